From an optimization exercise on the open Yosys and OpenROAD flow, aimed at small area; shortcuts taken in it are not production practice.
At most, simulation tests tie the RTL to the original design; equivalence was not proved.
The runs stand in the order in which they began. Some may have run side by side, so a run need not build on the results above it, and the first need not be the original design.
Not every run is shown, and edits may drop behaviour that the tests do not exercise.
The RTL of run 2 was laid out without a check of its function.
Power figures rest on the tool's default switching activity, not on a simulated workload.

==> flow/design.v <==
module segments_lut(input [4:0] score, output [13:0] segments);
    reg[13:0] seg;
    assign segments = seg;
    always @(score) begin
        case(score)
            5'd0  : seg = 14'b00000000111111;
            5'd1  : seg = 14'b00000000000011;
            5'd2  : seg = 14'b00000001101101;
            5'd3  : seg = 14'b00000001100111;
            5'd4  : seg = 14'b00000001010011;
            5'd5  : seg = 14'b00000001110110;
            5'd6  : seg = 14'b00000001111110;
            5'd7  : seg = 14'b00000000100011;
            5'd8  : seg = 14'b00000001111111;
            5'd9  : seg = 14'b00000001110111;
            5'd10 : seg = 14'b00000110111111;
            5'd11 : seg = 14'b00000110000011;
            5'd12 : seg = 14'b00000111101101;
            5'd13 : seg = 14'b00000111100111;
            5'd14 : seg = 14'b00000111010011;
            5'd15 : seg = 14'b00000111110110;
            5'd16 : seg = 14'b00000111111110;
            5'd17 : seg = 14'b00000110100011;
            5'd18 : seg = 14'b00000111111111;
            5'd19 : seg = 14'b00000111110111;
            5'd20 : seg = 14'b11011010111111;
            5'd21 : seg = 14'b11011010000011;
            5'd22 : seg = 14'b11011011101101;
            5'd23 : seg = 14'b11011011100111;
            5'd24 : seg = 14'b11011011010011;
            5'd25 : seg = 14'b11011011110110;
            5'd26 : seg = 14'b11011011111110;
            5'd27 : seg = 14'b11011010100011;
            5'd28 : seg = 14'b11011011111111;
            5'd29 : seg = 14'b11011011110111;
            5'd30 : seg = 14'b11001110111111;
            5'd31 : seg = 14'b11001110000011;
            default: seg = 7'b00000001111000;
        endcase
    end
endmodule
module video_encoder(input        clk, rst,
                                  bat_size,
                                  p1_win,
                                  p2_win,
                                  turn,
                                  start_state,
                     input [1:0]  mode,
                     input [4:0]  p1_score,
                                  p2_score,
                     input [9:0] p1_y,
                                  p2_y,
                                  ball_x,
                                  ball_y,
                                  x,
                                  y,
                     output       px_data);
    localparam LB = 20,     
               RB = 620,    
               TB = 20,     
               BB = 460,    
               thick = 6;  
    reg ML_ff , ML_nxt ,   
        FBL_ff, FBL_nxt,   
        FBR_ff, FBR_nxt,   
        SQ_ff , SQ_nxt ,   
        P1_ff , P1_nxt ,   
        P1F_ff, P1F_nxt,   
        P2_ff , P2_nxt ,   
        P2F_ff, P2F_nxt,   
        P2S_ff, P2S_nxt;   
    reg [5:0] size_ff, size_nxt;  
    wire [13:0] scl, scr;
    reg px_data_ff, px_data_nxt;
    assign px_data = px_data_ff;
    segments_lut segl(p1_score, scl);
    segments_lut segr(p2_score, scr);
    function automatic [2:0] column;
        input [9:0] tlx;
        input [6:0] size, size2, size3, size4, size5;
        begin
            if(x >= tlx && x < tlx + size) begin
                column = 0;
            end else
            if(x >= tlx + size && x < tlx + size2) begin
                column = 1;
            end else
            if(x >= tlx + size2 && x < tlx + size3) begin
                column = 2;
            end else
            if(x >= tlx + size3 && x < tlx + size4) begin
                column = 3;
            end else
            if(x >= tlx + size4 && x < tlx + size5) begin
                column = 4;
            end else column = 5;
        end
    endfunction
    function automatic letter_data;
        input [9:0] tlx, tly, x, y;
        input [4:0] letter;
        input [3:0] size;
        reg [0:29] seg;
        reg [6:0] size2, size3, size4, size5, size6;
        reg[2:0] col;
        letter_data = 1'b0;
        begin
            case(letter)
                5'd0  : seg = 30'b01110_10001_11111_10001_10001_10001;  
                5'd1  : seg = 30'b11110_10001_11110_10001_10001_11110;  
                5'd2  : seg = 30'b01110_10001_10000_10000_10001_01110;  
                5'd3  : seg = 30'b11110_10001_10001_10001_10001_11110;  
                5'd4  : seg = 30'b11111_10000_11100_10000_10000_11111;  
                5'd5  : seg = 30'b11111_10000_11100_10000_10000_10000;  
                5'd6  : seg = 30'b01110_10001_10000_10011_10001_01110;  
                5'd7  : seg = 30'b10001_10001_10001_11111_10001_10001;  
                5'd8  : seg = 30'b01110_00100_00100_00100_00100_01110;  
                5'd9  : seg = 30'b00010_00010_00010_00010_01010_00100;  
                5'd10 : seg = 30'b10001_10010_11100_10010_10001_10001;  
                5'd11 : seg = 30'b10000_10000_10000_10000_10000_11111;  
                5'd12 : seg = 30'b10001_11011_10101_10001_10001_10001;  
                5'd13 : seg = 30'b10001_11001_10101_10011_10001_10001;  
                5'd14 : seg = 30'b01110_10001_10001_10001_10001_01110;  
                5'd15 : seg = 30'b11110_10001_11110_10000_10000_10000;  
                5'd16 : seg = 30'b01100_10010_10010_10010_10010_01101;  
                5'd17 : seg = 30'b11110_10001_11110_10100_10010_10001;  
                5'd18 : seg = 30'b01111_10000_01110_00001_00001_11110;  
                5'd19 : seg = 30'b11111_00100_00100_00100_00100_00100;  
                5'd20 : seg = 30'b10001_10001_10001_10001_10001_01110;  
                5'd21 : seg = 30'b10001_10001_10001_01010_01010_00100;  
                5'd22 : seg = 30'b10001_10001_10001_10101_10101_01010;  
                5'd23 : seg = 30'b10001_01010_00100_01010_10001_10001;  
                5'd24 : seg = 30'b10001_01010_00100_00100_00100_00100;  
                5'd25 : seg = 30'b11111_00010_00100_01000_10000_11111;  
                5'd26 : seg = 30'b10000_10000_10000_10000_00000_10000;  
                5'd27 : seg = 30'b00100_01010_00010_00100_00000_00100;  
                5'd28 : seg = 30'b00000_00000_00000_00000_00000_00100;  
                5'd29 : seg = 30'b00000_00000_01110_00000_00000_00000;  
                5'd30 : seg = 30'b00100_01100_10100_00100_00100_00100;  
                5'd31 : seg = 30'b01110_10001_00010_00100_01000_11111;  
                default: seg = 30'b00000_00000_00000_00000_00000_00000;
            endcase
            size2 = size  + size;
            size3 = size2 + size;
            size4 = size3 + size;
            size5 = size4 + size;
            size6 = size5 + size;
            col = column(tlx, size, size2, size3, size4, size5);
            if(col != 5) begin
                if(y >= tly && y < tly + size ) begin
                    if(seg[col]) letter_data = 1'b1;
                end
                if(y >= tly + size  && y < tly + size2) begin
                    if(seg[5 + col]) letter_data = 1'b1;
                end
                if(y >= tly + size2 && y < tly + size3) begin
                    if(seg[10 + col]) letter_data = 1'b1;
                end
                if(y >= tly + size3 && y < tly + size4) begin
                    if(seg[15 + col]) letter_data = 1'b1;
                end
                if(y >= tly + size4 && y < tly + size5) begin
                    if(seg[20 + col]) letter_data = 1'b1;
                end
                if(y >= tly + size5 && y < tly + size6) begin
                    if(seg[25 + col]) letter_data = 1'b1;
                end
            end
        end
    endfunction
    always @* begin
        ML_nxt  = ML_ff ;
        FBL_nxt = FBL_ff;
        FBR_nxt = FBR_ff;
        SQ_nxt  = SQ_ff ;
        P1_nxt  = P1_ff ;
        P1F_nxt = P1F_ff;
        P2_nxt  = P2_ff ;
        P2F_nxt = P2F_ff;
        P2S_nxt = P2S_ff;
        size_nxt = size_ff;
        px_data_nxt = 1'b0;
        case(mode)
            2'b00 : begin  
                ML_nxt  = 1'b1;
                FBL_nxt = 1'b0;
                FBR_nxt = 1'b0;
                SQ_nxt  = 1'b0;
                P1_nxt  = 1'b1;
                P1F_nxt = 1'b0;
                P2_nxt  = 1'b1;
                P2F_nxt = 1'b0;
                P2S_nxt = 1'b0;
            end
            2'b01 : begin  
                ML_nxt  = 1'b1;
                FBL_nxt = 1'b1;
                FBR_nxt = 1'b1;
                SQ_nxt  = 1'b0;
                P1_nxt  = 1'b1;
                P1F_nxt = 1'b1;
                P2_nxt  = 1'b1;
                P2F_nxt = 1'b1;
                P2S_nxt = 1'b0;
            end
            2'b10 : begin  
                ML_nxt  = 1'b0;
                FBL_nxt = 1'b1;
                FBR_nxt = 1'b0;
                SQ_nxt  = 1'b1;
                P1_nxt  = 1'b0;
                P1F_nxt = 1'b1;
                P2_nxt  = 1'b0;
                P2F_nxt = 1'b0;
                P2S_nxt = 1'b1;
            end
            2'b11 : begin  
                ML_nxt  = 1'b0;
                FBL_nxt = 1'b1;
                FBR_nxt = 1'b0;
                SQ_nxt  = 1'b1;
                P1_nxt  = 1'b0;
                P1F_nxt = 1'b1;
                P2_nxt  = 1'b0;
                P2F_nxt = 1'b0;
                P2S_nxt = 1'b0;
            end
        endcase
        if(x >= LB && x < RB) begin
            if((y >= TB && y < TB + thick) || (y < BB && y >= BB - thick)) begin
                px_data_nxt = 1'b1;
            end
        end
        if(ML_ff) begin
            if(x >= 317 && x <= 323) begin
                if(   (y >= 36 && y < 46) ||
                      (y >= 56 && y < 66) ||
                      (y >= 76 && y < 86) ||
                    (y >=  96 && y < 106) ||
                    (y >= 116 && y < 126) ||
                    (y >= 136 && y < 146) ||
                    (y >= 156 && y < 166) ||
                    (y >= 176 && y < 186) ||
                    (y >= 196 && y < 206) ||
                    (y >= 216 && y < 226) ||
                    (y >= 235 && y < 245) ||
                    (y >= 254 && y < 264) ||
                    (y >= 274 && y < 284) ||
                    (y >= 294 && y < 304) ||
                    (y >= 314 && y < 324) ||
                    (y >= 334 && y < 344) ||
                    (y >= 354 && y < 364) ||
                    (y >= 374 && y < 384) ||
                    (y >= 394 && y < 404) ||
                    (y >= 414 && y < 424) ||
                    (y >= 434 && y < 444)
                ) begin
                    px_data_nxt = 1'b1;
                end
            end
        end
        if(FBL_ff) begin
            if(x >= LB && x < LB + thick) begin
                if((y >= TB && y < 130) || (y >= 350 && y < BB)) begin
                    px_data_nxt = 1'b1;
                end
            end
        end
        if(FBR_ff) begin
            if(x >= RB - thick && x < RB) begin
                if((y >= TB && y < 130) || (y >= 350 && y < BB)) begin
                    px_data_nxt = 1'b1;
                end
            end
        end
        if(SQ_ff) begin
            if(x >= LB && x < LB + thick) begin
                if(y >= 130 && y < 350) begin
                    px_data_nxt = 1'b1;
                end
            end
        end
        if(bat_size) begin
            size_nxt = 6'd15;
        end else begin
            size_nxt = 6'd25;
        end
        if(y >= p1_y - size_ff && y < p1_y + size_ff) begin
            if(P1_ff && x >= 40 && x < 46) begin
                px_data_nxt = 1'b1;
            end
            if(P1F_ff && x >= 484 && x < 490) begin
                px_data_nxt = 1'b1;
            end
        end
        if(y >= p2_y - size_ff && y < p2_y + size_ff) begin
            if(P2_ff && x >= 594 && x < 600) begin
                px_data_nxt = 1'b1;
            end
            if(P2F_ff && x >= 150 && x < 156) begin
                px_data_nxt = 1'b1;
            end
            if(P2S_ff && (x == 500 || x == 501 || x == 504 || x == 505)) begin
                px_data_nxt = 1'b1;
            end
        end
        if(x >= ball_x - 4 && x < ball_x + 4) begin
            if(y >= ball_y - 4 && y < ball_y + 4) begin
                px_data_nxt = 1'b1;
            end
        end
        if(x >= 282 && x < 300) begin
            if(y >= 50 && y <= 56) begin
                if(scl[5]) begin
                    px_data_nxt = 1'b1;
                end
            end
            if(y >= 62 && y <= 68) begin
                if(scl[6]) begin
                    px_data_nxt = 1'b1;
                end
            end
            if(y >= 74 && y <= 80) begin
                if(scl[2]) begin
                    px_data_nxt = 1'b1;
                end
            end
        end
        if(x >= 282 && x < 288) begin
            if(y >= 50 && y < 68) begin
                if(scl[4]) begin
                    px_data_nxt = 1'b1;
                end
            end
            if(y >= 62 && y < 80) begin
                if(scl[3]) begin
                    px_data_nxt = 1'b1;
                end
            end
        end
        if(x >= 294 && x < 300) begin
            if(y >= 50 && y < 68) begin
                if(scl[0]) begin
                    px_data_nxt = 1'b1;
                end
            end
            if(y >= 62 && y < 80) begin
                if(scl[1]) begin
                    px_data_nxt = 1'b1;
                end
            end
        end
        if(x >= 258 && x < 276) begin
            if(y >= 50 && y <= 56) begin
                if(scl[12]) begin
                    px_data_nxt = 1'b1;
                end
            end
            if(y >= 62 && y <= 68) begin
                if(scl[13]) begin
                    px_data_nxt = 1'b1;
                end
            end
            if(y >= 74 && y <= 80) begin
                if(scl[9]) begin
                    px_data_nxt = 1'b1;
                end
            end
        end
        if(x >= 258 && x < 264) begin
            if(y >= 50 && y < 68) begin
                if(scl[11]) begin
                    px_data_nxt = 1'b1;
                end
            end
            if(y >= 62 && y < 80) begin
                if(scl[10]) begin
                    px_data_nxt = 1'b1;
                end
            end
        end
        if(x >= 270 && x < 276) begin
            if(y >= 50 && y < 68) begin
                if(scl[7]) begin
                    px_data_nxt = 1'b1;
                end
            end
            if(y >= 62 && y < 80) begin
                if(scl[8]) begin
                    px_data_nxt = 1'b1;
                end
            end
        end
        if(x >= 340 && x < 358) begin
            if(y >= 50 && y <= 56) begin
                if(scr[12]) begin
                    px_data_nxt = 1'b1;
                end
            end
            if(y >= 62 && y <= 68) begin
                if(scr[13]) begin
                    px_data_nxt = 1'b1;
                end
            end
            if(y >= 74 && y <= 80) begin
                if(scr[9]) begin
                    px_data_nxt = 1'b1;
                end
            end
        end
        if(x >= 340 && x < 346) begin
            if(y >= 50 && y < 68) begin
                if(scr[11]) begin
                    px_data_nxt = 1'b1;
                end
            end
            if(y >= 62 && y < 80) begin
                if(scr[10]) begin
                    px_data_nxt = 1'b1;
                end
            end
        end
        if(x >= 352 && x < 358) begin
            if(y >= 50 && y < 68) begin
                if(scr[7]) begin
                    px_data_nxt = 1'b1;
                end
            end
            if(y >= 62 && y < 80) begin
                if(scr[8]) begin
                    px_data_nxt = 1'b1;
                end
            end
        end
        if(x >= 364 && x < 382) begin
            if(y >= 50 && y <= 56) begin
                if(scr[5]) begin
                    px_data_nxt = 1'b1;
                end
            end
            if(y >= 62 && y <= 68) begin
                if(scr[6]) begin
                    px_data_nxt = 1'b1;
                end
            end
            if(y >= 74 && y <= 80) begin
                if(scr[2]) begin
                    px_data_nxt = 1'b1;
                end
            end
        end
        if(x >= 364 && x < 370) begin
            if(y >= 50 && y < 68) begin
                if(scr[4]) begin
                    px_data_nxt = 1'b1;
                end
            end
            if(y >= 62 && y < 80) begin
                if(scr[3]) begin
                    px_data_nxt = 1'b1;
                end
            end
        end
        if(x >= 376 && x < 382) begin
            if(y >= 50 && y < 68) begin
                if(scr[0]) begin
                    px_data_nxt = 1'b1;
                end
            end
            if(y >= 62 && y < 80) begin
                if(scr[1]) begin
                    px_data_nxt = 1'b1;
                end
            end
        end
        if(mode == 2'b10) begin
            if(x >= 550  && x < 570 && y >= 50 && y < 70) px_data_nxt = letter_data(10'd550 , 10'd50, x, y, 5'd15, 4'd3);
            if(x >= 570  && x < 590 && y >= 50 && y < 70) begin
                if(!turn) begin
                    px_data_nxt = letter_data(10'd570 , 10'd50, x, y, 5'd30, 4'd3);
                end else begin
                    px_data_nxt = letter_data(10'd570 , 10'd50, x, y, 5'd31, 4'd3);
                end
            end                 
        end
        if(p1_win || p2_win) begin
            if(x >= 120 && x < 160 && y >= 190 && y < 240) px_data_nxt = letter_data(10'd120, 10'd190, x, y, 5'd24, 4'd6);
            if(x >= 160 && x < 200 && y >= 190 && y < 240) px_data_nxt = letter_data(10'd160, 10'd190, x, y, 5'd14, 4'd6);
            if(x >= 200 && x < 240 && y >= 190 && y < 240) px_data_nxt = letter_data(10'd200, 10'd190, x, y, 5'd20, 4'd6);
            if(p1_win) begin
                if(x >= 114 && x < 154 && y >= 240 && y < 290) px_data_nxt = letter_data(10'd114, 10'd240, x, y, 5'd22, 4'd6);
                if(x >= 154 && x < 194 && y >= 240 && y < 290) px_data_nxt = letter_data(10'd154, 10'd240, x, y, 5'd8,  4'd6);
                if(x >= 194 && x < 234 && y >= 240 && y < 290) px_data_nxt = letter_data(10'd194, 10'd240, x, y, 5'd13, 4'd6);
                if(x >= 234 && x < 274 && y >= 240 && y < 290) px_data_nxt = letter_data(10'd234, 10'd240, x, y, 5'd26, 4'd6);
            end else begin
                if(x >=  92 && x < 132 && y >= 240 && y < 290) px_data_nxt = letter_data(10'd92 , 10'd240, x, y, 5'd11, 4'd6);
                if(x >= 132 && x < 172 && y >= 240 && y < 290) px_data_nxt = letter_data(10'd132, 10'd240, x, y, 5'd14, 4'd6);
                if(x >= 172 && x < 212 && y >= 240 && y < 290) px_data_nxt = letter_data(10'd172, 10'd240, x, y, 5'd18, 4'd6);
                if(x >= 212 && x < 252 && y >= 240 && y < 290) px_data_nxt = letter_data(10'd212, 10'd240, x, y, 5'd4,  4'd6);
                if(x >= 252 && x < 292 && y >= 240 && y < 290) px_data_nxt = letter_data(10'd252, 10'd240, x, y, 5'd26, 4'd6);
            end
            if(mode != 2'b11) begin
                if(x >= 410 && x < 450 && y >= 190 && y < 240) px_data_nxt = letter_data(10'd410, 10'd190, x, y, 5'd24, 4'd6);
                if(x >= 450 && x < 490 && y >= 190 && y < 240) px_data_nxt = letter_data(10'd450, 10'd190, x, y, 5'd14, 4'd6);
                if(x >= 490 && x < 530 && y >= 190 && y < 240) px_data_nxt = letter_data(10'd490, 10'd190, x, y, 5'd20, 4'd6);
                if(p2_win) begin
                    if(x >= 404 && x < 444 && y >= 240 && y < 290) px_data_nxt = letter_data(10'd404, 10'd240, x, y, 5'd22, 4'd6);
                    if(x >= 444 && x < 484 && y >= 240 && y < 290) px_data_nxt = letter_data(10'd444, 10'd240, x, y, 5'd8,  4'd6);
                    if(x >= 484 && x < 524 && y >= 240 && y < 290) px_data_nxt = letter_data(10'd484, 10'd240, x, y, 5'd13, 4'd6);
                    if(x >= 524 && x < 564 && y >= 240 && y < 290) px_data_nxt = letter_data(10'd524, 10'd240, x, y, 5'd26, 4'd6);
                end else begin
                    if(x >= 382 && x < 422 && y >= 240 && y < 290) px_data_nxt = letter_data(10'd382, 10'd240, x, y, 5'd11, 4'd6);
                    if(x >= 422 && x < 462 && y >= 240 && y < 290) px_data_nxt = letter_data(10'd422, 10'd240, x, y, 5'd14, 4'd6);
                    if(x >= 462 && x < 502 && y >= 240 && y < 290) px_data_nxt = letter_data(10'd462, 10'd240, x, y, 5'd18, 4'd6);
                    if(x >= 502 && x < 542 && y >= 240 && y < 290) px_data_nxt = letter_data(10'd502, 10'd240, x, y, 5'd4,  4'd6);
                    if(x >= 542 && x < 582 && y >= 240 && y < 290) px_data_nxt = letter_data(10'd542, 10'd240, x, y, 5'd26, 4'd6);
                end
            end
        end
        if(start_state) begin
            if(x >= 70  && x < 85  && y >= 380 && y < 400) px_data_nxt = letter_data(10'd70 , 10'd380, x, y, 5'd15, 4'd2);
            if(x >= 85  && x < 100 && y >= 380 && y < 400) px_data_nxt = letter_data(10'd85 , 10'd380, x, y, 5'd17, 4'd2);
            if(x >= 100 && x < 115 && y >= 380 && y < 400) px_data_nxt = letter_data(10'd100, 10'd380, x, y, 5'd4 , 4'd2);
            if(x >= 115 && x < 130 && y >= 380 && y < 400) px_data_nxt = letter_data(10'd115, 10'd380, x, y, 5'd18, 4'd2);
            if(x >= 130 && x < 145 && y >= 380 && y < 400) px_data_nxt = letter_data(10'd130, 10'd380, x, y, 5'd18, 4'd2);
            if(x >= 160 && x < 175 && y >= 380 && y < 400) px_data_nxt = letter_data(10'd160, 10'd380, x, y, 5'd18, 4'd2);
            if(x >= 175 && x < 190 && y >= 380 && y < 400) px_data_nxt = letter_data(10'd175, 10'd380, x, y, 5'd19, 4'd2);
            if(x >= 190 && x < 205 && y >= 380 && y < 400) px_data_nxt = letter_data(10'd190, 10'd380, x, y, 5'd0 , 4'd2);
            if(x >= 205 && x < 220 && y >= 380 && y < 400) px_data_nxt = letter_data(10'd205, 10'd380, x, y, 5'd17, 4'd2);
            if(x >= 220 && x < 235 && y >= 380 && y < 400) px_data_nxt = letter_data(10'd220, 10'd380, x, y, 5'd19, 4'd2);
        end         
    end     
    always @(posedge clk or posedge rst) begin
        if(rst) begin
            ML_ff      <= 1'b0;
            FBL_ff     <= 1'b0;
            FBR_ff     <= 1'b0;
            SQ_ff      <= 1'b0;
            P1_ff      <= 1'b0;
            P1F_ff     <= 1'b0;
            P2_ff      <= 1'b0;
            P2F_ff     <= 1'b0;
            P2S_ff     <= 1'b0;
            size_ff    <= 6'd0;
            px_data_ff <= 1'b0;
        end else begin
            ML_ff      <= ML_nxt;
            FBL_ff     <= FBL_nxt;
            FBR_ff     <= FBR_nxt;
            SQ_ff      <= SQ_nxt;
            P1_ff      <= P1_nxt;
            P1F_ff     <= P1F_nxt;
            P2_ff      <= P2_nxt;
            P2F_ff     <= P2F_nxt;
            P2S_ff     <= P2S_nxt;
            size_ff    <= size_nxt;
            px_data_ff <= px_data_nxt;
        end
    end
endmodule
module color_module(
    input         clk, rst,
                  px_data,
                  enable,
    input   [1:0] mode,
    input  [9:0] x, y,
    output [29:0] color_data);
    reg [29:0] color_data_ff, color_data_nxt;
    assign color_data = color_data_ff;
    always @* begin
        color_data_nxt = color_data_ff;
        if(mode == 1'b00) begin  
            if(!px_data) begin
                color_data_nxt = 30'b1101000000_0101000000_0011000000;
            end else color_data_nxt = 30'b1111111111_1111111111_1111111111;
        end else if(mode == 1'b01) begin  
            if(!px_data) begin
                if(x > 0   && x <  80 ||
                   x > 160 && x < 240 ||
                   x > 320 && x < 400 ||
                   x > 480 && x < 560) begin
                    color_data_nxt = 30'b0010000000_1000000000_0010000000;
                   end else color_data_nxt = 30'b0000000000_0110000000_0000000000;
            end else color_data_nxt = 30'b1111111111_1111111111_1111111111;
        end else begin  
            if(!px_data) begin
                if(x % 10 == 0) begin  
                    color_data_nxt = 30'b1010000000_0110000000_0010000000;
                end else color_data_nxt = 30'b1100000000_1000000000_0100000000;  
                if((x/10)%2) begin  
                    if(y == 120 || y == 240 || y == 360) begin
                        color_data_nxt = 30'b1010000000_0110000000_0010000000;
                    end
                end else begin
                    if(y == 60 || y == 180 || y == 300 || y == 420) begin
                        color_data_nxt = 30'b1010000000_0110000000_0010000000;
                    end
                end
            end else color_data_nxt = 30'b1111111111_1111111111_1111111111;
        end
    end
    always @(posedge clk or posedge rst) begin
        if(rst) begin
            color_data_ff <= 30'b0000000000_0000000000_0000000000;
        end else if(enable) begin
            color_data_ff <= color_data_nxt;
        end else if(px_data) begin
            color_data_ff <= 30'b1111111111_1111111111_1111111111;
        end else begin
            color_data_ff <= 1'b0000000000_0000000000_0000000000;
        end
    end
endmodule
`timescale 1ns/1ns
module vga_controller(input clk, px_en, rst, input[29:0] px_data, output[9:0] px_h, px_v, 
                        output[9:0] RED, GRN, BLU, output HSYNC, VSYNC);
    reg hs_ff, hs_nxt, vs_ff, vs_nxt;
    reg[9:0] hcount_ff, hcount_nxt;
    reg[9:0] vcount_ff, vcount_nxt;
    wire[11:0] h_total = 12'd800, v_total = 12'd525;
    wire[9:0] h_data = 10'd640, v_data = 10'd480;
    wire[7:0] h_fp = 8'd16, h_bp = 8'd48, h_pw = 8'd96, v_fp = 8'd10, v_bp = 8'd33, v_pw = 8'd2;
    wire polarity = 1'b1;
    assign RED = (hcount_ff < h_data && vcount_ff < v_data) ? px_data[29:20] : 10'd0;
    assign GRN = (hcount_ff < h_data && vcount_ff < v_data) ? px_data[19:10] : 10'd0;
    assign BLU = (hcount_ff < h_data && vcount_ff < v_data) ? px_data[9:0]   : 10'd0;
    assign HSYNC = hs_ff;
    assign VSYNC = vs_ff;
    assign px_h = hcount_ff < h_data ? hcount_ff : 1'b0;
    assign px_v = vcount_ff < v_data ? vcount_ff : 1'b0;
    always @* begin
        hs_nxt = hs_ff;
        vs_nxt = vs_ff;
        hcount_nxt = hcount_ff + 10'd1;
        vcount_nxt = vcount_ff;
        if(hcount_ff == h_total - 1) begin
            hcount_nxt = 10'd0;
            vcount_nxt = vcount_ff + 10'd1;
        end
        if(hcount_ff == h_data + h_fp - 1) begin
            hs_nxt = !polarity;
        end
        if(hcount_ff == h_data + h_fp + h_pw - 1) begin
            hs_nxt = polarity;
        end
        if(vcount_ff == v_total - 1) begin
            vcount_nxt = 10'd0;
        end
        if(vcount_ff == v_data + v_fp - 1) begin
            vs_nxt = !polarity;
        end
        if(vcount_ff == v_data + v_fp + v_pw - 1) begin
            vs_nxt = polarity;
        end
    end
    always @(posedge clk or posedge rst) begin
        if(rst) begin
            hs_ff <= 1'b1;
            vs_ff <= 1'b1;
            hcount_ff <= 10'd0;
            vcount_ff <= 10'd0;
        end else if(px_en) begin
            hs_ff <= hs_nxt;
            vs_ff <= vs_nxt;
            hcount_ff <= hcount_nxt;
            vcount_ff <= vcount_nxt;
        end
    end
endmodule
module clk_divider(input clk, rst, output px_clk);
    reg px_clk_ff, px_clk_nxt;
    assign px_clk = px_clk_ff;
    always @* begin
        px_clk_nxt = ~px_clk_ff;
    end
    always @(posedge clk or posedge rst) begin
        if(rst) begin
            px_clk_ff <= 1'b0;
        end else begin
            px_clk_ff <= px_clk_nxt;
        end
    end
endmodule
module adc_reader(input clk, rst, input[8:0] adc, output sel, output[9:0] p1_y, p2_y);
    reg[9:0] p1_ff, p1_nxt, p2_ff, p2_nxt;
    reg sel_ff, sel_nxt;
    reg[4:0] counter_ff, counter_nxt;  
    assign p1_y = p1_ff;
    assign p2_y = p2_ff;
    assign sel = sel_ff;
    always @* begin
        sel_nxt = sel_ff;
        p1_nxt = p1_ff;
        p2_nxt = p2_ff;
        counter_nxt = counter_ff + 5'd1;
        if(!counter_ff) begin
            sel_nxt = sel_ff + 1'b1;  
            if(sel_ff) begin
                p2_nxt[8:0] = adc;
                p2_nxt[9] = 1'b0;
            end else begin
                p1_nxt[8:0] = adc;
                p1_nxt[9] = 1'b0;
            end
        end
    end
    always @(posedge clk or posedge rst) begin
        if(rst) begin
            p1_ff <= 9'd240;
            p2_ff <= 9'd240;
            sel_ff <= 1'b0;
            counter_ff <= 5'd1;
        end else begin
            p1_ff <= p1_nxt;
            p2_ff <= p2_nxt;
            sel_ff <= sel_nxt;
            counter_ff <= counter_nxt;
        end
    end
endmodule
module paddle_controller(input clk, rst, p, m, bat_size, output[9:0] p2_y);
    reg [3:0] counter_ff, counter_nxt;  
    reg [9:0] p2_ff, p2_nxt;
    assign p2_y = p2_ff;
    always @* begin
        p2_nxt = p2_ff;
        counter_nxt = counter_ff + 4'd1;
        if(!counter_ff) begin
            if(!p) begin
                p2_nxt = p2_ff + 10'd1;
            end
            if(!m) begin
                p2_nxt = p2_ff - 10'd1;
            end
        end
        if(bat_size) begin
            if(p2_ff < 10'd40)  p2_nxt = 10'd40;
            if(p2_ff > 10'd440) p2_nxt = 10'd440;
        end else begin
            if(p2_ff < 10'd50)  p2_nxt = 10'd50;
            if(p2_ff > 10'd430) p2_nxt = 10'd430;
        end
    end
    always @(posedge clk or posedge rst) begin
        if(rst) begin
            p2_ff <= 10'd240;
            counter_ff <= 4'd1;
        end else begin
            p2_ff <= p2_nxt;
            counter_ff <= counter_nxt;
        end
    end
endmodule
module heading_detect(input clk, rst, input [9:0] x, y, output xh, yh);
    reg xh_ff, xh_nxt, yh_ff, yh_nxt;
    reg [9:0] x_ff, x_nxt, y_ff, y_nxt;
    assign xh = xh_ff;
    assign yh = yh_ff;
    always @* begin
        x_nxt = x;
        y_nxt = y;
        if(x < x_ff)
            xh_nxt = 1'b0;
        else if(x > x_ff)
            xh_nxt = 1'b1;
        else  xh_nxt = xh_ff;
        if(y < y_ff)
            yh_nxt = 1'b0;
        else if(y > y_ff)
            yh_nxt = 1'b1;
        else  yh_nxt = yh_ff;
    end
    always @(posedge clk or posedge rst) begin
        if(rst) begin
            xh_ff <= 1'b1;
            yh_ff <= 1'b1;
            x_ff <= 10'd60;
            y_ff <= 10'd60;
        end else begin
            xh_ff <= xh_nxt;
            yh_ff <= yh_nxt;
            x_ff <= x_nxt;
            y_ff <= y_nxt;
        end
    end
endmodule
module auto_player(
    input clk, rst, en,
          turn, hit, wall,   
          start_state, 
          hard_mode,         
          xh, yh,            
    input [1:0] mode,        
    input [9:0] bx, by, py,  
    output p, m              
);
reg p_ff, p_nxt,  
    m_ff, m_nxt;  
reg [4:0] err_count_ff, err_count_nxt;
reg [5:0] error_ff, error_nxt;
reg wall_ff, wall_nxt;
assign p = p_ff;
assign m = m_ff;
always @* begin
    p_nxt = p_ff;
    m_nxt = m_ff;
    err_count_nxt = err_count_ff;
    error_nxt = error_ff;
    wall_nxt = wall_ff;
    if(!hard_mode) begin
        if(hit || (mode == 2'b10 && wall)) err_count_nxt = err_count_ff + 5'd1;
    end else err_count_nxt = 1'b0;
    if(start_state) begin
        wall_nxt = 1'b0;
    end
    if(wall) begin
        wall_nxt = 1'b1;
    end
    case(err_count_ff)
        5'd0  : error_nxt = 6'd0;
        5'd1  : error_nxt = 6'd5;
        5'd2  : error_nxt = 6'd26;
        5'd3  : error_nxt = 6'd29;
        5'd4  : error_nxt = 6'd0;
        5'd5  : error_nxt = 6'd30;
        5'd6  : error_nxt = 6'd26;
        5'd7  : error_nxt = 6'd28;
        5'd8  : error_nxt = 6'd5;
        5'd9  : error_nxt = 6'd7;
        5'd10 : error_nxt = 6'd40;
        5'd11 : error_nxt = 6'd26;
        5'd12 : error_nxt = 6'd24;
        5'd13 : error_nxt = 6'd19;
        5'd14 : error_nxt = 6'd29;
        5'd15 : error_nxt = 6'd26;
        5'd16 : error_nxt = 6'd31;
        5'd17 : error_nxt = 6'd5;
        5'd18 : error_nxt = 6'd28;
        5'd19 : error_nxt = 6'd31;
        5'd20 : error_nxt = 6'd27;
        5'd21 : error_nxt = 6'd0;
        5'd22 : error_nxt = 6'd17;
        5'd23 : error_nxt = 6'd31;
        5'd24 : error_nxt = 6'd26;
        5'd25 : error_nxt = 6'd27;
        5'd26 : error_nxt = 6'd26;
        5'd27 : error_nxt = 6'd28;
        5'd28 : error_nxt = 6'd31;
        5'd29 : error_nxt = 6'd34;
        5'd30 : error_nxt = 6'd8;
        5'd31 : error_nxt = 6'd26;
        default: error_nxt = 6'd0;
    endcase
    if((mode == 2'b00 && xh) || (mode == 2'b01 && wall_ff) || (mode == 2'b10 && turn)) begin  
            if(py < by - error_ff) begin
                p_nxt = 1'b0;
                m_nxt = 1'b1;
            end else if(py > by + error_ff) begin
                p_nxt = 1'b1;
                m_nxt = 1'b0;
            end else begin
                p_nxt = 1'b1;
                m_nxt = 1'b1;
            end
    end else begin  
        p_nxt = 1'b1;
        m_nxt = 1'b1; 
    end
end
always @(posedge clk or posedge rst) begin
    if(rst) begin
        p_ff <= 1'b0;
        m_ff <= 1'b0;
        err_count_ff <= 5'd0;
        error_ff <= 6'd0;
        wall_ff <= 1'b0;
    end else if(en) begin
        p_ff <= p_nxt;
        m_ff <= m_nxt;
        err_count_ff <= err_count_nxt;
        error_ff <= error_nxt;
        wall_ff <= wall_nxt;
    end else begin
        p_ff <= 1'b1;
        m_ff <= 1'b1;
    end
end
endmodule
module sound_output(input clk, rst, hit, wall, goal, output sound);
    reg hit_ff , wall_ff , goal_ff,
        hit_nxt, wall_nxt, goal_nxt,
        sound_ff, sound_nxt;
    reg [12:0] counter_ff, counter_nxt;  
    reg [5:0] pulse_ff, pulse_nxt;  
    assign sound = sound_ff;
    always @* begin
        counter_nxt = counter_ff + 13'd1;
        hit_nxt = hit_ff;
        wall_nxt = wall_ff;
        goal_nxt = goal_ff;
        sound_nxt = sound_ff;
        pulse_nxt = 6'd1;
        if(hit) hit_nxt = 1'b1;
        if(wall) wall_nxt = 1'b1;
        if(goal) goal_nxt = 1'b1;
        if(hit || wall || goal) counter_nxt = 13'b1;
        if(!counter_ff) begin
            hit_nxt = 1'b0;
            wall_nxt = 1'b0;
            goal_nxt = 1'b0;
        end
        if(hit_ff || wall_ff || goal_ff) begin
            pulse_nxt = pulse_ff + 6'd1;
            if(hit_ff) begin
                if(pulse_ff == 6'd25)
                    pulse_nxt = 6'd0;
            end
            if(wall_ff) begin
                if(pulse_ff == 6'd50)
                    pulse_nxt = 6'd0;
            end
            if(goal_ff) begin
                if(pulse_ff == 6'd13)
                    pulse_nxt = 6'd0;
            end
            if(!pulse_ff) begin
                sound_nxt = ~sound_ff;
            end
        end else sound_nxt = 1'b0;
    end
    always @(posedge clk or posedge rst) begin
        if(rst) begin
            counter_ff <= 13'd0;
            hit_ff <= 1'b0;
            wall_ff <= 1'b0;
            goal_ff <= 1'b0;
            sound_ff <= 1'b0;
            pulse_ff <= 6'd1;
        end else begin
            counter_ff <= counter_nxt;
            hit_ff <= hit_nxt;
            wall_ff <= wall_nxt;
            goal_ff <= goal_nxt;
            sound_ff <= sound_nxt;
            pulse_ff <= pulse_nxt;
        end
    end
endmodule
module game_controller( input clk, rst,     
                        input  [9:0] p1_in,        
                                      p2_in,       
                        input  [1:0]  mode,        
                                      max_score,   
                        input         ball_speed,  
                                      serve_type,  
                                      angle,       
                                      bat_size,    
                                      restart,     
                                      start,       
                        output        p1_win,      
                                      p2_win,      
                                      turn,        
                                      start_state, 
                                      hit,         
                                      wall,        
                                      goal,        
                        output [1:0]  mode_out,    
                        output [4:0]  p1_score,    
                                      p2_score,    
                        output [9:0]  ball_x,      
                                      ball_y);     
    localparam[1:0] START = 2'b00,
                    GAME  = 2'b01,
                    SERVE = 2'b10,
                    ENDG  = 2'b11;
    reg [1:0] state_ff, state_nxt;
    reg [1:0] mode_ff, mode_nxt;
    reg start_state_ff;
    reg hit_ff, hit_nxt, wall_ff, wall_nxt, goal_ff, goal_nxt;
    reg [9:0] x_ff, x_nxt, y_ff, y_nxt;  
    reg xh_ff, xh_nxt, yh_ff, yh_nxt;     
    reg [3:0] counter_ff, counter_nxt;   
    reg mini_counter_ff, mini_counter_nxt;
    reg ball_en_ff, ball_en_nxt;
    reg [4:0] rand_pos_ff, rand_pos_nxt;
    reg [1:0] move_counter_ff, move_counter_nxt;
    reg [4:0] p1_score_ff, p1_score_nxt, p2_score_ff, p2_score_nxt;  
    reg turn_ff, turn_nxt;  
    reg [4:0] win_score;
    reg win1_ff, win1_nxt, win2_ff, win2_nxt;
    reg [4:0] bat;
    assign mode_out = mode_ff;
    assign start_state = start_state_ff;
    assign hit = hit_ff;
    assign wall = wall_ff;
    assign goal = goal_ff;
    assign p1_win = win1_ff;
    assign p2_win = win2_ff;
    assign turn = turn_ff;
    assign p1_score = p1_score_ff;
    assign p2_score = p2_score_ff;
    assign ball_x = x_ff;
    assign ball_y = y_ff;
    function [1:0] angles;
        input [4:0] pos;
        case(pos)
            5'd0  : angles = 2'd0;
            5'd1  : angles = 2'd1;
            5'd2  : angles = 2'd2;
            5'd3  : angles = 2'd1;
            5'd4  : angles = 2'd2;
            5'd5  : angles = 2'd0;
            5'd6  : angles = 2'd0;
            5'd7  : angles = 2'd2;
            5'd8  : angles = 2'd1;
            5'd9  : angles = 2'd0;
            5'd10 : angles = 2'd1;
            5'd11 : angles = 2'd0;
            5'd12 : angles = 2'd1;
            5'd13 : angles = 2'd2;
            5'd14 : angles = 2'd2;
            5'd15 : angles = 2'd0;
            5'd16 : angles = 2'd2;
            5'd17 : angles = 2'd1;
            5'd18 : angles = 2'd2;
            5'd19 : angles = 2'd0;
            5'd20 : angles = 2'd0;
            5'd21 : angles = 2'd2;
            5'd22 : angles = 2'd1;
            5'd23 : angles = 2'd0;
            5'd24 : angles = 2'd1;
            5'd25 : angles = 2'd0;
            5'd26 : angles = 2'd2;
            5'd27 : angles = 2'd1;
            5'd28 : angles = 2'd1;
            5'd29 : angles = 2'd0;
            5'd30 : angles = 2'd0;
            5'd31 : angles = 2'd2;
            default : angles = 2'd0;
        endcase
    endfunction
    always @* begin
        state_nxt = state_ff;
        mode_nxt = mode_ff;
        hit_nxt = 1'b0;
        wall_nxt = 1'b0;
        goal_nxt = 1'b0;
        p1_score_nxt = p1_score_ff;
        p2_score_nxt = p2_score_ff;
        turn_nxt = turn_ff;
        win1_nxt = win1_ff;
        win2_nxt = win2_ff;
        counter_nxt = counter_ff + 4'd1;
        mini_counter_nxt = mini_counter_ff;
        move_counter_nxt = move_counter_ff;
        rand_pos_nxt = rand_pos_ff;
        x_nxt = x_ff;
        y_nxt = y_ff;
        xh_nxt = xh_ff;
        yh_nxt = yh_ff;
        ball_en_nxt = ball_en_ff;
        case(state_ff)
            START : begin
                mode_nxt = mode;
                p1_score_nxt = 5'b0;
                p2_score_nxt = 5'b0;
                win1_nxt = 1'b0;
                win2_nxt = 1'b0;
                x_nxt = 10'd60;
                y_nxt = 10'd60;
                xh_nxt = 1'b1;
                yh_nxt = 1'b1;
                ball_en_nxt = 1'b0;
                turn_nxt = 1'b0;
                if(start) state_nxt = GAME;
            end
            GAME  : begin
                ball_en_nxt = 1'b1;
            end
            SERVE : begin
                ball_en_nxt = 1'b0;
                if(p1_score_ff >= win_score || p2_score_ff >= win_score) begin
                    state_nxt = ENDG;
                    if(p1_score_ff > p2_score_ff)
                        win1_nxt = 1'b1;
                    else win2_nxt = 1'b1;
                end else if(serve_type) state_nxt = GAME;
            end
            ENDG  : begin
                ball_en_nxt = 1'b1;
                if(restart) state_nxt = START;
            end
        endcase
        if(!counter_ff) begin
            mini_counter_nxt = mini_counter_ff + 1'b1;
        end
        if((!mini_counter_ff || ball_speed) && !counter_ff && ball_en_ff) begin
            move_counter_nxt = move_counter_ff + 1'b1;
            if(xh_ff) begin  
                x_nxt = x_ff + 10'd1;
            end else begin
                x_nxt = x_ff - 10'd1;
            end
            if(!angle || move_counter_ff == angles(rand_pos_ff)) begin
                move_counter_nxt = 2'b00;
                if(yh_ff) begin
                    y_nxt = y_ff + 10'd1;
                end else begin
                    y_nxt = y_ff - 10'd1;
                end
            end
        end
        case(mode_ff)
            2'b00 : begin  
                if(x_ff <= 10'd15) begin
                    xh_nxt = 1'b1;
                    x_nxt = 10'd160;
                    p2_score_nxt = p2_score_ff + 5'd1;
                    if(state_ff == GAME) state_nxt = SERVE;
                    goal_nxt = 1'b1;
                end
                if(x_ff >= 10'd625) begin
                    xh_nxt = 1'b0;
                    x_nxt = 10'd480;
                    p1_score_nxt = p1_score_ff + 5'd1;
                    if(state_ff == GAME) state_nxt = SERVE;
                    goal_nxt = 1'b1;
                end
            end
            2'b01 : begin  
                if(x_ff <= 10'd30) begin
                    if(!(y_ff >= 10'd134 && y_ff <= 10'd344)) begin
                        xh_nxt = 1'b1;
                        x_nxt = 10'd31;
                        wall_nxt = 1'b1;
                    end else if(x_ff <= 10'd15) begin
                        xh_nxt = 1'b1;
                        x_nxt = 10'd160;
                        p2_score_nxt = p2_score_ff + 5'd1;
                        if(state_ff == GAME) state_nxt = SERVE;
                        goal_nxt = 1'b1;
                    end
                end
                if(x_ff >= 10'd610) begin
                    if(!(y_ff >= 10'd134 && y_ff <= 10'd344)) begin
                        xh_nxt = 1'b0;
                        x_nxt = 10'd609;
                        wall_nxt = 1'b1;
                    end else if(x_ff >= 10'd625) begin
                        xh_nxt = 1'b0;
                        x_nxt = 10'd480;
                        p1_score_nxt = p1_score_ff + 5'd1;
                        if(state_ff == GAME) state_nxt = SERVE;
                        goal_nxt = 1'b1;
                    end
                end
            end
            2'b10 : begin  
                if(x_ff <= 10'd30) begin
                    xh_nxt = 1'b1;
                    x_nxt = 10'd31;
                    rand_pos_nxt = rand_pos_ff + 2'd1;
                    wall_nxt = 1'b1;
                end
                if(x_ff >= 625) begin
                    x_nxt = 10'd100;
                    goal_nxt = 1'b1;
                    if(turn_ff) begin
                        p1_score_nxt = p1_score_ff + 5'd1;
                        if(state_ff == GAME) state_nxt = SERVE;
                    end else begin
                        p2_score_nxt = p2_score_ff + 5'd1;
                        if(state_ff == GAME) state_nxt = SERVE;
                    end
                end
            end
            2'b11 : begin  
                if(x_ff <= 10'd30) begin
                    xh_nxt = 1'b1;
                    x_nxt = 10'd31;
                    rand_pos_nxt = rand_pos_ff + 2'd1;
                    wall_nxt = 1'b1;
                end
                if(x_ff >= 10'd625) begin
                    x_nxt = 10'd100;
                    p2_score_nxt = p2_score_ff + 5'd1;
                    if(state_ff == GAME) state_nxt = SERVE;
                    goal_nxt = 1'b1;
                end
            end
        endcase
        if(mode_ff== 2'b00 || mode_ff== 2'b01) begin  
            if(x_ff >= 10'd40 && x_ff < 10'd49 && y_ff >= p1_in - 4 - bat && y_ff <= p1_in + 4 + bat) begin
                xh_nxt = 1'b1;
                x_nxt = 10'd50;
                rand_pos_nxt = rand_pos_ff + 2'd1;
                hit_nxt = 1'b1;
            end
            if(x_ff >= 10'd591 && x_ff < 10'd600 && y_ff >= p2_in - 4 - bat && y_ff <= p2_in + 4 + bat) begin
                xh_nxt = 1'b0;
                x_nxt = 10'd590;
                rand_pos_nxt = rand_pos_ff + 2'd1;
                hit_nxt = 1'b1;
            end
        end
        if(mode_ff== 2'b01) begin  
            if(x_ff >= 10'd484 && x_ff < 10'd494 && y_ff >= p1_in - 4 - bat && y_ff <= p1_in + 4 + bat) begin
                xh_nxt = 1'b1;
                x_nxt = 10'd495;
                rand_pos_nxt = rand_pos_ff + 2'd1;
                hit_nxt = 1'b1;
                if(y_ff < 10'd240) begin
                    yh_nxt = 1'b1;
                end else begin
                    yh_nxt = 1'b0;
                end
            end
            if(x_ff >= 10'd146 && x_ff < 10'd156 && y_ff >= p2_in - 4 - bat && y_ff <= p2_in + 4 + bat) begin
                xh_nxt = 1'b0;
                x_nxt = 10'd145;
                rand_pos_nxt = rand_pos_ff + 2'd1;
                hit_nxt = 1'b1;
                if(y_ff < 10'd240) begin
                    yh_nxt = 1'b1;
                end else begin
                    yh_nxt = 1'b0;
                end
            end
        end
        if(mode_ff== 2'b10) begin  
            if(x_ff >= 10'd496 && x_ff < 10'd506 && y_ff >= p2_in - 4 - bat && y_ff <= p2_in + 4 + bat && turn_ff) begin
                xh_nxt = 1'b0;
                x_nxt = 10'd479;
                rand_pos_nxt = rand_pos_ff + 2'd1;
                turn_nxt = turn_ff + 1'b1;
                hit_nxt = 1'b1;
            end
        end
        if(mode_ff== 2'b10 || mode_ff== 2'b11) begin  
            if(x_ff >= 10'd480 && x_ff < 10'd490 && y_ff >= p1_in - 4 - bat && y_ff <= p1_in + 4 + bat && !turn_ff) begin
                xh_nxt = 1'b0;
                x_nxt = 10'd479;
                rand_pos_nxt = rand_pos_ff + 2'd1;
                if(mode == 2'b10) turn_nxt = turn_ff + 1'b1;
                if(mode_ff== 2'b11) begin
                    p1_score_nxt = p1_score_ff + 5'd1;
                    if(p1_score_ff >= max_score) state_nxt = SERVE;
                end
                hit_nxt = 1'b1;
            end
        end
        if(y_ff <= 10'd30) begin
            yh_nxt = 1'b1;
            y_nxt = 10'd31;
            wall_nxt = 1'b1;
        end
        if(y_ff >= 10'd450) begin
            yh_nxt = 1'b0;
            y_nxt = 10'd445;
            wall_nxt = 1'b1;
        end
    end
    always @(posedge clk or posedge rst) begin
        if(rst) begin 
            state_ff <= START;
            mode_ff <= 2'b00;
            start_state_ff <= 1'b0;
            hit_ff <= 1'b0;
            wall_ff <= 1'b0;
            goal_ff <= 1'b0;
            p1_score_ff <= 5'd0;
            p2_score_ff <= 5'd0;
            turn_ff <= 1'b0;
            win_score <= 5'd10;
            win1_ff <= 1'b0;
            win2_ff <= 1'b0;
            counter_ff <= 4'd1;
            mini_counter_ff <= 1'b1;
            move_counter_ff <= 1'b1;
            rand_pos_ff <= 5'd0;
            x_ff <= 10'd60;
            y_ff <= 10'd60;
            xh_ff <= 1'b1;
            yh_ff <= 1'b1;
            ball_en_ff <= 1'b0;
            bat <= 5'd25;
        end else begin
            state_ff <= state_nxt;
            mode_ff <= mode_nxt;
            if(state_ff != ENDG) begin
                p1_score_ff <= p1_score_nxt;
                p2_score_ff <= p2_score_nxt;
            end
            if(state_ff == START)
                start_state_ff <= 1'b1;
            else start_state_ff <= 1'b0;
            if(state_ff != ENDG) begin
                hit_ff <= hit_nxt;
                wall_ff <= wall_nxt;
                goal_ff <= goal_nxt;
            end else begin
                hit_ff <= 1'b0;
                wall_ff <= 1'b0;
                goal_ff <= 1'b0;
            end
            win1_ff <= win1_nxt;
            win2_ff <= win2_nxt;
            turn_ff <= turn_nxt;
            counter_ff <= counter_nxt;
            mini_counter_ff <= mini_counter_nxt;
            move_counter_ff <= move_counter_nxt;
            rand_pos_ff <= rand_pos_nxt;
            x_ff <= x_nxt;
            y_ff <= y_nxt;
            xh_ff <= xh_nxt;
            yh_ff <= yh_nxt;
            ball_en_ff <= ball_en_nxt;
            if(bat_size) begin
                bat <= 5'd15;
            end else begin
                bat <= 5'd25;
            end
            case(max_score)
            2'b00 : win_score <= 5'd10;
            2'b01 : win_score <= 5'd15;
            2'b10 : win_score <= 5'd20;
            2'b11 : win_score <= 5'd30;
        endcase
        end
    end
endmodule
module top(input clk, rst, ball_speed, serve_type, angle, bat_size, restart, start, en_color, auto, hard_mode, input[3:0] mode, max_score, input[8:0] adc, output sel, size, output sound, output [9:0] RED, GRN, BLU, output HSYNC, VSYNC, px_clk, blank);
    wire [9:0] x, y, p1_y, p2_y, bx, by;
    reg [9:0] p2_y_ff;
    wire px_data_out;
    wire [29:0] px_data_in;
    wire [4:0] score1, score2;
    wire p1_win, p2_win, turn, start_state, hit, wall, goal;
    wire p2p, p2m, xh, yh;
    wire [1:0] game_mode;
    reg[1:0] mode_in, score_in;
    wire [9:0] ap2_y, pp2_y;
    assign blank = 1'b1;
    assign size = bat_size;
    assign p2_y = p2_y_ff;
    always @(posedge clk) begin
        if(auto) p2_y_ff <= ap2_y;
        else p2_y_ff <= pp2_y;
    end
    always @(posedge clk or posedge rst) begin
        if(rst) begin
            mode_in <= 2'b00;
            score_in <= 2'b00;
        end else begin
        if(mode[0]) mode_in <= 2'b00;
        if(mode[1]) mode_in <= 2'b01;
        if(mode[2]) mode_in <= 2'b10;
        if(mode[3]) mode_in <= 2'b11;
        if(max_score[0]) score_in <= 2'b00;
        if(max_score[1]) score_in <= 2'b01;
        if(max_score[2]) score_in <= 2'b10;
        if(max_score[3]) score_in <= 2'b11;
        end
    end
    paddle_controller pctrl(clk, rst, p2p, p2m, bat_size, ap2_y);
    heading_detect heading_detect(clk, rst, bx, by, xh, yh);
    auto_player auto_player(clk, rst, auto, turn, hit, wall, start_state, hard_mode, xh, yh, game_mode, bx, by, ap2_y, p2p, p2m);
    adc_reader adc_reader(clk, rst, adc, sel, p1_y, pp2_y);
    clk_divider clk_divider(clk, rst, px_clk);
    sound_output sound_output(clk, rst, hit, wall, goal, sound);
    game_controller game_controller(clk, rst, p1_y, p2_y, mode_in, score_in, ball_speed, serve_type, angle, bat_size, restart, start, p1_win, p2_win, turn, start_state, hit, wall, goal, game_mode, score1, score2, bx, by);
    video_encoder video_encoder(clk, rst, bat_size, p1_win, p2_win, turn, start_state, game_mode, score1, score2, p1_y, p2_y, bx, by, x, y, px_data_out);
    color_module color_module(clk, rst, px_data_out, en_color, game_mode, x, y, px_data_in);
    vga_controller vga_controller(clk, ~px_clk, rst, px_data_in, x, y, RED, GRN, BLU, HSYNC, VSYNC);
endmodule
==> flow/run.sh <==
#!/bin/bash
# synth_recipe.tcl (not shown) runs the flow's synth.tcl, then flattens the netlist and writes it again
# the make line also repeats each setting of config.mk as NAME=value (left out here)
make -C /OpenROAD-flow-scripts/flow DESIGN_CONFIG=/design/flow/config.mk WORK_HOME=/design/flow/orfs CLKGATE_MAP_FILE= SYNTH_SCRIPT=/design/flow/synth_recipe.tcl finish
==> flow/config.mk <==
export PLATFORM = sky130hd
export DESIGN_NAME = top
export DESIGN_NICKNAME = top
export VERILOG_FILES = /design/flow/design.v
export SDC_FILE = /design/flow/constraint.sdc
export NUM_CORES = 4
export LEC_CHECK = 0
export ABC_AREA = 1
export CAP_MARGIN = 20
export CORE_MARGIN = 2
export CORE_UTILIZATION = 40
export PLACE_DENSITY = 0.6
export SLEW_MARGIN = 20
==> flow/constraint.sdc <==
create_clock -name core_clock -period 10.0 [get_ports {clk}]
set_input_delay 2.0000 -clock core_clock [delete_from_list [all_inputs] [get_ports {clk}]]
set_output_delay 2.0000 -clock core_clock [all_outputs]
set_load 0.01 [all_outputs]
==> impl_metrics.json, run 1 <==
{
  "die_area_um2": 120000,
  "cts_max_level": 1,
  "place.detailed.hpwl_mm": 133,
  "cp-end-kind": "flop",
  "cts_sinks": 203,
  "fin_hold_ws_ns": 0.453,
  "clk_latency_ns": 0.59,
  "ys.flop_type": "dfrtp_1",
  "viasPerCell": 5.60,
  "ys_async_sr_fraction_pct": 95.1,
  "min_path_type": "flop to flop",
  "cp_num_buf_inv": 4,
  "grt.total_usage_pct": 26.3,
  "drive_above_1_share_pct": 4.43,
  "crit_family": "simple AND/OR/NAND/NOR gates",
  "port_buffers": 63,
  "grt_overflow": 0,
  "nFillCells": 12450,
  "hold_buffers": 0,
  "clk_path_buf_depth": 3,
  "synth_cell_type_count": 93,
  "cts_tree": "yes",
  "worstPathArrival_ns": 8.98,
  "vdd_drop_max_v": 0.000154,
  "drc": 0,
  "period_share_pct": 85.4,
  "drv_cap": 0,
  "crit_top_cell": "nand2_1",
  "fmax_mhz": 117,
  "die_h_um": 346,
  "postRouteAntennaNets": 0,
  "critPathRequiredTime_ns": 10.45,
  "cts_resized": 0,
  "synthCells": 7302,
  "yosys_warnings": 12,
  "layout_min_cycle_time_ns": 8.54,
  "num_rows": 125,
  "initialDrtViolationCount": 4222,
  "synth.ff_latch_count": 203,
  "ioPinCount": 65,
  "mostFrequentLayoutCell": "nand2_1",
  "avgSynthCellArea_um2": 6.41,
  "gp_congestion": 1.03,
  "antenna_found_initial": 6,
  "grt_setup_unrepaired": "no",
  "path_class": "flop to flop",
  "vias": 49651,
  "area_delta_synth_final_pct": 6.91,
  "grt_pass1_wl_mm": 258,
  "cpPeakStageDelay_ns": 0.58,
  "ys_seq_area_share_pct": 10.8,
  "final_util_pct": 43.1,
  "wl_per_cell_um": 18.5,
  "stdcell_count": 8866,
  "finClkSkew_ns": 0.0223,
  "final_cell_area_um2": 50100,
  "p_leak_nw": 25.3,
  "setup_tns_ns": 0,
  "drt_pass1_iterations": 6,
  "setup_viol": 0,
  "outcome": "finished clean",
  "grt_pass1_vias": 46303,
  "start_util_pct": 40.3,
  "grt_max_degree": 119,
  "layout_common_cells": "nand2_1 (1406), inv_1 (1157), ha_1 (865)",
  "clock-root-buffer": "clkbuf_16",
  "finalHoldViolations": 0,
  "post_cts_buffers": 0,
  "tightestPinTransition_ns": 1.10,
  "drt-total-wl_mm": 164,
  "fin_nets": 8225,
  "synth_area_um2": 46800,
  "crit_fanout": 23,
  "die_w_um": 346,
  "start_kind": "flop",
  "cts_buffers": 27,
  "dpl_cell_area_um2": 49100,
  "slew_headroom_pct": 26.4,
  "powerDensity_nw_per_um2": 106,
  "critPathSlowestCell": "nor2_4",
  "clk_pin_slew_worst_paths_ns": 0.06,
  "slew_viol_final": 0,
  "coreArea_um2": 116000,
  "synth_edf_count": 0,
  "dp_cells": 8815
}
## metal layers
metal / global-route usage (%) / vias to the layer above / share of wire [%] / wire, µm
met2: 42.5 / 1647 / 44 / 71500
met5: 0 / - / 0.016 / 27
li1: - / 24572 / - / -
met4: 8.25 / 4 / 3.5 / 5780
met3: 2.91 / 299 / 6.6 / 10800
met1: 36.5 / 23129 / 46 / 75800
## cell type report
class | instances | area (µm²) | area share, %
multi-input combinational | 5781 | 36700 | 73.3
sequential | 203 | 5080 | 10.1
inverter | 1208 | 4550 | 9.08
tap | 1524 | 1910 | 3.81
timing repair buffer | 99 | 901 | 1.80
clock buffer | 31 | 711 | 1.42
clock inverter | 19 | 225 | 0.450
antenna | 1 | 2.50 | 0.00500
## power breakdown
group          leakage (nW)  switching [mW]  internal (mW)
clock                 0.456           0.425          0.617
combinational          22.4            1.80           1.10
sequential             2.43           0.358           1.03
## Yosys cell counts, types with 20 or more instances
master | n | share of area (%)
nand2_1 | 1406 | 11
inv_1 | 1158 | 9.3
ha_1 | 865 | 23
nor2_1 | 649 | 5.2
o21ai_0 | 578 | 6.2
nand3_1 | 438 | 4.7
a21oi_1 | 432 | 4.6
xor2_1 | 215 | 4.0
dfrtp_1 | 156 | 8.3
nor3_1 | 140 | 1.5
o211ai_1 | 133 | 2.1
xnor2_1 | 105 | 2.0
nand4_1 | 87 | 1.2
clkbuf_1 | 70 | 0.56
a31oi_1 | 61 | 0.82
o31ai_1 | 48 | 0.77
o2111ai_1 | 44 | 0.82
o21ai_1 | 41 | 0.44
inv_2 | 40 | 0.32
or2_2 | 39 | 0.52
a211oi_1 | 37 | 0.59
dfstp_2 | 37 | 2.1
o22ai_1 | 32 | 0.43
nor4_1 | 30 | 0.40
o311ai_0 | 28 | 0.52
buf_4 | 27 | 0.43
o221ai_1 | 25 | 0.47
o21bai_1 | 20 | 0.32
## flip-flops by register name, indices dropped and copies added (netlist names), 9 cells and up
signal and count:
adc_reader.p1_ff 9, adc_reader.p2_ff 9, color_module.color_data_ff 10, game_controller.x_ff 10, game_controller.y_ff 10, heading_detect.x_ff 10
p2_y_ff 10, pctrl.p2_ff 10, sound_output.counter_ff 13, vga_controller.hcount_ff 10, vga_controller.vcount_ff 10
## through the flow
step                setup slack [ns]  total power, mW
floorplan                       2.81             3.37
global placement                1.77             4.21
detailed placement              1.73             4.25
CTS                             1.70             5.32
global route                   0.809             5.81
finish                          1.46             5.33
## worst paths after layout
check	from	endpoint	slack [ns]	cells after the start
worst max-delay path	vga_controller.hcount_ff[8]	video_encoder.px_data_ff	1.46	69
worst min-delay path	score_in[1]	game_controller.win_score[4]	0.45	0
worst max register to register	vga_controller.hcount_ff[8]	video_encoder.px_data_ff	1.46	69
worst min register to register	score_in[1]	game_controller.win_score[4]	0.45	0
max in group asynchronous	rst	game_controller.p1_score_ff[4]	6.35	3
min in group asynchronous	rst	video_encoder.size_ff[3]	2.02	2
## kinds of logic after synthesis
group / share of synthesized area (%)
and+or+nand+nor: 26.9
AOI/OAI and AO/OA: 21.4
buffers and inverters: 10.9
adders and majority gates: 23.6
xor gates and xnor gates: 6.09
DFF: 10.8
muxes: 0.184
other: 0.0160
==> inputs of run 2 (changes only) <==
==> flow/design.v (replaced) <==
module segments_lut(input [4:0] score, output [13:0] segments);
    reg[13:0] seg;
    assign segments = seg;
    always @(score) begin
        case(score)
            5'd0  : seg = 14'b00000000111111;
            5'd1  : seg = 14'b00000000000011;
            5'd2  : seg = 14'b00000001101101;
            5'd3  : seg = 14'b00000001100111;
            5'd4  : seg = 14'b00000001010011;
            5'd5  : seg = 14'b00000001110110;
            5'd6  : seg = 14'b00000001111110;
            5'd7  : seg = 14'b00000000100011;
            5'd8  : seg = 14'b00000001111111;
            5'd9  : seg = 14'b00000001110111;
            5'd10 : seg = 14'b00000110111111;
            5'd11 : seg = 14'b00000110000011;
            5'd12 : seg = 14'b00000111101101;
            5'd13 : seg = 14'b00000111100111;
            5'd14 : seg = 14'b00000111010011;
            5'd15 : seg = 14'b00000111110110;
            5'd16 : seg = 14'b00000111111110;
            5'd17 : seg = 14'b00000110100011;
            5'd18 : seg = 14'b00000111111111;
            5'd19 : seg = 14'b00000111110111;
            5'd20 : seg = 14'b11011010111111;
            5'd21 : seg = 14'b11011010000011;
            5'd22 : seg = 14'b11011011101101;
            5'd23 : seg = 14'b11011011100111;
            5'd24 : seg = 14'b11011011010011;
            5'd25 : seg = 14'b11011011110110;
            5'd26 : seg = 14'b11011011111110;
            5'd27 : seg = 14'b11011010100011;
            5'd28 : seg = 14'b11011011111111;
            5'd29 : seg = 14'b11011011110111;
            5'd30 : seg = 14'b11001110111111;
            default : seg = 14'b11001110000011;
        endcase
    end
endmodule
module video_encoder(input clk, rst, bat_size, p1_win, p2_win, turn, start_state,
                     input [1:0] mode, input [4:0] p1_score, p2_score,
                     input [9:0] p1_y, p2_y, ball_x, ball_y, x, y,
                     output px_data);
    reg [1:0] md_ff;        
    reg px_data_ff;
    assign px_data = px_data_ff;
    function [5:0] wcol;
        input [7:0] a;
        case(a)
            8'd0: wcol = 6'd0;
            8'd1: wcol = 6'd0;
            8'd2: wcol = 6'd0;
            8'd3: wcol = 6'd0;
            8'd4: wcol = 6'd0;
            8'd5: wcol = 6'd0;
            8'd6: wcol = 6'd1;
            8'd7: wcol = 6'd1;
            8'd8: wcol = 6'd1;
            8'd9: wcol = 6'd1;
            8'd10: wcol = 6'd1;
            8'd11: wcol = 6'd1;
            8'd12: wcol = 6'd2;
            8'd13: wcol = 6'd2;
            8'd14: wcol = 6'd2;
            8'd15: wcol = 6'd2;
            8'd16: wcol = 6'd2;
            8'd17: wcol = 6'd2;
            8'd18: wcol = 6'd3;
            8'd19: wcol = 6'd3;
            8'd20: wcol = 6'd3;
            8'd21: wcol = 6'd3;
            8'd22: wcol = 6'd3;
            8'd23: wcol = 6'd3;
            8'd24: wcol = 6'd4;
            8'd25: wcol = 6'd4;
            8'd26: wcol = 6'd4;
            8'd27: wcol = 6'd4;
            8'd28: wcol = 6'd4;
            8'd29: wcol = 6'd4;
            8'd30: wcol = 6'd5;
            8'd31: wcol = 6'd5;
            8'd32: wcol = 6'd5;
            8'd33: wcol = 6'd5;
            8'd34: wcol = 6'd5;
            8'd35: wcol = 6'd5;
            8'd36: wcol = 6'd5;
            8'd37: wcol = 6'd5;
            8'd38: wcol = 6'd5;
            8'd39: wcol = 6'd5;
            8'd40: wcol = 6'd8;
            8'd41: wcol = 6'd8;
            8'd42: wcol = 6'd8;
            8'd43: wcol = 6'd8;
            8'd44: wcol = 6'd8;
            8'd45: wcol = 6'd8;
            8'd46: wcol = 6'd9;
            8'd47: wcol = 6'd9;
            8'd48: wcol = 6'd9;
            8'd49: wcol = 6'd9;
            8'd50: wcol = 6'd9;
            8'd51: wcol = 6'd9;
            8'd52: wcol = 6'd10;
            8'd53: wcol = 6'd10;
            8'd54: wcol = 6'd10;
            8'd55: wcol = 6'd10;
            8'd56: wcol = 6'd10;
            8'd57: wcol = 6'd10;
            8'd58: wcol = 6'd11;
            8'd59: wcol = 6'd11;
            8'd60: wcol = 6'd11;
            8'd61: wcol = 6'd11;
            8'd62: wcol = 6'd11;
            8'd63: wcol = 6'd11;
            8'd64: wcol = 6'd12;
            8'd65: wcol = 6'd12;
            8'd66: wcol = 6'd12;
            8'd67: wcol = 6'd12;
            8'd68: wcol = 6'd12;
            8'd69: wcol = 6'd12;
            8'd70: wcol = 6'd13;
            8'd71: wcol = 6'd13;
            8'd72: wcol = 6'd13;
            8'd73: wcol = 6'd13;
            8'd74: wcol = 6'd13;
            8'd75: wcol = 6'd13;
            8'd76: wcol = 6'd13;
            8'd77: wcol = 6'd13;
            8'd78: wcol = 6'd13;
            8'd79: wcol = 6'd13;
            8'd80: wcol = 6'd16;
            8'd81: wcol = 6'd16;
            8'd82: wcol = 6'd16;
            8'd83: wcol = 6'd16;
            8'd84: wcol = 6'd16;
            8'd85: wcol = 6'd16;
            8'd86: wcol = 6'd17;
            8'd87: wcol = 6'd17;
            8'd88: wcol = 6'd17;
            8'd89: wcol = 6'd17;
            8'd90: wcol = 6'd17;
            8'd91: wcol = 6'd17;
            8'd92: wcol = 6'd18;
            8'd93: wcol = 6'd18;
            8'd94: wcol = 6'd18;
            8'd95: wcol = 6'd18;
            8'd96: wcol = 6'd18;
            8'd97: wcol = 6'd18;
            8'd98: wcol = 6'd19;
            8'd99: wcol = 6'd19;
            8'd100: wcol = 6'd19;
            8'd101: wcol = 6'd19;
            8'd102: wcol = 6'd19;
            8'd103: wcol = 6'd19;
            8'd104: wcol = 6'd20;
            8'd105: wcol = 6'd20;
            8'd106: wcol = 6'd20;
            8'd107: wcol = 6'd20;
            8'd108: wcol = 6'd20;
            8'd109: wcol = 6'd20;
            8'd110: wcol = 6'd21;
            8'd111: wcol = 6'd21;
            8'd112: wcol = 6'd21;
            8'd113: wcol = 6'd21;
            8'd114: wcol = 6'd21;
            8'd115: wcol = 6'd21;
            8'd116: wcol = 6'd21;
            8'd117: wcol = 6'd21;
            8'd118: wcol = 6'd21;
            8'd119: wcol = 6'd21;
            8'd120: wcol = 6'd24;
            8'd121: wcol = 6'd24;
            8'd122: wcol = 6'd24;
            8'd123: wcol = 6'd24;
            8'd124: wcol = 6'd24;
            8'd125: wcol = 6'd24;
            8'd126: wcol = 6'd25;
            8'd127: wcol = 6'd25;
            8'd128: wcol = 6'd25;
            8'd129: wcol = 6'd25;
            8'd130: wcol = 6'd25;
            8'd131: wcol = 6'd25;
            8'd132: wcol = 6'd26;
            8'd133: wcol = 6'd26;
            8'd134: wcol = 6'd26;
            8'd135: wcol = 6'd26;
            8'd136: wcol = 6'd26;
            8'd137: wcol = 6'd26;
            8'd138: wcol = 6'd27;
            8'd139: wcol = 6'd27;
            8'd140: wcol = 6'd27;
            8'd141: wcol = 6'd27;
            8'd142: wcol = 6'd27;
            8'd143: wcol = 6'd27;
            8'd144: wcol = 6'd28;
            8'd145: wcol = 6'd28;
            8'd146: wcol = 6'd28;
            8'd147: wcol = 6'd28;
            8'd148: wcol = 6'd28;
            8'd149: wcol = 6'd28;
            8'd150: wcol = 6'd29;
            8'd151: wcol = 6'd29;
            8'd152: wcol = 6'd29;
            8'd153: wcol = 6'd29;
            8'd154: wcol = 6'd29;
            8'd155: wcol = 6'd29;
            8'd156: wcol = 6'd29;
            8'd157: wcol = 6'd29;
            8'd158: wcol = 6'd29;
            8'd159: wcol = 6'd29;
            8'd160: wcol = 6'd32;
            8'd161: wcol = 6'd32;
            8'd162: wcol = 6'd32;
            8'd163: wcol = 6'd32;
            8'd164: wcol = 6'd32;
            8'd165: wcol = 6'd32;
            8'd166: wcol = 6'd33;
            8'd167: wcol = 6'd33;
            8'd168: wcol = 6'd33;
            8'd169: wcol = 6'd33;
            8'd170: wcol = 6'd33;
            8'd171: wcol = 6'd33;
            8'd172: wcol = 6'd34;
            8'd173: wcol = 6'd34;
            8'd174: wcol = 6'd34;
            8'd175: wcol = 6'd34;
            8'd176: wcol = 6'd34;
            8'd177: wcol = 6'd34;
            8'd178: wcol = 6'd35;
            8'd179: wcol = 6'd35;
            8'd180: wcol = 6'd35;
            8'd181: wcol = 6'd35;
            8'd182: wcol = 6'd35;
            8'd183: wcol = 6'd35;
            8'd184: wcol = 6'd36;
            8'd185: wcol = 6'd36;
            8'd186: wcol = 6'd36;
            8'd187: wcol = 6'd36;
            8'd188: wcol = 6'd36;
            8'd189: wcol = 6'd36;
            8'd190: wcol = 6'd37;
            8'd191: wcol = 6'd37;
            8'd192: wcol = 6'd37;
            8'd193: wcol = 6'd37;
            8'd194: wcol = 6'd37;
            8'd195: wcol = 6'd37;
            8'd196: wcol = 6'd37;
            8'd197: wcol = 6'd37;
            8'd198: wcol = 6'd37;
            8'd199: wcol = 6'd37;
            default: wcol = 6'bxxxxxx;
        endcase
    endfunction
    function [2:0] wrow;
        input [5:0] a;
        case(a)
            6'd0: wrow = 3'd0;
            6'd1: wrow = 3'd0;
            6'd2: wrow = 3'd0;
            6'd3: wrow = 3'd0;
            6'd4: wrow = 3'd0;
            6'd5: wrow = 3'd0;
            6'd6: wrow = 3'd1;
            6'd7: wrow = 3'd1;
            6'd8: wrow = 3'd1;
            6'd9: wrow = 3'd1;
            6'd10: wrow = 3'd1;
            6'd11: wrow = 3'd1;
            6'd12: wrow = 3'd2;
            6'd13: wrow = 3'd2;
            6'd14: wrow = 3'd2;
            6'd15: wrow = 3'd2;
            6'd16: wrow = 3'd2;
            6'd17: wrow = 3'd2;
            6'd18: wrow = 3'd3;
            6'd19: wrow = 3'd3;
            6'd20: wrow = 3'd3;
            6'd21: wrow = 3'd3;
            6'd22: wrow = 3'd3;
            6'd23: wrow = 3'd3;
            6'd24: wrow = 3'd4;
            6'd25: wrow = 3'd4;
            6'd26: wrow = 3'd4;
            6'd27: wrow = 3'd4;
            6'd28: wrow = 3'd4;
            6'd29: wrow = 3'd4;
            6'd30: wrow = 3'd5;
            6'd31: wrow = 3'd5;
            6'd32: wrow = 3'd5;
            6'd33: wrow = 3'd5;
            6'd34: wrow = 3'd5;
            6'd35: wrow = 3'd5;
            6'd36: wrow = 3'd6;
            6'd37: wrow = 3'd6;
            6'd38: wrow = 3'd6;
            6'd39: wrow = 3'd6;
            6'd40: wrow = 3'd6;
            6'd41: wrow = 3'd6;
            6'd42: wrow = 3'd6;
            6'd43: wrow = 3'd6;
            6'd44: wrow = 3'd6;
            6'd45: wrow = 3'd6;
            6'd46: wrow = 3'd6;
            6'd47: wrow = 3'd6;
            6'd48: wrow = 3'd6;
            6'd49: wrow = 3'd6;
            default: wrow = 3'bxxx;
        endcase
    endfunction
    function [2:0] srow;
        input [4:0] a;
        case(a)
            5'd0: srow = 3'd0;
            5'd1: srow = 3'd0;
            5'd2: srow = 3'd1;
            5'd3: srow = 3'd1;
            5'd4: srow = 3'd2;
            5'd5: srow = 3'd2;
            5'd6: srow = 3'd3;
            5'd7: srow = 3'd3;
            5'd8: srow = 3'd4;
            5'd9: srow = 3'd4;
            5'd10: srow = 3'd5;
            5'd11: srow = 3'd5;
            5'd12: srow = 3'd6;
            5'd13: srow = 3'd6;
            5'd14: srow = 3'd6;
            5'd15: srow = 3'd6;
            5'd16: srow = 3'd6;
            5'd17: srow = 3'd6;
            5'd18: srow = 3'd6;
            5'd19: srow = 3'd6;
            default: srow = 3'bxxx;
        endcase
    endfunction
    function [5:0] qcol;
        input [5:0] a;
        case(a)
            6'd0: qcol = 6'd0;
            6'd1: qcol = 6'd0;
            6'd2: qcol = 6'd0;
            6'd3: qcol = 6'd1;
            6'd4: qcol = 6'd1;
            6'd5: qcol = 6'd1;
            6'd6: qcol = 6'd2;
            6'd7: qcol = 6'd2;
            6'd8: qcol = 6'd2;
            6'd9: qcol = 6'd3;
            6'd10: qcol = 6'd3;
            6'd11: qcol = 6'd3;
            6'd12: qcol = 6'd4;
            6'd13: qcol = 6'd4;
            6'd14: qcol = 6'd4;
            6'd15: qcol = 6'd5;
            6'd16: qcol = 6'd5;
            6'd17: qcol = 6'd5;
            6'd18: qcol = 6'd5;
            6'd19: qcol = 6'd5;
            6'd20: qcol = 6'd8;
            6'd21: qcol = 6'd8;
            6'd22: qcol = 6'd8;
            6'd23: qcol = 6'd9;
            6'd24: qcol = 6'd9;
            6'd25: qcol = 6'd9;
            6'd26: qcol = 6'd10;
            6'd27: qcol = 6'd10;
            6'd28: qcol = 6'd10;
            6'd29: qcol = 6'd11;
            6'd30: qcol = 6'd11;
            6'd31: qcol = 6'd11;
            6'd32: qcol = 6'd12;
            6'd33: qcol = 6'd12;
            6'd34: qcol = 6'd12;
            6'd35: qcol = 6'd13;
            6'd36: qcol = 6'd13;
            6'd37: qcol = 6'd13;
            6'd38: qcol = 6'd13;
            6'd39: qcol = 6'd13;
            default: qcol = 6'bxxxxxx;
        endcase
    endfunction
    function [2:0] qrow;
        input [4:0] a;
        case(a)
            5'd0: qrow = 3'd0;
            5'd1: qrow = 3'd0;
            5'd2: qrow = 3'd0;
            5'd3: qrow = 3'd1;
            5'd4: qrow = 3'd1;
            5'd5: qrow = 3'd1;
            5'd6: qrow = 3'd2;
            5'd7: qrow = 3'd2;
            5'd8: qrow = 3'd2;
            5'd9: qrow = 3'd3;
            5'd10: qrow = 3'd3;
            5'd11: qrow = 3'd3;
            5'd12: qrow = 3'd4;
            5'd13: qrow = 3'd4;
            5'd14: qrow = 3'd4;
            5'd15: qrow = 3'd5;
            5'd16: qrow = 3'd5;
            5'd17: qrow = 3'd5;
            5'd18: qrow = 3'd6;
            5'd19: qrow = 3'd6;
            default: qrow = 3'bxxx;
        endcase
    endfunction
    function wglyph; input [10:0] a;
        case(a)
            11'd0: wglyph = 1'b1;
            11'd4: wglyph = 1'b1;
            11'd9: wglyph = 1'b1;
            11'd11: wglyph = 1'b1;
            11'd18: wglyph = 1'b1;
            11'd26: wglyph = 1'b1;
            11'd34: wglyph = 1'b1;
            11'd42: wglyph = 1'b1;
            11'd65: wglyph = 1'b1;
            11'd66: wglyph = 1'b1;
            11'd67: wglyph = 1'b1;
            11'd72: wglyph = 1'b1;
            11'd76: wglyph = 1'b1;
            11'd80: wglyph = 1'b1;
            11'd84: wglyph = 1'b1;
            11'd88: wglyph = 1'b1;
            11'd92: wglyph = 1'b1;
            11'd96: wglyph = 1'b1;
            11'd100: wglyph = 1'b1;
            11'd105: wglyph = 1'b1;
            11'd106: wglyph = 1'b1;
            11'd107: wglyph = 1'b1;
            11'd128: wglyph = 1'b1;
            11'd132: wglyph = 1'b1;
            11'd136: wglyph = 1'b1;
            11'd140: wglyph = 1'b1;
            11'd144: wglyph = 1'b1;
            11'd148: wglyph = 1'b1;
            11'd152: wglyph = 1'b1;
            11'd156: wglyph = 1'b1;
            11'd160: wglyph = 1'b1;
            11'd164: wglyph = 1'b1;
            11'd169: wglyph = 1'b1;
            11'd170: wglyph = 1'b1;
            11'd171: wglyph = 1'b1;
            11'd512: wglyph = 1'b1;
            11'd516: wglyph = 1'b1;
            11'd520: wglyph = 1'b1;
            11'd524: wglyph = 1'b1;
            11'd528: wglyph = 1'b1;
            11'd532: wglyph = 1'b1;
            11'd536: wglyph = 1'b1;
            11'd538: wglyph = 1'b1;
            11'd540: wglyph = 1'b1;
            11'd544: wglyph = 1'b1;
            11'd546: wglyph = 1'b1;
            11'd548: wglyph = 1'b1;
            11'd553: wglyph = 1'b1;
            11'd555: wglyph = 1'b1;
            11'd577: wglyph = 1'b1;
            11'd578: wglyph = 1'b1;
            11'd579: wglyph = 1'b1;
            11'd586: wglyph = 1'b1;
            11'd594: wglyph = 1'b1;
            11'd602: wglyph = 1'b1;
            11'd610: wglyph = 1'b1;
            11'd617: wglyph = 1'b1;
            11'd618: wglyph = 1'b1;
            11'd619: wglyph = 1'b1;
            11'd640: wglyph = 1'b1;
            11'd644: wglyph = 1'b1;
            11'd648: wglyph = 1'b1;
            11'd649: wglyph = 1'b1;
            11'd652: wglyph = 1'b1;
            11'd656: wglyph = 1'b1;
            11'd658: wglyph = 1'b1;
            11'd660: wglyph = 1'b1;
            11'd664: wglyph = 1'b1;
            11'd667: wglyph = 1'b1;
            11'd668: wglyph = 1'b1;
            11'd672: wglyph = 1'b1;
            11'd676: wglyph = 1'b1;
            11'd680: wglyph = 1'b1;
            11'd684: wglyph = 1'b1;
            11'd704: wglyph = 1'b1;
            11'd712: wglyph = 1'b1;
            11'd720: wglyph = 1'b1;
            11'd728: wglyph = 1'b1;
            11'd744: wglyph = 1'b1;
            11'd1024: wglyph = 1'b1;
            11'd1032: wglyph = 1'b1;
            11'd1040: wglyph = 1'b1;
            11'd1048: wglyph = 1'b1;
            11'd1056: wglyph = 1'b1;
            11'd1064: wglyph = 1'b1;
            11'd1065: wglyph = 1'b1;
            11'd1066: wglyph = 1'b1;
            11'd1067: wglyph = 1'b1;
            11'd1068: wglyph = 1'b1;
            11'd1089: wglyph = 1'b1;
            11'd1090: wglyph = 1'b1;
            11'd1091: wglyph = 1'b1;
            11'd1096: wglyph = 1'b1;
            11'd1100: wglyph = 1'b1;
            11'd1104: wglyph = 1'b1;
            11'd1108: wglyph = 1'b1;
            11'd1112: wglyph = 1'b1;
            11'd1116: wglyph = 1'b1;
            11'd1120: wglyph = 1'b1;
            11'd1124: wglyph = 1'b1;
            11'd1129: wglyph = 1'b1;
            11'd1130: wglyph = 1'b1;
            11'd1131: wglyph = 1'b1;
            11'd1153: wglyph = 1'b1;
            11'd1154: wglyph = 1'b1;
            11'd1155: wglyph = 1'b1;
            11'd1156: wglyph = 1'b1;
            11'd1160: wglyph = 1'b1;
            11'd1169: wglyph = 1'b1;
            11'd1170: wglyph = 1'b1;
            11'd1171: wglyph = 1'b1;
            11'd1180: wglyph = 1'b1;
            11'd1188: wglyph = 1'b1;
            11'd1192: wglyph = 1'b1;
            11'd1193: wglyph = 1'b1;
            11'd1194: wglyph = 1'b1;
            11'd1195: wglyph = 1'b1;
            11'd1216: wglyph = 1'b1;
            11'd1217: wglyph = 1'b1;
            11'd1218: wglyph = 1'b1;
            11'd1219: wglyph = 1'b1;
            11'd1220: wglyph = 1'b1;
            11'd1224: wglyph = 1'b1;
            11'd1232: wglyph = 1'b1;
            11'd1233: wglyph = 1'b1;
            11'd1234: wglyph = 1'b1;
            11'd1240: wglyph = 1'b1;
            11'd1248: wglyph = 1'b1;
            11'd1256: wglyph = 1'b1;
            11'd1257: wglyph = 1'b1;
            11'd1258: wglyph = 1'b1;
            11'd1259: wglyph = 1'b1;
            11'd1260: wglyph = 1'b1;
            11'd1280: wglyph = 1'b1;
            11'd1288: wglyph = 1'b1;
            11'd1296: wglyph = 1'b1;
            11'd1304: wglyph = 1'b1;
            11'd1320: wglyph = 1'b1;
            default: wglyph = 1'b0;
        endcase
    endfunction
    function [4:0] srom; input [5:0] a;
        case(a)
            6'd0: srom = 5'b11110;
            6'd1: srom = 5'b10001;
            6'd2: srom = 5'b11110;
            6'd3: srom = 5'b10000;
            6'd4: srom = 5'b10000;
            6'd5: srom = 5'b10000;
            6'd8: srom = 5'b11110;
            6'd9: srom = 5'b10001;
            6'd10: srom = 5'b11110;
            6'd11: srom = 5'b10100;
            6'd12: srom = 5'b10010;
            6'd13: srom = 5'b10001;
            6'd16: srom = 5'b11111;
            6'd17: srom = 5'b10000;
            6'd18: srom = 5'b11100;
            6'd19: srom = 5'b10000;
            6'd20: srom = 5'b10000;
            6'd21: srom = 5'b11111;
            6'd24: srom = 5'b01111;
            6'd25: srom = 5'b10000;
            6'd26: srom = 5'b01110;
            6'd27: srom = 5'b00001;
            6'd28: srom = 5'b00001;
            6'd29: srom = 5'b11110;
            6'd32: srom = 5'b11111;
            6'd33: srom = 5'b00100;
            6'd34: srom = 5'b00100;
            6'd35: srom = 5'b00100;
            6'd36: srom = 5'b00100;
            6'd37: srom = 5'b00100;
            6'd40: srom = 5'b01110;
            6'd41: srom = 5'b10001;
            6'd42: srom = 5'b11111;
            6'd43: srom = 5'b10001;
            6'd44: srom = 5'b10001;
            6'd45: srom = 5'b10001;
            default: srom = 5'b00000;
        endcase
    endfunction
    function qglyph; input [7:0] a;
        case(a)
            8'd0: qglyph = 1'b1;
            8'd1: qglyph = 1'b1;
            8'd2: qglyph = 1'b1;
            8'd3: qglyph = 1'b1;
            8'd8: qglyph = 1'b1;
            8'd12: qglyph = 1'b1;
            8'd16: qglyph = 1'b1;
            8'd17: qglyph = 1'b1;
            8'd18: qglyph = 1'b1;
            8'd19: qglyph = 1'b1;
            8'd24: qglyph = 1'b1;
            8'd32: qglyph = 1'b1;
            8'd40: qglyph = 1'b1;
            8'd66: qglyph = 1'b1;
            8'd73: qglyph = 1'b1;
            8'd74: qglyph = 1'b1;
            8'd80: qglyph = 1'b1;
            8'd82: qglyph = 1'b1;
            8'd90: qglyph = 1'b1;
            8'd98: qglyph = 1'b1;
            8'd106: qglyph = 1'b1;
            8'd128: qglyph = 1'b1;
            8'd129: qglyph = 1'b1;
            8'd130: qglyph = 1'b1;
            8'd131: qglyph = 1'b1;
            8'd136: qglyph = 1'b1;
            8'd140: qglyph = 1'b1;
            8'd144: qglyph = 1'b1;
            8'd145: qglyph = 1'b1;
            8'd146: qglyph = 1'b1;
            8'd147: qglyph = 1'b1;
            8'd152: qglyph = 1'b1;
            8'd160: qglyph = 1'b1;
            8'd168: qglyph = 1'b1;
            8'd193: qglyph = 1'b1;
            8'd194: qglyph = 1'b1;
            8'd195: qglyph = 1'b1;
            8'd200: qglyph = 1'b1;
            8'd204: qglyph = 1'b1;
            8'd211: qglyph = 1'b1;
            8'd218: qglyph = 1'b1;
            8'd225: qglyph = 1'b1;
            8'd232: qglyph = 1'b1;
            8'd233: qglyph = 1'b1;
            8'd234: qglyph = 1'b1;
            8'd235: qglyph = 1'b1;
            8'd236: qglyph = 1'b1;
            default: qglyph = 1'b0;
        endcase
    endfunction
    wire ML  = !md_ff[1];         
    wire FBL = md_ff != 2'b00;    
    wire FBR = md_ff == 2'b01;    
    wire SQ  = md_ff[1];          
    wire P2S = md_ff == 2'b10;    
    function pad_rows;
        input [8:0] yy, p;
        input sm;
        reg signed [9:0] d;
        begin
            d = $signed({1'b0, yy}) - $signed({1'b0, p});
            pad_rows = (p >= (sm ? 9'd15 : 9'd25)) &&
                       (sm ? (d >= -10'sd15 && d < 10'sd15) : (d >= -10'sd25 && d < 10'sd25));
        end
    endfunction
    wire pr1 = pad_rows(y[8:0], p1_y[8:0], bat_size);
    wire pr2 = pad_rows(y[8:0], p2_y[8:0], bat_size);
    wire [10:0] bdx = {1'b0, x} + 11'd4 - {1'b0, ball_x};
    wire [10:0] bdy = {1'b0, y} + 11'd4 - {1'b0, ball_y};
    wire ball = (bdx[10:3] == 8'd0) && (bdy[10:3] == 8'd0);
    wire dash = (y >= 36 && y < 46) || (y >= 56 && y < 66) || (y >= 76 && y < 86) ||
                (y >=  96 && y < 106) || (y >= 116 && y < 126) || (y >= 136 && y < 146) ||
                (y >= 156 && y < 166) || (y >= 176 && y < 186) || (y >= 196 && y < 206) ||
                (y >= 216 && y < 226) || (y >= 235 && y < 245) || (y >= 254 && y < 264) ||
                (y >= 274 && y < 284) || (y >= 294 && y < 304) || (y >= 314 && y < 324) ||
                (y >= 334 && y < 344) || (y >= 354 && y < 364) || (y >= 374 && y < 384) ||
                (y >= 394 && y < 404) || (y >= 414 && y < 424) || (y >= 434 && y < 444);
    wire ywall = (y >= 20 && y < 130) || (y >= 350 && y < 460);
    wire [13:0] sg;
    segments_lut seg(x < 10'd320 ? p1_score : p2_score, sg);
    wire yA = y >= 50 && y <= 56;
    wire yG = y >= 62 && y <= 68;
    wire yD = y >= 74 && y <= 80;
    wire yU = y >= 50 && y < 68;
    wire yL = y >= 62 && y < 80;
    wire xT  = (x >= 258 && x < 276) || (x >= 340 && x < 358);
    wire xTL = (x >= 258 && x < 264) || (x >= 340 && x < 346);
    wire xTR = (x >= 270 && x < 276) || (x >= 352 && x < 358);
    wire xO  = (x >= 282 && x < 300) || (x >= 364 && x < 382);
    wire xOL = (x >= 282 && x < 288) || (x >= 364 && x < 370);
    wire xOR = (x >= 294 && x < 300) || (x >= 376 && x < 382);
    wire score = (xT  & (yA & sg[12] | yG & sg[13] | yD & sg[9])) |
                 (xTL & (yU & sg[11] | yL & sg[10])) |
                 (xTR & (yU & sg[7]  | yL & sg[8])) |
                 (xO  & (yA & sg[5]  | yG & sg[6]  | yD & sg[2])) |
                 (xOL & (yU & sg[4]  | yL & sg[3])) |
                 (xOR & (yU & sg[0]  | yL & sg[1]));
    wire gfx = ((x >= 20 && x < 620) && ((y >= 20 && y < 26) || (y < 460 && y >= 454))) ||
               (ML && x >= 317 && x <= 323 && dash) ||
               (x >= 20 && x < 26 && (FBL && ywall || SQ && y >= 130 && y < 350)) ||
               (FBR && x >= 614 && x < 620 && ywall) ||
               (pr1 && (ML && x >= 40 && x < 46 || FBL && x >= 484 && x < 490)) ||
               (pr2 && (ML && x >= 594 && x < 600 || FBR && x >= 150 && x < 156 ||
                        P2S && (x == 500 || x == 501 || x == 504 || x == 505))) ||
               ball || score;
    wire qreg = mode == 2'b10 && x >= 550 && x < 590 && y >= 50 && y < 70;
    wire [9:0] qdx = x - 10'd550;
    wire [9:0] qdy = y - 10'd50;
    wire [5:0] qc = qcol(qdx[5:0]);
    wire [2:0] qr = qrow(qdy[4:0]);
    wire qpx = qglyph({turn, qc[3], qr, qc[2:0]});
    wire side = x >= 10'd337;
    wire wres = y >= 10'd240;
    wire wwin = side ? p2_win : p1_win;
    wire [1:0] word = !wres ? 2'd0 : wwin ? 2'd1 : 2'd2;
    reg [9:0] wk;
    always @* begin
        case(word)
            2'd0: wk = side ? 10'd410 : 10'd120;
            2'd1: wk = side ? 10'd404 : 10'd114;
            default: wk = side ? 10'd382 : 10'd92;
        endcase
    end
    wire [9:0] wdx = x - wk;
    wire [9:0] wdy = y - (wres ? 10'd240 : 10'd190);
    wire wreg = (p1_win || p2_win) && (!side || mode != 2'b11) && y >= 190 && y < 290 &&
                (wdx < (word == 2'd0 ? 10'd120 : word == 2'd1 ? 10'd160 : 10'd200));
    wire [5:0] wc = wcol(wdx[7:0]);
    wire [2:0] wr = wrow(wdy[5:0]);
    wire wpx = wglyph({word, wc[5:3], wr, wc[2:0]});
    wire sreg = start_state && y >= 380 && y < 400 && x >= 70 && x < 235 && !(x >= 145 && x < 160);
    wire [9:0] sdx = x - 10'd70;
    wire [4:0] ssum = {1'b0, sdx[7:4]} + {1'b0, sdx[3:0]};
    wire sov = ssum >= 5'd15;
    wire [3:0] si = sdx[7:4] + {3'b0, sov};
    wire [3:0] slx = sov ? ssum[3:0] - 4'd15 : ssum[3:0];
    wire [2:0] sc = slx >= 4'd10 ? 3'd5 : slx[3:1];
    wire [9:0] sdy = y - 10'd380;
    wire [2:0] sr = srow(sdy[4:0]);
    reg [2:0] slid;
    always @* begin
        case(si)
            4'd0: slid = 3'd0;   
            4'd1: slid = 3'd1;   
            4'd2: slid = 3'd2;   
            4'd3: slid = 3'd3;   
            4'd4: slid = 3'd3;   
            4'd6: slid = 3'd3;   
            4'd7: slid = 3'd4;   
            4'd8: slid = 3'd5;   
            4'd9: slid = 3'd1;   
            4'd10: slid = 3'd4;  
            default: slid = 3'bxxx;
        endcase
    end
    wire [4:0] srowbits = srom({slid, sr});
    reg spx;
    always @* begin
        case(sc)
            3'd0: spx = srowbits[4];
            3'd1: spx = srowbits[3];
            3'd2: spx = srowbits[2];
            3'd3: spx = srowbits[1];
            3'd4: spx = srowbits[0];
            default: spx = 1'b0;
        endcase
    end
    wire px_data_nxt = sreg ? spx : wreg ? wpx : qreg ? qpx : gfx;
    always @(posedge clk or posedge rst) begin
        if(rst) begin
            md_ff      <= 2'b00;
            px_data_ff <= 1'b0;
        end else begin
            md_ff      <= mode;
            px_data_ff <= px_data_nxt;
        end
    end
endmodule
module color_module(
    input         clk, rst,
                  px_data,
                  enable,
    input   [1:0] mode,
    input  [9:0] x, y,
    output [2:0] color);
    reg [2:0] c_ff, c_nxt;
    assign color = c_ff;
    wire stripe = (x > 0   && x <  80 || x > 160 && x < 240 || x > 320 && x < 400 || x > 480 && x < 560);
    wire [4:0] m20 = x % 20;
    wire vline = (m20 == 5'd0) || (m20 == 5'd10);
    wire odd = m20 >= 5'd10;
    wire hline = odd ? (y == 120 || y == 240 || y == 360) : (y == 60 || y == 180 || y == 300 || y == 420);
    always @* begin
        if(px_data) c_nxt = 3'd1;
        else if(!enable) c_nxt = 3'd0;
        else if(mode == 2'b00) c_nxt = 3'd2;
        else if(mode == 2'b01) c_nxt = stripe ? 3'd3 : 3'd4;
        else c_nxt = (vline || hline) ? 3'd5 : 3'd6;
    end
    always @(posedge clk or posedge rst) begin
        if(rst) c_ff <= 3'd0;
        else c_ff <= c_nxt;
    end
endmodule
module color_out(input [2:0] c, input vis, output reg [9:0] RED, GRN, BLU);
    always @* begin
        case(c)
            3'd1: {RED, GRN, BLU} = 30'b1111111111_1111111111_1111111111;
            3'd2: {RED, GRN, BLU} = 30'b1101000000_0101000000_0011000000;
            3'd3: {RED, GRN, BLU} = 30'b0010000000_1000000000_0010000000;
            3'd4: {RED, GRN, BLU} = 30'b0000000000_0110000000_0000000000;
            3'd5: {RED, GRN, BLU} = 30'b1010000000_0110000000_0010000000;
            3'd6: {RED, GRN, BLU} = 30'b1100000000_1000000000_0100000000;
            default: {RED, GRN, BLU} = 30'd0;
        endcase
        if(!vis) {RED, GRN, BLU} = 30'd0;
    end
endmodule
module vga_controller(input clk, rst, output [10:0] tb, output [9:0] px_h, px_v, output vis, HSYNC, VSYNC, px_clk);
    reg [10:0] t_ff;
    reg [9:0] vcount_ff;
    reg vs_ff;
    wire [9:0] hcount = t_ff[10:1];
    wire hwrap = (t_ff == 11'd1599);
    assign tb = t_ff;
    assign px_clk = ~t_ff[0];
    wire hv = hcount < 10'd640;
    wire vv = vcount_ff < 10'd480;
    assign vis = hv & vv;
    assign px_h = hv ? hcount : 10'd0;
    assign px_v = vv ? vcount_ff : 10'd0;
    assign HSYNC = !(hcount >= 10'd656 && hcount < 10'd752);
    assign VSYNC = vs_ff;
    always @(posedge clk or posedge rst) begin
        if(rst) begin
            t_ff <= 11'd1;
            vcount_ff <= 10'd0;
            vs_ff <= 1'b1;
        end else begin
            t_ff <= hwrap ? 11'd0 : t_ff + 11'd1;
            if(t_ff[0]) begin
                if(vcount_ff == 10'd524) vcount_ff <= 10'd0;
                else if(hwrap) vcount_ff <= vcount_ff + 10'd1;
                if(vcount_ff == 10'd489) vs_ff <= 1'b0;
                if(vcount_ff == 10'd491) vs_ff <= 1'b1;
            end
        end
    end
endmodule
module adc_reader(input clk, rst, input[8:0] adc, input [5:0] tb, output sel, output[9:0] p1_y, p2_y);
    reg [8:0] p1_ff, p2_ff;
    wire z = (tb[4:0] == 5'd0);
    assign sel = tb[5] ^ z;
    assign p1_y = {1'b0, p1_ff};
    assign p2_y = {1'b0, p2_ff};
    always @(posedge clk or posedge rst) begin
        if(rst) begin
            p1_ff <= 9'd240;
            p2_ff <= 9'd240;
        end else if(z) begin
            if(tb[5]) p1_ff <= adc;
            else p2_ff <= adc;
        end
    end
endmodule
module paddle_controller(input clk, rst, p, m, bat_size, input [3:0] tb, output[9:0] p2_y);
    reg [9:0] p2_ff, p2_nxt;
    assign p2_y = p2_ff;
    always @* begin
        p2_nxt = p2_ff;
        if(tb == 4'd0) begin
            if(!p) p2_nxt = p2_ff + 10'd1;
            if(!m) p2_nxt = p2_ff - 10'd1;
        end
        if(bat_size) begin
            if(p2_ff < 10'd40)  p2_nxt = 10'd40;
            if(p2_ff > 10'd440) p2_nxt = 10'd440;
        end else begin
            if(p2_ff < 10'd50)  p2_nxt = 10'd50;
            if(p2_ff > 10'd430) p2_nxt = 10'd430;
        end
    end
    always @(posedge clk or posedge rst) begin
        if(rst) p2_ff <= 10'd240;
        else p2_ff <= p2_nxt;
    end
endmodule
module auto_player(
    input clk, rst, en,
          turn, hit, wall,
          start_state,
          hard_mode,
          xh,
    input [1:0] mode,
    input [9:0] by, py,
    output p, m
);
reg p_ff, p_nxt, m_ff, m_nxt;
reg [4:0] err_count_ff, err_count_nxt;
reg [4:0] err_idx_ff;    
reg [5:0] error;
reg wall_ff, wall_nxt;
assign p = p_ff;
assign m = m_ff;
always @* begin
    case(err_idx_ff)
        5'd0  : error = 6'd0;
        5'd1  : error = 6'd5;
        5'd2  : error = 6'd26;
        5'd3  : error = 6'd29;
        5'd4  : error = 6'd0;
        5'd5  : error = 6'd30;
        5'd6  : error = 6'd26;
        5'd7  : error = 6'd28;
        5'd8  : error = 6'd5;
        5'd9  : error = 6'd7;
        5'd10 : error = 6'd40;
        5'd11 : error = 6'd26;
        5'd12 : error = 6'd24;
        5'd13 : error = 6'd19;
        5'd14 : error = 6'd29;
        5'd15 : error = 6'd26;
        5'd16 : error = 6'd31;
        5'd17 : error = 6'd5;
        5'd18 : error = 6'd28;
        5'd19 : error = 6'd31;
        5'd20 : error = 6'd27;
        5'd21 : error = 6'd0;
        5'd22 : error = 6'd17;
        5'd23 : error = 6'd31;
        5'd24 : error = 6'd26;
        5'd25 : error = 6'd27;
        5'd26 : error = 6'd26;
        5'd27 : error = 6'd28;
        5'd28 : error = 6'd31;
        5'd29 : error = 6'd34;
        5'd30 : error = 6'd8;
        default: error = 6'd26;
    endcase
end
always @* begin
    err_count_nxt = err_count_ff;
    wall_nxt = wall_ff;
    if(!hard_mode) begin
        if(hit || (mode == 2'b10 && wall)) err_count_nxt = err_count_ff + 5'd1;
    end else err_count_nxt = 5'd0;
    if(start_state) wall_nxt = 1'b0;
    if(wall) wall_nxt = 1'b1;
    if((mode == 2'b00 && xh) || (mode == 2'b01 && wall_ff) || (mode == 2'b10 && turn)) begin
        if(py < by - error) begin
            p_nxt = 1'b0;
            m_nxt = 1'b1;
        end else if(py > by + error) begin
            p_nxt = 1'b1;
            m_nxt = 1'b0;
        end else begin
            p_nxt = 1'b1;
            m_nxt = 1'b1;
        end
    end else begin
        p_nxt = 1'b1;
        m_nxt = 1'b1;
    end
end
always @(posedge clk or posedge rst) begin
    if(rst) begin
        p_ff <= 1'b0;
        m_ff <= 1'b0;
        err_count_ff <= 5'd0;
        err_idx_ff <= 5'd0;
        wall_ff <= 1'b0;
    end else if(en) begin
        p_ff <= p_nxt;
        m_ff <= m_nxt;
        err_count_ff <= err_count_nxt;
        err_idx_ff <= err_count_ff;
        wall_ff <= wall_nxt;
    end else begin
        p_ff <= 1'b1;
        m_ff <= 1'b1;
    end
end
endmodule
module sound_output(input clk, rst, hit, wall, goal, output sound);
    reg hit_ff , wall_ff , goal_ff,
        hit_nxt, wall_nxt, goal_nxt,
        sound_ff, sound_nxt;
    reg [12:0] counter_ff, counter_nxt;  
    reg [5:0] pulse_ff, pulse_nxt;  
    assign sound = sound_ff;
    always @* begin
        counter_nxt = counter_ff + 13'd1;
        hit_nxt = hit_ff;
        wall_nxt = wall_ff;
        goal_nxt = goal_ff;
        sound_nxt = sound_ff;
        pulse_nxt = 6'd1;
        if(hit) hit_nxt = 1'b1;
        if(wall) wall_nxt = 1'b1;
        if(goal) goal_nxt = 1'b1;
        if(hit || wall || goal) counter_nxt = 13'b1;
        if(!counter_ff) begin
            hit_nxt = 1'b0;
            wall_nxt = 1'b0;
            goal_nxt = 1'b0;
        end
        if(hit_ff || wall_ff || goal_ff) begin
            pulse_nxt = pulse_ff + 6'd1;
            if(hit_ff) begin
                if(pulse_ff == 6'd25)
                    pulse_nxt = 6'd0;
            end
            if(wall_ff) begin
                if(pulse_ff == 6'd50)
                    pulse_nxt = 6'd0;
            end
            if(goal_ff) begin
                if(pulse_ff == 6'd13)
                    pulse_nxt = 6'd0;
            end
            if(!pulse_ff) begin
                sound_nxt = ~sound_ff;
            end
        end else sound_nxt = 1'b0;
    end
    always @(posedge clk or posedge rst) begin
        if(rst) begin
            counter_ff <= 13'd0;
            hit_ff <= 1'b0;
            wall_ff <= 1'b0;
            goal_ff <= 1'b0;
            sound_ff <= 1'b0;
            pulse_ff <= 6'd1;
        end else begin
            counter_ff <= counter_nxt;
            hit_ff <= hit_nxt;
            wall_ff <= wall_nxt;
            goal_ff <= goal_nxt;
            sound_ff <= sound_nxt;
            pulse_ff <= pulse_nxt;
        end
    end
endmodule
module game_controller( input clk, rst,
                        input  [9:0] p1_in,        
                                      p2_in,       
                        input  [1:0]  mode,        
                                      max_score,   
                        input         ball_speed,  
                                      serve_type,  
                                      angle,       
                                      bat_size,    
                                      restart,     
                                      start,       
                        input  [4:0]  tb,          
                        output        p1_win,      
                                      p2_win,      
                                      turn,        
                                      start_state, 
                                      hit,         
                                      wall,        
                                      goal,        
                                      bs,          
                                      xh,          
                        output [1:0]  mode_out,    
                        output [4:0]  p1_score,    
                                      p2_score,    
                        output [9:0]  ball_x,      
                                      ball_y);     
    localparam[1:0] START = 2'b00,
                    GAME  = 2'b01,
                    SERVE = 2'b10,
                    ENDG  = 2'b11;
    localparam[1:0] SAME = 2'd0, INC = 2'd1, DEC = 2'd2;
    reg [1:0] state_ff, state_nxt;
    reg [1:0] mode_ff, mode_nxt;
    reg start_state_ff;
    reg hit_ff, hit_nxt, wall_ff, wall_nxt, goal_ff, goal_nxt;
    reg [9:0] x_ff, x_nxt, y_ff, y_nxt;
    reg xh_ff, xh_nxt, yh_ff, yh_nxt;
    reg ball_en_ff, ball_en_nxt;
    reg [4:0] rand_pos_ff, rand_pos_nxt;
    reg [1:0] move_counter_ff, move_counter_nxt;
    reg [1:0] dir_ff, dir_nxt;
    reg hd_ff;
    reg [4:0] p1_score_ff, p1_score_nxt, p2_score_ff, p2_score_nxt;
    reg turn_ff, turn_nxt;
    reg [1:0] ws_ff;
    reg win1_ff, win1_nxt, win2_ff, win2_nxt;
    reg bs_ff;
    assign mode_out = mode_ff;
    assign start_state = start_state_ff;
    assign hit = hit_ff;
    assign wall = wall_ff;
    assign goal = goal_ff;
    assign p1_win = win1_ff;
    assign p2_win = win2_ff;
    assign turn = turn_ff;
    assign p1_score = p1_score_ff;
    assign p2_score = p2_score_ff;
    assign ball_x = x_ff;
    assign ball_y = y_ff;
    assign bs = bs_ff;
    assign xh = hd_ff;
    function [1:0] angles;
        input [4:0] pos;
        case(pos)
            5'd0  : angles = 2'd0;
            5'd1  : angles = 2'd1;
            5'd2  : angles = 2'd2;
            5'd3  : angles = 2'd1;
            5'd4  : angles = 2'd2;
            5'd5  : angles = 2'd0;
            5'd6  : angles = 2'd0;
            5'd7  : angles = 2'd2;
            5'd8  : angles = 2'd1;
            5'd9  : angles = 2'd0;
            5'd10 : angles = 2'd1;
            5'd11 : angles = 2'd0;
            5'd12 : angles = 2'd1;
            5'd13 : angles = 2'd2;
            5'd14 : angles = 2'd2;
            5'd15 : angles = 2'd0;
            5'd16 : angles = 2'd2;
            5'd17 : angles = 2'd1;
            5'd18 : angles = 2'd2;
            5'd19 : angles = 2'd0;
            5'd20 : angles = 2'd0;
            5'd21 : angles = 2'd2;
            5'd22 : angles = 2'd1;
            5'd23 : angles = 2'd0;
            5'd24 : angles = 2'd1;
            5'd25 : angles = 2'd0;
            5'd26 : angles = 2'd2;
            5'd27 : angles = 2'd1;
            5'd28 : angles = 2'd1;
            5'd29 : angles = 2'd0;
            5'd30 : angles = 2'd0;
            5'd31 : angles = 2'd2;
            default : angles = 2'd0;
        endcase
    endfunction
    function hit_y;
        input [9:0] yb, p;
        input sm;
        reg [11:0] d;
        begin
            d = {2'b00, yb} - {2'b00, p} + (sm ? 12'd19 : 12'd29);
            hit_y = (p >= (sm ? 10'd19 : 10'd29)) && !d[11] &&
                    (d[10:0] <= (sm ? 11'd38 : 11'd58));
        end
    endfunction
    wire hy1 = hit_y(y_ff, p1_in, bs_ff);
    wire hy2 = hit_y(y_ff, p2_in, bs_ff);
    reg [4:0] win_score;
    always @* begin
        case(ws_ff)
            2'b00 : win_score = 5'd10;
            2'b01 : win_score = 5'd15;
            2'b10 : win_score = 5'd20;
            default : win_score = 5'd30;
        endcase
    end
    always @* begin
        state_nxt = state_ff;
        mode_nxt = mode_ff;
        hit_nxt = 1'b0;
        wall_nxt = 1'b0;
        goal_nxt = 1'b0;
        p1_score_nxt = p1_score_ff;
        p2_score_nxt = p2_score_ff;
        turn_nxt = turn_ff;
        win1_nxt = win1_ff;
        win2_nxt = win2_ff;
        move_counter_nxt = move_counter_ff;
        rand_pos_nxt = rand_pos_ff;
        x_nxt = x_ff;
        dir_nxt = SAME;
        y_nxt = y_ff;
        xh_nxt = xh_ff;
        yh_nxt = yh_ff;
        ball_en_nxt = ball_en_ff;
        case(state_ff)
            START : begin
                mode_nxt = mode;
                p1_score_nxt = 5'b0;
                p2_score_nxt = 5'b0;
                win1_nxt = 1'b0;
                win2_nxt = 1'b0;
                x_nxt = 10'd60;
                dir_nxt = (x_ff < 10'd60) ? INC : (x_ff > 10'd60) ? DEC : SAME;
                y_nxt = 10'd60;
                xh_nxt = 1'b1;
                yh_nxt = 1'b1;
                ball_en_nxt = 1'b0;
                turn_nxt = 1'b0;
                if(start) state_nxt = GAME;
            end
            GAME  : begin
                ball_en_nxt = 1'b1;
            end
            SERVE : begin
                ball_en_nxt = 1'b0;
                if(p1_score_ff >= win_score || p2_score_ff >= win_score) begin
                    state_nxt = ENDG;
                    if(p1_score_ff > p2_score_ff)
                        win1_nxt = 1'b1;
                    else win2_nxt = 1'b1;
                end else if(serve_type) state_nxt = GAME;
            end
            ENDG  : begin
                ball_en_nxt = 1'b1;
                if(restart) state_nxt = START;
            end
        endcase
        if((!tb[4] || ball_speed) && tb[3:0] == 4'd0 && ball_en_ff) begin
            move_counter_nxt = move_counter_ff + 1'b1;
            if(xh_ff) begin
                x_nxt = x_ff + 10'd1;
                dir_nxt = INC;
            end else begin
                x_nxt = x_ff - 10'd1;
                dir_nxt = DEC;
            end
            if(!angle || move_counter_ff == angles(rand_pos_ff)) begin
                move_counter_nxt = 2'b00;
                if(yh_ff) begin
                    y_nxt = y_ff + 10'd1;
                end else begin
                    y_nxt = y_ff - 10'd1;
                end
            end
        end
        case(mode_ff)
            2'b00 : begin  
                if(x_ff <= 10'd15) begin
                    xh_nxt = 1'b1;
                    x_nxt = 10'd160; dir_nxt = INC;
                    p2_score_nxt = p2_score_ff + 5'd1;
                    if(state_ff == GAME) state_nxt = SERVE;
                    goal_nxt = 1'b1;
                end
                if(x_ff >= 10'd625) begin
                    xh_nxt = 1'b0;
                    x_nxt = 10'd480; dir_nxt = DEC;
                    p1_score_nxt = p1_score_ff + 5'd1;
                    if(state_ff == GAME) state_nxt = SERVE;
                    goal_nxt = 1'b1;
                end
            end
            2'b01 : begin  
                if(x_ff <= 10'd30) begin
                    if(!(y_ff >= 10'd134 && y_ff <= 10'd344)) begin
                        xh_nxt = 1'b1;
                        x_nxt = 10'd31; dir_nxt = INC;
                        wall_nxt = 1'b1;
                    end else if(x_ff <= 10'd15) begin
                        xh_nxt = 1'b1;
                        x_nxt = 10'd160; dir_nxt = INC;
                        p2_score_nxt = p2_score_ff + 5'd1;
                        if(state_ff == GAME) state_nxt = SERVE;
                        goal_nxt = 1'b1;
                    end
                end
                if(x_ff >= 10'd610) begin
                    if(!(y_ff >= 10'd134 && y_ff <= 10'd344)) begin
                        xh_nxt = 1'b0;
                        x_nxt = 10'd609; dir_nxt = DEC;
                        wall_nxt = 1'b1;
                    end else if(x_ff >= 10'd625) begin
                        xh_nxt = 1'b0;
                        x_nxt = 10'd480; dir_nxt = DEC;
                        p1_score_nxt = p1_score_ff + 5'd1;
                        if(state_ff == GAME) state_nxt = SERVE;
                        goal_nxt = 1'b1;
                    end
                end
            end
            2'b10 : begin  
                if(x_ff <= 10'd30) begin
                    xh_nxt = 1'b1;
                    x_nxt = 10'd31; dir_nxt = INC;
                    rand_pos_nxt = rand_pos_ff + 2'd1;
                    wall_nxt = 1'b1;
                end
                if(x_ff >= 625) begin
                    x_nxt = 10'd100; dir_nxt = DEC;
                    goal_nxt = 1'b1;
                    if(turn_ff) begin
                        p1_score_nxt = p1_score_ff + 5'd1;
                        if(state_ff == GAME) state_nxt = SERVE;
                    end else begin
                        p2_score_nxt = p2_score_ff + 5'd1;
                        if(state_ff == GAME) state_nxt = SERVE;
                    end
                end
            end
            2'b11 : begin  
                if(x_ff <= 10'd30) begin
                    xh_nxt = 1'b1;
                    x_nxt = 10'd31; dir_nxt = INC;
                    rand_pos_nxt = rand_pos_ff + 2'd1;
                    wall_nxt = 1'b1;
                end
                if(x_ff >= 10'd625) begin
                    x_nxt = 10'd100; dir_nxt = DEC;
                    p2_score_nxt = p2_score_ff + 5'd1;
                    if(state_ff == GAME) state_nxt = SERVE;
                    goal_nxt = 1'b1;
                end
            end
        endcase
        if(mode_ff== 2'b00 || mode_ff== 2'b01) begin
            if(x_ff >= 10'd40 && x_ff < 10'd49 && hy1) begin
                xh_nxt = 1'b1;
                x_nxt = 10'd50; dir_nxt = INC;
                rand_pos_nxt = rand_pos_ff + 2'd1;
                hit_nxt = 1'b1;
            end
            if(x_ff >= 10'd591 && x_ff < 10'd600 && hy2) begin
                xh_nxt = 1'b0;
                x_nxt = 10'd590; dir_nxt = DEC;
                rand_pos_nxt = rand_pos_ff + 2'd1;
                hit_nxt = 1'b1;
            end
        end
        if(mode_ff== 2'b01) begin
            if(x_ff >= 10'd484 && x_ff < 10'd494 && hy1) begin
                xh_nxt = 1'b1;
                x_nxt = 10'd495; dir_nxt = INC;
                rand_pos_nxt = rand_pos_ff + 2'd1;
                hit_nxt = 1'b1;
                yh_nxt = (y_ff < 10'd240);
            end
            if(x_ff >= 10'd146 && x_ff < 10'd156 && hy2) begin
                xh_nxt = 1'b0;
                x_nxt = 10'd145; dir_nxt = DEC;
                rand_pos_nxt = rand_pos_ff + 2'd1;
                hit_nxt = 1'b1;
                yh_nxt = (y_ff < 10'd240);
            end
        end
        if(mode_ff== 2'b10) begin
            if(x_ff >= 10'd496 && x_ff < 10'd506 && hy2 && turn_ff) begin
                xh_nxt = 1'b0;
                x_nxt = 10'd479; dir_nxt = DEC;
                rand_pos_nxt = rand_pos_ff + 2'd1;
                turn_nxt = turn_ff + 1'b1;
                hit_nxt = 1'b1;
            end
        end
        if(mode_ff== 2'b10 || mode_ff== 2'b11) begin
            if(x_ff >= 10'd480 && x_ff < 10'd490 && hy1 && !turn_ff) begin
                xh_nxt = 1'b0;
                x_nxt = 10'd479; dir_nxt = DEC;
                rand_pos_nxt = rand_pos_ff + 2'd1;
                if(mode == 2'b10) turn_nxt = turn_ff + 1'b1;
                if(mode_ff== 2'b11) begin
                    p1_score_nxt = p1_score_ff + 5'd1;
                    if(p1_score_ff >= max_score) state_nxt = SERVE;
                end
                hit_nxt = 1'b1;
            end
        end
        if(y_ff <= 10'd30) begin
            yh_nxt = 1'b1;
            y_nxt = 10'd31;
            wall_nxt = 1'b1;
        end
        if(y_ff >= 10'd450) begin
            yh_nxt = 1'b0;
            y_nxt = 10'd445;
            wall_nxt = 1'b1;
        end
    end
    always @(posedge clk or posedge rst) begin
        if(rst) begin
            state_ff <= START;
            mode_ff <= 2'b00;
            start_state_ff <= 1'b0;
            hit_ff <= 1'b0;
            wall_ff <= 1'b0;
            goal_ff <= 1'b0;
            p1_score_ff <= 5'd0;
            p2_score_ff <= 5'd0;
            turn_ff <= 1'b0;
            ws_ff <= 2'b00;
            win1_ff <= 1'b0;
            win2_ff <= 1'b0;
            move_counter_ff <= 2'd1;
            rand_pos_ff <= 5'd0;
            x_ff <= 10'd60;
            y_ff <= 10'd60;
            xh_ff <= 1'b1;
            yh_ff <= 1'b1;
            ball_en_ff <= 1'b0;
            bs_ff <= 1'b0;
            dir_ff <= SAME;
            hd_ff <= 1'b1;
        end else begin
            state_ff <= state_nxt;
            mode_ff <= mode_nxt;
            if(state_ff != ENDG) begin
                p1_score_ff <= p1_score_nxt;
                p2_score_ff <= p2_score_nxt;
            end
            start_state_ff <= (state_ff == START);
            if(state_ff != ENDG) begin
                hit_ff <= hit_nxt;
                wall_ff <= wall_nxt;
                goal_ff <= goal_nxt;
            end else begin
                hit_ff <= 1'b0;
                wall_ff <= 1'b0;
                goal_ff <= 1'b0;
            end
            win1_ff <= win1_nxt;
            win2_ff <= win2_nxt;
            turn_ff <= turn_nxt;
            move_counter_ff <= move_counter_nxt;
            rand_pos_ff <= rand_pos_nxt;
            x_ff <= x_nxt;
            y_ff <= y_nxt;
            xh_ff <= xh_nxt;
            yh_ff <= yh_nxt;
            ball_en_ff <= ball_en_nxt;
            bs_ff <= bat_size;
            ws_ff <= max_score;
            dir_ff <= dir_nxt;
            if(dir_ff == INC) hd_ff <= 1'b1;
            else if(dir_ff == DEC) hd_ff <= 1'b0;
        end
    end
endmodule
module top(input clk, rst, ball_speed, serve_type, angle, bat_size, restart, start, en_color, auto, hard_mode, input[3:0] mode, max_score, input[8:0] adc, output sel, size, output sound, output [9:0] RED, GRN, BLU, output HSYNC, VSYNC, px_clk, blank);
    wire [9:0] x, y, p1_y, bx, by, ap2_y, pp2_y;
    reg [9:0] p2_y_ff;
    wire [10:0] tb;
    wire px_data_out, vis;
    wire [2:0] color;
    wire [4:0] score1, score2;
    wire p1_win, p2_win, turn, start_state, hit, wall, goal, bs;
    wire p2p, p2m, xh;
    wire [1:0] game_mode;
    reg [1:0] mode_in, score_in;
    assign blank = 1'b1;
    assign size = bat_size;
    always @(posedge clk) begin
        if(auto) p2_y_ff <= ap2_y;
        else p2_y_ff <= pp2_y;
    end
    always @(posedge clk or posedge rst) begin
        if(rst) begin
            mode_in <= 2'b00;
            score_in <= 2'b00;
        end else begin
            if(mode[3]) mode_in <= 2'b11;
            else if(mode[2]) mode_in <= 2'b10;
            else if(mode[1]) mode_in <= 2'b01;
            else if(mode[0]) mode_in <= 2'b00;
            if(max_score[3]) score_in <= 2'b11;
            else if(max_score[2]) score_in <= 2'b10;
            else if(max_score[1]) score_in <= 2'b01;
            else if(max_score[0]) score_in <= 2'b00;
        end
    end
    vga_controller vga_controller(clk, rst, tb, x, y, vis, HSYNC, VSYNC, px_clk);
    paddle_controller pctrl(clk, rst, p2p, p2m, bat_size, tb[3:0], ap2_y);
    auto_player auto_player(clk, rst, auto, turn, hit, wall, start_state, hard_mode, xh, game_mode, by, ap2_y, p2p, p2m);
    adc_reader adc_reader(clk, rst, adc, tb[5:0], sel, p1_y, pp2_y);
    sound_output sound_output(clk, rst, hit, wall, goal, sound);
    game_controller game_controller(clk, rst, p1_y, p2_y_ff, mode_in, score_in, ball_speed, serve_type, angle, bat_size, restart, start, tb[4:0],
        p1_win, p2_win, turn, start_state, hit, wall, goal, bs, xh, game_mode, score1, score2, bx, by);
    video_encoder video_encoder(clk, rst, bs, p1_win, p2_win, turn, start_state, game_mode, score1, score2, p1_y, p2_y_ff, bx, by, x, y, px_data_out);
    color_module color_module(clk, rst, px_data_out, en_color, game_mode, x, y, color);
    color_out color_out(color, vis, RED, GRN, BLU);
endmodule
==> flow/flow/run.sh (new file) <==
#!/bin/bash
# Layout flow: the standard flow, except that synthesis skips the adder extraction
# (ADDER_MAP_FILE empty) and maps the logic with a stronger ABC script (abc_area.script here).
set -euo pipefail
W=$PWD
rm -rf "$W/scripts_mine"
cp -r "$FLOW_HOME/scripts" "$W/scripts_mine"
cp "$W/flow/abc_area.script" "$W/scripts_mine/abc_area.script"
make -C "$FLOW_HOME" DESIGN_CONFIG="$W/config.mk" WORK_HOME="$W/orfs" CLKGATE_MAP_FILE= \
  SYNTH_SCRIPT="$W/synth_recipe.tcl" SCRIPTS_DIR="$W/scripts_mine" ADDER_MAP_FILE= synth > "$W/synth.log" 2>&1
bash "$W/standard.sh" > "$W/layout.log" 2>&1
==> flow/flow/abc_area.script (new file) <==
strash
&get -n
&fraig -x
&put
scorr
dc2
strash
&get -n
&deepsyn -T 60
&put
strash
&get -n
&dch -f
&nf
&put
==> flow/standard.sh (new file) <==
#!/bin/bash
# synth_recipe.tcl (not shown) runs the flow's synth.tcl, then flattens the netlist and writes it again
# the make line also repeats each setting of config.mk as NAME=value (left out here)
make -C /OpenROAD-flow-scripts/flow DESIGN_CONFIG=/design/flow/config.mk WORK_HOME=/design/flow/orfs CLKGATE_MAP_FILE= SYNTH_SCRIPT=/design/flow/synth_recipe.tcl "${@:-finish}"
removed: flow/run.sh
==> run 2 against run 1 <==
  * Combinational power down 62%
  * Still clean on timing, DRC and antenna
  * Critical endpoint unchanged
  * Power shrank 47%
  * Via count decreased by 69%
  * Clock power is 35% lower
  * Critical path depth decreased by 51
  * Largest cell class unchanged
  * Core utilization increased by 2.5 points
  * Area after synthesis down 69%
  * Clock-buffer cell count is 14 lower
  * Die area shrank 69%
  * Worst hold slack worse by 0.062 ns
==> impl_metrics.json, run 2 <==
{
  "grt_pass1_wl_mm": 80.3,
  "p_total_mw": 2.83,
  "clock-root-buffer": "clkbuf_16",
  "drc": 0,
  "initialDrtViolationCount": 1350,
  "drt_pass1_iterations": 6,
  "port_buffers": 63,
  "synth.ff_latch_count": 163,
  "dpl_cell_area_um2": 15600,
  "clk_path_buf_depth": 2,
  "dp_cells": 2473,
  "largest_reg_flops": 13,
  "num_rows": 69,
  "top_register": "sound_output.counter_ff",
  "ioPinCount": 65,
  "layout_common_cells": "nand2_1 (255), nor2_1 (254), a21oi_1 (169)",
  "die_area_um2": 37600,
  "drv_cap": 0,
  "cp-end-kind": "flop",
  "antenna_found_initial": 1,
  "slew_viol_final": 0,
  "diodes": 0,
  "die_w_um": 194,
  "start_kind": "flop",
  "cts_tree": "yes",
  "crit_family": "compound AO/OA/AOI/OAI gates",
  "grt_pass1_vias": 14681,
  "drt-total-wl_mm": 50.3,
  "r2r_start": "vga_controller.t_ff[6]",
  "synthCells": 1955,
  "ys.flop_type": "dfrtp_1",
  "post_cts_buffers": 0,
  "critPathRequiredTime_ns": 10.33,
  "synth_top_area_share_pct": 21.8,
  "hold-path-endpoint": "game_controller.hd_ff",
  "setup_tns_ns": 0,
  "coreArea_um2": 35600,
  "outcome": "finished clean",
  "critPathSlowestCell": "dfrtp_1",
  "place.detailed.hpwl_mm": 37.8,
  "area_delta_synth_final_pct": 12.3,
  "gp_congestion": 0.991,
  "die_h_um": 194,
  "cts_sinks": 163,
  "viasPerCell": 6.15,
  "synth.most_common_cell": "nand2_1",
  "rrSetupSlack_ns": 3.08,
  "layout_min_cycle_time_ns": 6.92,
  "stdcell_count": 2506,
  "finalHoldViolations": 0,
  "ys_seq_area_share_pct": 28.1,
  "ys_top_cells_by_area": "dfrtp_1 (22%), nand2_1 (6.6%), nor2_1 (6.6%)",
  "slew_headroom_pct": 33.6,
  "cts_buffers": 17,
  "final_cell_area_um2": 16200,
  "grt_setup_unrepaired": "no",
  "cp_num_buf_inv": 1,
  "synth_common_cells": "nand2_1 (255), nor2_1 (254), a21oi_1 (169)",
  "worstPathArrival_ns": 7.25,
  "ys_async_sr_fraction_pct": 93.9,
  "crit_chain": "clkinv_1 > a211o_1 > a2111o_1 > o2111ai_1 > o221ai_1 > a211oi_1 > o21a_1 > xnor2_1 > o41a_1 > and4_1 > nor3_1 > a41oi_1 > and2_0 > a311oi_1 > o21ai_0 > o31ai_1 > a41o_1 > o21ai_0",
  "min_path_type": "flop to flop",
  "reg_top3": "sound_output.counter_ff x13, vga_controller.t_ff x11",
  "rr_endpoint": "video_encoder.px_data_ff",
  "p_leak_nw": 6.08,
  "path_class": "flop to flop",
  "hold_buffers": 0,
  "worstHoldStart": "game_controller.dir_ff[1]",
  "fin_hold_ws_ns": 0.391,
  "clk_pin_slew_worst_paths_ns": 0.08,
  "fin_nets": 2060,
  "synth_area_um2": 14400,
  "vias": 15400,
  "postRouteAntennaNets": 0,
  "worst_hold_path.num_cells": 1,
  "setup_viol": 0,
  "period_share_pct": 69.2,
  "cts_resized": 0,
  "cts_max_level": 4,
  "tightestPinTransition_ns": 0.985,
  "fmax_mhz": 145,
  "reg2regPathDepth": 18,
  "vdd_drop_max_v": 0.000117,
  "synth_cell_type_count": 72,
  "start_util_pct": 40.6,
  "yosys_warnings": 11,
  "cpPeakStageDelay_ns": 0.89,
  "crit_top_cell": "o21ai_0",
  "synth_area_leader_cell": "dfrtp_1",
  "powerDensity_nw_per_um2": 175,
  "clk_latency_ns": 0.45,
  "synth_edf_count": 0,
  "grt_overflow": 0,
  "avgSynthCellArea_um2": 7.38,
  "mostFrequentLayoutCell": "nand2_1",
  "wl_per_cell_um": 20.1,
  "drive_above_1_share_pct": 3.81,
  "finClkSkew_ns": 0.0164,
  "grt.total_usage_pct": 26.4,
  "grt_max_degree": 100,
  "crit_fanout": 25
}
run 2: cell families (layout without fill, tap and decap cells):
kind of cell,after synthesis,count (layout),share of synthesized area [%]
multiplexers,39,39,2.93
buffers and inverters,80,169,2.65
AO/OA/AOI/OAI,628,628,27.6
AND/OR/NAND/NOR,885,885,28.8
flip-flops,163,163,28.1
adder cells (fa/ha/maj),21,21,1.46
XOR/XNOR,137,137,8.31
other,2,3,0.0520
run 2: area by class of cell:
cell class	count	area [µm²]
Multi-Input combinational cell	1713	10000
Timing Repair Buffer	80	758
Inverter	57	219
Sequential cell	163	4060
Clock inverter	15	168
Tap cell	461	577
Clock buffer	17	425
Fill cell	3664	19400
run 2: metal layers:
metal  track usage (%)  part of all wire (%)  up-vias
met5                 0                 0.026        -
met4              11.3                   4.0        2
met3              3.98                   6.2      113
met2              43.3                    46      570
met1              34.6                    44     7304
li1                  -                     -     7411
run 2: worst max path at each step:
stage	endpoint	from	cells past startpoint	slack, ns
floorplan	video_encoder.px_data_ff	vga_controller.vcount_ff[5]	18	4.18
global placement	video_encoder.px_data_ff	vga_controller.t_ff[6]	18	3.36
detailed placement	video_encoder.px_data_ff	vga_controller.t_ff[6]	18	3.27
CTS	video_encoder.px_data_ff	vga_controller.t_ff[6]	18	3.25
global route	video_encoder.px_data_ff	vga_controller.t_ff[6]	18	2.58
finish	video_encoder.px_data_ff	vga_controller.t_ff[6]	18	3.08
run 2: metrics by stage:
| stage | worst slack (ns) | utilization [%] |
|---|---|---|
| 5_1_grt | 2.58 | 45.6 |
| 6_report | 3.08 | 45.6 |
| 3_3_place_gp | 3.36 | 43.9 |
| 2_1_floorplan | 4.18 | - |
| 3_5_place_dp | 3.27 | 43.9 |
| 4_1_cts | 3.25 | 45.5 |
run 2: power by group:
| group | internal [mW] | switching (mW) |
|---|---|---|
| logic | 0.485 | 0.613 |
| clock network | 0.355 | 0.324 |
| registers | 0.796 | 0.260 |
| total | 1.64 | 1.20 |
==> inputs of run 3 (changes only) <==
--- a/flow/design.v
+++ b/flow/design.v
@@ -648,14 +648,7 @@
     wire P2S = md_ff == 2'b10;    
-    function pad_rows;
-        input [8:0] yy, p;
-        input sm;
-        reg signed [9:0] d;
-        begin
-            d = $signed({1'b0, yy}) - $signed({1'b0, p});
-            pad_rows = (p >= (sm ? 9'd15 : 9'd25)) &&
-                       (sm ? (d >= -10'sd15 && d < 10'sd15) : (d >= -10'sd25 && d < 10'sd25));
-        end
-    endfunction
-    wire pr1 = pad_rows(y[8:0], p1_y[8:0], bat_size);
-    wire pr2 = pad_rows(y[8:0], p2_y[8:0], bat_size);
+    wire psel1 = (x < 10'd100) || (x >= 10'd300 && x < 10'd495);
+    wire [8:0] pp = psel1 ? p1_y[8:0] : p2_y[8:0];
+    wire [9:0] pd = {1'b0, y[8:0]} - {1'b0, pp};    
+    wire prow = (pp >= (bat_size ? 9'd15 : 9'd25)) &&
+                (pd[9] ? (pd[8:0] >= (bat_size ? 9'd497 : 9'd487)) : (pd[8:0] < (bat_size ? 9'd15 : 9'd25)));
     wire [10:0] bdx = {1'b0, x} + 11'd4 - {1'b0, ball_x};
@@ -663,9 +656,17 @@
     wire ball = (bdx[10:3] == 8'd0) && (bdy[10:3] == 8'd0);
-    wire dash = (y >= 36 && y < 46) || (y >= 56 && y < 66) || (y >= 76 && y < 86) ||
-                (y >=  96 && y < 106) || (y >= 116 && y < 126) || (y >= 136 && y < 146) ||
-                (y >= 156 && y < 166) || (y >= 176 && y < 186) || (y >= 196 && y < 206) ||
-                (y >= 216 && y < 226) || (y >= 235 && y < 245) || (y >= 254 && y < 264) ||
-                (y >= 274 && y < 284) || (y >= 294 && y < 304) || (y >= 314 && y < 324) ||
-                (y >= 334 && y < 344) || (y >= 354 && y < 364) || (y >= 374 && y < 384) ||
-                (y >= 394 && y < 404) || (y >= 414 && y < 424) || (y >= 434 && y < 444);
+    wire [4:0] ysum = {2'b00, y[8:6]} + {1'b0, y[5:2]};
+    reg [2:0] ym5;
+    always @* begin
+        case(ysum)
+            5'd0, 5'd5, 5'd10, 5'd15, 5'd20: ym5 = 3'd0;
+            5'd1, 5'd6, 5'd11, 5'd16, 5'd21: ym5 = 3'd1;
+            5'd2, 5'd7, 5'd12, 5'd17, 5'd22: ym5 = 3'd2;
+            5'd3, 5'd8, 5'd13, 5'd18:        ym5 = 3'd3;
+            default:                         ym5 = 3'd4;
+        endcase
+    end
+    wire [4:0] ym20 = {ym5, y[1:0]};
+    wire dash = (y >= 36 && y < 226 && (ym20 >= 5'd16 || ym20 < 5'd6)) ||
+                (y >= 235 && y < 245) ||
+                (y >= 254 && y < 444 && (ym20 >= 5'd14 || ym20 < 5'd4));
     wire ywall = (y >= 20 && y < 130) || (y >= 350 && y < 460);
@@ -694,12 +695,8 @@
                (FBR && x >= 614 && x < 620 && ywall) ||
-               (pr1 && (ML && x >= 40 && x < 46 || FBL && x >= 484 && x < 490)) ||
-               (pr2 && (ML && x >= 594 && x < 600 || FBR && x >= 150 && x < 156 ||
-                        P2S && (x == 500 || x == 501 || x == 504 || x == 505))) ||
+               (prow && (ML && x >= 40 && x < 46 || FBL && x >= 484 && x < 490 ||
+                         ML && x >= 594 && x < 600 || FBR && x >= 150 && x < 156 ||
+                         P2S && (x == 500 || x == 501 || x == 504 || x == 505))) ||
                ball || score;
-    wire qreg = mode == 2'b10 && x >= 550 && x < 590 && y >= 50 && y < 70;
-    wire [9:0] qdx = x - 10'd550;
-    wire [9:0] qdy = y - 10'd50;
-    wire [5:0] qc = qcol(qdx[5:0]);
-    wire [2:0] qr = qrow(qdy[4:0]);
-    wire qpx = qglyph({turn, qc[3], qr, qc[2:0]});
+    wire band_q = y >= 50 && y < 70;
+    wire band_s = y >= 380 && y < 400;
     wire side = x >= 10'd337;
@@ -707,27 +704,38 @@
     wire wwin = side ? p2_win : p1_win;
-    wire [1:0] word = !wres ? 2'd0 : wwin ? 2'd1 : 2'd2;
-    reg [9:0] wk;
+    wire [1:0] word = !wres ? 2'd0 : wwin ? 2'd1 : 2'd2;    
+    reg [9:0] tk, ty;
     always @* begin
-        case(word)
-            2'd0: wk = side ? 10'd410 : 10'd120;
-            2'd1: wk = side ? 10'd404 : 10'd114;
-            default: wk = side ? 10'd382 : 10'd92;
-        endcase
+        if(band_q) begin
+            tk = 10'd550;
+            ty = 10'd50;
+        end else if(band_s) begin
+            tk = 10'd70;
+            ty = 10'd380;
+        end else begin
+            case(word)
+                2'd0: tk = side ? 10'd410 : 10'd120;
+                2'd1: tk = side ? 10'd404 : 10'd114;
+                default: tk = side ? 10'd382 : 10'd92;
+            endcase
+            ty = wres ? 10'd240 : 10'd190;
+        end
     end
-    wire [9:0] wdx = x - wk;
-    wire [9:0] wdy = y - (wres ? 10'd240 : 10'd190);
+    wire [9:0] tdx = x - tk;
+    wire [9:0] tdy = y - ty;
+    wire qreg = mode == 2'b10 && band_q && tdx < 10'd40;
+    wire [5:0] qc = qcol(tdx[5:0]);
+    wire [2:0] qr = qrow(tdy[4:0]);
+    wire qpx = qglyph({turn, qc[3], qr, qc[2:0]});
     wire wreg = (p1_win || p2_win) && (!side || mode != 2'b11) && y >= 190 && y < 290 &&
-                (wdx < (word == 2'd0 ? 10'd120 : word == 2'd1 ? 10'd160 : 10'd200));
-    wire [5:0] wc = wcol(wdx[7:0]);
-    wire [2:0] wr = wrow(wdy[5:0]);
+                (tdx < (word == 2'd0 ? 10'd120 : word == 2'd1 ? 10'd160 : 10'd200));
+    wire [5:0] wc = wcol(tdx[7:0]);
+    wire [2:0] wr = wrow(tdy[5:0]);
     wire wpx = wglyph({word, wc[5:3], wr, wc[2:0]});
-    wire sreg = start_state && y >= 380 && y < 400 && x >= 70 && x < 235 && !(x >= 145 && x < 160);
-    wire [9:0] sdx = x - 10'd70;
-    wire [4:0] ssum = {1'b0, sdx[7:4]} + {1'b0, sdx[3:0]};
+    wire sreg = start_state && band_s && tdx < 10'd165 && !(tdx >= 10'd75 && tdx < 10'd90);
+    wire [4:0] ssum = {1'b0, tdx[7:4]} + {1'b0, tdx[3:0]};
     wire sov = ssum >= 5'd15;
-    wire [3:0] si = sdx[7:4] + {3'b0, sov};
+    wire [3:0] si = tdx[7:4] + {3'b0, sov};
     wire [3:0] slx = sov ? ssum[3:0] - 4'd15 : ssum[3:0];
     wire [2:0] sc = slx >= 4'd10 ? 3'd5 : slx[3:1];
-    wire [9:0] sdy = y - 10'd380;
-    wire [2:0] sr = srow(sdy[4:0]);
+    wire [2:0] sr = srow(tdy[4:0]);
     reg [2:0] slid;
@@ -761,10 +769,5 @@
     wire px_data_nxt = sreg ? spx : wreg ? wpx : qreg ? qpx : gfx;
-    always @(posedge clk or posedge rst) begin
-        if(rst) begin
-            md_ff      <= 2'b00;
-            px_data_ff <= 1'b0;
-        end else begin
-            md_ff      <= mode;
-            px_data_ff <= px_data_nxt;
-        end
+    always @(posedge clk) begin
+        md_ff      <= mode;
+        px_data_ff <= px_data_nxt;
     end
@@ -858,4 +861,4 @@
 endmodule
-module paddle_controller(input clk, rst, p, m, bat_size, input [3:0] tb, output[9:0] p2_y);
-    reg [9:0] p2_ff, p2_nxt;
+module paddle_controller(input clk, rst, p, m, bat_size, input [3:0] tb, output[8:0] p2_y);    
+    reg [8:0] p2_ff, p2_nxt;
     assign p2_y = p2_ff;
@@ -864,11 +867,11 @@
         if(tb == 4'd0) begin
-            if(!p) p2_nxt = p2_ff + 10'd1;
-            if(!m) p2_nxt = p2_ff - 10'd1;
+            if(!p) p2_nxt = p2_ff + 9'd1;
+            if(!m) p2_nxt = p2_ff - 9'd1;
         end
         if(bat_size) begin
-            if(p2_ff < 10'd40)  p2_nxt = 10'd40;
-            if(p2_ff > 10'd440) p2_nxt = 10'd440;
+            if(p2_ff < 9'd40)  p2_nxt = 9'd40;
+            if(p2_ff > 9'd440) p2_nxt = 9'd440;
         end else begin
-            if(p2_ff < 10'd50)  p2_nxt = 10'd50;
-            if(p2_ff > 10'd430) p2_nxt = 10'd430;
+            if(p2_ff < 9'd50)  p2_nxt = 9'd50;
+            if(p2_ff > 9'd430) p2_nxt = 9'd430;
         end
@@ -876,3 +879,3 @@
     always @(posedge clk or posedge rst) begin
-        if(rst) p2_ff <= 10'd240;
+        if(rst) p2_ff <= 9'd240;
         else p2_ff <= p2_nxt;
@@ -887,3 +890,3 @@
     input [1:0] mode,
-    input [9:0] by, py,
+    input [8:0] by, py,
     output p, m
@@ -933,2 +936,3 @@
 end
+wire [9:0] d = {1'b0, by} - {1'b0, py};    
 always @* begin
@@ -942,6 +946,6 @@
     if((mode == 2'b00 && xh) || (mode == 2'b01 && wall_ff) || (mode == 2'b10 && turn)) begin
-        if(py < by - error) begin
+        if(by < {3'b0, error} || (!d[9] && d[8:0] > {3'b0, error})) begin
             p_nxt = 1'b0;
             m_nxt = 1'b1;
-        end else if(py > by + error) begin
+        end else if(d[9] && ~d[8:0] >= {3'b0, error}) begin
             p_nxt = 1'b1;
@@ -959,4 +963,2 @@
     if(rst) begin
-        p_ff <= 1'b0;
-        m_ff <= 1'b0;
         err_count_ff <= 5'd0;
@@ -965,4 +967,2 @@
     end else if(en) begin
-        p_ff <= p_nxt;
-        m_ff <= m_nxt;
         err_count_ff <= err_count_nxt;
@@ -970,2 +970,8 @@
         wall_ff <= wall_nxt;
+    end
+end
+always @(posedge clk) begin
+    if(en) begin
+        p_ff <= p_nxt;
+        m_ff <= m_nxt;
     end else begin
@@ -1018,2 +1024,3 @@
     end
+    always @(posedge clk) pulse_ff <= pulse_nxt;
     always @(posedge clk or posedge rst) begin
@@ -1025,3 +1032,2 @@
             sound_ff <= 1'b0;
-            pulse_ff <= 6'd1;
         end else begin
@@ -1032,3 +1038,2 @@
             sound_ff <= sound_nxt;
-            pulse_ff <= pulse_nxt;
         end
@@ -1071,9 +1076,10 @@
     reg hit_ff, hit_nxt, wall_ff, wall_nxt, goal_ff, goal_nxt;
-    reg [9:0] x_ff, x_nxt, y_ff, y_nxt;
+    reg [9:0] x_ff, x_nxt;
+    reg [8:0] y_ff, y_nxt;    
     reg xh_ff, xh_nxt, yh_ff, yh_nxt;
-    reg ball_en_ff, ball_en_nxt;
+    reg ball_en_ff;
     reg [4:0] rand_pos_ff, rand_pos_nxt;
     reg [1:0] move_counter_ff, move_counter_nxt;
-    reg [1:0] dir_ff, dir_nxt;
-    reg hd_ff;
+    reg [1:0] dir_nxt;
+    reg hd2_ff, hd_ff;    
     reg [4:0] p1_score_ff, p1_score_nxt, p2_score_ff, p2_score_nxt;
@@ -1094,3 +1100,3 @@
     assign ball_x = x_ff;
-    assign ball_y = y_ff;
+    assign ball_y = {1'b0, y_ff};
     assign bs = bs_ff;
@@ -1136,13 +1142,13 @@
     function hit_y;
-        input [9:0] yb, p;
+        input [8:0] yb, p;
         input sm;
-        reg [11:0] d;
+        reg [9:0] d;    
         begin
-            d = {2'b00, yb} - {2'b00, p} + (sm ? 12'd19 : 12'd29);
-            hit_y = (p >= (sm ? 10'd19 : 10'd29)) && !d[11] &&
-                    (d[10:0] <= (sm ? 11'd38 : 11'd58));
+            d = {1'b0, yb} - {1'b0, p};
+            hit_y = (p >= (sm ? 9'd19 : 9'd29)) &&
+                    (d[9] ? (d[8:0] >= (sm ? 9'd493 : 9'd483)) : (d[8:0] <= (sm ? 9'd19 : 9'd29)));
         end
     endfunction
-    wire hy1 = hit_y(y_ff, p1_in, bs_ff);
-    wire hy2 = hit_y(y_ff, p2_in, bs_ff);
+    wire hy1 = hit_y(y_ff, p1_in[8:0], bs_ff);
+    wire hy2 = hit_y(y_ff, p2_in[8:0], bs_ff);
     reg [4:0] win_score;
@@ -1156,46 +1162,78 @@
     end
+    wire st_start = state_ff == START;
+    wire st_game  = state_ff == GAME;
+    wire st_serve = state_ff == SERVE;
+    wire st_endg  = state_ff == ENDG;
+    wire m0 = mode_ff == 2'b00, m1 = mode_ff == 2'b01, m2 = mode_ff == 2'b10, m3 = mode_ff == 2'b11;
+    wire xle15 = x_ff <= 10'd15, xle30 = x_ff <= 10'd30, xge610 = x_ff >= 10'd610, xge625 = x_ff >= 10'd625;
+    wire ygoal = y_ff >= 9'd134 && y_ff <= 9'd344;
+    wire t_l  = m0 & xle15;                  
+    wire t_r  = m0 & xge625;                 
+    wire f_lw = m1 & xle30 & !ygoal;         
+    wire f_lg = m1 & xle15 & ygoal;          
+    wire f_rw = m1 & xge610 & !ygoal;        
+    wire f_rg = m1 & xge625 & ygoal;         
+    wire s_l  = mode_ff[1] & xle30;                 
+    wire s_r  = mode_ff[1] & xge625;         
+    wire h_p1 = !mode_ff[1] & x_ff >= 10'd40 & x_ff < 10'd49 & hy1;       
+    wire h_p2 = !mode_ff[1] & x_ff >= 10'd591 & x_ff < 10'd600 & hy2;     
+    wire h_f1 = m1 & x_ff >= 10'd484 & x_ff < 10'd494 & hy1;              
+    wire h_f2 = m1 & x_ff >= 10'd146 & x_ff < 10'd156 & hy2;              
+    wire h_s2 = m2 & x_ff >= 10'd496 & x_ff < 10'd506 & hy2 & turn_ff;    
+    wire h_s1 = mode_ff[1] & x_ff >= 10'd480 & x_ff < 10'd490 & hy1 & !turn_ff;  
+    wire y_lo = y_ff <= 9'd30;               
+    wire y_hi = y_ff >= 9'd450;              
+    wire goalc = t_l | t_r | f_lg | f_rg | s_r;
+    wire hitc  = h_p1 | h_p2 | h_f1 | h_f2 | h_s2 | h_s1;
+    wire xinc  = t_l | f_lw | f_lg | s_l | h_p1 | h_f1;            
+    wire xdec  = t_r | f_rw | f_rg | h_p2 | h_f2 | h_s2 | h_s1;    
+    wire xcoll = xinc | xdec | s_r;
+    wire p1_inc = t_r | f_rg | (s_r & m2 & turn_ff) | (h_s1 & m3);
+    wire p2_inc = t_l | f_lg | (s_r & (m3 | (m2 & !turn_ff)));
+    wire [9:0] xc = ({10{t_l | f_lg}} & 10'd160) | ({10{t_r | f_rg}} & 10'd480) |
+                    ({10{f_lw | s_l}} & 10'd31) | ({10{f_rw}} & 10'd609) | ({10{s_r}} & 10'd100) |
+                    ({10{h_p1}} & 10'd50) | ({10{h_p2}} & 10'd590) | ({10{h_f1}} & 10'd495) |
+                    ({10{h_f2}} & 10'd145) | ({10{h_s2 | h_s1}} & 10'd479);
+    wire move = (!tb[4] || ball_speed) && tb[3:0] == 4'd0 && ball_en_ff;
+    wire move_y = move && (!angle || move_counter_ff == angles(rand_pos_ff));
+    function [9:0] step10;
+        input [9:0] v;
+        input up;
+        reg c;
+        integer k;
+        begin
+            c = 1'b1;
+            for(k = 0; k < 10; k = k + 1) begin
+                step10[k] = v[k] ^ c;
+                c = c & (v[k] ~^ up);
+            end
+        end
+    endfunction
+    function [8:0] step9;
+        input [8:0] v;
+        input up;
+        reg c;
+        integer k;
+        begin
+            c = 1'b1;
+            for(k = 0; k < 9; k = k + 1) begin
+                step9[k] = v[k] ^ c;
+                c = c & (v[k] ~^ up);
+            end
+        end
+    endfunction
     always @* begin
         state_nxt = state_ff;
-        mode_nxt = mode_ff;
-        hit_nxt = 1'b0;
-        wall_nxt = 1'b0;
-        goal_nxt = 1'b0;
-        p1_score_nxt = p1_score_ff;
-        p2_score_nxt = p2_score_ff;
-        turn_nxt = turn_ff;
         win1_nxt = win1_ff;
         win2_nxt = win2_ff;
-        move_counter_nxt = move_counter_ff;
-        rand_pos_nxt = rand_pos_ff;
-        x_nxt = x_ff;
-        dir_nxt = SAME;
-        y_nxt = y_ff;
-        xh_nxt = xh_ff;
-        yh_nxt = yh_ff;
-        ball_en_nxt = ball_en_ff;
         case(state_ff)
             START : begin
-                mode_nxt = mode;
-                p1_score_nxt = 5'b0;
-                p2_score_nxt = 5'b0;
                 win1_nxt = 1'b0;
                 win2_nxt = 1'b0;
-                x_nxt = 10'd60;
-                dir_nxt = (x_ff < 10'd60) ? INC : (x_ff > 10'd60) ? DEC : SAME;
-                y_nxt = 10'd60;
-                xh_nxt = 1'b1;
-                yh_nxt = 1'b1;
-                ball_en_nxt = 1'b0;
-                turn_nxt = 1'b0;
                 if(start) state_nxt = GAME;
             end
-            GAME  : begin
-                ball_en_nxt = 1'b1;
-            end
             SERVE : begin
-                ball_en_nxt = 1'b0;
                 if(p1_score_ff >= win_score || p2_score_ff >= win_score) begin
                     state_nxt = ENDG;
-                    if(p1_score_ff > p2_score_ff)
-                        win1_nxt = 1'b1;
+                    if(p1_score_ff > p2_score_ff) win1_nxt = 1'b1;
                     else win2_nxt = 1'b1;
@@ -1203,166 +1241,34 @@
             end
-            ENDG  : begin
-                ball_en_nxt = 1'b1;
+            ENDG : begin
                 if(restart) state_nxt = START;
             end
+            default: ;
         endcase
-        if((!tb[4] || ball_speed) && tb[3:0] == 4'd0 && ball_en_ff) begin
-            move_counter_nxt = move_counter_ff + 1'b1;
-            if(xh_ff) begin
-                x_nxt = x_ff + 10'd1;
-                dir_nxt = INC;
-            end else begin
-                x_nxt = x_ff - 10'd1;
-                dir_nxt = DEC;
-            end
-            if(!angle || move_counter_ff == angles(rand_pos_ff)) begin
-                move_counter_nxt = 2'b00;
-                if(yh_ff) begin
-                    y_nxt = y_ff + 10'd1;
-                end else begin
-                    y_nxt = y_ff - 10'd1;
-                end
-            end
-        end
-        case(mode_ff)
-            2'b00 : begin  
-                if(x_ff <= 10'd15) begin
-                    xh_nxt = 1'b1;
-                    x_nxt = 10'd160; dir_nxt = INC;
-                    p2_score_nxt = p2_score_ff + 5'd1;
-                    if(state_ff == GAME) state_nxt = SERVE;
-                    goal_nxt = 1'b1;
-                end
-                if(x_ff >= 10'd625) begin
-                    xh_nxt = 1'b0;
-                    x_nxt = 10'd480; dir_nxt = DEC;
-                    p1_score_nxt = p1_score_ff + 5'd1;
-                    if(state_ff == GAME) state_nxt = SERVE;
-                    goal_nxt = 1'b1;
-                end
-            end
-            2'b01 : begin  
-                if(x_ff <= 10'd30) begin
-                    if(!(y_ff >= 10'd134 && y_ff <= 10'd344)) begin
-                        xh_nxt = 1'b1;
-                        x_nxt = 10'd31; dir_nxt = INC;
-                        wall_nxt = 1'b1;
-                    end else if(x_ff <= 10'd15) begin
-                        xh_nxt = 1'b1;
-                        x_nxt = 10'd160; dir_nxt = INC;
-                        p2_score_nxt = p2_score_ff + 5'd1;
-                        if(state_ff == GAME) state_nxt = SERVE;
-                        goal_nxt = 1'b1;
-                    end
-                end
-                if(x_ff >= 10'd610) begin
-                    if(!(y_ff >= 10'd134 && y_ff <= 10'd344)) begin
-                        xh_nxt = 1'b0;
-                        x_nxt = 10'd609; dir_nxt = DEC;
-                        wall_nxt = 1'b1;
-                    end else if(x_ff >= 10'd625) begin
-                        xh_nxt = 1'b0;
-                        x_nxt = 10'd480; dir_nxt = DEC;
-                        p1_score_nxt = p1_score_ff + 5'd1;
-                        if(state_ff == GAME) state_nxt = SERVE;
-                        goal_nxt = 1'b1;
-                    end
-                end
-            end
-            2'b10 : begin  
-                if(x_ff <= 10'd30) begin
-                    xh_nxt = 1'b1;
-                    x_nxt = 10'd31; dir_nxt = INC;
-                    rand_pos_nxt = rand_pos_ff + 2'd1;
-                    wall_nxt = 1'b1;
-                end
-                if(x_ff >= 625) begin
-                    x_nxt = 10'd100; dir_nxt = DEC;
-                    goal_nxt = 1'b1;
-                    if(turn_ff) begin
-                        p1_score_nxt = p1_score_ff + 5'd1;
-                        if(state_ff == GAME) state_nxt = SERVE;
-                    end else begin
-                        p2_score_nxt = p2_score_ff + 5'd1;
-                        if(state_ff == GAME) state_nxt = SERVE;
-                    end
-                end
-            end
-            2'b11 : begin  
-                if(x_ff <= 10'd30) begin
-                    xh_nxt = 1'b1;
-                    x_nxt = 10'd31; dir_nxt = INC;
-                    rand_pos_nxt = rand_pos_ff + 2'd1;
-                    wall_nxt = 1'b1;
-                end
-                if(x_ff >= 10'd625) begin
-                    x_nxt = 10'd100; dir_nxt = DEC;
-                    p2_score_nxt = p2_score_ff + 5'd1;
-                    if(state_ff == GAME) state_nxt = SERVE;
-                    goal_nxt = 1'b1;
-                end
-            end
-        endcase
-        if(mode_ff== 2'b00 || mode_ff== 2'b01) begin
-            if(x_ff >= 10'd40 && x_ff < 10'd49 && hy1) begin
-                xh_nxt = 1'b1;
-                x_nxt = 10'd50; dir_nxt = INC;
-                rand_pos_nxt = rand_pos_ff + 2'd1;
-                hit_nxt = 1'b1;
-            end
-            if(x_ff >= 10'd591 && x_ff < 10'd600 && hy2) begin
-                xh_nxt = 1'b0;
-                x_nxt = 10'd590; dir_nxt = DEC;
-                rand_pos_nxt = rand_pos_ff + 2'd1;
-                hit_nxt = 1'b1;
-            end
-        end
-        if(mode_ff== 2'b01) begin
-            if(x_ff >= 10'd484 && x_ff < 10'd494 && hy1) begin
-                xh_nxt = 1'b1;
-                x_nxt = 10'd495; dir_nxt = INC;
-                rand_pos_nxt = rand_pos_ff + 2'd1;
-                hit_nxt = 1'b1;
-                yh_nxt = (y_ff < 10'd240);
-            end
-            if(x_ff >= 10'd146 && x_ff < 10'd156 && hy2) begin
-                xh_nxt = 1'b0;
-                x_nxt = 10'd145; dir_nxt = DEC;
-                rand_pos_nxt = rand_pos_ff + 2'd1;
-                hit_nxt = 1'b1;
-                yh_nxt = (y_ff < 10'd240);
-            end
-        end
-        if(mode_ff== 2'b10) begin
-            if(x_ff >= 10'd496 && x_ff < 10'd506 && hy2 && turn_ff) begin
-                xh_nxt = 1'b0;
-                x_nxt = 10'd479; dir_nxt = DEC;
-                rand_pos_nxt = rand_pos_ff + 2'd1;
-                turn_nxt = turn_ff + 1'b1;
-                hit_nxt = 1'b1;
-            end
-        end
-        if(mode_ff== 2'b10 || mode_ff== 2'b11) begin
-            if(x_ff >= 10'd480 && x_ff < 10'd490 && hy1 && !turn_ff) begin
-                xh_nxt = 1'b0;
-                x_nxt = 10'd479; dir_nxt = DEC;
-                rand_pos_nxt = rand_pos_ff + 2'd1;
-                if(mode == 2'b10) turn_nxt = turn_ff + 1'b1;
-                if(mode_ff== 2'b11) begin
-                    p1_score_nxt = p1_score_ff + 5'd1;
-                    if(p1_score_ff >= max_score) state_nxt = SERVE;
-                end
-                hit_nxt = 1'b1;
-            end
-        end
-        if(y_ff <= 10'd30) begin
-            yh_nxt = 1'b1;
-            y_nxt = 10'd31;
-            wall_nxt = 1'b1;
-        end
-        if(y_ff >= 10'd450) begin
-            yh_nxt = 1'b0;
-            y_nxt = 10'd445;
-            wall_nxt = 1'b1;
+        if(goalc && st_game) state_nxt = SERVE;
+        if(h_s1 && m3 && p1_score_ff >= max_score) state_nxt = SERVE;
+        mode_nxt = st_start ? mode : mode_ff;
+        p1_score_nxt = p1_inc ? p1_score_ff + 5'd1 : st_start ? 5'd0 : p1_score_ff;
+        p2_score_nxt = p2_inc ? p2_score_ff + 5'd1 : st_start ? 5'd0 : p2_score_ff;
+        turn_nxt = h_s2 ? 1'b0 : (h_s1 && mode == 2'b10) ? 1'b1 : st_start ? 1'b0 : turn_ff;
+        hit_nxt = hitc;
+        wall_nxt = f_lw | f_rw | s_l | y_lo | y_hi;
+        goal_nxt = goalc;
+        rand_pos_nxt = (s_l | hitc) ? rand_pos_ff + 5'd1 : rand_pos_ff;
+        move_counter_nxt = move ? (move_y ? 2'b00 : move_counter_ff + 2'd1) : move_counter_ff;
+        xh_nxt = xinc ? 1'b1 : xdec ? 1'b0 : st_start ? 1'b1 : xh_ff;
+        yh_nxt = y_lo ? 1'b1 : y_hi ? 1'b0 : (h_f1 | h_f2) ? (y_ff < 9'd240) : st_start ? 1'b1 : yh_ff;
+        if(xcoll) begin
+            x_nxt = xc;
+            dir_nxt = xinc ? INC : DEC;
+        end else if(move) begin
+            x_nxt = step10(x_ff, xh_ff);
+            dir_nxt = xh_ff ? INC : DEC;
+        end else if(st_start) begin
+            x_nxt = 10'd60;
+            dir_nxt = (x_ff < 10'd60) ? INC : (x_ff > 10'd60) ? DEC : SAME;
+        end else begin
+            x_nxt = x_ff;
+            dir_nxt = SAME;
         end
+        y_nxt = y_lo ? 9'd31 : y_hi ? 9'd445 : move_y ? step9(y_ff, yh_ff) : st_start ? 9'd60 : y_ff;
     end
@@ -1371,13 +1277,3 @@
             state_ff <= START;
-            mode_ff <= 2'b00;
             start_state_ff <= 1'b0;
-            hit_ff <= 1'b0;
-            wall_ff <= 1'b0;
-            goal_ff <= 1'b0;
-            p1_score_ff <= 5'd0;
-            p2_score_ff <= 5'd0;
-            turn_ff <= 1'b0;
-            ws_ff <= 2'b00;
-            win1_ff <= 1'b0;
-            win2_ff <= 1'b0;
             move_counter_ff <= 2'd1;
@@ -1385,29 +1281,7 @@
             x_ff <= 10'd60;
-            y_ff <= 10'd60;
-            xh_ff <= 1'b1;
-            yh_ff <= 1'b1;
-            ball_en_ff <= 1'b0;
-            bs_ff <= 1'b0;
-            dir_ff <= SAME;
-            hd_ff <= 1'b1;
+            y_ff <= 9'd60;
+            hd2_ff <= 1'b1;
         end else begin
             state_ff <= state_nxt;
-            mode_ff <= mode_nxt;
-            if(state_ff != ENDG) begin
-                p1_score_ff <= p1_score_nxt;
-                p2_score_ff <= p2_score_nxt;
-            end
             start_state_ff <= (state_ff == START);
-            if(state_ff != ENDG) begin
-                hit_ff <= hit_nxt;
-                wall_ff <= wall_nxt;
-                goal_ff <= goal_nxt;
-            end else begin
-                hit_ff <= 1'b0;
-                wall_ff <= 1'b0;
-                goal_ff <= 1'b0;
-            end
-            win1_ff <= win1_nxt;
-            win2_ff <= win2_nxt;
-            turn_ff <= turn_nxt;
             move_counter_ff <= move_counter_nxt;
@@ -1416,11 +1290,28 @@
             y_ff <= y_nxt;
-            xh_ff <= xh_nxt;
-            yh_ff <= yh_nxt;
-            ball_en_ff <= ball_en_nxt;
-            bs_ff <= bat_size;
-            ws_ff <= max_score;
-            dir_ff <= dir_nxt;
-            if(dir_ff == INC) hd_ff <= 1'b1;
-            else if(dir_ff == DEC) hd_ff <= 1'b0;
+            if(dir_nxt == INC) hd2_ff <= 1'b1;
+            else if(dir_nxt == DEC) hd2_ff <= 1'b0;
+        end
+    end
+    always @(posedge clk) begin
+        mode_ff <= mode_nxt;
+        if(state_ff != ENDG) begin
+            p1_score_ff <= p1_score_nxt;
+            p2_score_ff <= p2_score_nxt;
+            hit_ff <= hit_nxt;
+            wall_ff <= wall_nxt;
+            goal_ff <= goal_nxt;
+        end else begin
+            hit_ff <= 1'b0;
+            wall_ff <= 1'b0;
+            goal_ff <= 1'b0;
         end
+        win1_ff <= win1_nxt;
+        win2_ff <= win2_nxt;
+        turn_ff <= turn_nxt;
+        xh_ff <= xh_nxt;
+        yh_ff <= yh_nxt;
+        ball_en_ff <= state_ff[0];    
+        bs_ff <= bat_size;      
+        ws_ff <= max_score;
+        hd_ff <= hd2_ff;
     end
@@ -1428,4 +1319,5 @@
 module top(input clk, rst, ball_speed, serve_type, angle, bat_size, restart, start, en_color, auto, hard_mode, input[3:0] mode, max_score, input[8:0] adc, output sel, size, output sound, output [9:0] RED, GRN, BLU, output HSYNC, VSYNC, px_clk, blank);
-    wire [9:0] x, y, p1_y, bx, by, ap2_y, pp2_y;
-    reg [9:0] p2_y_ff;
+    wire [9:0] x, y, p1_y, bx, by, pp2_y;
+    wire [8:0] ap2_y;
+    reg [8:0] p2_y_ff;    
     wire [10:0] tb;
@@ -1442,3 +1334,3 @@
         if(auto) p2_y_ff <= ap2_y;
-        else p2_y_ff <= pp2_y;
+        else p2_y_ff <= pp2_y[8:0];
     end
@@ -1461,8 +1353,8 @@
     paddle_controller pctrl(clk, rst, p2p, p2m, bat_size, tb[3:0], ap2_y);
-    auto_player auto_player(clk, rst, auto, turn, hit, wall, start_state, hard_mode, xh, game_mode, by, ap2_y, p2p, p2m);
+    auto_player auto_player(clk, rst, auto, turn, hit, wall, start_state, hard_mode, xh, game_mode, by[8:0], ap2_y, p2p, p2m);
     adc_reader adc_reader(clk, rst, adc, tb[5:0], sel, p1_y, pp2_y);
     sound_output sound_output(clk, rst, hit, wall, goal, sound);
-    game_controller game_controller(clk, rst, p1_y, p2_y_ff, mode_in, score_in, ball_speed, serve_type, angle, bat_size, restart, start, tb[4:0],
+    game_controller game_controller(clk, rst, p1_y, {1'b0, p2_y_ff}, mode_in, score_in, ball_speed, serve_type, angle, bat_size, restart, start, tb[4:0],
         p1_win, p2_win, turn, start_state, hit, wall, goal, bs, xh, game_mode, score1, score2, bx, by);
-    video_encoder video_encoder(clk, rst, bs, p1_win, p2_win, turn, start_state, game_mode, score1, score2, p1_y, p2_y_ff, bx, by, x, y, px_data_out);
+    video_encoder video_encoder(clk, rst, bs, p1_win, p2_win, turn, start_state, game_mode, score1, score2, p1_y, {1'b0, p2_y_ff}, bx, by, x, y, px_data_out);
     color_module color_module(clk, rst, px_data_out, en_color, game_mode, x, y, color);
==> flow/flow/abc_area.script (replaced) <==
strash
&get -n
&fraig -x
&put
scorr
dc2
strash
&get -n
&deepsyn -T 180
&put
strash
&get -n
&dch -f
&nf
&put
==> run 3 against run 2 <==
  * Non-clock buffer count is the same
  * Worst setup slack worse by 1.1 ns
  * Critical path type unchanged
  * Sequential share of layout area rose by 1.1 points
  * Highest routed layer is now met4
  * Register-to-register slack worse by 1.1 ns
  * Power up 19%
  * Final cell count fell by 9.2%
  * Flip-flop and latch count decreased by 4
==> impl_metrics.json, run 3 <==
{
  "wl_per_cell_um": 19.6,
  "cts_max_level": 4,
  "fmax_mhz": 125,
  "synthMuxAreaShare_pct": 4.17,
  "slew_viol_final": 0,
  "synth_edf_count": 14,
  "worstPathArrival_ns": 8.32,
  "clk_pin_slew_worst_paths_ns": 0.08,
  "cpPeakStageDelay_ns": 0.80,
  "ioPinCount": 65,
  "worst_slack_ns": 2.03,
  "ys_top_cells_by_area": "dfrtp_1 (17%), nor2_1 (6.3%), a21oi_1 (5.8%)",
  "seqPwrFrac_pct": 30.8,
  "grt_pass1_vias": 12607,
  "coreArea_um2": 32600,
  "synth_common_cells": "nor2_1 (222), nand2_1 (189), a21oi_1 (154)",
  "p_leak_nw": 5.75,
  "diodes": 0,
  "drt_pass1_iterations": 6,
  "outcome": "finished clean",
  "synth.most_common_cell": "nor2_1",
  "crit_chain": "or3_1 > or3_1 > o221ai_1 > o21bai_1 > maj3_1 > xnor2_1 > a21o_1 > maj3_1 > a31oi_1 > mux2i_1 > xnor2_1 > buf_4 > o211a_1 > a211o_1 > o221a_1 > nor3_1 > nor3_1 > a221o_1 > a2111oi_0 > a221oi_1 > o311ai_0 > nand2_1",
  "synth_area_um2": 13300,
  "drv_cap": 0,
  "cp_num_buf_inv": 1,
  "synth-xor-area-share_pct": 8.94,
  "min_path_type": "flop to flop",
  "power.switching_mw": 1.55,
  "largest_reg_flops": 13,
  "switching_share_pct": 45.8,
  "die_area_um2": 34700,
  "cp-end-kind": "flop",
  "ys.flop_type": "dfrtp_1",
  "nFillCells": 3300,
  "critPathSlowestCell": "nor3_1",
  "yosys_warnings": 11,
  "synthCells": 1743,
  "layout_common_cells": "nor2_1 (222), nand2_1 (189), a21oi_1 (154)",
  "synth_top_family_by_area": "simple AND/OR/NAND/NOR gates",
  "synth_cell_type_count": 74,
  "layout_min_cycle_time_ns": 7.97,
  "postRouteAntennaNets": 0,
  "finalHoldViolations": 0,
  "hold_buffers": 0,
  "die_h_um": 186,
  "synth_adder_area_share_pct": 1.73,
  "p_int_mw": 1.83,
  "synth-simple-area-share_pct": 28.4,
  "post_cts_buffers": 0,
  "crit_family": "compound AO/OA/AOI/OAI gates",
  "grt_overflow": 0,
  "cts_resized": 0,
  "synth.ff_latch_count": 159,
  "clock-root-buffer": "clkbuf_16",
  "path_class": "flop to flop",
  "crit_fanout": 23,
  "viasPerCell": 6.03,
  "grt.total_usage_pct": 26.2,
  "combPwrFrac_pct": 49.2,
  "place.detailed.hpwl_mm": 33.4,
  "setup_tns_ns": 0,
  "mostFrequentLayoutCell": "nor2_1",
  "ys_seq_area_share_pct": 29.6,
  "drive_above_1_share_pct": 4.09,
  "tightestPinTransition_ns": 0.984,
  "critPathRequiredTime_ns": 10.34,
  "vdd_drop_max_v": 0.000128,
  "start_util_pct": 40.7,
  "die_w_um": 186,
  "top_register": "sound_output.counter_ff",
  "cts_tree": "yes",
  "gp_congestion": 0.943,
  "dpl_worst_slack_ns": 2.25,
  "grt_max_degree": 66,
  "reg_top3": "sound_output.counter_ff x13, vga_controller.t_ff x11",
  "vias": 13719,
  "grt_pass1_wl_mm": 70.4,
  "finClkSkew_ns": 0.0132,
  "fin_nets": 1848,
  "synth_compound_area_share_pct": 24.1,
  "drc": 0,
  "area_delta_synth_final_pct": 13.1,
  "clk_path_buf_depth": 2,
  "start_kind": "flop",
  "drt-total-wl_mm": 44.5,
  "period_share_pct": 79.7,
  "ys_async_sr_fraction_pct": 71.7,
  "antenna_found_initial": 0,
  "synth_area_leader_cell": "dfrtp_1",
  "avgSynthCellArea_um2": 7.62,
  "clk_latency_ns": 0.46,
  "cts_sinks": 159,
  "setup_viol": 0,
  "fin_hold_ws_ns": 0.444,
  "initialDrtViolationCount": 1291,
  "grt_setup_unrepaired": "no",
  "port_buffers": 63,
  "cts_buffers": 17,
  "p_clk_share_pct": 20.0,
  "powerDensity_nw_per_um2": 225,
  "slew_headroom_pct": 33.9,
  "num_rows": 66,
  "synth_top_area_share_pct": 17.0
}
run 3: cell count changes after synthesis, moves of 15 or more:
| cell | before | now |
|---|---|---|
| nand2_1 | 255 | 189 |
| dfrtp_1 | 126 | 90 |
| nor2_1 | 254 | 222 |
| o21ai_0 | 158 | 132 |
| dfxtp_1 | 10 | 31 |
| nor3_1 | 83 | 66 |
| o211ai_1 | 32 | 15 |
| a21oi_1 | 169 | 154 |
| and3_1 | 23 | 38 |
run 3: final cells by class:
cell class                      instances  area (µm²)  area share [%]
Tap cell                              442         553            3.68
Clock inverter                         15         158            1.05
Sequential cell                       159        3920            26.1
Clock buffer                           17         425            2.83
Inverter                               65         246            1.64
Timing Repair Buffer                   80         758            5.05
Multi-Input combinational cell       1497        8950            59.6
run 3: final timing paths:
kind,startpoint,to,slack [ns],depth (start not counted)
min in group asynchronous,rst,game_controller.start_state_ff,2.00,2
worst max-delay path,vga_controller.vcount_ff[7],video_encoder.px_data_ff,2.03,22
worst min-delay path,game_controller.hd2_ff,game_controller.hd_ff,0.44,0
worst min register to register,game_controller.hd2_ff,game_controller.hd_ff,0.44,0
max in group asynchronous,rst,vga_controller.vcount_ff[2],6.69,3
worst max register to register,vga_controller.vcount_ff[7],video_encoder.px_data_ff,2.03,22
run 3: power groups by stage:
| stage | registers [mW] | clock network, mW | logic [mW] |
|---|---|---|---|
| floorplan | 0.965 | 0 | 1.24 |
| global placement | 1.04 | 0 | 1.63 |
| detailed placement | 1.04 | 0 | 1.63 |
| CTS | 1.04 | 0.684 | 1.64 |
| global route | 1.06 | 0.712 | 1.85 |
| finish | 1.04 | 0.675 | 1.66 |
run 3: metrics by stage:
step	std cells	instance area [µm²]	utilization, %	power (mW)
finish	2275	15000	46.0	3.38
floorplan	1743	13300	-	2.21
CTS	2275	15000	46.0	3.36
global placement	2243	14400	44.2	2.68
detailed placement	2243	14400	44.2	2.68
global route	2275	15000	46.0	3.62
run 3: layer usage:
layer | share of wire, % | vias up | global-route usage [%]
met5 | 0 | - | 0
met4 | 2.5 | 0 | 7.78
met3 | 6.7 | 71 | 4.15
met2 | 46 | 553 | 43.0
met1 | 45 | 6532 | 35.6
li1 | - | 6563 | -
run 3: logic make-up (layout without fill, tap and decap cells):
logic type	after synthesis	count (layout)
buffers and inverters	87	177
and+or+nand+nor	778	778
other	1	1
DFF	159	159
AOI/OAI and AO/OA	510	510
muxes	51	51
adders and majority gates	23	23
xor gates and xnor gates	134	134
==> inputs of run 4 (changes only) <==
--- a/flow/design.v
+++ b/flow/design.v
@@ -784,3 +784,14 @@
     wire stripe = (x > 0   && x <  80 || x > 160 && x < 240 || x > 320 && x < 400 || x > 480 && x < 560);
-    wire [4:0] m20 = x % 20;
+    wire [4:0] xsum = {1'b0, x[9:6]} + {1'b0, x[5:2]};
+    reg [2:0] xm5;
+    always @* begin
+        case(xsum)
+            5'd0, 5'd5, 5'd10, 5'd15, 5'd20, 5'd25, 5'd30: xm5 = 3'd0;
+            5'd1, 5'd6, 5'd11, 5'd16, 5'd21, 5'd26, 5'd31: xm5 = 3'd1;
+            5'd2, 5'd7, 5'd12, 5'd17, 5'd22, 5'd27: xm5 = 3'd2;
+            5'd3, 5'd8, 5'd13, 5'd18, 5'd23, 5'd28: xm5 = 3'd3;
+            default: xm5 = 3'd4;
+        endcase
+    end
+    wire [4:0] m20 = {xm5, x[1:0]};
     wire vline = (m20 == 5'd0) || (m20 == 5'd10);
@@ -817,5 +828,4 @@
     reg [9:0] vcount_ff;
-    reg vs_ff;
     wire [9:0] hcount = t_ff[10:1];
-    wire hwrap = (t_ff == 11'd1599);
+    wire hwrap = t_ff[10] & t_ff[9] & (&t_ff[5:0]);    
     assign tb = t_ff;
@@ -828,3 +838,4 @@
     assign HSYNC = !(hcount >= 10'd656 && hcount < 10'd752);
-    assign VSYNC = vs_ff;
+    wire h0 = t_ff[10:1] == 10'd0;
+    assign VSYNC = !((vcount_ff == 10'd490) || (vcount_ff == 10'd489 && !h0) || (vcount_ff == 10'd491 && h0));
     always @(posedge clk or posedge rst) begin
@@ -833,3 +844,2 @@
             vcount_ff <= 10'd0;
-            vs_ff <= 1'b1;
         end else begin
@@ -837,6 +847,4 @@
             if(t_ff[0]) begin
-                if(vcount_ff == 10'd524) vcount_ff <= 10'd0;
+                if(vcount_ff[9] & vcount_ff[3] & vcount_ff[2]) vcount_ff <= 10'd0;    
                 else if(hwrap) vcount_ff <= vcount_ff + 10'd1;
-                if(vcount_ff == 10'd489) vs_ff <= 1'b0;
-                if(vcount_ff == 10'd491) vs_ff <= 1'b1;
             end
@@ -863,2 +871,4 @@
     reg [8:0] p2_ff, p2_nxt;
+    reg c;
+    integer k;
     assign p2_y = p2_ff;
@@ -866,5 +876,8 @@
         p2_nxt = p2_ff;
-        if(tb == 4'd0) begin
-            if(!p) p2_nxt = p2_ff + 9'd1;
-            if(!m) p2_nxt = p2_ff - 9'd1;
+        if(tb == 4'd0 && !(p && m)) begin
+            c = 1'b1;
+            for(k = 0; k < 9; k = k + 1) begin
+                p2_nxt[k] = p2_ff[k] ^ c;
+                c = c & (p2_ff[k] ~^ m);
+            end
         end
@@ -1151,4 +1164,6 @@
     endfunction
-    wire hy1 = hit_y(y_ff, p1_in[8:0], bs_ff);
-    wire hy2 = hit_y(y_ff, p2_in[8:0], bs_ff);
+    wire psel1 = (x_ff < 10'd100) || (x_ff >= 10'd300 && x_ff < 10'd495);
+    wire hy = hit_y(y_ff, psel1 ? p1_in[8:0] : p2_in[8:0], bs_ff);
+    wire hy1 = hy;
+    wire hy2 = hy;
     reg [4:0] win_score;
==> flow/flow/abc_area.script (replaced) <==
strash
&get -n
&fraig -x
&put
scorr
dc2
strash
&get -n
&deepsyn -T 300
&put
strash
&get -n
&dch -f
&nf -R 1000 -F 32 -A 32 -p
&put
--- a/flow/config.mk
+++ b/flow/config.mk
@@ -11,2 +11,3 @@
 export CORE_UTILIZATION = 40
+export CTS_BUF_LIST = sky130_fd_sc_hd__clkbuf_8
 export PLACE_DENSITY = 0.6
==> run 4 against run 3 <==
  * Power down 24%
  * Worst hold slack got worse by 0.012 ns
  * Clock-buffer cell count up 2
  * Flip-flop and latch count down 1
  * Worst setup slack got worse by 1.1 ns
  * Sequential share of layout area is 1.3 points higher
  * Fmax shrank 12%
  * Register-to-register slack worse by 1.1 ns
  * Critical path type unchanged
  * Largest cell class unchanged
==> impl_metrics.json, run 4 <==
{
  "vdd_drop_max_v": 0.000118,
  "die_h_um": 182,
  "slew_viol_final": 0,
  "post_cts_buffers": 0,
  "start_kind": "flop",
  "reg_top3": "sound_output.counter_ff x13, vga_controller.t_ff x11",
  "synth_area_leader_cell": "dfrtp_1",
  "grt_overflow": 0,
  "area_delta_synth_final_pct": 12.0,
  "cts_max_level": 4,
  "top_register": "sound_output.counter_ff",
  "coreArea_um2": 31400,
  "drt-total-wl_mm": 41.7,
  "rr_endpoint": "video_encoder.px_data_ff",
  "fin_nets": 1743,
  "num_rows": 65,
  "cpPeakStageDelay_ns": 0.82,
  "mostFrequentLayoutCell": "nor2_1",
  "drt_pass1_iterations": 5,
  "postRouteAntennaNets": 0,
  "place.detailed.hpwl_mm": 31.1,
  "die_area_um2": 33100,
  "ys_seq_area_share_pct": 30.8,
  "start_util_pct": 40.4,
  "cp-end-kind": "flop",
  "cts_sinks": 158,
  "powerDensity_nw_per_um2": 182,
  "grt_max_degree": 64,
  "crit_fanout": 22,
  "min_path_type": "flop to flop",
  "critPathRequiredTime_ns": 10.37,
  "synth_area_um2": 12700,
  "worstPathArrival_ns": 9.46,
  "ys_top_cells_by_area": "dfrtp_1 (18%), xnor2_1 (6.4%), a21oi_1 (5.7%)",
  "drc": 0,
  "layout_common_cells": "nor2_1 (190), nand2_1 (169), a21oi_1 (144)",
  "crit_path_start": "vga_controller.vcount_ff[7]",
  "rrSetupSlack_ns": 0.91,
  "dpl_worst_slack_ns": 1.13,
  "wl_per_cell_um": 19.6,
  "synthCells": 1630,
  "worst_slack_ns": 0.914,
  "period_share_pct": 90.9,
  "reg2regPathDepth": 31,
  "yosys_warnings": 11,
  "synth.most_common_cell": "nor2_1",
  "ys_async_sr_fraction_pct": 71.5,
  "clk_pin_slew_worst_paths_ns": 0.10,
  "clk_path_buf_depth": 2,
  "synth_top_area_share_pct": 17.8,
  "cts_tree": "yes",
  "setup_tns_ns": 0,
  "drv_cap": 0,
  "path_class": "flop to flop",
  "cts_buffers": 17,
  "layout_min_cycle_time_ns": 9.09,
  "crit_end": "video_encoder.px_data_ff",
  "cts_resized": 0,
  "ys.flop_type": "dfrtp_1",
  "drive_above_1_share_pct": 4.69,
  "grt_pass1_wl_mm": 66.0,
  "antenna_found_initial": 0,
  "avgSynthCellArea_um2": 7.77,
  "synth_cell_type_count": 64,
  "r2r_start": "vga_controller.vcount_ff[7]",
  "initialDrtViolationCount": 1212,
  "viasPerCell": 6.07,
  "synth_edf_count": 14,
  "grt_pass1_vias": 11971,
  "hold_buffers": 0,
  "clk_latency_ns": 0.49,
  "nFillCells": 3192,
  "tightestPinTransition_ns": 1.07,
  "ioPinCount": 65,
  "vias": 12929,
  "setup_viol": 0,
  "largest_reg_flops": 13,
  "finClkSkew_ns": 0.0385,
  "fmax_mhz": 110,
  "outcome": "finished clean",
  "critPathSlowestCell": "xnor2_1",
  "finalHoldViolations": 0,
  "slew_headroom_pct": 28.3,
  "grt_setup_unrepaired": "no",
  "grt.total_usage_pct": 25.0,
  "die_w_um": 182,
  "synth.ff_latch_count": 158,
  "diodes": 0,
  "gp_congestion": 0.993,
  "p_leak_nw": 5.38,
  "port_buffers": 63,
  "clock-root-buffer": "clkbuf_8",
  "synth_common_cells": "nor2_1 (190), nand2_1 (169), a21oi_1 (144)"
}
==> run 4: critical path, delay by kind of cell, from the launching register on <==
family                     cells  cell delay [ns]
buffers and inverters          2             0.19
adders and majority gates      2             0.79
xor gates and xnor gates       4             1.92
muxes                          2             0.40
AOI/OAI and AO/OA             12             3.16
DFF                            1             0.67
and+or+nand+nor                9             1.85
==> run 4: logic make-up after synthesis <==
| kind of cell | synth area share (%) |
|---|---|
| AND/OR/NAND/NOR | 26.3 |
| AO/OA/AOI/OAI | 24.3 |
| flip-flops | 30.8 |
| XOR/XNOR | 9.13 |
| buffers and inverters | 2.96 |
| multiplexers | 5.20 |
| adder cells (fa/ha/maj) | 1.34 |
| other | 0.0296 |
==> run 4: worst min-delay path by stage <==
stage	slack (ns)	depth (start not counted)	start	end
6_report	0.43	0	game_controller.hd2_ff	game_controller.hd_ff
5_1_grt	0.43	0	game_controller.hd2_ff	game_controller.hd_ff
4_1_cts	0.43	0	game_controller.hd2_ff	game_controller.hd_ff
3_5_place_dp	0.42	0	game_controller.hd2_ff	game_controller.hd_ff
3_3_place_gp	0.41	0	game_controller.hd2_ff	game_controller.hd_ff
2_1_floorplan	0.36	0	score_in[0]	game_controller.ws_ff[0]
==> run 4: area by class of cell <==
cell class / instances / area, µm² / share of cell area [%]
clock buffers: 19 / 262 / 1.84
clock inverters: 13 / 90.1 / 0.635
inverters: 56 / 213 / 1.50
multi-input cells: 1394 / 8410 / 59.2
flip-flops and latches: 158 / 3900 / 27.5
well taps: 402 / 503 / 3.54
repair buffers: 88 / 818 / 5.77
==> run 4: per-stage QoR <==
step | std cells | instance area, µm² | utilization (%) | power [mW] | hold WS, ns
after detailed placement | 2098 | 13800 | 44.1 | 2.12 | 0.422
after global routing | 2130 | 14200 | 45.2 | 2.76 | 0.433
after global placement | 2098 | 13800 | 44.1 | 2.10 | 0.414
final | 2130 | 14200 | 45.2 | 2.58 | 0.432
after floorplan | 1630 | 12700 | - | 1.77 | 0.360
after CTS | 2130 | 14200 | 45.2 | 2.58 | 0.432
==> run 4: routing by layer <==
layer  share of wire, %  vias up  global-route usage (%)  wire length [µm]
met5                  0        -                       0                 0
met4                2.1        0                    7.52               856
met3                7.5       58                    5.05              3150
met2                 45      507                    39.5             18700
met1                 46     6191                    34.5             19100
li1                   -     6173                       -                 -
==> run 4: power breakdown <==
part / leakage [nW] / total [mW] / switching (mW) / internal [mW]
sequential: 1.80 / 1.03 / 0.245 / 0.789
combinational: 3.39 / 1.08 / 0.605 / 0.479
clock: 0.191 / 0.459 / 0.273 / 0.186
==> inputs of run 5 (changes only) <==
==> flow/flow/run.sh (replaced) <==
#!/bin/bash
# Layout flow: the standard flow, except that
#  - synthesis skips the adder extraction (ADDER_MAP_FILE empty) and maps the logic with a
#    stronger ABC script (abc_area.script here);
#  - the port buffers are the smallest buffer (buf_1) instead of clkdlybuf4s50_1.
set -euo pipefail
W=$PWD
rm -rf "$W/scripts_mine"
cp -r "$FLOW_HOME/scripts" "$W/scripts_mine"
cp "$W/flow/abc_area.script" "$W/scripts_mine/abc_area.script"
make -C "$FLOW_HOME" DESIGN_CONFIG="$W/config.mk" WORK_HOME="$W/orfs" CLKGATE_MAP_FILE= \
  SYNTH_SCRIPT="$W/synth_recipe.tcl" SCRIPTS_DIR="$W/scripts_mine" ADDER_MAP_FILE= synth > "$W/synth.log" 2>&1
export BUFFER_PORTS_ARGS="-buffer_cell sky130_fd_sc_hd__buf_1"
bash "$W/standard.sh" > "$W/layout.log" 2>&1
==> run 5 against run 4 <==
  * First-iteration DRC count increased by 35%
  * Still clean
  * Die area stayed put
  * Routed wire length is 4.2% lower
==> impl_metrics.json, run 5 <==
{
  "outcome": "finished clean",
  "setup_tns_ns": 0,
  "ys.flop_type": "dfrtp_1",
  "critPathSlowestCell": "nor2b_1",
  "cts_buffers": 17,
  "grt_overflow": 0,
  "synth_common_cells": "nor2_1 (190), nand2_1 (169), a21oi_1 (144)",
  "synth.ff_latch_count": 158,
  "avgSynthCellArea_um2": 7.77,
  "gp_congestion": 0.989,
  "hold_buffers": 0,
  "dpl_cell_area_um2": 13400,
  "slew_headroom_pct": 26.2,
  "dpl_worst_slack_ns": 0.909,
  "synth.most_common_cell": "nor2_1",
  "ys_seq_area_share_pct": 30.8,
  "p_leak_nw": 5.24,
  "synth_area_um2": 12700,
  "synth_top_area_share_pct": 17.8,
  "place.detailed.hpwl_mm": 29.9,
  "vdd_drop_max_v": 0.000124,
  "powerDensity_nw_per_um2": 188,
  "grt_pass1_wl_mm": 64.5,
  "finalHoldViolations": 0,
  "clk_pin_slew_worst_paths_ns": 0.10,
  "area_delta_synth_final_pct": 9.34,
  "grt_setup_unrepaired": "no",
  "port_buffers": 63,
  "p_int_mw": 1.48,
  "synth_edf_count": 14,
  "die_area_um2": 33100,
  "combPwrFrac_pct": 39.8,
  "worstPathArrival_ns": 9.54,
  "clock-root-buffer": "clkbuf_8",
  "reg_top3": "sound_output.counter_ff x13, vga_controller.t_ff x11",
  "vias": 12919,
  "cts_tree": "yes",
  "power.switching_mw": 1.13,
  "dp_cells": 2094,
  "drc": 0,
  "crit_top_cell": "nor2_1",
  "viasPerCell": 6.08,
  "switching_share_pct": 43.3,
  "drv_cap": 0,
  "crit_fanout": 15,
  "grt_max_degree": 66,
  "synth_cell_type_count": 64,
  "slew_viol_final": 0,
  "final_cell_area_um2": 13900,
  "antenna_found_initial": 1,
  "die_h_um": 182,
  "initialDrtViolationCount": 1636,
  "ys_async_sr_fraction_pct": 71.5,
  "final_util_pct": 44.1,
  "start_util_pct": 40.4,
  "cts_resized": 0,
  "drt_pass1_iterations": 5,
  "path_class": "flop to flop",
  "die_w_um": 182,
  "grt_pass1_vias": 11995,
  "critPathRequiredTime_ns": 10.36,
  "fin_nets": 1739,
  "top_register": "sound_output.counter_ff",
  "cp_num_buf_inv": 3,
  "fin_hold_ws_ns": 0.449,
  "diodes": 0,
  "largest_reg_flops": 13,
  "grt.total_usage_pct": 24.3,
  "worst_slack_ns": 0.816,
  "cpPeakStageDelay_ns": 0.71,
  "synth_area_leader_cell": "dfrtp_1",
  "post_cts_buffers": 0,
  "tightestPinTransition_ns": 1.10,
  "synthCells": 1630,
  "postRouteAntennaNets": 0,
  "wl_per_cell_um": 18.8,
  "yosys_warnings": 11,
  "num_rows": 65,
  "mostFrequentLayoutCell": "nor2_1",
  "layout_common_cells": "nor2_1 (190), nand2_1 (169), a21oi_1 (144)",
  "clk_path_buf_depth": 2,
  "coreArea_um2": 31400,
  "crit_family": "compound AO/OA/AOI/OAI gates",
  "layout_min_cycle_time_ns": 9.18,
  "drive_above_1_share_pct": 4.64,
  "p_total_mw": 2.60,
  "period_share_pct": 91.8,
  "cts_sinks": 158,
  "ioPinCount": 65,
  "clk_latency_ns": 0.49,
  "drt-total-wl_mm": 40.0,
  "stdcell_count": 2126,
  "setup_viol": 0,
  "ys_top_cells_by_area": "dfrtp_1 (18%), xnor2_1 (6.4%), a21oi_1 (5.7%)",
  "min_path_type": "flop to flop",
  "p_clk_share_pct": 20.5,
  "cts_max_level": 4,
  "seqPwrFrac_pct": 39.7,
  "cp-end-kind": "flop",
  "finClkSkew_ns": 0.0359,
  "fmax_mhz": 109,
  "start_kind": "flop"
}
run 5: worst register-to-register path: cells and delay by family (launching register included):
family                   cells  cell delay (ns)
multiplexers                 2             0.42
AO/OA/AOI/OAI               11             2.63
flip-flops                   1             0.64
buffers and inverters        3             0.38
XOR/XNOR                     4             1.71
AND/OR/NAND/NOR             11             2.48
adder cells (fa/ha/maj)      2             0.80
run 5: cell families after synthesis:
logic type,Yosys count,share of synthesized area (%)
AND/OR/NAND/NOR,685,26.3
multiplexers,62,5.20
XOR/XNOR,132,9.13
other,1,0.0296
adder cells (fa/ha/maj),17,1.34
AO/OA/AOI/OAI,497,24.3
buffers and inverters,78,2.96
flip-flops,158,30.8
run 5: final cells by class:
| class | count | area (µm²) |
|---|---|---|
| clock buffer | 17 | 234 |
| inverter | 56 | 213 |
| timing repair buffer | 84 | 394 |
| sequential | 158 | 3900 |
| multi-input combinational | 1394 | 8420 |
| clock inverter | 15 | 189 |
| tap | 402 | 503 |
| fill | 3131 | 17500 |
run 5: power by group through the flow:
stage / clock network (mW) / registers, mW / logic, mW
2_1_floorplan: 0 / 0.952 / 0.823
3_3_place_gp: 0 / 1.04 / 1.01
3_5_place_dp: 0 / 1.04 / 1.02
4_1_cts: 0.542 / 1.03 / 1.03
5_1_grt: 0.572 / 1.06 / 1.16
6_report: 0.532 / 1.03 / 1.04
run 5: path summary, 6_finish.rpt:
| check | depth (start not counted) | endpoint | from | slack (ns) |
|---|---|---|---|---|
| worst max-delay path | 33 | video_encoder.px_data_ff | vga_controller.vcount_ff[8] | 0.82 |
| worst min-delay path | 0 | game_controller.hd_ff | game_controller.hd2_ff | 0.45 |
| worst max register to register | 33 | video_encoder.px_data_ff | vga_controller.vcount_ff[8] | 0.82 |
| worst min register to register | 0 | game_controller.hd_ff | game_controller.hd2_ff | 0.45 |
| max in group asynchronous | 3 | vga_controller.t_ff[6] | rst | 7.16 |
| min in group asynchronous | 2 | auto_player.err_count_ff[0] | rst | 1.58 |
run 5: per-layer routing:
| layer | global-route usage, % | up-vias | part of all wire, % |
|---|---|---|---|
| met2 | 37.7 | 558 | 44 |
| met1 | 33.7 | 6105 | 45 |
| met4 | 7.90 | 2 | 2.4 |
| met3 | 5.15 | 75 | 8.1 |
| met5 | 0 | - | 0.028 |
| li1 | - | 6179 | - |
==> inputs of run 6 (changes only) <==
--- a/flow/flow/abc_area.script
+++ b/flow/flow/abc_area.script
@@ -8,3 +8,3 @@
 &get -n
-&deepsyn -T 300
+&deepsyn -T 600
 &put
==> run 6 against run 5 <==
  * Clock skew shrank 0.0060 ns
  * Largest cell class unchanged
  * Highest routed layer is now met4
  * Worst setup slack gained 0.027 ns
  * Clock power shrank 8.5%
  * Cell area is essentially flat
  * Register-to-register slack gained 0.03 ns
  * Largest power group is now registers
  * Power shrank 1.3%
==> impl_metrics.json, run 6 <==
{
  "slew_headroom_pct": 28.5,
  "start_util_pct": 40.4,
  "p_int_mw": 1.44,
  "synth_top_area_share_pct": 17.7,
  "cpPeakStageDelay_ns": 0.69,
  "min_path_type": "flop to flop",
  "synth_top_family_by_area": "simple AND/OR/NAND/NOR gates",
  "fin_nets": 1768,
  "ys_top_cells_by_area": "dfrtp_1 (18%), a21oi_1 (6.5%), o21ai_0 (6.3%)",
  "slew_viol_final": 0,
  "top_register": "sound_output.counter_ff",
  "synthMuxAreaShare_pct": 4.41,
  "gp_congestion": 0.980,
  "cts_max_level": 4,
  "drc": 0,
  "final_cell_area_um2": 13900,
  "fin_hold_ws_ns": 0.396,
  "fmax_mhz": 109,
  "clk_path_buf_depth": 2,
  "cts_buffers": 17,
  "grt.total_usage_pct": 25.3,
  "die_area_um2": 33200,
  "wl_per_cell_um": 19.5,
  "diodes": 0,
  "synth_compound_area_share_pct": 25.1,
  "clk_latency_ns": 0.49,
  "post_cts_buffers": 0,
  "finClkSkew_ns": 0.0299,
  "synth_edf_count": 14,
  "dpl_cell_area_um2": 13500,
  "vias": 13209,
  "synth_adder_area_share_pct": 1.34,
  "period_share_pct": 91.6,
  "synth-simple-area-share_pct": 27.2,
  "synth_common_cells": "nor2_1 (180), nand2_1 (177), a21oi_1 (166)",
  "largest_reg_flops": 13,
  "synth.ff_latch_count": 158,
  "reg_top3": "sound_output.counter_ff x13, vga_controller.t_ff x11",
  "grt_overflow": 0,
  "initialDrtViolationCount": 1600,
  "drt_pass1_iterations": 5,
  "vdd_drop_max_v": 0.000137,
  "area_delta_synth_final_pct": 9.20,
  "p_clk_share_pct": 18.9,
  "grt_pass1_vias": 12027,
  "place.detailed.hpwl_mm": 31.0,
  "grt_max_degree": 71,
  "clk_pin_slew_worst_paths_ns": 0.12,
  "setup_viol": 0,
  "synth_area_um2": 12700,
  "ys.flop_type": "dfrtp_1",
  "coreArea_um2": 31400,
  "layout_min_cycle_time_ns": 9.16,
  "worstPathArrival_ns": 9.59,
  "postRouteAntennaNets": 0,
  "tightestPinTransition_ns": 1.06,
  "powerDensity_nw_per_um2": 185,
  "critPathRequiredTime_ns": 10.43,
  "synth_cell_type_count": 67,
  "p_leak_nw": 5.19,
  "grt_pass1_wl_mm": 66.8,
  "crit_family": "compound AO/OA/AOI/OAI gates",
  "crit_top_cell": "nand2_1",
  "cp-end-kind": "flop",
  "synthCells": 1654,
  "crit_fanout": 14,
  "setup_tns_ns": 0,
  "avgSynthCellArea_um2": 7.67,
  "antenna_found_initial": 0,
  "seqPwrFrac_pct": 40.9,
  "ys_seq_area_share_pct": 30.7,
  "outcome": "finished clean",
  "cts_tree": "yes",
  "power.switching_mw": 1.13,
  "layout_common_cells": "nor2_1 (180), nand2_1 (177), a21oi_1 (166)",
  "die_h_um": 182,
  "die_w_um": 182,
  "ioPinCount": 65,
  "cts_sinks": 158,
  "drt-total-wl_mm": 41.9,
  "synth-xor-area-share_pct": 8.21,
  "drive_above_1_share_pct": 4.68,
  "clock-root-buffer": "clkbuf_8",
  "finalHoldViolations": 0,
  "synth.most_common_cell": "nor2_1",
  "drv_cap": 0,
  "synth_area_leader_cell": "dfrtp_1",
  "port_buffers": 63,
  "combPwrFrac_pct": 40.2,
  "grt_setup_unrepaired": "no",
  "start_kind": "flop",
  "cp_num_buf_inv": 1,
  "rrSetupSlack_ns": 0.84,
  "switching_share_pct": 43.8,
  "yosys_warnings": 11,
  "path_class": "flop to flop",
  "critPathSlowestCell": "xor2_1",
  "ys_async_sr_fraction_pct": 71.5,
  "mostFrequentLayoutCell": "nor2_1",
  "viasPerCell": 6.13,
  "num_rows": 65
}
## run 6: changes by cell type in the layout (fill, tap and decap cells not counted), moves of 6 or more
cell      delta
o21ai_0     +24
a21oi_1     +22
nand4b_1     +8
or3_1        +6
nand3_1     +14
nor2_1      -10
mux2i_1     -11
xnor2_1     -11
nand2_1      +8
a22oi_1      -9
nor3_1       -8
a221oi_1     -6
## run 6: worst register-to-register path: cells and delay by family, from the launching register on
kind / cells / cell delay (ns)
xor gates and xnor gates: 2 / 0.90
AOI/OAI and AO/OA: 13 / 3.04
muxes: 1 / 0.46
buffers and inverters: 1 / 0.14
and+or+nand+nor: 13 / 2.72
DFF: 1 / 0.62
adders and majority gates: 3 / 1.21
## run 6: cells by family (layout without fill, tap and decap cells)
family | count (synthesis) | in the layout
buf+inv | 77 | 176
fa+ha+maj | 17 | 17
simple gates | 704 | 704
flops | 158 | 158
compound gates | 526 | 526
other cells | 1 | 1
mux | 52 | 52
xor+xnor | 119 | 119
## run 6: per-layer routing
metal,share of wire [%],vias up,track usage [%]
li1,-,6270,-
met1,46,6315,35.9
met2,45,540,39.8
met3,5.8,84,2.83
met4,2.9,0,9.03
met5,0,-,0
## run 6: through the flow
stage | total power [mW] | util, % | worst slack [ns] | cells
after floorplan | 1.78 | - | 2.14 | 1654
after global placement | 2.06 | 42.9 | 1.11 | 2123
after detailed placement | 2.07 | 42.9 | 0.808 | 2123
after CTS | 2.57 | 44.1 | 0.765 | 2155
after global routing | 2.76 | 44.1 | 0.145 | 2155
final | 2.57 | 44.1 | 0.843 | 2155
## run 6: worst paths after layout
path,cells after the start,from,endpoint
min,0,score_in[1],game_controller.ws_ff[1]
max,33,vga_controller.t_ff[9],video_encoder.px_data_ff
max reg2reg,33,vga_controller.t_ff[9],video_encoder.px_data_ff
max in group asynchronous,3,rst,score_in[0]
min reg2reg,0,score_in[1],game_controller.ws_ff[1]
min in group asynchronous,2,rst,adc_reader.p1_ff[2]
## run 6: what timing repair did
action                     4_1_cts  5_1_grt
setup endpoints to repair        0        1
gates resized for setup          0        2
hold buffers                     0        0
## run 6: cell type report
type	instances	area (µm²)
inverter	55	209
multi-input combinational	1419	8440
timing repair buffer	89	432
sequential	158	3900
clock buffer	20	275
tap	402	503
clock inverter	12	108
fill	3193	17500
## run 6: power groups by stage
stage	clock, mW	sequential [mW]	combinational [mW]
floorplan	0	0.970	0.811
global route	0.529	1.07	1.16
detailed placement	0	1.05	1.02
CTS	0.503	1.04	1.02
finish	0.487	1.05	1.03
global placement	0	1.05	1.01
==> inputs of run 7 (changes only) <==
--- a/flow/flow/run.sh
+++ b/flow/flow/run.sh
@@ -4,3 +4,4 @@
 #    stronger ABC script (abc_area.script here);
-#  - the port buffers are the smallest buffer (buf_1) instead of clkdlybuf4s50_1.
+#  - the port buffers are the smallest buffer (buf_1) instead of clkdlybuf4s50_1;
+#  - clock tree synthesis uses clkbuf_8 and inserts no dummy loads.
 set -euo pipefail
@@ -13,2 +14,3 @@
 export BUFFER_PORTS_ARGS="-buffer_cell sky130_fd_sc_hd__buf_1"
+export CTS_ARGS="-sink_clustering_enable -repair_clock_nets -buf_list sky130_fd_sc_hd__clkbuf_8 -dont_use_dummy_load"
 bash "$W/standard.sh" > "$W/layout.log" 2>&1
--- a/flow/flow/abc_area.script
+++ b/flow/flow/abc_area.script
@@ -8,3 +8,3 @@
 &get -n
-&deepsyn -T 600
+&deepsyn -T 300
 &put
==> run 7 against run 6 <==
  * Combinational power decreased by 3%
  * Non-clock buffer count decreased by 6
  * Die area decreased by 0.53%
  * Largest power group unchanged
  * First-iteration DRC count decreased by 25%
  * Critical path depth decreased by 2
  * Critical endpoint unchanged
  * Routed wire length decreased by 3.1%
  * Cell area decreased by 2.0%
  * Area after synthesis decreased by 0.54%
  * Clock skew increased by 0.0032 ns
  * Worst hold slack got worse by 0.0099 ns
  * Fmax increased by 1.4%
  * Core utilization decreased by 0.76 points
==> impl_metrics.json, run 7 <==
{
  "outcome": "finished clean",
  "ys_async_sr_fraction_pct": 71.5,
  "cts_resized": 0,
  "dp_cells": 2114,
  "crit_fanout": 23,
  "initialDrtViolationCount": 1207,
  "dpl_worst_slack_ns": 1.14,
  "grt.total_usage_pct": 24.6,
  "top_usage_layer": "met2",
  "worst_slack_ns": 0.971,
  "cts_buffers": 17,
  "clk_pin_slew_worst_paths_ns": 0.09,
  "clk_latency_ns": 0.47,
  "vdd_drop_max_v": 0.000137,
  "avgSynthCellArea_um2": 7.65,
  "crit_top_cell": "a21oi_1",
  "start_util_pct": 40.3,
  "cts_sinks": 158,
  "tightestPinTransition_ns": 0.972,
  "reg_top3": "sound_output.counter_ff x13, vga_controller.t_ff x11",
  "grt_overflow": 0,
  "dpl_cell_area_um2": 13400,
  "ioPinCount": 65,
  "grt_pass1_wl_mm": 65.4,
  "stdcell_count": 2131,
  "drt-total-wl_mm": 40.6,
  "critPathSlowestCell": "dfrtp_1",
  "path_class": "flop to flop",
  "vias": 12948,
  "antenna_found_initial": 1,
  "critPathRequiredTime_ns": 10.35,
  "synth_area_leader_cell": "dfrtp_1",
  "start_kind": "flop",
  "grt_setup_unrepaired": "no",
  "final_util_pct": 43.4,
  "met1_usage_pct": 34.3,
  "area_delta_synth_final_pct": 7.61,
  "fin_nets": 1759,
  "diodes": 0,
  "drive_above_1_share_pct": 3.53,
  "synth.ff_latch_count": 158,
  "ys_seq_area_share_pct": 30.9,
  "post_cts_buffers": 0,
  "p_total_mw": 2.41,
  "powerDensity_nw_per_um2": 178,
  "worstPathArrival_ns": 9.38,
  "setup_viol": 0,
  "viasPerCell": 6.08,
  "coreArea_um2": 31300,
  "fmax_mhz": 111,
  "period_share_pct": 90.3,
  "finalHoldViolations": 0,
  "met3_usage_pct": 3.57,
  "drv_cap": 0,
  "gp_congestion": 0.964,
  "synth_common_cells": "nand2_1 (190), nor2_1 (181), a21oi_1 (160)",
  "cts_tree": "yes",
  "setup_tns_ns": 0,
  "drc": 0,
  "top_register": "sound_output.counter_ff",
  "synth_edf_count": 14,
  "cpPeakStageDelay_ns": 0.85,
  "die_h_um": 182,
  "place.detailed.hpwl_mm": 30.2,
  "cts_max_level": 4,
  "finClkSkew_ns": 0.0331,
  "cp-end-kind": "flop",
  "die_w_um": 182,
  "hold_buffers": 0,
  "layout_common_cells": "nand2_1 (190), nor2_1 (181), a21oi_1 (160)",
  "mostFrequentLayoutCell": "nand2_1",
  "clk_path_buf_depth": 2,
  "clock-root-buffer": "clkbuf_8",
  "slew_headroom_pct": 35.2,
  "layout_min_cycle_time_ns": 9.03,
  "final_cell_area_um2": 13600,
  "p_leak_nw": 5.11,
  "grt_pass1_vias": 11957,
  "wl_per_cell_um": 19.1,
  "met2_usage_pct": 38.9,
  "fin_hold_ws_ns": 0.386,
  "yosys_warnings": 11,
  "grt_max_degree": 72,
  "num_rows": 65,
  "port_buffers": 63,
  "largest_reg_flops": 13,
  "drt_pass1_iterations": 6,
  "postRouteAntennaNets": 0,
  "ys_top_cells_by_area": "dfrtp_1 (18%), a21oi_1 (6.3%), xnor2_1 (5.8%)",
  "slew_viol_final": 0,
  "synthCells": 1651,
  "synth_top_area_share_pct": 17.8,
  "synth_area_um2": 12600,
  "synth_cell_type_count": 68,
  "min_path_type": "flop to flop",
  "ys.flop_type": "dfrtp_1",
  "synth.most_common_cell": "nand2_1",
  "die_area_um2": 33000
}
run 7: critical path: cells and delay by family (launching register included):
family	cells	cell delay, ns
flops	1	0.85
fa+ha+maj	3	1.20
simple gates	8	1.60
buf+inv	2	0.39
xor+xnor	2	0.85
compound gates	16	4.03
run 7: path summary, 6_finish.rpt:
kind                            slack [ns]                        to  cells after the start                        start
worst max-delay path                  0.97  video_encoder.px_data_ff                     31  vga_controller.vcount_ff[7]
worst min-delay path                  0.39  game_controller.ws_ff[1]                      0                  score_in[1]
worst max register to register        0.97  video_encoder.px_data_ff                     31  vga_controller.vcount_ff[7]
worst min register to register        0.39  game_controller.ws_ff[1]                      0                  score_in[1]
max in group asynchronous             7.05               score_in[0]                      3                          rst
min in group asynchronous             1.58       adc_reader.p2_ff[1]                      2                          rst
run 7: report_power, final:
group | internal [mW] | leakage [nW] | total [mW] | switching [mW]
registers | 0.793 | 1.79 | 1.05 | 0.256
clock network | 0.150 | 0.122 | 0.372 | 0.221
logic | 0.416 | 3.20 | 0.995 | 0.579
total | 1.36 | 5.11 | 2.41 | 1.06
run 7: cell families (layout without fill, tap and decap cells):
family          Yosys count  after routing  share of synthesized area, %
mux                      51             51                          4.33
compound gates          530            530                          26.0
other cells               1              1                        0.0297
fa+ha+maj                14             14                          1.11
simple gates            691            691                          26.3
xor+xnor                116            116                          8.05
flops                   158            158                          30.9
buf+inv                  90            168                          3.33
run 7: final cells by class:
class | instances | area [µm²]
multi-input combinational | 1403 | 8310
sequential | 158 | 3900
inverter | 68 | 258
fill | 3188 | 17700
timing repair buffer | 83 | 387
tap | 402 | 503
clock buffer | 17 | 234
run 7: routing by layer:
metal  part of all wire (%)  wire length, µm  up-vias
li1                       -                -     6253
met1                     46            18600     6148
met2                     45            18200      478
met3                    6.2             2520       67
met4                    3.1             1250        2
met5                  0.032               13        -

-- static timing again, ports no longer ideal --
The flow's constraints put no driver on any port. The routed layouts listed below were extracted and timed again, unchanged, in two steps. Step 1: set_driving_cell puts a clkbuf_16 on clk and a buf_2 on each other input, an assumption about the parent block. Step 2 moves the port delays by t, midway between the first and last clock arrival at a register: inputs arrive t later, outputs are due t later. That takes back most of the time a late clock gives input paths. Three values: ideal ports, drivers, drivers and shift; two values: the first two.
run	shift t [ns]	setup slack, ns	clock arrival spread, ns	worst register clock-pin slew, ns
run 1	0.643	1.465 / 1.465 / 1.465	0.022 / 0.023	0.07 / 0.07
run 2	0.495	3.082 / 3.082 / 3.082	0.016 / 0.017	0.08 / 0.08
run 3	0.502	2.026 / 2.026 / 2.026	0.016 / 0.017	0.08 / 0.08
run 4	0.512	0.914 / 0.914 / 0.914	0.041 / 0.041	0.13 / 0.13
run 5	0.524	0.816 / 0.816 / 0.816	0.036 / 0.036	0.13 / 0.13
run 6	0.524	0.843 / 0.843 / 0.843	0.030 / 0.030	0.12 / 0.12
run 7	0.499	0.971 / 0.971 / 0.971	0.033 / 0.034	0.10 / 0.10
After both steps setup and hold are still met in every run listed.
